From an optimization exercise on the open Yosys and OpenROAD flow, aimed at small area; shortcuts taken in it are not production practice. The RTL was checked by simulation tests, not by an equivalence proof against the original design. Order is by start time. A run may have started before the one above it ended, and the first run may already hold edits. The series may have gaps, and a smaller design here may also do less where the tests do not look. Power figures rest on the tool's default switching activity, not on a simulated workload.

$ cat run.sh
#!/bin/bash
# synth_recipe.tcl (not shown) runs the flow's synth.tcl, then flattens the netlist and writes it again
# the make line also repeats each setting of config.mk as NAME=value (left out here)
make -C /OpenROAD-flow-scripts/flow DESIGN_CONFIG=/design/flow/config.mk WORK_HOME=/design/flow/orfs CLKGATE_MAP_FILE= SYNTH_SCRIPT=/design/flow/synth_recipe.tcl finish
$ cat constraint.sdc
create_clock -name core_clock -period 10.0 [get_ports {clk}]
set_input_delay 2.0000 -clock core_clock [delete_from_list [all_inputs] [get_ports {clk}]]
set_output_delay 2.0000 -clock core_clock [all_outputs]
set_load 0.01 [all_outputs]
$ cat config.mk
export PLATFORM = sky130hd
export DESIGN_NAME = simd_core
export DESIGN_NICKNAME = simd_core
export VERILOG_FILES = /design/flow/design.v
export SDC_FILE = /design/flow/constraint.sdc
export NUM_CORES = 4
export LEC_CHECK = 0
export CAP_MARGIN = 20
export CORE_MARGIN = 2
export CORE_UTILIZATION = 40
export SLEW_MARGIN = 20
$ cat design.v
module simd_alu #(
    parameter LANES = 4
)(
    input  wire               clk,
    input  wire               reset,
    input  wire [1:0]         op,      
    input  wire [32*LANES-1:0] a,
    input  wire [32*LANES-1:0] b,
    output reg  [32*LANES-1:0] result
);
integer i;
always @(posedge clk) begin
    if (reset) begin
        result <= {32*LANES{1'b0}};
    end else begin
        for (i = 0; i < LANES; i = i + 1) begin
            case (op)
                2'b00: result[i*32 +: 32] <= a[i*32 +: 32] + b[i*32 +: 32];
                2'b01: result[i*32 +: 32] <= a[i*32 +: 32] * b[i*32 +: 32];
                default: result[i*32 +: 32] <= 32'd0;
            endcase
        end
    end
end
endmodule
module simd_core (
    input  wire         clk,
    input  wire         reset,
    input  wire [1:0]   opcode,
    input  wire [127:0] src_a,
    input  wire [127:0] src_b,
    output wire [127:0] result
);
simd_alu #(
    .LANES(4)
) alu (
    .clk(clk),
    .reset(reset),
    .op(opcode),
    .a(src_a),
    .b(src_b),
    .result(result)
);
endmodule
==> results.toml, run 1 <==
[final_layout]
area.growth.synth_to_final_pct = 12.0
layoutNonFillerInstCount = 10797
fillerInstances = 17287
fin_nets = 10934
drive_gt1_share_pct = 4.55
multi_input_area_um2 = 62300
regMostFlops = "alu.result"
register_area_um2 = 2560
top_regs = "alu.result: 128 flops"
largest_reg_flops = 128
utilization_pct = 45.2

[global_route]
grt.overflow.total = 0
antenna_found_initial = 6
grt_start_max_net_pins = 71
grt_pass1_wl_um = 378000
grt_usage_pct = 27.0
grt_pass1_vias = 61782

[timing]
worst_slack_ns = 0.728
clock.fmax_ghz = 0.108
fin_crit_sh_pct = 92.7
drv_slew = 0
slew_headroom_pct = 26.8
final-hold-violation-count = 0
rsz0062_at_grt = "false"
finalSetupViolations = 0
period_needed_ns = 9.27
tns_ns = 0
tightest_slew_ns = 1.09

[logic_synthesis]
ys_seq_area_share_pct = 3.56
synth.distinct_cells = 87
ys_seq_elements = 128
synth_top_area_cell = "fa_1"
netlist_top_cells_count = "fa_1, inv_1, and2_1, nand2_1, ha_1"
syn_avg_cell_area_um2 = 8.94
synthesis.nets = 10572
syn_area_um2 = 72000
synth_edf_count = 0
async_reset_ff_share_pct = 0
synth_ff_type = "dfxtp_1"
yosys.area.top_type_share_pct = 45.5
synth.area.top_cells = "fa_1, ha_1, and2_1, inv_1, nand2_1"
synthMostInstantiatedCell = "fa_1"
synthesis.instances = 8060
ys_warn_count = 1

[critical_path]
crit_type = "in -> reg"
crit_fanout = 14
crit_path_start_kind = "input port"
end_kind = "flop"
arrival_ns = 9.63
required_ns = 10.36

[drt]
wirelength_um = 243000
drt-pass1-iter-count = 7
drtAntennaViolNets = 0
wl_per_cell_um = 22.5
num_vias = 56460
viasPerCell = 5.23
drc_errors = 0
drt_iter0_drc = 4007

[floorplan]
ios = 388
core_area_um2 = 179000
rows = 155
dieHeight_um = 428
start_util_pct = 40.3
die_w_um = 428
die-area_um2 = 184000

[cts]
clockBufferDepth = 2
numCtsBuffers = 17
cts.sinks = 128
clockRootBuffer = "clkbuf_16"
path_clk_slew_ns = 0.08
cts_setup_buffers = 0
cts_tree = "built"
htreeDepth = 4
post_cts_resized = 0
hold_buffers = 0

[placement]
gp_congestion = 0.958
portBuffers = 387
dp_hpwl_um = 204000
place_ws_ns = 0.232
place_inst = 10758

[min_path]
hold_path.class = "in -> reg"

[job]
maxCapViolations = 0

[status]
status = "complete, no violations"
-- per-layer routing --
layer	vias to the layer above	share of wire, %	track usage [%]
li1	24873	-	-
met1	29338	42	35.7
met4	0	5.0	12.0
met2	1884	48	45.1
met3	365	5.7	2.76
met5	-	0	0
-- kinds of logic after synthesis --
kind of cell | share of synthesized area, %
mux | 0.254
fa+ha+maj | 56.2
compound gates | 6.35
buf+inv | 10.0
xor+xnor | 5.30
flops | 3.56
simple gates | 18.4
-- stage by stage --
step                      area, um2  hold WS (ns)
after CTS                     80700          2.01
after floorplan               72000          2.25
after detailed placement      80100          2.56
final                         80700          2.04
after global routing          80700          2.05
after global placement        80100          2.54
-- worst max-delay path, stage by stage --
cell and delay (ns):
clkdlybuf4s50_1 0.77, and2_1 0.37, fa_1 0.50, inv_1 0.05
fa_1 0.35, inv_1 0.08, fa_1 0.42, inv_1 0.09
fa_1 0.42, inv_1 0.09, fa_1 0.47, fa_1 0.57
fa_1 0.43, fa_1 0.46, ha_1 0.32, a21oi_1 0.26
o2111ai_1 0.16, a221o_1 0.41, or3_1 0.35, o21ai_1 0.28
nor3_1 0.14, buf_4 0.16, nor3_1 0.20, xor2_1 0.17
o22ai_1 0.09
-- area by class of cell --
type / instances / area share, %
clock inverters: 15 / 0.181
clock buffers: 17 / 0.527
multi-input cells: 6023 / 77.2
repair buffers: 704 / 8.02
flip-flops and latches: 128 / 3.18
diodes: 7 / 0.0217
well taps: 2355 / 3.65
inverters: 1548 / 7.20
-- cell usage in the layout (no fill, tap or decap), types with 19 or more instances in the layout --
cell and n:
o21bai_1 20, nor3_1 33, o22ai_1 27, dfxtp_1 128, buf_4 300, nand2_1 990, xnor2_1 298, nand3_1 49
a211oi_1 49, o21ai_0 99, or3_1 19, a21oi_1 206, and2_1 1214, xor2_1 138, inv_1 1547, a31oi_1 33
fa_1 1636, o21ai_1 30, clkdlybuf4s50_1 386, o21a_1 37, nand2b_1 32, a21o_1 88, nor2_1 205, ha_1 616
-- worst paths after layout --
path | slack [ns] | depth (start not counted) | end | startpoint
setup / recovery | 0.73 | 25 | alu.result[29] | src_b[12]
hold / removal | 2.04 | 3 | alu.result[127] | opcode[0]
Power of run 1 is left out: the tool's default activity adds up to more than one toggle a clock period on the data nets, which glitch-free logic cannot reach.
==> run 2: changes to the inputs <==
==> design.v (replaced) <==
module simd_lane (
    input  wire        mul,
    input  wire        add,
    input  wire [31:0] a,
    input  wire [31:0] b,
    output wire [31:0] y
);
    wire [31:0] bm = b & {32{mul}};
    wire one0 = (bm[0] ^ 1'b0) | add;
    wire two0 = (bm[1] & ~bm[0] & ~1'b0) | (~bm[1] & bm[0] & 1'b0);
    wire neg0 = bm[1];
    wire pp0_0 = a[0] & one0;
    wire nc0 = neg0 & ~pp0_0;
    wire pp0_1 = ((a[1] & one0) | (a[0] & two0)) ^ neg0;
    wire pp0_2 = ((a[2] & one0) | (a[1] & two0)) ^ neg0;
    wire pp0_3 = ((a[3] & one0) | (a[2] & two0)) ^ neg0;
    wire pp0_4 = ((a[4] & one0) | (a[3] & two0)) ^ neg0;
    wire pp0_5 = ((a[5] & one0) | (a[4] & two0)) ^ neg0;
    wire pp0_6 = ((a[6] & one0) | (a[5] & two0)) ^ neg0;
    wire pp0_7 = ((a[7] & one0) | (a[6] & two0)) ^ neg0;
    wire pp0_8 = ((a[8] & one0) | (a[7] & two0)) ^ neg0;
    wire pp0_9 = ((a[9] & one0) | (a[8] & two0)) ^ neg0;
    wire pp0_10 = ((a[10] & one0) | (a[9] & two0)) ^ neg0;
    wire pp0_11 = ((a[11] & one0) | (a[10] & two0)) ^ neg0;
    wire pp0_12 = ((a[12] & one0) | (a[11] & two0)) ^ neg0;
    wire pp0_13 = ((a[13] & one0) | (a[12] & two0)) ^ neg0;
    wire pp0_14 = ((a[14] & one0) | (a[13] & two0)) ^ neg0;
    wire pp0_15 = ((a[15] & one0) | (a[14] & two0)) ^ neg0;
    wire pp0_16 = ((a[16] & one0) | (a[15] & two0)) ^ neg0;
    wire pp0_17 = ((a[17] & one0) | (a[16] & two0)) ^ neg0;
    wire pp0_18 = ((a[18] & one0) | (a[17] & two0)) ^ neg0;
    wire pp0_19 = ((a[19] & one0) | (a[18] & two0)) ^ neg0;
    wire pp0_20 = ((a[20] & one0) | (a[19] & two0)) ^ neg0;
    wire pp0_21 = ((a[21] & one0) | (a[20] & two0)) ^ neg0;
    wire pp0_22 = ((a[22] & one0) | (a[21] & two0)) ^ neg0;
    wire pp0_23 = ((a[23] & one0) | (a[22] & two0)) ^ neg0;
    wire pp0_24 = ((a[24] & one0) | (a[23] & two0)) ^ neg0;
    wire pp0_25 = ((a[25] & one0) | (a[24] & two0)) ^ neg0;
    wire pp0_26 = ((a[26] & one0) | (a[25] & two0)) ^ neg0;
    wire pp0_27 = ((a[27] & one0) | (a[26] & two0)) ^ neg0;
    wire pp0_28 = ((a[28] & one0) | (a[27] & two0)) ^ neg0;
    wire pp0_29 = ((a[29] & one0) | (a[28] & two0)) ^ neg0;
    wire pp0_30 = ((a[30] & one0) | (a[29] & two0)) ^ neg0;
    wire pp0_31 = ((a[31] & one0) | (a[30] & two0)) ^ neg0;
    wire one1 = (bm[2] ^ bm[1]);
    wire two1 = (bm[3] & ~bm[2] & ~bm[1]) | (~bm[3] & bm[2] & bm[1]);
    wire neg1 = bm[3];
    wire pp1_0 = a[0] & one1 | (b[2] & add);
    wire nc1 = neg1 & ~pp1_0;
    wire pp1_1 = ((a[1] & one1) | (a[0] & two1) | (b[3] & add)) ^ neg1;
    wire pp1_2 = ((a[2] & one1) | (a[1] & two1) | (b[4] & add)) ^ neg1;
    wire pp1_3 = ((a[3] & one1) | (a[2] & two1) | (b[5] & add)) ^ neg1;
    wire pp1_4 = ((a[4] & one1) | (a[3] & two1) | (b[6] & add)) ^ neg1;
    wire pp1_5 = ((a[5] & one1) | (a[4] & two1) | (b[7] & add)) ^ neg1;
    wire pp1_6 = ((a[6] & one1) | (a[5] & two1) | (b[8] & add)) ^ neg1;
    wire pp1_7 = ((a[7] & one1) | (a[6] & two1) | (b[9] & add)) ^ neg1;
    wire pp1_8 = ((a[8] & one1) | (a[7] & two1) | (b[10] & add)) ^ neg1;
    wire pp1_9 = ((a[9] & one1) | (a[8] & two1) | (b[11] & add)) ^ neg1;
    wire pp1_10 = ((a[10] & one1) | (a[9] & two1) | (b[12] & add)) ^ neg1;
    wire pp1_11 = ((a[11] & one1) | (a[10] & two1) | (b[13] & add)) ^ neg1;
    wire pp1_12 = ((a[12] & one1) | (a[11] & two1) | (b[14] & add)) ^ neg1;
    wire pp1_13 = ((a[13] & one1) | (a[12] & two1) | (b[15] & add)) ^ neg1;
    wire pp1_14 = ((a[14] & one1) | (a[13] & two1) | (b[16] & add)) ^ neg1;
    wire pp1_15 = ((a[15] & one1) | (a[14] & two1) | (b[17] & add)) ^ neg1;
    wire pp1_16 = ((a[16] & one1) | (a[15] & two1) | (b[18] & add)) ^ neg1;
    wire pp1_17 = ((a[17] & one1) | (a[16] & two1) | (b[19] & add)) ^ neg1;
    wire pp1_18 = ((a[18] & one1) | (a[17] & two1) | (b[20] & add)) ^ neg1;
    wire pp1_19 = ((a[19] & one1) | (a[18] & two1) | (b[21] & add)) ^ neg1;
    wire pp1_20 = ((a[20] & one1) | (a[19] & two1) | (b[22] & add)) ^ neg1;
    wire pp1_21 = ((a[21] & one1) | (a[20] & two1) | (b[23] & add)) ^ neg1;
    wire pp1_22 = ((a[22] & one1) | (a[21] & two1) | (b[24] & add)) ^ neg1;
    wire pp1_23 = ((a[23] & one1) | (a[22] & two1) | (b[25] & add)) ^ neg1;
    wire pp1_24 = ((a[24] & one1) | (a[23] & two1) | (b[26] & add)) ^ neg1;
    wire pp1_25 = ((a[25] & one1) | (a[24] & two1) | (b[27] & add)) ^ neg1;
    wire pp1_26 = ((a[26] & one1) | (a[25] & two1) | (b[28] & add)) ^ neg1;
    wire pp1_27 = ((a[27] & one1) | (a[26] & two1) | (b[29] & add)) ^ neg1;
    wire pp1_28 = ((a[28] & one1) | (a[27] & two1) | (b[30] & add)) ^ neg1;
    wire pp1_29 = ((a[29] & one1) | (a[28] & two1) | (b[31] & add)) ^ neg1;
    wire one2 = (bm[4] ^ bm[3]);
    wire two2 = (bm[5] & ~bm[4] & ~bm[3]) | (~bm[5] & bm[4] & bm[3]);
    wire neg2 = bm[5];
    wire pp2_0 = a[0] & one2;
    wire nc2 = neg2 & ~pp2_0;
    wire pp2_1 = ((a[1] & one2) | (a[0] & two2)) ^ neg2;
    wire pp2_2 = ((a[2] & one2) | (a[1] & two2)) ^ neg2;
    wire pp2_3 = ((a[3] & one2) | (a[2] & two2)) ^ neg2;
    wire pp2_4 = ((a[4] & one2) | (a[3] & two2)) ^ neg2;
    wire pp2_5 = ((a[5] & one2) | (a[4] & two2)) ^ neg2;
    wire pp2_6 = ((a[6] & one2) | (a[5] & two2)) ^ neg2;
    wire pp2_7 = ((a[7] & one2) | (a[6] & two2)) ^ neg2;
    wire pp2_8 = ((a[8] & one2) | (a[7] & two2)) ^ neg2;
    wire pp2_9 = ((a[9] & one2) | (a[8] & two2)) ^ neg2;
    wire pp2_10 = ((a[10] & one2) | (a[9] & two2)) ^ neg2;
    wire pp2_11 = ((a[11] & one2) | (a[10] & two2)) ^ neg2;
    wire pp2_12 = ((a[12] & one2) | (a[11] & two2)) ^ neg2;
    wire pp2_13 = ((a[13] & one2) | (a[12] & two2)) ^ neg2;
    wire pp2_14 = ((a[14] & one2) | (a[13] & two2)) ^ neg2;
    wire pp2_15 = ((a[15] & one2) | (a[14] & two2)) ^ neg2;
    wire pp2_16 = ((a[16] & one2) | (a[15] & two2)) ^ neg2;
    wire pp2_17 = ((a[17] & one2) | (a[16] & two2)) ^ neg2;
    wire pp2_18 = ((a[18] & one2) | (a[17] & two2)) ^ neg2;
    wire pp2_19 = ((a[19] & one2) | (a[18] & two2)) ^ neg2;
    wire pp2_20 = ((a[20] & one2) | (a[19] & two2)) ^ neg2;
    wire pp2_21 = ((a[21] & one2) | (a[20] & two2)) ^ neg2;
    wire pp2_22 = ((a[22] & one2) | (a[21] & two2)) ^ neg2;
    wire pp2_23 = ((a[23] & one2) | (a[22] & two2)) ^ neg2;
    wire pp2_24 = ((a[24] & one2) | (a[23] & two2)) ^ neg2;
    wire pp2_25 = ((a[25] & one2) | (a[24] & two2)) ^ neg2;
    wire pp2_26 = ((a[26] & one2) | (a[25] & two2)) ^ neg2;
    wire pp2_27 = ((a[27] & one2) | (a[26] & two2)) ^ neg2;
    wire one3 = (bm[6] ^ bm[5]);
    wire two3 = (bm[7] & ~bm[6] & ~bm[5]) | (~bm[7] & bm[6] & bm[5]);
    wire neg3 = bm[7];
    wire pp3_0 = a[0] & one3;
    wire nc3 = neg3 & ~pp3_0;
    wire pp3_1 = ((a[1] & one3) | (a[0] & two3)) ^ neg3;
    wire pp3_2 = ((a[2] & one3) | (a[1] & two3)) ^ neg3;
    wire pp3_3 = ((a[3] & one3) | (a[2] & two3)) ^ neg3;
    wire pp3_4 = ((a[4] & one3) | (a[3] & two3)) ^ neg3;
    wire pp3_5 = ((a[5] & one3) | (a[4] & two3)) ^ neg3;
    wire pp3_6 = ((a[6] & one3) | (a[5] & two3)) ^ neg3;
    wire pp3_7 = ((a[7] & one3) | (a[6] & two3)) ^ neg3;
    wire pp3_8 = ((a[8] & one3) | (a[7] & two3)) ^ neg3;
    wire pp3_9 = ((a[9] & one3) | (a[8] & two3)) ^ neg3;
    wire pp3_10 = ((a[10] & one3) | (a[9] & two3)) ^ neg3;
    wire pp3_11 = ((a[11] & one3) | (a[10] & two3)) ^ neg3;
    wire pp3_12 = ((a[12] & one3) | (a[11] & two3)) ^ neg3;
    wire pp3_13 = ((a[13] & one3) | (a[12] & two3)) ^ neg3;
    wire pp3_14 = ((a[14] & one3) | (a[13] & two3)) ^ neg3;
    wire pp3_15 = ((a[15] & one3) | (a[14] & two3)) ^ neg3;
    wire pp3_16 = ((a[16] & one3) | (a[15] & two3)) ^ neg3;
    wire pp3_17 = ((a[17] & one3) | (a[16] & two3)) ^ neg3;
    wire pp3_18 = ((a[18] & one3) | (a[17] & two3)) ^ neg3;
    wire pp3_19 = ((a[19] & one3) | (a[18] & two3)) ^ neg3;
    wire pp3_20 = ((a[20] & one3) | (a[19] & two3)) ^ neg3;
    wire pp3_21 = ((a[21] & one3) | (a[20] & two3)) ^ neg3;
    wire pp3_22 = ((a[22] & one3) | (a[21] & two3)) ^ neg3;
    wire pp3_23 = ((a[23] & one3) | (a[22] & two3)) ^ neg3;
    wire pp3_24 = ((a[24] & one3) | (a[23] & two3)) ^ neg3;
    wire pp3_25 = ((a[25] & one3) | (a[24] & two3)) ^ neg3;
    wire one4 = (bm[8] ^ bm[7]);
    wire two4 = (bm[9] & ~bm[8] & ~bm[7]) | (~bm[9] & bm[8] & bm[7]);
    wire neg4 = bm[9];
    wire pp4_0 = a[0] & one4;
    wire nc4 = neg4 & ~pp4_0;
    wire pp4_1 = ((a[1] & one4) | (a[0] & two4)) ^ neg4;
    wire pp4_2 = ((a[2] & one4) | (a[1] & two4)) ^ neg4;
    wire pp4_3 = ((a[3] & one4) | (a[2] & two4)) ^ neg4;
    wire pp4_4 = ((a[4] & one4) | (a[3] & two4)) ^ neg4;
    wire pp4_5 = ((a[5] & one4) | (a[4] & two4)) ^ neg4;
    wire pp4_6 = ((a[6] & one4) | (a[5] & two4)) ^ neg4;
    wire pp4_7 = ((a[7] & one4) | (a[6] & two4)) ^ neg4;
    wire pp4_8 = ((a[8] & one4) | (a[7] & two4)) ^ neg4;
    wire pp4_9 = ((a[9] & one4) | (a[8] & two4)) ^ neg4;
    wire pp4_10 = ((a[10] & one4) | (a[9] & two4)) ^ neg4;
    wire pp4_11 = ((a[11] & one4) | (a[10] & two4)) ^ neg4;
    wire pp4_12 = ((a[12] & one4) | (a[11] & two4)) ^ neg4;
    wire pp4_13 = ((a[13] & one4) | (a[12] & two4)) ^ neg4;
    wire pp4_14 = ((a[14] & one4) | (a[13] & two4)) ^ neg4;
    wire pp4_15 = ((a[15] & one4) | (a[14] & two4)) ^ neg4;
    wire pp4_16 = ((a[16] & one4) | (a[15] & two4)) ^ neg4;
    wire pp4_17 = ((a[17] & one4) | (a[16] & two4)) ^ neg4;
    wire pp4_18 = ((a[18] & one4) | (a[17] & two4)) ^ neg4;
    wire pp4_19 = ((a[19] & one4) | (a[18] & two4)) ^ neg4;
    wire pp4_20 = ((a[20] & one4) | (a[19] & two4)) ^ neg4;
    wire pp4_21 = ((a[21] & one4) | (a[20] & two4)) ^ neg4;
    wire pp4_22 = ((a[22] & one4) | (a[21] & two4)) ^ neg4;
    wire pp4_23 = ((a[23] & one4) | (a[22] & two4)) ^ neg4;
    wire one5 = (bm[10] ^ bm[9]);
    wire two5 = (bm[11] & ~bm[10] & ~bm[9]) | (~bm[11] & bm[10] & bm[9]);
    wire neg5 = bm[11];
    wire pp5_0 = a[0] & one5;
    wire nc5 = neg5 & ~pp5_0;
    wire pp5_1 = ((a[1] & one5) | (a[0] & two5)) ^ neg5;
    wire pp5_2 = ((a[2] & one5) | (a[1] & two5)) ^ neg5;
    wire pp5_3 = ((a[3] & one5) | (a[2] & two5)) ^ neg5;
    wire pp5_4 = ((a[4] & one5) | (a[3] & two5)) ^ neg5;
    wire pp5_5 = ((a[5] & one5) | (a[4] & two5)) ^ neg5;
    wire pp5_6 = ((a[6] & one5) | (a[5] & two5)) ^ neg5;
    wire pp5_7 = ((a[7] & one5) | (a[6] & two5)) ^ neg5;
    wire pp5_8 = ((a[8] & one5) | (a[7] & two5)) ^ neg5;
    wire pp5_9 = ((a[9] & one5) | (a[8] & two5)) ^ neg5;
    wire pp5_10 = ((a[10] & one5) | (a[9] & two5)) ^ neg5;
    wire pp5_11 = ((a[11] & one5) | (a[10] & two5)) ^ neg5;
    wire pp5_12 = ((a[12] & one5) | (a[11] & two5)) ^ neg5;
    wire pp5_13 = ((a[13] & one5) | (a[12] & two5)) ^ neg5;
    wire pp5_14 = ((a[14] & one5) | (a[13] & two5)) ^ neg5;
    wire pp5_15 = ((a[15] & one5) | (a[14] & two5)) ^ neg5;
    wire pp5_16 = ((a[16] & one5) | (a[15] & two5)) ^ neg5;
    wire pp5_17 = ((a[17] & one5) | (a[16] & two5)) ^ neg5;
    wire pp5_18 = ((a[18] & one5) | (a[17] & two5)) ^ neg5;
    wire pp5_19 = ((a[19] & one5) | (a[18] & two5)) ^ neg5;
    wire pp5_20 = ((a[20] & one5) | (a[19] & two5)) ^ neg5;
    wire pp5_21 = ((a[21] & one5) | (a[20] & two5)) ^ neg5;
    wire one6 = (bm[12] ^ bm[11]);
    wire two6 = (bm[13] & ~bm[12] & ~bm[11]) | (~bm[13] & bm[12] & bm[11]);
    wire neg6 = bm[13];
    wire pp6_0 = a[0] & one6;
    wire nc6 = neg6 & ~pp6_0;
    wire pp6_1 = ((a[1] & one6) | (a[0] & two6)) ^ neg6;
    wire pp6_2 = ((a[2] & one6) | (a[1] & two6)) ^ neg6;
    wire pp6_3 = ((a[3] & one6) | (a[2] & two6)) ^ neg6;
    wire pp6_4 = ((a[4] & one6) | (a[3] & two6)) ^ neg6;
    wire pp6_5 = ((a[5] & one6) | (a[4] & two6)) ^ neg6;
    wire pp6_6 = ((a[6] & one6) | (a[5] & two6)) ^ neg6;
    wire pp6_7 = ((a[7] & one6) | (a[6] & two6)) ^ neg6;
    wire pp6_8 = ((a[8] & one6) | (a[7] & two6)) ^ neg6;
    wire pp6_9 = ((a[9] & one6) | (a[8] & two6)) ^ neg6;
    wire pp6_10 = ((a[10] & one6) | (a[9] & two6)) ^ neg6;
    wire pp6_11 = ((a[11] & one6) | (a[10] & two6)) ^ neg6;
    wire pp6_12 = ((a[12] & one6) | (a[11] & two6)) ^ neg6;
    wire pp6_13 = ((a[13] & one6) | (a[12] & two6)) ^ neg6;
    wire pp6_14 = ((a[14] & one6) | (a[13] & two6)) ^ neg6;
    wire pp6_15 = ((a[15] & one6) | (a[14] & two6)) ^ neg6;
    wire pp6_16 = ((a[16] & one6) | (a[15] & two6)) ^ neg6;
    wire pp6_17 = ((a[17] & one6) | (a[16] & two6)) ^ neg6;
    wire pp6_18 = ((a[18] & one6) | (a[17] & two6)) ^ neg6;
    wire pp6_19 = ((a[19] & one6) | (a[18] & two6)) ^ neg6;
    wire one7 = (bm[14] ^ bm[13]);
    wire two7 = (bm[15] & ~bm[14] & ~bm[13]) | (~bm[15] & bm[14] & bm[13]);
    wire neg7 = bm[15];
    wire pp7_0 = a[0] & one7;
    wire nc7 = neg7 & ~pp7_0;
    wire pp7_1 = ((a[1] & one7) | (a[0] & two7)) ^ neg7;
    wire pp7_2 = ((a[2] & one7) | (a[1] & two7)) ^ neg7;
    wire pp7_3 = ((a[3] & one7) | (a[2] & two7)) ^ neg7;
    wire pp7_4 = ((a[4] & one7) | (a[3] & two7)) ^ neg7;
    wire pp7_5 = ((a[5] & one7) | (a[4] & two7)) ^ neg7;
    wire pp7_6 = ((a[6] & one7) | (a[5] & two7)) ^ neg7;
    wire pp7_7 = ((a[7] & one7) | (a[6] & two7)) ^ neg7;
    wire pp7_8 = ((a[8] & one7) | (a[7] & two7)) ^ neg7;
    wire pp7_9 = ((a[9] & one7) | (a[8] & two7)) ^ neg7;
    wire pp7_10 = ((a[10] & one7) | (a[9] & two7)) ^ neg7;
    wire pp7_11 = ((a[11] & one7) | (a[10] & two7)) ^ neg7;
    wire pp7_12 = ((a[12] & one7) | (a[11] & two7)) ^ neg7;
    wire pp7_13 = ((a[13] & one7) | (a[12] & two7)) ^ neg7;
    wire pp7_14 = ((a[14] & one7) | (a[13] & two7)) ^ neg7;
    wire pp7_15 = ((a[15] & one7) | (a[14] & two7)) ^ neg7;
    wire pp7_16 = ((a[16] & one7) | (a[15] & two7)) ^ neg7;
    wire pp7_17 = ((a[17] & one7) | (a[16] & two7)) ^ neg7;
    wire one8 = (bm[16] ^ bm[15]);
    wire two8 = (bm[17] & ~bm[16] & ~bm[15]) | (~bm[17] & bm[16] & bm[15]);
    wire neg8 = bm[17];
    wire pp8_0 = a[0] & one8;
    wire nc8 = neg8 & ~pp8_0;
    wire pp8_1 = ((a[1] & one8) | (a[0] & two8)) ^ neg8;
    wire pp8_2 = ((a[2] & one8) | (a[1] & two8)) ^ neg8;
    wire pp8_3 = ((a[3] & one8) | (a[2] & two8)) ^ neg8;
    wire pp8_4 = ((a[4] & one8) | (a[3] & two8)) ^ neg8;
    wire pp8_5 = ((a[5] & one8) | (a[4] & two8)) ^ neg8;
    wire pp8_6 = ((a[6] & one8) | (a[5] & two8)) ^ neg8;
    wire pp8_7 = ((a[7] & one8) | (a[6] & two8)) ^ neg8;
    wire pp8_8 = ((a[8] & one8) | (a[7] & two8)) ^ neg8;
    wire pp8_9 = ((a[9] & one8) | (a[8] & two8)) ^ neg8;
    wire pp8_10 = ((a[10] & one8) | (a[9] & two8)) ^ neg8;
    wire pp8_11 = ((a[11] & one8) | (a[10] & two8)) ^ neg8;
    wire pp8_12 = ((a[12] & one8) | (a[11] & two8)) ^ neg8;
    wire pp8_13 = ((a[13] & one8) | (a[12] & two8)) ^ neg8;
    wire pp8_14 = ((a[14] & one8) | (a[13] & two8)) ^ neg8;
    wire pp8_15 = ((a[15] & one8) | (a[14] & two8)) ^ neg8;
    wire one9 = (bm[18] ^ bm[17]);
    wire two9 = (bm[19] & ~bm[18] & ~bm[17]) | (~bm[19] & bm[18] & bm[17]);
    wire neg9 = bm[19];
    wire pp9_0 = a[0] & one9;
    wire nc9 = neg9 & ~pp9_0;
    wire pp9_1 = ((a[1] & one9) | (a[0] & two9)) ^ neg9;
    wire pp9_2 = ((a[2] & one9) | (a[1] & two9)) ^ neg9;
    wire pp9_3 = ((a[3] & one9) | (a[2] & two9)) ^ neg9;
    wire pp9_4 = ((a[4] & one9) | (a[3] & two9)) ^ neg9;
    wire pp9_5 = ((a[5] & one9) | (a[4] & two9)) ^ neg9;
    wire pp9_6 = ((a[6] & one9) | (a[5] & two9)) ^ neg9;
    wire pp9_7 = ((a[7] & one9) | (a[6] & two9)) ^ neg9;
    wire pp9_8 = ((a[8] & one9) | (a[7] & two9)) ^ neg9;
    wire pp9_9 = ((a[9] & one9) | (a[8] & two9)) ^ neg9;
    wire pp9_10 = ((a[10] & one9) | (a[9] & two9)) ^ neg9;
    wire pp9_11 = ((a[11] & one9) | (a[10] & two9)) ^ neg9;
    wire pp9_12 = ((a[12] & one9) | (a[11] & two9)) ^ neg9;
    wire pp9_13 = ((a[13] & one9) | (a[12] & two9)) ^ neg9;
    wire one10 = (bm[20] ^ bm[19]);
    wire two10 = (bm[21] & ~bm[20] & ~bm[19]) | (~bm[21] & bm[20] & bm[19]);
    wire neg10 = bm[21];
    wire pp10_0 = a[0] & one10;
    wire nc10 = neg10 & ~pp10_0;
    wire pp10_1 = ((a[1] & one10) | (a[0] & two10)) ^ neg10;
    wire pp10_2 = ((a[2] & one10) | (a[1] & two10)) ^ neg10;
    wire pp10_3 = ((a[3] & one10) | (a[2] & two10)) ^ neg10;
    wire pp10_4 = ((a[4] & one10) | (a[3] & two10)) ^ neg10;
    wire pp10_5 = ((a[5] & one10) | (a[4] & two10)) ^ neg10;
    wire pp10_6 = ((a[6] & one10) | (a[5] & two10)) ^ neg10;
    wire pp10_7 = ((a[7] & one10) | (a[6] & two10)) ^ neg10;
    wire pp10_8 = ((a[8] & one10) | (a[7] & two10)) ^ neg10;
    wire pp10_9 = ((a[9] & one10) | (a[8] & two10)) ^ neg10;
    wire pp10_10 = ((a[10] & one10) | (a[9] & two10)) ^ neg10;
    wire pp10_11 = ((a[11] & one10) | (a[10] & two10)) ^ neg10;
    wire one11 = (bm[22] ^ bm[21]);
    wire two11 = (bm[23] & ~bm[22] & ~bm[21]) | (~bm[23] & bm[22] & bm[21]);
    wire neg11 = bm[23];
    wire pp11_0 = a[0] & one11;
    wire nc11 = neg11 & ~pp11_0;
    wire pp11_1 = ((a[1] & one11) | (a[0] & two11)) ^ neg11;
    wire pp11_2 = ((a[2] & one11) | (a[1] & two11)) ^ neg11;
    wire pp11_3 = ((a[3] & one11) | (a[2] & two11)) ^ neg11;
    wire pp11_4 = ((a[4] & one11) | (a[3] & two11)) ^ neg11;
    wire pp11_5 = ((a[5] & one11) | (a[4] & two11)) ^ neg11;
    wire pp11_6 = ((a[6] & one11) | (a[5] & two11)) ^ neg11;
    wire pp11_7 = ((a[7] & one11) | (a[6] & two11)) ^ neg11;
    wire pp11_8 = ((a[8] & one11) | (a[7] & two11)) ^ neg11;
    wire pp11_9 = ((a[9] & one11) | (a[8] & two11)) ^ neg11;
    wire one12 = (bm[24] ^ bm[23]);
    wire two12 = (bm[25] & ~bm[24] & ~bm[23]) | (~bm[25] & bm[24] & bm[23]);
    wire neg12 = bm[25];
    wire pp12_0 = a[0] & one12;
    wire nc12 = neg12 & ~pp12_0;
    wire pp12_1 = ((a[1] & one12) | (a[0] & two12)) ^ neg12;
    wire pp12_2 = ((a[2] & one12) | (a[1] & two12)) ^ neg12;
    wire pp12_3 = ((a[3] & one12) | (a[2] & two12)) ^ neg12;
    wire pp12_4 = ((a[4] & one12) | (a[3] & two12)) ^ neg12;
    wire pp12_5 = ((a[5] & one12) | (a[4] & two12)) ^ neg12;
    wire pp12_6 = ((a[6] & one12) | (a[5] & two12)) ^ neg12;
    wire pp12_7 = ((a[7] & one12) | (a[6] & two12)) ^ neg12;
    wire one13 = (bm[26] ^ bm[25]);
    wire two13 = (bm[27] & ~bm[26] & ~bm[25]) | (~bm[27] & bm[26] & bm[25]);
    wire neg13 = bm[27];
    wire pp13_0 = a[0] & one13;
    wire nc13 = neg13 & ~pp13_0;
    wire pp13_1 = ((a[1] & one13) | (a[0] & two13)) ^ neg13;
    wire pp13_2 = ((a[2] & one13) | (a[1] & two13)) ^ neg13;
    wire pp13_3 = ((a[3] & one13) | (a[2] & two13)) ^ neg13;
    wire pp13_4 = ((a[4] & one13) | (a[3] & two13)) ^ neg13;
    wire pp13_5 = ((a[5] & one13) | (a[4] & two13)) ^ neg13;
    wire one14 = (bm[28] ^ bm[27]);
    wire two14 = (bm[29] & ~bm[28] & ~bm[27]) | (~bm[29] & bm[28] & bm[27]);
    wire neg14 = bm[29];
    wire pp14_0 = a[0] & one14;
    wire nc14 = neg14 & ~pp14_0;
    wire pp14_1 = ((a[1] & one14) | (a[0] & two14)) ^ neg14;
    wire pp14_2 = ((a[2] & one14) | (a[1] & two14)) ^ neg14;
    wire pp14_3 = ((a[3] & one14) | (a[2] & two14)) ^ neg14;
    wire one15 = (bm[30] ^ bm[29]);
    wire two15 = (bm[31] & ~bm[30] & ~bm[29]) | (~bm[31] & bm[30] & bm[29]);
    wire neg15 = bm[31];
    wire pp15_0 = a[0] & one15;
    wire nc15 = neg15 & ~pp15_0;
    wire pp15_1 = ((a[1] & one15) | (a[0] & two15)) ^ neg15;
    wire ab0 = b[0] & add;
    wire ab1 = b[1] & add;
    wire fs0, fc0;
    simd_fa u_fa0 (.a(ab1), .b(pp0_1), .c(nc0), .s(fs0), .co(fc0));
    wire fs1, fc1;
    simd_fa u_fa1 (.a(pp0_2), .b(pp1_0), .c(fc0), .s(fs1), .co(fc1));
    wire fs2, fc2;
    simd_fa u_fa2 (.a(pp0_3), .b(pp1_1), .c(nc1), .s(fs2), .co(fc2));
    wire fs3, fc3;
    simd_fa u_fa3 (.a(pp0_4), .b(pp1_2), .c(pp2_0), .s(fs3), .co(fc3));
    wire fs4, fc4;
    simd_fa u_fa4 (.a(pp0_5), .b(pp1_3), .c(pp2_1), .s(fs4), .co(fc4));
    wire fs5, fc5;
    simd_fa u_fa5 (.a(nc2), .b(fc3), .c(fs4), .s(fs5), .co(fc5));
    wire fs6, fc6;
    simd_fa u_fa6 (.a(pp0_6), .b(pp1_4), .c(pp2_2), .s(fs6), .co(fc6));
    wire fs7, fc7;
    simd_fa u_fa7 (.a(pp3_0), .b(fc4), .c(fs6), .s(fs7), .co(fc7));
    wire fs8, fc8;
    simd_fa u_fa8 (.a(pp0_7), .b(pp1_5), .c(pp2_3), .s(fs8), .co(fc8));
    wire fs9, fc9;
    simd_fa u_fa9 (.a(pp3_1), .b(nc3), .c(fc6), .s(fs9), .co(fc9));
    wire fs10, fc10;
    simd_fa u_fa10 (.a(fs8), .b(fs9), .c(fc7), .s(fs10), .co(fc10));
    wire fs11, fc11;
    simd_fa u_fa11 (.a(pp0_8), .b(pp1_6), .c(pp2_4), .s(fs11), .co(fc11));
    wire fs12, fc12;
    simd_fa u_fa12 (.a(pp3_2), .b(pp4_0), .c(fc8), .s(fs12), .co(fc12));
    wire fs13, fc13;
    simd_fa u_fa13 (.a(fs11), .b(fc9), .c(fs12), .s(fs13), .co(fc13));
    wire fs14, fc14;
    simd_fa u_fa14 (.a(pp0_9), .b(pp1_7), .c(pp2_5), .s(fs14), .co(fc14));
    wire fs15, fc15;
    simd_fa u_fa15 (.a(pp3_3), .b(pp4_1), .c(nc4), .s(fs15), .co(fc15));
    wire fs16, fc16;
    simd_fa u_fa16 (.a(fc11), .b(fs14), .c(fs15), .s(fs16), .co(fc16));
    wire fs17, fc17;
    simd_fa u_fa17 (.a(fc12), .b(fs16), .c(fc13), .s(fs17), .co(fc17));
    wire fs18, fc18;
    simd_fa u_fa18 (.a(pp0_10), .b(pp1_8), .c(pp2_6), .s(fs18), .co(fc18));
    wire fs19, fc19;
    simd_fa u_fa19 (.a(pp3_4), .b(pp4_2), .c(pp5_0), .s(fs19), .co(fc19));
    wire fs20, fc20;
    simd_fa u_fa20 (.a(fc14), .b(fs18), .c(fs19), .s(fs20), .co(fc20));
    wire fs21, fc21;
    simd_fa u_fa21 (.a(fc15), .b(fs20), .c(fc16), .s(fs21), .co(fc21));
    wire fs22, fc22;
    simd_fa u_fa22 (.a(pp0_11), .b(pp1_9), .c(pp2_7), .s(fs22), .co(fc22));
    wire fs23, fc23;
    simd_fa u_fa23 (.a(pp3_5), .b(pp4_3), .c(pp5_1), .s(fs23), .co(fc23));
    wire fs24, fc24;
    simd_fa u_fa24 (.a(nc5), .b(fc18), .c(fc19), .s(fs24), .co(fc24));
    wire fs25, fc25;
    simd_fa u_fa25 (.a(fs22), .b(fs23), .c(fs24), .s(fs25), .co(fc25));
    wire fs26, fc26;
    simd_fa u_fa26 (.a(fc20), .b(fs25), .c(fc21), .s(fs26), .co(fc26));
    wire fs27, fc27;
    simd_fa u_fa27 (.a(pp0_12), .b(pp1_10), .c(pp2_8), .s(fs27), .co(fc27));
    wire fs28, fc28;
    simd_fa u_fa28 (.a(pp3_6), .b(pp4_4), .c(pp5_2), .s(fs28), .co(fc28));
    wire fs29, fc29;
    simd_fa u_fa29 (.a(pp6_0), .b(fc22), .c(fc23), .s(fs29), .co(fc29));
    wire fs30, fc30;
    simd_fa u_fa30 (.a(fs27), .b(fs28), .c(fc24), .s(fs30), .co(fc30));
    wire fs31, fc31;
    simd_fa u_fa31 (.a(fs29), .b(fc25), .c(fs30), .s(fs31), .co(fc31));
    wire fs32, fc32;
    simd_fa u_fa32 (.a(pp0_13), .b(pp1_11), .c(pp2_9), .s(fs32), .co(fc32));
    wire fs33, fc33;
    simd_fa u_fa33 (.a(pp3_7), .b(pp4_5), .c(pp5_3), .s(fs33), .co(fc33));
    wire fs34, fc34;
    simd_fa u_fa34 (.a(pp6_1), .b(nc6), .c(fc27), .s(fs34), .co(fc34));
    wire fs35, fc35;
    simd_fa u_fa35 (.a(fc28), .b(fs32), .c(fs33), .s(fs35), .co(fc35));
    wire fs36, fc36;
    simd_fa u_fa36 (.a(fc29), .b(fs34), .c(fs35), .s(fs36), .co(fc36));
    wire fs37, fc37;
    simd_fa u_fa37 (.a(fc30), .b(fs36), .c(fc31), .s(fs37), .co(fc37));
    wire fs38, fc38;
    simd_fa u_fa38 (.a(pp0_14), .b(pp1_12), .c(pp2_10), .s(fs38), .co(fc38));
    wire fs39, fc39;
    simd_fa u_fa39 (.a(pp3_8), .b(pp4_6), .c(pp5_4), .s(fs39), .co(fc39));
    wire fs40, fc40;
    simd_fa u_fa40 (.a(pp6_2), .b(pp7_0), .c(fc32), .s(fs40), .co(fc40));
    wire fs41, fc41;
    simd_fa u_fa41 (.a(fc33), .b(fs38), .c(fs39), .s(fs41), .co(fc41));
    wire fs42, fc42;
    simd_fa u_fa42 (.a(fc34), .b(fs40), .c(fc35), .s(fs42), .co(fc42));
    wire fs43, fc43;
    simd_fa u_fa43 (.a(fs41), .b(fc36), .c(fs42), .s(fs43), .co(fc43));
    wire fs44, fc44;
    simd_fa u_fa44 (.a(pp0_15), .b(pp1_13), .c(pp2_11), .s(fs44), .co(fc44));
    wire fs45, fc45;
    simd_fa u_fa45 (.a(pp3_9), .b(pp4_7), .c(pp5_5), .s(fs45), .co(fc45));
    wire fs46, fc46;
    simd_fa u_fa46 (.a(pp6_3), .b(pp7_1), .c(nc7), .s(fs46), .co(fc46));
    wire fs47, fc47;
    simd_fa u_fa47 (.a(fc38), .b(fc39), .c(fs44), .s(fs47), .co(fc47));
    wire fs48, fc48;
    simd_fa u_fa48 (.a(fs45), .b(fs46), .c(fc40), .s(fs48), .co(fc48));
    wire fs49, fc49;
    simd_fa u_fa49 (.a(fc41), .b(fs47), .c(fc42), .s(fs49), .co(fc49));
    wire fs50, fc50;
    simd_fa u_fa50 (.a(fs48), .b(fc43), .c(fs49), .s(fs50), .co(fc50));
    wire fs51, fc51;
    simd_fa u_fa51 (.a(pp0_16), .b(pp1_14), .c(pp2_12), .s(fs51), .co(fc51));
    wire fs52, fc52;
    simd_fa u_fa52 (.a(pp3_10), .b(pp4_8), .c(pp5_6), .s(fs52), .co(fc52));
    wire fs53, fc53;
    simd_fa u_fa53 (.a(pp6_4), .b(pp7_2), .c(pp8_0), .s(fs53), .co(fc53));
    wire fs54, fc54;
    simd_fa u_fa54 (.a(fc44), .b(fc45), .c(fs51), .s(fs54), .co(fc54));
    wire fs55, fc55;
    simd_fa u_fa55 (.a(fs52), .b(fs53), .c(fc46), .s(fs55), .co(fc55));
    wire fs56, fc56;
    simd_fa u_fa56 (.a(fc47), .b(fs54), .c(fs55), .s(fs56), .co(fc56));
    wire fs57, fc57;
    simd_fa u_fa57 (.a(fc48), .b(fs56), .c(fc49), .s(fs57), .co(fc57));
    wire fs58, fc58;
    simd_fa u_fa58 (.a(pp0_17), .b(pp1_15), .c(pp2_13), .s(fs58), .co(fc58));
    wire fs59, fc59;
    simd_fa u_fa59 (.a(pp3_11), .b(pp4_9), .c(pp5_7), .s(fs59), .co(fc59));
    wire fs60, fc60;
    simd_fa u_fa60 (.a(pp6_5), .b(pp7_3), .c(pp8_1), .s(fs60), .co(fc60));
    wire fs61, fc61;
    simd_fa u_fa61 (.a(nc8), .b(fc51), .c(fc52), .s(fs61), .co(fc61));
    wire fs62, fc62;
    simd_fa u_fa62 (.a(fc53), .b(fs58), .c(fs59), .s(fs62), .co(fc62));
    wire fs63, fc63;
    simd_fa u_fa63 (.a(fs60), .b(fs61), .c(fc54), .s(fs63), .co(fc63));
    wire fs64, fc64;
    simd_fa u_fa64 (.a(fs62), .b(fc55), .c(fs63), .s(fs64), .co(fc64));
    wire fs65, fc65;
    simd_fa u_fa65 (.a(fc56), .b(fs64), .c(fc57), .s(fs65), .co(fc65));
    wire fs66, fc66;
    simd_fa u_fa66 (.a(pp0_18), .b(pp1_16), .c(pp2_14), .s(fs66), .co(fc66));
    wire fs67, fc67;
    simd_fa u_fa67 (.a(pp3_12), .b(pp4_10), .c(pp5_8), .s(fs67), .co(fc67));
    wire fs68, fc68;
    simd_fa u_fa68 (.a(pp6_6), .b(pp7_4), .c(pp8_2), .s(fs68), .co(fc68));
    wire fs69, fc69;
    simd_fa u_fa69 (.a(pp9_0), .b(fc58), .c(fc59), .s(fs69), .co(fc69));
    wire fs70, fc70;
    simd_fa u_fa70 (.a(fc60), .b(fs66), .c(fs67), .s(fs70), .co(fc70));
    wire fs71, fc71;
    simd_fa u_fa71 (.a(fs68), .b(fc61), .c(fs69), .s(fs71), .co(fc71));
    wire fs72, fc72;
    simd_fa u_fa72 (.a(fc62), .b(fs70), .c(fc63), .s(fs72), .co(fc72));
    wire fs73, fc73;
    simd_fa u_fa73 (.a(fs71), .b(fc64), .c(fs72), .s(fs73), .co(fc73));
    wire fs74, fc74;
    simd_fa u_fa74 (.a(pp0_19), .b(pp1_17), .c(pp2_15), .s(fs74), .co(fc74));
    wire fs75, fc75;
    simd_fa u_fa75 (.a(pp3_13), .b(pp4_11), .c(pp5_9), .s(fs75), .co(fc75));
    wire fs76, fc76;
    simd_fa u_fa76 (.a(pp6_7), .b(pp7_5), .c(pp8_3), .s(fs76), .co(fc76));
    wire fs77, fc77;
    simd_fa u_fa77 (.a(pp9_1), .b(nc9), .c(fc66), .s(fs77), .co(fc77));
    wire fs78, fc78;
    simd_fa u_fa78 (.a(fc67), .b(fc68), .c(fs74), .s(fs78), .co(fc78));
    wire fs79, fc79;
    simd_fa u_fa79 (.a(fs75), .b(fs76), .c(fc69), .s(fs79), .co(fc79));
    wire fs80, fc80;
    simd_fa u_fa80 (.a(fs77), .b(fc70), .c(fs78), .s(fs80), .co(fc80));
    wire fs81, fc81;
    simd_fa u_fa81 (.a(fc71), .b(fs79), .c(fs80), .s(fs81), .co(fc81));
    wire fs82, fc82;
    simd_fa u_fa82 (.a(fc72), .b(fs81), .c(fc73), .s(fs82), .co(fc82));
    wire fs83, fc83;
    simd_fa u_fa83 (.a(pp0_20), .b(pp1_18), .c(pp2_16), .s(fs83), .co(fc83));
    wire fs84, fc84;
    simd_fa u_fa84 (.a(pp3_14), .b(pp4_12), .c(pp5_10), .s(fs84), .co(fc84));
    wire fs85, fc85;
    simd_fa u_fa85 (.a(pp6_8), .b(pp7_6), .c(pp8_4), .s(fs85), .co(fc85));
    wire fs86, fc86;
    simd_fa u_fa86 (.a(pp9_2), .b(pp10_0), .c(fc74), .s(fs86), .co(fc86));
    wire fs87, fc87;
    simd_fa u_fa87 (.a(fc75), .b(fc76), .c(fs83), .s(fs87), .co(fc87));
    wire fs88, fc88;
    simd_fa u_fa88 (.a(fs84), .b(fs85), .c(fc77), .s(fs88), .co(fc88));
    wire fs89, fc89;
    simd_fa u_fa89 (.a(fs86), .b(fc78), .c(fs87), .s(fs89), .co(fc89));
    wire fs90, fc90;
    simd_fa u_fa90 (.a(fc79), .b(fs88), .c(fc80), .s(fs90), .co(fc90));
    wire fs91, fc91;
    simd_fa u_fa91 (.a(fs89), .b(fc81), .c(fs90), .s(fs91), .co(fc91));
    wire fs92, fc92;
    simd_fa u_fa92 (.a(pp0_21), .b(pp1_19), .c(pp2_17), .s(fs92), .co(fc92));
    wire fs93, fc93;
    simd_fa u_fa93 (.a(pp3_15), .b(pp4_13), .c(pp5_11), .s(fs93), .co(fc93));
    wire fs94, fc94;
    simd_fa u_fa94 (.a(pp6_9), .b(pp7_7), .c(pp8_5), .s(fs94), .co(fc94));
    wire fs95, fc95;
    simd_fa u_fa95 (.a(pp9_3), .b(pp10_1), .c(nc10), .s(fs95), .co(fc95));
    wire fs96, fc96;
    simd_fa u_fa96 (.a(fc83), .b(fc84), .c(fc85), .s(fs96), .co(fc96));
    wire fs97, fc97;
    simd_fa u_fa97 (.a(fs92), .b(fs93), .c(fs94), .s(fs97), .co(fc97));
    wire fs98, fc98;
    simd_fa u_fa98 (.a(fs95), .b(fc86), .c(fs96), .s(fs98), .co(fc98));
    wire fs99, fc99;
    simd_fa u_fa99 (.a(fc87), .b(fs97), .c(fc88), .s(fs99), .co(fc99));
    wire fs100, fc100;
    simd_fa u_fa100 (.a(fc89), .b(fs98), .c(fs99), .s(fs100), .co(fc100));
    wire fs101, fc101;
    simd_fa u_fa101 (.a(fc90), .b(fs100), .c(fc91), .s(fs101), .co(fc101));
    wire fs102, fc102;
    simd_fa u_fa102 (.a(pp0_22), .b(pp1_20), .c(pp2_18), .s(fs102), .co(fc102));
    wire fs103, fc103;
    simd_fa u_fa103 (.a(pp3_16), .b(pp4_14), .c(pp5_12), .s(fs103), .co(fc103));
    wire fs104, fc104;
    simd_fa u_fa104 (.a(pp6_10), .b(pp7_8), .c(pp8_6), .s(fs104), .co(fc104));
    wire fs105, fc105;
    simd_fa u_fa105 (.a(pp9_4), .b(pp10_2), .c(pp11_0), .s(fs105), .co(fc105));
    wire fs106, fc106;
    simd_fa u_fa106 (.a(fc92), .b(fc93), .c(fc94), .s(fs106), .co(fc106));
    wire fs107, fc107;
    simd_fa u_fa107 (.a(fs102), .b(fs103), .c(fs104), .s(fs107), .co(fc107));
    wire fs108, fc108;
    simd_fa u_fa108 (.a(fs105), .b(fc95), .c(fc96), .s(fs108), .co(fc108));
    wire fs109, fc109;
    simd_fa u_fa109 (.a(fs106), .b(fc97), .c(fs107), .s(fs109), .co(fc109));
    wire fs110, fc110;
    simd_fa u_fa110 (.a(fc98), .b(fs108), .c(fs109), .s(fs110), .co(fc110));
    wire fs111, fc111;
    simd_fa u_fa111 (.a(fc99), .b(fs110), .c(fc100), .s(fs111), .co(fc111));
    wire fs112, fc112;
    simd_fa u_fa112 (.a(pp0_23), .b(pp1_21), .c(pp2_19), .s(fs112), .co(fc112));
    wire fs113, fc113;
    simd_fa u_fa113 (.a(pp3_17), .b(pp4_15), .c(pp5_13), .s(fs113), .co(fc113));
    wire fs114, fc114;
    simd_fa u_fa114 (.a(pp6_11), .b(pp7_9), .c(pp8_7), .s(fs114), .co(fc114));
    wire fs115, fc115;
    simd_fa u_fa115 (.a(pp9_5), .b(pp10_3), .c(pp11_1), .s(fs115), .co(fc115));
    wire fs116, fc116;
    simd_fa u_fa116 (.a(nc11), .b(fc102), .c(fc103), .s(fs116), .co(fc116));
    wire fs117, fc117;
    simd_fa u_fa117 (.a(fc104), .b(fc105), .c(fs112), .s(fs117), .co(fc117));
    wire fs118, fc118;
    simd_fa u_fa118 (.a(fs113), .b(fs114), .c(fs115), .s(fs118), .co(fc118));
    wire fs119, fc119;
    simd_fa u_fa119 (.a(fc106), .b(fs116), .c(fc107), .s(fs119), .co(fc119));
    wire fs120, fc120;
    simd_fa u_fa120 (.a(fs117), .b(fs118), .c(fc108), .s(fs120), .co(fc120));
    wire fs121, fc121;
    simd_fa u_fa121 (.a(fc109), .b(fs119), .c(fs120), .s(fs121), .co(fc121));
    wire fs122, fc122;
    simd_fa u_fa122 (.a(fc110), .b(fs121), .c(fc111), .s(fs122), .co(fc122));
    wire fs123, fc123;
    simd_fa u_fa123 (.a(pp0_24), .b(pp1_22), .c(pp2_20), .s(fs123), .co(fc123));
    wire fs124, fc124;
    simd_fa u_fa124 (.a(pp3_18), .b(pp4_16), .c(pp5_14), .s(fs124), .co(fc124));
    wire fs125, fc125;
    simd_fa u_fa125 (.a(pp6_12), .b(pp7_10), .c(pp8_8), .s(fs125), .co(fc125));
    wire fs126, fc126;
    simd_fa u_fa126 (.a(pp9_6), .b(pp10_4), .c(pp11_2), .s(fs126), .co(fc126));
    wire fs127, fc127;
    simd_fa u_fa127 (.a(pp12_0), .b(fc112), .c(fc113), .s(fs127), .co(fc127));
    wire fs128, fc128;
    simd_fa u_fa128 (.a(fc114), .b(fc115), .c(fs123), .s(fs128), .co(fc128));
    wire fs129, fc129;
    simd_fa u_fa129 (.a(fs124), .b(fs125), .c(fs126), .s(fs129), .co(fc129));
    wire fs130, fc130;
    simd_fa u_fa130 (.a(fc116), .b(fs127), .c(fc117), .s(fs130), .co(fc130));
    wire fs131, fc131;
    simd_fa u_fa131 (.a(fc118), .b(fs128), .c(fs129), .s(fs131), .co(fc131));
    wire fs132, fc132;
    simd_fa u_fa132 (.a(fc119), .b(fs130), .c(fs131), .s(fs132), .co(fc132));
    wire fs133, fc133;
    simd_fa u_fa133 (.a(fc120), .b(fs132), .c(fc121), .s(fs133), .co(fc133));
    wire fs134, fc134;
    simd_fa u_fa134 (.a(pp0_25), .b(pp1_23), .c(pp2_21), .s(fs134), .co(fc134));
    wire fs135, fc135;
    simd_fa u_fa135 (.a(pp3_19), .b(pp4_17), .c(pp5_15), .s(fs135), .co(fc135));
    wire fs136, fc136;
    simd_fa u_fa136 (.a(pp6_13), .b(pp7_11), .c(pp8_9), .s(fs136), .co(fc136));
    wire fs137, fc137;
    simd_fa u_fa137 (.a(pp9_7), .b(pp10_5), .c(pp11_3), .s(fs137), .co(fc137));
    wire fs138, fc138;
    simd_fa u_fa138 (.a(pp12_1), .b(nc12), .c(fc123), .s(fs138), .co(fc138));
    wire fs139, fc139;
    simd_fa u_fa139 (.a(fc124), .b(fc125), .c(fc126), .s(fs139), .co(fc139));
    wire fs140, fc140;
    simd_fa u_fa140 (.a(fs134), .b(fs135), .c(fs136), .s(fs140), .co(fc140));
    wire fs141, fc141;
    simd_fa u_fa141 (.a(fs137), .b(fc127), .c(fs138), .s(fs141), .co(fc141));
    wire fs142, fc142;
    simd_fa u_fa142 (.a(fs139), .b(fc128), .c(fc129), .s(fs142), .co(fc142));
    wire fs143, fc143;
    simd_fa u_fa143 (.a(fs140), .b(fc130), .c(fc131), .s(fs143), .co(fc143));
    wire fs144, fc144;
    simd_fa u_fa144 (.a(fs141), .b(fs142), .c(fc132), .s(fs144), .co(fc144));
    wire fs145, fc145;
    simd_fa u_fa145 (.a(fs143), .b(fs144), .c(fc133), .s(fs145), .co(fc145));
    wire fs146, fc146;
    simd_fa u_fa146 (.a(pp0_26), .b(pp1_24), .c(pp2_22), .s(fs146), .co(fc146));
    wire fs147, fc147;
    simd_fa u_fa147 (.a(pp3_20), .b(pp4_18), .c(pp5_16), .s(fs147), .co(fc147));
    wire fs148, fc148;
    simd_fa u_fa148 (.a(pp6_14), .b(pp7_12), .c(pp8_10), .s(fs148), .co(fc148));
    wire fs149, fc149;
    simd_fa u_fa149 (.a(pp9_8), .b(pp10_6), .c(pp11_4), .s(fs149), .co(fc149));
    wire fs150, fc150;
    simd_fa u_fa150 (.a(pp12_2), .b(pp13_0), .c(fc134), .s(fs150), .co(fc150));
    wire fs151, fc151;
    simd_fa u_fa151 (.a(fc135), .b(fc136), .c(fc137), .s(fs151), .co(fc151));
    wire fs152, fc152;
    simd_fa u_fa152 (.a(fs146), .b(fs147), .c(fs148), .s(fs152), .co(fc152));
    wire fs153, fc153;
    simd_fa u_fa153 (.a(fs149), .b(fc138), .c(fc139), .s(fs153), .co(fc153));
    wire fs154, fc154;
    simd_fa u_fa154 (.a(fs150), .b(fs151), .c(fc140), .s(fs154), .co(fc154));
    wire fs155, fc155;
    simd_fa u_fa155 (.a(fs152), .b(fc141), .c(fc142), .s(fs155), .co(fc155));
    wire fs156, fc156;
    simd_fa u_fa156 (.a(fs153), .b(fs154), .c(fc143), .s(fs156), .co(fc156));
    wire fs157, fc157;
    simd_fa u_fa157 (.a(fs155), .b(fc144), .c(fs156), .s(fs157), .co(fc157));
    wire fs158, fc158;
    simd_fa u_fa158 (.a(pp0_27), .b(pp1_25), .c(pp2_23), .s(fs158), .co(fc158));
    wire fs159, fc159;
    simd_fa u_fa159 (.a(pp3_21), .b(pp4_19), .c(pp5_17), .s(fs159), .co(fc159));
    wire fs160, fc160;
    simd_fa u_fa160 (.a(pp6_15), .b(pp7_13), .c(pp8_11), .s(fs160), .co(fc160));
    wire fs161, fc161;
    simd_fa u_fa161 (.a(pp9_9), .b(pp10_7), .c(pp11_5), .s(fs161), .co(fc161));
    wire fs162, fc162;
    simd_fa u_fa162 (.a(pp12_3), .b(pp13_1), .c(nc13), .s(fs162), .co(fc162));
    wire fs163, fc163;
    simd_fa u_fa163 (.a(fc146), .b(fc147), .c(fc148), .s(fs163), .co(fc163));
    wire fs164, fc164;
    simd_fa u_fa164 (.a(fc149), .b(fs158), .c(fs159), .s(fs164), .co(fc164));
    wire fs165, fc165;
    simd_fa u_fa165 (.a(fs160), .b(fs161), .c(fs162), .s(fs165), .co(fc165));
    wire fs166, fc166;
    simd_fa u_fa166 (.a(fc150), .b(fc151), .c(fs163), .s(fs166), .co(fc166));
    wire fs167, fc167;
    simd_fa u_fa167 (.a(fc152), .b(fs164), .c(fs165), .s(fs167), .co(fc167));
    wire fs168, fc168;
    simd_fa u_fa168 (.a(fc153), .b(fc154), .c(fs166), .s(fs168), .co(fc168));
    wire fs169, fc169;
    simd_fa u_fa169 (.a(fs167), .b(fc155), .c(fs168), .s(fs169), .co(fc169));
    wire fs170, fc170;
    simd_fa u_fa170 (.a(fc156), .b(fs169), .c(fc157), .s(fs170), .co(fc170));
    wire fs171, fc171;
    simd_fa u_fa171 (.a(pp0_28), .b(pp1_26), .c(pp2_24), .s(fs171), .co(fc171));
    wire fs172, fc172;
    simd_fa u_fa172 (.a(pp3_22), .b(pp4_20), .c(pp5_18), .s(fs172), .co(fc172));
    wire fs173, fc173;
    simd_fa u_fa173 (.a(pp6_16), .b(pp7_14), .c(pp8_12), .s(fs173), .co(fc173));
    wire fs174, fc174;
    simd_fa u_fa174 (.a(pp9_10), .b(pp10_8), .c(pp11_6), .s(fs174), .co(fc174));
    wire fs175, fc175;
    simd_fa u_fa175 (.a(pp12_4), .b(pp13_2), .c(pp14_0), .s(fs175), .co(fc175));
    wire fs176, fc176;
    simd_fa u_fa176 (.a(fc158), .b(fc159), .c(fc160), .s(fs176), .co(fc176));
    wire fs177, fc177;
    simd_fa u_fa177 (.a(fc161), .b(fs171), .c(fs172), .s(fs177), .co(fc177));
    wire fs178, fc178;
    simd_fa u_fa178 (.a(fs173), .b(fs174), .c(fs175), .s(fs178), .co(fc178));
    wire fs179, fc179;
    simd_fa u_fa179 (.a(fc162), .b(fc163), .c(fs176), .s(fs179), .co(fc179));
    wire fs180, fc180;
    simd_fa u_fa180 (.a(fc164), .b(fs177), .c(fs178), .s(fs180), .co(fc180));
    wire fs181, fc181;
    simd_fa u_fa181 (.a(fc165), .b(fc166), .c(fs179), .s(fs181), .co(fc181));
    wire fs182, fc182;
    simd_fa u_fa182 (.a(fs180), .b(fc167), .c(fc168), .s(fs182), .co(fc182));
    wire fs183, fc183;
    simd_fa u_fa183 (.a(fs181), .b(fc169), .c(fs182), .s(fs183), .co(fc183));
    wire fs184, fc184;
    simd_fa u_fa184 (.a(pp0_29), .b(pp1_27), .c(pp2_25), .s(fs184), .co(fc184));
    wire fs185, fc185;
    simd_fa u_fa185 (.a(pp3_23), .b(pp4_21), .c(pp5_19), .s(fs185), .co(fc185));
    wire fs186, fc186;
    simd_fa u_fa186 (.a(pp6_17), .b(pp7_15), .c(pp8_13), .s(fs186), .co(fc186));
    wire fs187, fc187;
    simd_fa u_fa187 (.a(pp9_11), .b(pp10_9), .c(pp11_7), .s(fs187), .co(fc187));
    wire fs188, fc188;
    simd_fa u_fa188 (.a(pp12_5), .b(pp13_3), .c(pp14_1), .s(fs188), .co(fc188));
    wire fs189, fc189;
    simd_fa u_fa189 (.a(nc14), .b(fc171), .c(fc172), .s(fs189), .co(fc189));
    wire fs190, fc190;
    simd_fa u_fa190 (.a(fc173), .b(fc174), .c(fc175), .s(fs190), .co(fc190));
    wire fs191, fc191;
    simd_fa u_fa191 (.a(fs184), .b(fs185), .c(fs186), .s(fs191), .co(fc191));
    wire fs192, fc192;
    simd_fa u_fa192 (.a(fs187), .b(fs188), .c(fc176), .s(fs192), .co(fc192));
    wire fs193, fc193;
    simd_fa u_fa193 (.a(fs189), .b(fs190), .c(fc177), .s(fs193), .co(fc193));
    wire fs194, fc194;
    simd_fa u_fa194 (.a(fc178), .b(fs191), .c(fc179), .s(fs194), .co(fc194));
    wire fs195, fc195;
    simd_fa u_fa195 (.a(fs192), .b(fc180), .c(fs193), .s(fs195), .co(fc195));
    wire fs196, fc196;
    simd_fa u_fa196 (.a(fc181), .b(fs194), .c(fs195), .s(fs196), .co(fc196));
    wire fs197, fc197;
    simd_fa u_fa197 (.a(fc182), .b(fs196), .c(fc183), .s(fs197), .co(fc197));
    wire fs198, fc198;
    simd_fa u_fa198 (.a(pp0_30), .b(pp1_28), .c(pp2_26), .s(fs198), .co(fc198));
    wire fs199, fc199;
    simd_fa u_fa199 (.a(pp3_24), .b(pp4_22), .c(pp5_20), .s(fs199), .co(fc199));
    wire fs200, fc200;
    simd_fa u_fa200 (.a(pp6_18), .b(pp7_16), .c(pp8_14), .s(fs200), .co(fc200));
    wire fs201, fc201;
    simd_fa u_fa201 (.a(pp9_12), .b(pp10_10), .c(pp11_8), .s(fs201), .co(fc201));
    wire fs202, fc202;
    simd_fa u_fa202 (.a(pp12_6), .b(pp13_4), .c(pp14_2), .s(fs202), .co(fc202));
    wire fs203, fc203;
    simd_fa u_fa203 (.a(pp15_0), .b(fc184), .c(fc185), .s(fs203), .co(fc203));
    wire fs204, fc204;
    simd_fa u_fa204 (.a(fc186), .b(fc187), .c(fc188), .s(fs204), .co(fc204));
    wire fs205, fc205;
    simd_fa u_fa205 (.a(fs198), .b(fs199), .c(fs200), .s(fs205), .co(fc205));
    wire fs206, fc206;
    simd_fa u_fa206 (.a(fs201), .b(fs202), .c(fc189), .s(fs206), .co(fc206));
    wire fs207, fc207;
    simd_fa u_fa207 (.a(fc190), .b(fs203), .c(fs204), .s(fs207), .co(fc207));
    wire fs208, fc208;
    simd_fa u_fa208 (.a(fc191), .b(fs205), .c(fc192), .s(fs208), .co(fc208));
    wire fs209, fc209;
    simd_fa u_fa209 (.a(fc193), .b(fs206), .c(fs207), .s(fs209), .co(fc209));
    wire fs210, fc210;
    simd_fa u_fa210 (.a(fc194), .b(fs208), .c(fc195), .s(fs210), .co(fc210));
    wire fs211, fc211;
    simd_fa u_fa211 (.a(fs209), .b(fc196), .c(fs210), .s(fs211), .co(fc211));
    wire xs0 = pp0_31 ^ pp1_29;
    wire xs1 = pp2_27 ^ pp3_25;
    wire xs2 = pp4_23 ^ pp5_21;
    wire xs3 = pp6_19 ^ pp7_17;
    wire xs4 = pp8_15 ^ pp9_13;
    wire xs5 = pp10_11 ^ pp11_9;
    wire xs6 = pp12_7 ^ pp13_5;
    wire xs7 = pp14_3 ^ pp15_1;
    wire xs8 = nc15 ^ xs0;
    wire xs9 = xs1 ^ xs2;
    wire xs10 = xs3 ^ xs4;
    wire xs11 = xs5 ^ xs6;
    wire xs12 = xs7 ^ fc198;
    wire xs13 = fc199 ^ fc200;
    wire xs14 = fc201 ^ fc202;
    wire xs15 = xs8 ^ xs9;
    wire xs16 = xs10 ^ xs11;
    wire xs17 = xs12 ^ xs13;
    wire xs18 = xs14 ^ xs15;
    wire xs19 = xs16 ^ fc203;
    wire xs20 = fc204 ^ fc205;
    wire xs21 = xs17 ^ xs18;
    wire xs22 = xs19 ^ xs20;
    wire xs23 = fc206 ^ fc207;
    wire xs24 = xs21 ^ xs22;
    wire xs25 = xs23 ^ fc208;
    wire xs26 = xs24 ^ fc209;
    wire xs27 = xs25 ^ xs26;
    wire xs28 = fc210 ^ xs27;
    wire [31:0] r0 = {fc211, fc197, fs197, fc170, fs170, fc145, fs145, fc122, fs122, fc101, fs101, fc82, fs82, fc65, fs65, fc50, fs50, fc37, fs37, fc26, fs26, fc17, fs17, fc10, fs10, fc5, fs5, fc2, fc1, fs1, fs0, ab0};
    wire [31:0] r1 = {xs28, fs211, 1'b0, fs183, 1'b0, fs157, 1'b0, fs133, 1'b0, fs111, 1'b0, fs91, 1'b0, fs73, 1'b0, fs57, 1'b0, fs43, 1'b0, fs31, 1'b0, fs21, 1'b0, fs13, 1'b0, fs7, 1'b0, fs3, fs2, 1'b0, 1'b0, pp0_0};
    wire [32:0] cy;
    assign cy[0] = 1'b0;
    wire [31:0] p = r0 ^ r1;
    wire [31:0] g = r0 & r1;
    assign cy[1] = g[0] | (p[0] & cy[0]);
    assign cy[2] = g[1] | (p[1] & cy[1]);
    assign cy[3] = g[2] | (p[2] & cy[2]);
    assign cy[4] = g[3] | (p[3] & cy[3]);
    assign cy[5] = g[4] | (p[4] & cy[4]);
    assign cy[6] = g[5] | (p[5] & cy[5]);
    assign cy[7] = g[6] | (p[6] & cy[6]);
    assign cy[8] = g[7] | (p[7] & cy[7]);
    wire G0_0 = (g[8] | (p[8] & cy[8]));
    wire G0_1 = g[9];
    wire P0_1 = p[9];
    wire G0_2 = g[10];
    wire P0_2 = p[10];
    wire G0_3 = g[11];
    wire P0_3 = p[11];
    wire G0_4 = g[12];
    wire P0_4 = p[12];
    wire G0_5 = g[13];
    wire P0_5 = p[13];
    wire G0_6 = g[14];
    wire P0_6 = p[14];
    wire G0_7 = g[15];
    wire P0_7 = p[15];
    wire G0_8 = g[16];
    wire P0_8 = p[16];
    wire G0_9 = g[17];
    wire P0_9 = p[17];
    wire G0_10 = g[18];
    wire P0_10 = p[18];
    wire G0_11 = g[19];
    wire P0_11 = p[19];
    wire G0_12 = g[20];
    wire P0_12 = p[20];
    wire G0_13 = g[21];
    wire P0_13 = p[21];
    wire G0_14 = g[22];
    wire P0_14 = p[22];
    wire G0_15 = g[23];
    wire P0_15 = p[23];
    wire G0_16 = g[24];
    wire P0_16 = p[24];
    wire G0_17 = g[25];
    wire P0_17 = p[25];
    wire G0_18 = g[26];
    wire P0_18 = p[26];
    wire G0_19 = g[27];
    wire P0_19 = p[27];
    wire G0_20 = g[28];
    wire P0_20 = p[28];
    wire G0_21 = g[29];
    wire P0_21 = p[29];
    wire G0_22 = g[30];
    wire P0_22 = p[30];
    wire G0_23 = g[31];
    wire P0_23 = p[31];
    wire G1_1 = G0_1 | (P0_1 & G0_0);
    wire G1_3 = G0_3 | (P0_3 & G0_2);
    wire P1_3 = P0_3 & P0_2;
    wire G1_5 = G0_5 | (P0_5 & G0_4);
    wire P1_5 = P0_5 & P0_4;
    wire G1_7 = G0_7 | (P0_7 & G0_6);
    wire P1_7 = P0_7 & P0_6;
    wire G1_9 = G0_9 | (P0_9 & G0_8);
    wire P1_9 = P0_9 & P0_8;
    wire G1_11 = G0_11 | (P0_11 & G0_10);
    wire P1_11 = P0_11 & P0_10;
    wire G1_13 = G0_13 | (P0_13 & G0_12);
    wire P1_13 = P0_13 & P0_12;
    wire G1_15 = G0_15 | (P0_15 & G0_14);
    wire P1_15 = P0_15 & P0_14;
    wire G1_17 = G0_17 | (P0_17 & G0_16);
    wire P1_17 = P0_17 & P0_16;
    wire G1_19 = G0_19 | (P0_19 & G0_18);
    wire P1_19 = P0_19 & P0_18;
    wire G1_21 = G0_21 | (P0_21 & G0_20);
    wire P1_21 = P0_21 & P0_20;
    wire G1_23 = G0_23 | (P0_23 & G0_22);
    wire P1_23 = P0_23 & P0_22;
    wire G2_2 = G0_2 | (P0_2 & G1_1);
    wire G2_3 = G1_3 | (P1_3 & G1_1);
    wire G2_6 = G0_6 | (P0_6 & G1_5);
    wire P2_6 = P0_6 & P1_5;
    wire G2_7 = G1_7 | (P1_7 & G1_5);
    wire P2_7 = P1_7 & P1_5;
    wire G2_10 = G0_10 | (P0_10 & G1_9);
    wire P2_10 = P0_10 & P1_9;
    wire G2_11 = G1_11 | (P1_11 & G1_9);
    wire P2_11 = P1_11 & P1_9;
    wire G2_14 = G0_14 | (P0_14 & G1_13);
    wire P2_14 = P0_14 & P1_13;
    wire G2_15 = G1_15 | (P1_15 & G1_13);
    wire P2_15 = P1_15 & P1_13;
    wire G2_18 = G0_18 | (P0_18 & G1_17);
    wire P2_18 = P0_18 & P1_17;
    wire G2_19 = G1_19 | (P1_19 & G1_17);
    wire P2_19 = P1_19 & P1_17;
    wire G2_22 = G0_22 | (P0_22 & G1_21);
    wire P2_22 = P0_22 & P1_21;
    wire G2_23 = G1_23 | (P1_23 & G1_21);
    wire P2_23 = P1_23 & P1_21;
    wire G3_4 = G0_4 | (P0_4 & G2_3);
    wire G3_5 = G1_5 | (P1_5 & G2_3);
    wire G3_6 = G2_6 | (P2_6 & G2_3);
    wire G3_7 = G2_7 | (P2_7 & G2_3);
    wire G3_12 = G0_12 | (P0_12 & G2_11);
    wire P3_12 = P0_12 & P2_11;
    wire G3_13 = G1_13 | (P1_13 & G2_11);
    wire P3_13 = P1_13 & P2_11;
    wire G3_14 = G2_14 | (P2_14 & G2_11);
    wire P3_14 = P2_14 & P2_11;
    wire G3_15 = G2_15 | (P2_15 & G2_11);
    wire P3_15 = P2_15 & P2_11;
    wire G3_20 = G0_20 | (P0_20 & G2_19);
    wire P3_20 = P0_20 & P2_19;
    wire G3_21 = G1_21 | (P1_21 & G2_19);
    wire P3_21 = P1_21 & P2_19;
    wire G3_22 = G2_22 | (P2_22 & G2_19);
    wire P3_22 = P2_22 & P2_19;
    wire G3_23 = G2_23 | (P2_23 & G2_19);
    wire P3_23 = P2_23 & P2_19;
    wire G4_8 = G0_8 | (P0_8 & G3_7);
    wire G4_9 = G1_9 | (P1_9 & G3_7);
    wire G4_10 = G2_10 | (P2_10 & G3_7);
    wire G4_11 = G2_11 | (P2_11 & G3_7);
    wire G4_12 = G3_12 | (P3_12 & G3_7);
    wire G4_13 = G3_13 | (P3_13 & G3_7);
    wire G4_14 = G3_14 | (P3_14 & G3_7);
    wire G4_15 = G3_15 | (P3_15 & G3_7);
    wire G5_16 = G0_16 | (P0_16 & G4_15);
    wire G5_17 = G1_17 | (P1_17 & G4_15);
    wire G5_18 = G2_18 | (P2_18 & G4_15);
    wire G5_19 = G2_19 | (P2_19 & G4_15);
    wire G5_20 = G3_20 | (P3_20 & G4_15);
    wire G5_21 = G3_21 | (P3_21 & G4_15);
    wire G5_22 = G3_22 | (P3_22 & G4_15);
    wire G5_23 = G3_23 | (P3_23 & G4_15);
    assign cy[9] = G0_0;
    assign cy[10] = G1_1;
    assign cy[11] = G2_2;
    assign cy[12] = G2_3;
    assign cy[13] = G3_4;
    assign cy[14] = G3_5;
    assign cy[15] = G3_6;
    assign cy[16] = G3_7;
    assign cy[17] = G4_8;
    assign cy[18] = G4_9;
    assign cy[19] = G4_10;
    assign cy[20] = G4_11;
    assign cy[21] = G4_12;
    assign cy[22] = G4_13;
    assign cy[23] = G4_14;
    assign cy[24] = G4_15;
    assign cy[25] = G5_16;
    assign cy[26] = G5_17;
    assign cy[27] = G5_18;
    assign cy[28] = G5_19;
    assign cy[29] = G5_20;
    assign cy[30] = G5_21;
    assign cy[31] = G5_22;
    assign cy[32] = G5_23;
    assign y = p ^ cy[31:0];
endmodule
module simd_alu #(
    parameter LANES = 4
)(
    input  wire                clk,
    input  wire                reset,
    input  wire [1:0]          op,      
    input  wire [32*LANES-1:0] a,
    input  wire [32*LANES-1:0] b,
    output reg  [32*LANES-1:0] result
);
wire mul = ~reset & ~op[1] &  op[0];
wire add = ~reset & ~op[1] & ~op[0];
wire [32*LANES-1:0] y;
genvar i;
generate
    for (i = 0; i < LANES; i = i + 1) begin : lane
        simd_lane u (
            .mul(mul),
            .add(add),
            .a(a[i*32 +: 32]),
            .b(b[i*32 +: 32]),
            .y(y[i*32 +: 32])
        );
    end
endgenerate
always @(posedge clk)
    result <= y;
endmodule
module simd_fa (
    input  wire a,
    input  wire b,
    input  wire c,
    output wire s,
    output wire co
);
    assign s  = a ^ b ^ c;
    assign co = (a & b) | (a & c) | (b & c);
endmodule
module simd_core (
    input  wire         clk,
    input  wire         reset,
    input  wire [1:0]   opcode,
    input  wire [127:0] src_a,
    input  wire [127:0] src_b,
    output wire [127:0] result
);
simd_alu #(
    .LANES(4)
) alu (
    .clk(clk),
    .reset(reset),
    .op(opcode),
    .a(src_a),
    .b(src_b),
    .result(result)
);
endmodule
--- a/config.mk
+++ b/config.mk
@@ -5,7 +5,10 @@
 export SDC_FILE = /design/flow/constraint.sdc
 export NUM_CORES = 4
 export LEC_CHECK = 0
+export ABC_AREA = 1
 export CAP_MARGIN = 20
 export CORE_MARGIN = 2
-export CORE_UTILIZATION = 40
+export CORE_UTILIZATION = 60
 export SLEW_MARGIN = 20
+export SYNTH_HIERARCHICAL = 1
+export SYNTH_MINIMUM_KEEP_SIZE = 0
==> run 2 against run 1 <==
First-iteration DRC count up 36%. Area after synthesis is 34% lower. Global-route usage is 15 points higher. Die area decreased by 56%. Utilization is 21 points higher. Via count shrank 20%. Hold slack improved by 0.33 ns. Final area is 35% lower. Non-clock buffer count shrank 199. Fmax rose by 2.3%. Sequential share of layout area grew 1.7 points. Count of clock-buffer cells in the layout increased by 2. Critical endpoint is now alu.result[25]. Largest cell class unchanged.
==> results.toml, run 2 <==
[timing]
tightest_slew_ns = 1.14
drv_slew = 0
finalSetupViolations = 0
rsz0062_at_grt = "false"
period_needed_ns = 9.07
tns_ns = 0
final-hold-violation-count = 0
slew_headroom_pct = 23.7
clock.fmax_ghz = 0.110
fin_crit_sh_pct = 90.7
hold_slack_ns = 2.38

[floorplan]
dieHeight_um = 285
die-area_um2 = 81200
start_util_pct = 60.3
ios = 388
rows = 103
die_w_um = 285
core_area_um2 = 78600

[logic_synthesis]
ys_warn_count = 7
async_reset_ff_share_pct = 0
synthMostInstantiatedCell = "nand2_1"
synth.distinct_cells = 35
syn_avg_cell_area_um2 = 8.23
synth.area.top_cells = "fa_1, xor2_1, o22ai_1, nand2_1, dfxtp_1"
netlist_top_cells_count = "nand2_1, xor2_1, fa_1, o22ai_1, inv_1"
yosys.area.top_type_share_pct = 37.2
synthesis.nets = 6966
syn_area_um2 = 47400
synth_top_area_cell = "fa_1"
synth_edf_count = 0
ys_seq_area_share_pct = 5.41
synth_ff_type = "dfxtp_1"
synthesis.instances = 5758
ys_seq_elements = 128

[cts]
cts.sinks = 128
hold_buffers = 0
cts_setup_buffers = 0
clockRootBuffer = "clkbuf_16"
post_cts_resized = 0
numCtsBuffers = 17
clockBufferDepth = 2
cts_tree = "built"
htreeDepth = 4
path_clk_slew_ns = 0.08

[critical_path]
required_ns = 10.42
arrival_ns = 9.49
end_kind = "flop"
crit_path_start_kind = "input port"
crit_type = "in -> reg"
crit_fanout = 48

[min_path]
hold_path.class = "in -> reg"
min_path_cells = 4

[power_and_ir_drop]
pwr_density_cell_nw_per_um2 = 219
p_leak_nw = 28.3
p_total_w = 0.0115
vdd_drop_max_v = 0.000532

[final_layout]
layout_commonest_cell = "nand2_1"
fin_nets = 7078
final_area_um2 = 52300
multi_input_area_um2 = 41400
utilization_pct = 66.6
area.growth.synth_to_final_pct = 10.5
drive_gt1_share_pct = 4.40
mostFrequentLayoutCells = "nand2_1, xor2_1, fa_1"
top_regs = "alu.result: 128 flops"
register_area_um2 = 2560
fillerInstances = 6795
largest_reg_flops = 128
regMostFlops = "alu.result"

[drt]
drt-pass1-iter-count = 8
drc_errors = 0
num_vias = 44937
viasPerCell = 6.48
wl_per_cell_um = 24.4
drtAntennaViolNets = 0
wirelength_um = 170000
drt_iter0_drc = 5439

[global_route]
antenna_found_initial = 2
grt_start_max_net_pins = 68
grt_pass1_wl_um = 262000
grt_usage_pct = 42.0
grt.overflow.total = 0
grt_pass1_vias = 44611

[status]
status = "complete, no violations"

[placement]
gp_congestion = 1.00
portBuffers = 387
dp_hpwl_um = 130000
place_area_um2 = 51800

[job]
maxCapViolations = 0
run 2: where the power goes:
group | switching, W | total (W) | internal (W)
sequential | 0.0000833 | 0.000973 | 0.000890
combinational | 0.00572 | 0.00981 | 0.00409
clock | 0.000339 | 0.000691 | 0.000352
total | 0.00614 | 0.0115 | 0.00533
run 2: final cells by class:
type / count / area share [%]
clock inverter: 13 / 0.249
tap: 1050 / 2.51
clock buffer: 19 / 0.846
multi-input combinational: 4763 / 79.0
antenna: 2 / 0.00956
inverter: 455 / 3.30
sequential: 128 / 4.90
timing repair buffer: 505 / 9.17
run 2: per-stage QoR:
step	std cells	worst slack (ns)
global placement	6901	0.529
floorplan	5758	2.07
global route	6933	0.500
detailed placement	6901	0.415
CTS	6933	0.989
finish	6935	0.933
run 2: worst paths after layout:
| path | startpoint | end | slack (ns) |
|---|---|---|---|
| max | opcode[0] | alu.result[25] | 0.93 |
| min | src_a[0] | alu.result[0] | 2.38 |
run 2: logic make-up after synthesis:
logic type	Yosys count	synth area share, %
and+or+nand+nor	1667	14.7
DFF	128	5.41
AOI/OAI and AO/OA	1224	16.4
xor gates and xnor gates	924	17.1
adders and majority gates	948	39.0
buffers and inverters	867	7.33
run 2: worst max-delay path, cell delays in order:
cell and delay [ns]:
clkdlybuf4s50_1 0.55, inv_1 0.09, nor2_4 0.30, buf_12 0.28, nand2_2 0.14, nand2_1 0.12, nand2_1 0.08, nand2_1 0.56
buf_4 0.31, o22ai_1 0.08, a21oi_1 0.18, xor2_1 0.37, fa_1 0.51, fa_1 0.46, fa_1 0.53, fa_1 0.43
fa_1 0.49, ha_1 0.33, nand3_1 0.09, inv_1 0.05, a221oi_1 0.68, a21boi_2 0.22, fa_1 0.42, xor2_1 0.16
run 2: metal layers:
| layer | track usage (%) | part of all wire (%) |
|---|---|---|
| met1 | 54.9 | 37 |
| met2 | 64.8 | 45 |
| met3 | 11.4 | 12 |
| met4 | 20.7 | 5.7 |
| met5 | 0 | 0.016 |
run 2: per-module statistics from Yosys, one instance, submodules excluded, a selection:
module	area, um2	copies in the design	cells inside	flip-flops and latches
simd_lane	6950	4	1194	0
simd_fa	20.0	848	1	0
==> run 3: changes to the inputs <==
--- a/config.mk
+++ b/config.mk
@@ -8,7 +8,7 @@
 export ABC_AREA = 1
 export CAP_MARGIN = 20
 export CORE_MARGIN = 2
-export CORE_UTILIZATION = 60
+export CORE_UTILIZATION = 40
 export SLEW_MARGIN = 20
 export SYNTH_HIERARCHICAL = 1
 export SYNTH_MINIMUM_KEEP_SIZE = 0
==> run 3 against run 2 <==
Final cell count increased by 7.6%. Fmax increased by 1.6%. Power increased by 6.4%. Count of clock-buffer cells in the layout decreased by 1. Critical path depth decreased by 1. Flip-flop and latch count unchanged. Setup slack improved by 0.14 ns. First-iteration DRC count decreased by 9.1%. Die area increased by 49%. Utilization decreased by 21 points.
==> results.toml, run 3 <==
[cts]
post_cts_resized = 0
numCtsBuffers = 17
cts_tree = "built"
hold_buffers = 0
clockRootBuffer = "clkbuf_16"
cts.sinks = 128
path_clk_slew_ns = 0.07
cts_setup_buffers = 0
clockBufferDepth = 2
htreeDepth = 4

[drt]
wirelength_um = 182000
viasPerCell = 6.00
drt_iter0_drc = 4945
wl_per_cell_um = 24.4
drt-pass1-iter-count = 6
num_vias = 44723
drc_errors = 0
drtAntennaViolNets = 0

[final_layout]
multi_input_area_um2 = 41400
regMostFlops = "alu.result"
final_area_um2 = 53300
drive_gt1_share_pct = 5.00
largest_reg_flops = 128
layout_commonest_cell = "nand2_1"
layoutNonFillerInstCount = 7459
fillerInstances = 11460
fin_nets = 7114
area.growth.synth_to_final_pct = 12.5
mostFrequentLayoutCells = "nand2_1, xor2_1, fa_1"
top_regs = "alu.result: 128 flops"
register_area_um2 = 2560

[timing]
period_needed_ns = 8.93
rsz0062_at_grt = "false"
tns_ns = 0
fin_crit_sh_pct = 89.3
tightest_slew_ns = 1.11
drv_slew = 0
finalSetupViolations = 0
clock.fmax_ghz = 0.112
final-hold-violation-count = 0
hold_slack_ns = 2.40
slew_headroom_pct = 25.9

[power_and_ir_drop]
vdd_drop_max_v = 0.000336
combPwrFrac_pct = 86.2
seqPwrFrac_pct = 8.2
p_leak_nw = 28.5
p_sw_share_pct = 54.9
p_total_w = 0.0122
p_sw_w = 0.00670
pwr-share-clk_pct = 5.7
p_int_w = 0.00551
pwr_density_cell_nw_per_um2 = 229

[placement]
place_inst = 7422
gp_congestion = 0.980
portBuffers = 387
place_area_um2 = 52700
dp_hpwl_um = 140000

[global_route]
grt_usage_pct = 30.0
grt_pass1_wl_um = 277000
grt.overflow.total = 0
grt_start_max_net_pins = 63
grt_pass1_vias = 44492
antenna_found_initial = 5

[critical_path]
crit_path_start_kind = "input port"
crit_fanout = 52
arrival_ns = 9.35
end_kind = "flop"
crit_type = "in -> reg"
required_ns = 10.42

[job]
maxCapViolations = 0

[logic_synthesis]
ys_warn_count = 7
synthMostInstantiatedCell = "nand2_1"
synth_ff_type = "dfxtp_1"
syn_avg_cell_area_um2 = 8.23
synth.distinct_cells = 35
synth_edf_count = 0
netlist_top_cells_count = "nand2_1, xor2_1, fa_1, o22ai_1, inv_1"
synth.area.top_cells = "fa_1, xor2_1, o22ai_1, nand2_1, dfxtp_1"
yosys.area.top_type_share_pct = 37.2
synthesis.instances = 5758
ys_seq_elements = 128
async_reset_ff_share_pct = 0
ys_seq_area_share_pct = 5.41
synthesis.nets = 6966
synth_top_area_cell = "fa_1"
syn_area_um2 = 47400

[floorplan]
die_w_um = 348
dieHeight_um = 348
start_util_pct = 40.2
die-area_um2 = 121000
rows = 126
ios = 388
core_area_um2 = 118000

[status]
status = "complete, no violations"

[min_path]
hold_path.class = "in -> reg"
[run 3: cell count changes in the layout (fill, tap and decap cells not counted), sizes merged]
| cell | previous run | this run |
|---|---|---|
| clkbuf | 19 | 18 |
| clkinv | 44 | 46 |
| buf | 118 | 154 |
| clkinvlp | 3 | 4 |
| inv | 420 | 418 |
| diode | 2 | 4 |
[run 3: final cells by class]
| class | instances | area share (%) |
|---|---|---|
| timing repair buffer | 541 | 9.62 |
| sequential | 128 | 4.81 |
| tap | 1536 | 3.61 |
| multi-input combinational | 4763 | 77.6 |
| inverter | 455 | 3.24 |
| clock buffer | 18 | 0.824 |
| clock inverter | 14 | 0.251 |
| antenna | 4 | 0.0188 |
[run 3: routing by layer]
metal  GRT usage (%)  wire length, um  vias up
li1                -                -    19609
met1            40.9            75900    22076
met2            47.2            82800     2609
met3            6.05            17000      427
met4            10.9             6540        2
met5               0               13        -
[run 3: power groups by stage]
| stage | clock network (W) | registers (W) | logic, W |
|---|---|---|---|
| final | 0.000690 | 0.00100 | 0.0105 |
| after global routing | 0.000729 | 0.00102 | 0.0117 |
| after CTS | 0.000720 | 0.00101 | 0.0106 |
| after detailed placement | 0 | 0.00102 | 0.0105 |
| after global placement | 0 | 0.00102 | 0.0104 |
| after floorplan | 0 | 0.00109 | 0.00660 |
[run 3: cells by family (layout without fill, tap and decap cells)]
logic type,Yosys count,after routing,share of synthesized area [%]
buf+inv,867,1028,7.33
flops,128,128,5.41
simple gates,1667,1667,14.7
other cells,0,4,0
xor+xnor,924,924,17.1
fa+ha+maj,948,948,39.0
compound gates,1224,1224,16.4
[run 3: final timing paths]
path | start | endpoint | slack, ns | depth (start not counted)
worst max-delay path | opcode[0] | alu.result[88] | 1.07 | 23
worst min-delay path | src_a[96] | alu.result[96] | 2.40 | 4
[run 3: worst max-delay path: stages]
cell             delay (ns)
clkdlybuf4s50_1        0.54
inv_1                  0.09
nor2_4                 0.28
buf_12                 0.31
nand2_4                0.21
nand2_1                0.16
nand2_1                0.54
buf_4                  0.40
o22ai_1                0.18
xor2_1                 0.14
fa_1                   0.43
fa_1                   0.41
fa_1                   0.47
fa_1                   0.44
fa_1                   0.40
fa_1                   0.39
ha_1                   0.34
nand2_1                0.08
o22ai_1                0.35
a221oi_1               0.14
buf_4                  0.17
a21boi_2               0.30
fa_1                   0.49
[run 3: through the flow]
stage | worst slack, ns | util (%)
after detailed placement | 0.690 | 44.7
final | 1.07 | 45.2
after global routing | 0.798 | 45.2
after CTS | 1.28 | 45.2
after floorplan | 2.07 | -
after global placement | 0.766 | 44.7
[run 3: Yosys stat by module, one instance, submodules excluded, excerpt]
module	cell area (um2)	copies in the design
simd_fa	20.0	848
simd_lane	6950	4
==> run 4: changes to the inputs <==
==> flow/run.sh (new file) <==
#!/bin/bash
# The standard layout (standard.sh), with the ports buffered by the smallest buffer.
set -euo pipefail
export BUFFER_PORTS_ARGS="-buffer_cell sky130_fd_sc_hd__buf_1"
bash standard.sh > standard.log 2>&1
==> standard.sh (new file) <==
#!/bin/bash
# synth_recipe.tcl (not shown) runs the flow's synth.tcl, then flattens the netlist and writes it again
# the make line also repeats each setting of config.mk as NAME=value (left out here)
make -C /OpenROAD-flow-scripts/flow DESIGN_CONFIG=/design/flow/config.mk WORK_HOME=/design/flow/orfs CLKGATE_MAP_FILE= SYNTH_SCRIPT=/design/flow/synth_recipe.tcl "${@:-finish}"
removed: run.sh
==> run 4 against run 3 <==
Highest routed layer unchanged. Final cell count barely moved. Die area did not move. Sequential power barely moved. Flip-flop and latch count did not move. Largest cell class unchanged. Via count fell by 1.4%. Hold slack got worse by 0.33 ns. Power fell by 1.3%. Wire length fell by 3.3%. Sequential share of layout area rose by 0.23 points. Count of clock-buffer cells in the layout fell by 1.
==> results.toml, run 4 <==
[logic_synthesis]
syn_avg_cell_area_um2 = 8.23
synthesis.instances = 5758
synth.distinct_cells = 35
synth_edf_count = 0
ys_seq_area_share_pct = 5.41
synth_ff_type = "dfxtp_1"
ys_warn_count = 7
synth.area.top_cells = "fa_1, xor2_1, o22ai_1, nand2_1, dfxtp_1"
netlist_top_cells_count = "nand2_1, xor2_1, fa_1, o22ai_1, inv_1"
syn_area_um2 = 47400
synth_top_area_cell = "fa_1"
synthMostInstantiatedCell = "nand2_1"
ys_seq_elements = 128
yosys.area.top_type_share_pct = 37.2
async_reset_ff_share_pct = 0
synthesis.nets = 6966

[floorplan]
start_util_pct = 40.2
dieHeight_um = 348
ios = 388
die-area_um2 = 121000
core_area_um2 = 118000
rows = 126
die_w_um = 348

[placement]
place_inst = 7415
dp_hpwl_um = 138000
gp_congestion = 0.951
portBuffers = 387

[critical_path]
crit_path_start_kind = "input port"
crit_type = "in -> reg"
cp_slowest_cell = "fa_1"
required_ns = 10.43
endpoint = "alu.result[63]"
end_kind = "flop"
crit_buf_inv = 7
slowest_delay_ns = 0.54
crit_fanout = 26
arrival_ns = 8.94
crit_path_start = "opcode[0]"
cp_num_cells = 27
cp_top_family = "adder cells"

[cts]
hold_buffers = 0
htreeDepth = 4
numCtsBuffers = 17
cts.sinks = 128
clockBufferDepth = 2
path_clk_slew_ns = 0.06
clockRootBuffer = "clkbuf_16"
cts_tree = "built"
post_cts_resized = 0
cts_setup_buffers = 0

[global_route]
grt_pass1_vias = 43412
grt_usage_pct = 29.1
grt.overflow.total = 0
antenna_found_initial = 13
grt_start_max_net_pins = 94
grt_pass1_wl_um = 270000

[final_layout]
multi_input_area_um2 = 41400
layoutNonFillerInstCount = 7457
fillerInstances = 11864
area.growth.synth_to_final_pct = 7.22
register_area_um2 = 2560
layout_commonest_cell = "nand2_1"
fin_nets = 7106
top_regs = "alu.result: 128 flops"
largest_reg_flops = 128
regMostFlops = "alu.result"
mostFrequentLayoutCells = "nand2_1, xor2_1, fa_1"
drive_gt1_share_pct = 4.84

[drt]
drtAntennaViolNets = 0
drt-pass1-iter-count = 8
viasPerCell = 5.91
dr_wl_met2_um = 79700
wl_per_cell_um = 23.6
drt_iter0_drc = 4865
met3_length_um = 16900
wirelength_um = 176000
met1Wirelength_um = 73700
drc_errors = 0
top_layer_used = "met5"
num_vias = 44081

[timing]
tns_ns = 0
slew_headroom_pct = 25.2
period_needed_ns = 8.51
final-hold-violation-count = 0
clock.fmax_ghz = 0.117
tightest_slew_ns = 1.12
finalSetupViolations = 0
rsz0062_at_grt = "false"
drv_slew = 0
fin_crit_sh_pct = 85.1

[power_and_ir_drop]
p_leak_nw = 27.4
vdd_drop_max_v = 0.000409
pwr_density_cell_nw_per_um2 = 237

[job]
maxCapViolations = 0

[min_path]
min_path_cells = 5
hold_path.class = "in -> reg"

[status]
status = "complete, no violations"
[run 4: cell count changes in the layout (fill, tap and decap cells not counted)]
cell             change
buf_12               -2
buf_1              +387
diode_2              +8
bufinv_16            +2
buf_8                -1
inv_8                -1
clkinv_4             -1
clkinv_2             +1
clkbuf_8             -1
clkdlybuf4s50_1    -387
buf_4                -5
clkinvlp_4           -2
[run 4: modules after synthesis, one instance, submodules excluded, a selection]
| module | copies in the design | cell area [um2] | flops+latches | cells inside |
|---|---|---|---|---|
| simd_lane | 4 | 6950 | 0 | 1194 |
| simd_fa | 848 | 20.0 | 0 | 1 |
[run 4: cell type report]
cell class / instances / share of cell area [%]
multi-input cells: 4763 / 81.4
clock inverters: 13 / 0.323
well taps: 1536 / 3.78
inverters: 455 / 3.40
diodes: 12 / 0.0591
repair buffers: 533 / 5.14
clock buffers: 17 / 0.838
flip-flops and latches: 128 / 5.04
[run 4: logic make-up after synthesis]
kind of cell	count (synthesis)	synth area share, %
adder cells (fa/ha/maj)	948	39.0
buffers and inverters	867	7.33
AND/OR/NAND/NOR	1667	14.7
XOR/XNOR	924	17.1
AO/OA/AOI/OAI	1224	16.4
flip-flops	128	5.41
[run 4: worst min-delay path by stage]
stage               startpoint        endpoint  slack, ns
6_report             src_b[65]  alu.result[65]       2.07
5_1_grt               src_a[0]   alu.result[0]       2.06
4_1_cts              src_b[96]  alu.result[96]       2.03
3_5_place_dp   alu.result[104]     result[104]       2.38
3_3_place_gp    alu.result[42]      result[42]       2.39
2_1_floorplan    alu.result[0]       result[0]       2.30
[run 4: layer usage]
layer  GRT usage (%)  up-vias
met5               0        -
met4            9.66        8
met3            5.51      336
met2            45.4     2475
met1            40.5    21662
li1                -    19600
[run 4: through the flow]
step / utilization [%] / total power, W / worst slack [ns] / hold WS [ns] / area [um2]
detailed placement: 42.6 / 0.0114 / 1.06 / 2.38 / 50200
CTS: 43.1 / 0.0122 / 1.63 / 2.03 / 50800
global placement: 42.6 / 0.0113 / 1.10 / 2.39 / 50200
global route: 43.1 / 0.0134 / 1.19 / 2.06 / 50800
finish: 43.1 / 0.0121 / 1.49 / 2.07 / 50800
floorplan: - / 0.00769 / 2.07 / 2.30 / 47400
[run 4: where the power goes]
group / total [W] / switching (W) / internal [W]
combinational: 0.0103 / 0.00631 / 0.00401
clock: 0.000712 / 0.000324 / 0.000389
sequential: 0.00102 / 0.000130 / 0.000891
total: 0.0121 / 0.00677 / 0.00529
[run 4: tightest hold or removal path, cell delays in order]
cell and delay, ns:
buf_1 0.14, nand2_1 0.07, inv_1 0.07, fa_1 0.17
ha_1 0.13
--- run 5: outline of the changes from run 4 ---
design.v: 1024 -> 1835 lines; modules unchanged: 2
  simd_lane: edited, 967 -> 1683 lines, shown in part
  simd_alu: edited, 28 -> 29 lines
  simd_ha: new, 9 lines
  simd_pp: new, 11 lines
  simd_pp2: new, 9 lines
  simd_mux: new, 8 lines
  simd_xor: new, 7 lines
  simd_xnor: new, 7 lines
  simd_inv: new, 6 lines
  simd_nor2: new, 7 lines
  simd_nor2b: new, 7 lines
  simd_nand2: new, 7 lines
  simd_ao21i: new, 8 lines
  simd_oa21i: new, 8 lines
==> module simd_lane as of run 5, first 45 of 1683 lines <==
module simd_lane (
    input  wire        mul,
    input  wire        add,
    input  wire        opm,
    input  wire [31:0] a,
    input  wire [31:0] b,
    output wire [31:0] y
);
    wire [31:0] bm = b & {32{mul}};
    wire m0 = b[0] & ~opm;
    wire mux_0_y;
    simd_mux u_mux_0 (.a0(b[1]), .a1(a[0]), .s(opm), .y(mux_0_y));
    wire mux_1_y;
    simd_mux u_mux_1 (.a0(b[2]), .a1(a[1]), .s(opm), .y(mux_1_y));
    wire mux_2_y;
    simd_mux u_mux_2 (.a0(b[3]), .a1(a[2]), .s(opm), .y(mux_2_y));
    wire mux_3_y;
    simd_mux u_mux_3 (.a0(b[4]), .a1(a[3]), .s(opm), .y(mux_3_y));
    wire mux_4_y;
    simd_mux u_mux_4 (.a0(b[5]), .a1(a[4]), .s(opm), .y(mux_4_y));
    wire mux_5_y;
    simd_mux u_mux_5 (.a0(b[6]), .a1(a[5]), .s(opm), .y(mux_5_y));
    wire mux_6_y;
    simd_mux u_mux_6 (.a0(b[7]), .a1(a[6]), .s(opm), .y(mux_6_y));
    wire mux_7_y;
    simd_mux u_mux_7 (.a0(b[8]), .a1(a[7]), .s(opm), .y(mux_7_y));
    wire mux_8_y;
    simd_mux u_mux_8 (.a0(b[9]), .a1(a[8]), .s(opm), .y(mux_8_y));
    wire mux_9_y;
    simd_mux u_mux_9 (.a0(b[10]), .a1(a[9]), .s(opm), .y(mux_9_y));
    wire mux_10_y;
    simd_mux u_mux_10 (.a0(b[11]), .a1(a[10]), .s(opm), .y(mux_10_y));
    wire mux_11_y;
    simd_mux u_mux_11 (.a0(b[12]), .a1(a[11]), .s(opm), .y(mux_11_y));
    wire mux_12_y;
    simd_mux u_mux_12 (.a0(b[13]), .a1(a[12]), .s(opm), .y(mux_12_y));
    wire mux_13_y;
    simd_mux u_mux_13 (.a0(b[14]), .a1(a[13]), .s(opm), .y(mux_13_y));
    wire mux_14_y;
    simd_mux u_mux_14 (.a0(b[15]), .a1(a[14]), .s(opm), .y(mux_14_y));
    wire mux_15_y;
    simd_mux u_mux_15 (.a0(b[16]), .a1(a[15]), .s(opm), .y(mux_15_y));
    wire mux_16_y;
    simd_mux u_mux_16 (.a0(b[17]), .a1(a[16]), .s(opm), .y(mux_16_y));
    wire mux_17_y;
==> module simd_alu, changes in run 5 <==
@@ -17,6 +17,7 @@
         simd_lane u (
             .mul(mul),
             .add(add),
+            .opm(op[0]),
             .a(a[i*32 +: 32]),
             .b(b[i*32 +: 32]),
             .y(y[i*32 +: 32])
==> module simd_ha as of run 5 <==
module simd_ha (
    input  wire a,
    input  wire b,
    output wire s,
    output wire co
);
    assign s  = a ^ b;
    assign co = a & b;
endmodule
==> module simd_pp as of run 5 <==
module simd_pp (
    input  wire a1,
    input  wire s1,
    input  wire a2,
    input  wire s2,
    input  wire a3,
    input  wire s3,
    output wire y
);
    assign y = ~((a1 & s1) | (a2 & s2) | (a3 & s3));
endmodule
==> module simd_pp2 as of run 5 <==
module simd_pp2 (
    input  wire a1,
    input  wire s1,
    input  wire a2,
    input  wire s2,
    output wire y
);
    assign y = ~((a1 & s1) | (a2 & s2));
endmodule
==> module simd_mux as of run 5 <==
module simd_mux (
    input  wire a0,
    input  wire a1,
    input  wire s,
    output wire y
);
    assign y = s ? a1 : a0;
endmodule
==> module simd_xor as of run 5 <==
module simd_xor (
    input  wire a,
    input  wire b,
    output wire y
);
    assign y = a ^ b;
endmodule
==> module simd_xnor as of run 5 <==
module simd_xnor (
    input  wire a,
    input  wire b,
    output wire y
);
    assign y = ~(a ^ b);
endmodule
==> module simd_inv as of run 5 <==
module simd_inv (
    input  wire a,
    output wire y
);
    assign y = ~a;
endmodule
==> module simd_nor2 as of run 5 <==
module simd_nor2 (
    input  wire a,
    input  wire b,
    output wire y
);
    assign y = ~(a | b);
endmodule
==> module simd_nor2b as of run 5 <==
module simd_nor2b (
    input  wire a,
    input  wire bn,
    output wire y
);
    assign y = ~(a | ~bn);
endmodule
==> module simd_nand2 as of run 5 <==
module simd_nand2 (
    input  wire a,
    input  wire b,
    output wire y
);
    assign y = ~(a & b);
endmodule
==> module simd_ao21i as of run 5 <==
module simd_ao21i (
    input  wire a1,
    input  wire a2,
    input  wire b1,
    output wire y
);
    assign y = ~((a1 & a2) | b1);
endmodule
==> module simd_oa21i as of run 5 <==
module simd_oa21i (
    input  wire a1,
    input  wire a2,
    input  wire b1,
    output wire y
);
    assign y = ~((a1 | a2) & b1);
endmodule
==> flow/run.sh (replaced) <==
#!/bin/bash
set -euo pipefail
export SYNTH_CANONICALIZE_TCL=$PWD/flow/canon.tcl
export BUFFER_PORTS_ARGS="-buffer_cell sky130_fd_sc_hd__buf_1"
bash standard.sh > standard.log 2>&1
==> flow/canon.tcl (new file) <==
read_verilog -overwrite [file join [file dirname [info script]] cells.v]
hierarchy -check -top $::env(DESIGN_NAME)
==> flow/cells.v (new file) <==
// Library-cell bodies for the leaf modules of rtl/simd_alu.v,
// read by flow/canon.tcl in place of the behavioural ones.
module simd_fa (
    input  wire a,
    input  wire b,
    input  wire c,
    output wire s,
    output wire co
);
    sky130_fd_sc_hd__fa_1 u (.A(a), .B(b), .CIN(c), .SUM(s), .COUT(co));
endmodule

module simd_ha (
    input  wire a,
    input  wire b,
    output wire s,
    output wire co
);
    sky130_fd_sc_hd__ha_1 u (.A(a), .B(b), .SUM(s), .COUT(co));
endmodule

module simd_pp (
    input  wire a1,
    input  wire s1,
    input  wire a2,
    input  wire s2,
    input  wire a3,
    input  wire s3,
    output wire y
);
    sky130_fd_sc_hd__a222oi_1 u (.A1(a1), .A2(s1), .B1(a2), .B2(s2), .C1(a3), .C2(s3), .Y(y));
endmodule

module simd_pp2 (
    input  wire a1,
    input  wire s1,
    input  wire a2,
    input  wire s2,
    output wire y
);
    sky130_fd_sc_hd__a22oi_1 u (.A1(a1), .A2(s1), .B1(a2), .B2(s2), .Y(y));
endmodule

module simd_mux (
    input  wire a0,
    input  wire a1,
    input  wire s,
    output wire y
);
    sky130_fd_sc_hd__mux2_1 u (.A0(a0), .A1(a1), .S(s), .X(y));
endmodule

module simd_xor (
    input  wire a,
    input  wire b,
    output wire y
);
    sky130_fd_sc_hd__xor2_1 u (.A(a), .B(b), .X(y));
endmodule

module simd_xnor (
    input  wire a,
    input  wire b,
    output wire y
);
    sky130_fd_sc_hd__xnor2_1 u (.A(a), .B(b), .Y(y));
endmodule

module simd_inv (
    input  wire a,
    output wire y
);
    sky130_fd_sc_hd__inv_1 u (.A(a), .Y(y));
endmodule

module simd_nor2 (
    input  wire a,
    input  wire b,
    output wire y
);
    sky130_fd_sc_hd__nor2_1 u (.A(a), .B(b), .Y(y));
endmodule

module simd_nor2b (
    input  wire a,
    input  wire bn,
    output wire y
);
    sky130_fd_sc_hd__nor2b_1 u (.A(a), .B_N(bn), .Y(y));
endmodule

module simd_nand2 (
    input  wire a,
    input  wire b,
    output wire y
);
    sky130_fd_sc_hd__nand2_1 u (.A(a), .B(b), .Y(y));
endmodule

module simd_ao21i (
    input  wire a1,
    input  wire a2,
    input  wire b1,
    output wire y
);
    sky130_fd_sc_hd__a21oi_1 u (.A1(a1), .A2(a2), .B1(b1), .Y(y));
endmodule

module simd_oa21i (
    input  wire a1,
    input  wire a2,
    input  wire b1,
    output wire y
);
    sky130_fd_sc_hd__o21ai_1 u (.A1(a1), .A2(a2), .B1(b1), .Y(y));
endmodule
--- a/config.mk
+++ b/config.mk
@@ -7,8 +7,9 @@
 export LEC_CHECK = 0
 export ABC_AREA = 1
 export CAP_MARGIN = 20
+export CELL_PAD_IN_SITES_DETAIL_PLACEMENT = 1
+export CELL_PAD_IN_SITES_GLOBAL_PLACEMENT = 1
 export CORE_MARGIN = 2
 export CORE_UTILIZATION = 40
+export PLACE_DENSITY = 0.5
 export SLEW_MARGIN = 20
-export SYNTH_HIERARCHICAL = 1
-export SYNTH_MINIMUM_KEEP_SIZE = 0
==> run 5 against run 4 <==
Clock power rose by 1%. Critical path type unchanged. Die area fell by 15%. Synthesized cell count fell by 36%. Non-clock buffer count rose by 208. Utilization rose by 3.7 points. Largest cell class unchanged. Flip-flop and latch count did not move. Fmax fell by 10%. First-iteration DRC count rose by 150%. Wire length rose by 16%. Combinational power fell by 62%. Area after synthesis fell by 15%. Largest power group unchanged.
==> results.toml, run 5 <==
[global_route]
grt_usage_pct = 38.9
antenna_found_initial = 16
grt_pass1_wl_um = 301000
grt.overflow.total = 0
grt_pass1_vias = 44107
grt_start_max_net_pins = 70

[logic_synthesis]
syn_avg_cell_area_um2 = 10.9
syn_area_um2 = 40100
ys_seq_elements = 128
async_reset_ff_share_pct = 0
synth_edf_count = 0
synth_top_area_cell = "fa_1"
ys_warn_count = 1
yosys.area.top_type_share_pct = 39.1
synthesis.nets = 4837
synth_ff_type = "dfxtp_1"
ys_seq_area_share_pct = 6.39
synthesis.instances = 3665
synth.area.top_cells = "fa_1, a222oi_1, xor2_1, dfxtp_1, ha_1"
synthMostInstantiatedCell = "a222oi_1"
synth.distinct_cells = 22
netlist_top_cells_count = "a222oi_1, fa_1, xor2_1, nor2_1, a21oi_1"

[final_layout]
fillerInstances = 11127
fin_nets = 5576
regMostFlops = "alu.result"
area.growth.synth_to_final_pct = 16.4
final_area_um2 = 46700
drive_gt1_share_pct = 10.1
layout_commonest_cell = "a222oi_1"
top_regs = "alu.result: 128 flops"
mostFrequentLayoutCells = "a222oi_1, fa_1, buf_1"
largest_reg_flops = 128

[drt]
wl_per_cell_um = 35.5
wirelength_um = 203000
num_vias = 43520
viasPerCell = 7.60
drtAntennaViolNets = 0
drt-pass1-iter-count = 19
drt_iter0_drc = 11985
drc_errors = 0

[timing]
tightest_slew_ns = 1.16
clock.fmax_ghz = 0.106
slew_headroom_pct = 22.4
fin_crit_sh_pct = 94.6
tns_ns = 0
drv_slew = 0
hold_slack_ns = 2.27
finalSetupViolations = 0
final-hold-violation-count = 0
period_needed_ns = 9.46
rsz0062_at_grt = "false"

[critical_path]
required_ns = 10.43
timing.critical_path.mode_cell = "a21oi_1"
crit_type = "in -> reg"
crit_path_start_kind = "input port"
slowest_delay_ns = 0.84
end_kind = "flop"
cp_slowest_cell = "xor2_1"
crit_fanout = 51
arrival_ns = 9.89

[placement]
dp_hpwl_um = 150000
portBuffers = 387
place_area_um2 = 46100
gp_congestion = 0.938

[min_path]
hold_path.class = "in -> reg"

[power_and_ir_drop]
pwr_density_cell_nw_per_um2 = 116
combPwrFrac_pct = 72.3
p_sw_share_pct = 53.3
vdd_drop_max_v = 0.000125
p_leak_nw = 12.2
p_sw_w = 0.00289
p_int_w = 0.00254
pwr-share-clk_pct = 13.2
seqPwrFrac_pct = 14.5
p_total_w = 0.00543

[floorplan]
die_w_um = 321
start_util_pct = 40.2
ios = 388
core_area_um2 = 99700
die-area_um2 = 103000
dieHeight_um = 321
rows = 116

[cts]
clockRootBuffer = "clkbuf_16"
clockBufferDepth = 2
hold_buffers = 0
numCtsBuffers = 17
path_clk_slew_ns = 0.08
cts_setup_buffers = 0
htreeDepth = 4
cts_tree = "built"
post_cts_resized = 0
cts.sinks = 128

[status]
status = "complete, no violations"

[job]
maxCapViolations = 0
run 5: worst max-delay path, delay by kind of cell:
| family | cells | cell delay [ns] |
|---|---|---|
| AO/OA/AOI/OAI | 10 | 2.07 |
| buffers and inverters | 5 | 1.14 |
| adder cells (fa/ha/maj) | 6 | 2.81 |
| XOR/XNOR | 3 | 1.18 |
| multiplexers | 1 | 0.37 |
| AND/OR/NAND/NOR | 2 | 0.24 |
run 5: final cells by class:
class | instances | area, um2 | share of cell area, %
antenna | 11 | 27.5 | 0.0589
clock buffer | 17 | 425 | 0.911
clock inverter | 14 | 159 | 0.340
inverter | 125 | 469 | 1.00
multi-input combinational | 3391 | 37200 | 79.7
sequential | 128 | 2560 | 5.49
tap | 1298 | 1620 | 3.48
timing repair buffer | 741 | 4230 | 9.05
run 5: path summary, 6_finish.rpt:
path / endpoint / startpoint / depth (start not counted) / slack, ns
max: alu.result[29] / opcode[0] / 27 / 0.54
min: alu.result[96] / src_a[96] / 4 / 2.27
run 5: cell families (layout without fill, tap and decap cells):
group	Yosys count	in the layout	synth area share, %
buffers and inverters	146	897	1.43
other	0	11	0
xor gates and xnor gates	416	416	9.08
adders and majority gates	912	912	43.1
and+or+nand+nor	555	555	6.07
DFF	128	128	6.39
AOI/OAI and AO/OA	1384	1384	30.4
muxes	124	124	3.48
run 5: power by group through the flow:
stage | Clock (W) | Sequential [W] | Combinational (W)
finish | 0.000719 | 0.000788 | 0.00393
detailed placement | 0 | 0.000799 | 0.00386
CTS | 0.000741 | 0.000790 | 0.00389
global route | 0.000754 | 0.000803 | 0.00423
floorplan | 0 | 0.000888 | 0.00222
global placement | 0 | 0.000798 | 0.00383
run 5: per-layer routing:
| metal | share of wire (%) | global-route usage [%] | vias to the layer above | wire [um] |
|---|---|---|---|---|
| met5 | 0.037 | 0.284 | - | 76 |
| met4 | 4.4 | 14.6 | 10 | 9020 |
| met3 | 13 | 8.72 | 541 | 26100 |
| met2 | 45 | 60.5 | 3486 | 90700 |
| met1 | 38 | 52.8 | 22164 | 77500 |
| li1 | - | - | 17319 | - |
run 5: metrics by stage:
| step | setup slack [ns] | util [%] | std cells |
|---|---|---|---|
| after floorplan | 1.60 | - | 3665 |
| after global placement | 0.301 | 46.2 | 5683 |
| after detailed placement | 0.185 | 46.2 | 5683 |
| after CTS | 0.764 | 46.8 | 5714 |
| after global routing | 0.252 | 46.8 | 5722 |
| final | 0.539 | 46.8 | 5725 |
==> run 6: changes to the inputs <==
--- a/design.v
+++ b/design.v
@@ -1468,186 +1468,172 @@
     simd_xor u_xor_54 (.a(fa_168_co), .b(fa_181_s), .y(xor_54_y));
     wire ao21i_36_y;
     simd_ao21i u_ao21i_36 (.a1(xor_41_y), .a2(nor2_6_y), .b1(nor2_7_y), .y(ao21i_36_y));
+    wire nor2_21_y;
+    simd_nor2 u_nor2_21 (.a(fa_0_s), .b(ao21i_36_y), .y(nor2_21_y));
+    wire ao21i_37_y;
+    simd_ao21i u_ao21i_37 (.a1(xor_42_y), .a2(nor2_21_y), .b1(nor2_8_y), .y(ao21i_37_y));
+    wire nor2_22_y;
+    simd_nor2 u_nor2_22 (.a(fa_3_s), .b(ao21i_37_y), .y(nor2_22_y));
+    wire ao21i_38_y;
+    simd_ao21i u_ao21i_38 (.a1(xor_43_y), .a2(nor2_22_y), .b1(nor2_9_y), .y(ao21i_38_y));
+    wire nor2_23_y;
+    simd_nor2 u_nor2_23 (.a(fa_8_s), .b(ao21i_38_y), .y(nor2_23_y));
+    wire ao21i_39_y;
+    simd_ao21i u_ao21i_39 (.a1(xor_44_y), .a2(nor2_23_y), .b1(nor2_10_y), .y(ao21i_39_y));
+    wire nor2_24_y;
+    simd_nor2 u_nor2_24 (.a(fa_15_s), .b(ao21i_39_y), .y(nor2_24_y));
+    wire ao21i_40_y;
+    simd_ao21i u_ao21i_40 (.a1(xor_45_y), .a2(nor2_24_y), .b1(nor2_11_y), .y(ao21i_40_y));
+    wire nor2_25_y;
+    simd_nor2 u_nor2_25 (.a(fa_24_s), .b(ao21i_40_y), .y(nor2_25_y));
+    wire ao21i_41_y;
+    simd_ao21i u_ao21i_41 (.a1(xor_46_y), .a2(nor2_25_y), .b1(nor2_12_y), .y(ao21i_41_y));
+    wire nor2_26_y;
+    simd_nor2 u_nor2_26 (.a(fa_35_s), .b(ao21i_41_y), .y(nor2_26_y));
+    wire ao21i_42_y;
+    simd_ao21i u_ao21i_42 (.a1(xor_47_y), .a2(nor2_26_y), .b1(nor2_13_y), .y(ao21i_42_y));
+    wire nor2_27_y;
+    simd_nor2 u_nor2_27 (.a(fa_48_s), .b(ao21i_42_y), .y(nor2_27_y));
     wire nor2b_0_y;
-    simd_nor2b u_nor2b_0 (.a(fa_0_s), .bn(xor_42_y), .y(nor2b_0_y));
+    simd_nor2b u_nor2b_0 (.a(fa_63_s), .bn(nor2_14_y), .y(nor2b_0_y));
     wire nor2b_1_y;
-    simd_nor2b u_nor2b_1 (.a(fa_3_s), .bn(xor_43_y), .y(nor2b_1_y));
+    simd_nor2b u_nor2b_1 (.a(fa_63_s), .bn(xor_48_y), .y(nor2b_1_y));
     wire nor2b_2_y;
-    simd_nor2b u_nor2b_2 (.a(fa_8_s), .bn(xor_44_y), .y(nor2b_2_y));
+    simd_nor2b u_nor2b_2 (.a(fa_80_s), .bn(nor2_15_y), .y(nor2b_2_y));
     wire nor2b_3_y;
-    simd_nor2b u_nor2b_3 (.a(fa_15_s), .bn(xor_45_y), .y(nor2b_3_y));
+    simd_nor2b u_nor2b_3 (.a(fa_80_s), .bn(xor_49_y), .y(nor2b_3_y));
     wire nor2b_4_y;
-    simd_nor2b u_nor2b_4 (.a(fa_24_s), .bn(xor_46_y), .y(nor2b_4_y));
+    simd_nor2b u_nor2b_4 (.a(fa_99_s), .bn(nor2_16_y), .y(nor2b_4_y));
     wire nor2b_5_y;
-    simd_nor2b u_nor2b_5 (.a(fa_35_s), .bn(xor_47_y), .y(nor2b_5_y));
+    simd_nor2b u_nor2b_5 (.a(fa_99_s), .bn(xor_50_y), .y(nor2b_5_y));
     wire nor2b_6_y;
-    simd_nor2b u_nor2b_6 (.a(fa_48_s), .bn(xor_48_y), .y(nor2b_6_y));
+    simd_nor2b u_nor2b_6 (.a(fa_120_s), .bn(nor2_17_y), .y(nor2b_6_y));
     wire nor2b_7_y;
-    simd_nor2b u_nor2b_7 (.a(fa_63_s), .bn(xor_49_y), .y(nor2b_7_y));
+    simd_nor2b u_nor2b_7 (.a(fa_120_s), .bn(xor_51_y), .y(nor2b_7_y));
     wire nor2b_8_y;
-    simd_nor2b u_nor2b_8 (.a(fa_80_s), .bn(xor_50_y), .y(nor2b_8_y));
+    simd_nor2b u_nor2b_8 (.a(fa_143_s), .bn(nor2_18_y), .y(nor2b_8_y));
     wire nor2b_9_y;
-    simd_nor2b u_nor2b_9 (.a(fa_99_s), .bn(xor_51_y), .y(nor2b_9_y));
+    simd_nor2b u_nor2b_9 (.a(fa_143_s), .bn(xor_52_y), .y(nor2b_9_y));
     wire nor2b_10_y;
-    simd_nor2b u_nor2b_10 (.a(fa_120_s), .bn(xor_52_y), .y(nor2b_10_y));
+    simd_nor2b u_nor2b_10 (.a(fa_168_s), .bn(nor2_19_y), .y(nor2b_10_y));
     wire nor2b_11_y;
-    simd_nor2b u_nor2b_11 (.a(fa_143_s), .bn(xor_53_y), .y(nor2b_11_y));
+    simd_nor2b u_nor2b_11 (.a(fa_168_s), .bn(xor_53_y), .y(nor2b_11_y));
     wire nor2b_12_y;
-    simd_nor2b u_nor2b_12 (.a(fa_168_s), .bn(xor_54_y), .y(nor2b_12_y));
-    wire inv_10_y;
-    simd_inv u_inv_10 (.a(ao21i_36_y), .y(inv_10_y));
-    wire ao21i_37_y;
-    simd_ao21i u_ao21i_37 (.a1(nor2b_0_y), .a2(inv_10_y), .b1(nor2_8_y), .y(ao21i_37_y));
-    wire ao21i_38_y;
-    simd_ao21i u_ao21i_38 (.a1(nor2b_2_y), .a2(nor2_9_y), .b1(nor2_10_y), .y(ao21i_38_y));
+    simd_nor2b u_nor2b_12 (.a(fa_195_s), .bn(nor2_20_y), .y(nor2b_12_y));
+    wire nor2b_13_y;
+    simd_nor2b u_nor2b_13 (.a(fa_195_s), .bn(xor_54_y), .y(nor2b_13_y));
+    wire ao21i_43_y;
+    simd_ao21i u_ao21i_43 (.a1(nor2b_1_y), .a2(nor2_27_y), .b1(nor2b_0_y), .y(ao21i_43_y));
+    wire ao21i_44_y;
+    simd_ao21i u_ao21i_44 (.a1(nor2b_5_y), .a2(nor2b_2_y), .b1(nor2b_4_y), .y(ao21i_44_y));
     wire nand2_16_y;
-    simd_nand2 u_nand2_16 (.a(nor2b_2_y), .b(nor2b_1_y), .y(nand2_16_y));
-    wire ao21i_39_y;
-    simd_ao21i u_ao21i_39 (.a1(nor2b_4_y), .a2(nor2_11_y), .b1(nor2_12_y), .y(ao21i_39_y));
+    simd_nand2 u_nand2_16 (.a(nor2b_5_y), .b(nor2b_3_y), .y(nand2_16_y));
+    wire ao21i_45_y;
+    simd_ao21i u_ao21i_45 (.a1(nor2b_9_y), .a2(nor2b_6_y), .b1(nor2b_8_y), .y(ao21i_45_y));
     wire nand2_17_y;
-    simd_nand2 u_nand2_17 (.a(nor2b_4_y), .b(nor2b_3_y), .y(nand2_17_y));
-    wire ao21i_40_y;
-    simd_ao21i u_ao21i_40 (.a1(nor2b_6_y), .a2(nor2_13_y), .b1(nor2_14_y), .y(ao21i_40_y));
+    simd_nand2 u_nand2_17 (.a(nor2b_9_y), .b(nor2b_7_y), .y(nand2_17_y));
+    wire ao21i_46_y;
+    simd_ao21i u_ao21i_46 (.a1(nor2b_13_y), .a2(nor2b_10_y), .b1(nor2b_12_y), .y(ao21i_46_y));
     wire nand2_18_y;
-    simd_nand2 u_nand2_18 (.a(nor2b_6_y), .b(nor2b_5_y), .y(nand2_18_y));
-    wire ao21i_41_y;
-    simd_ao21i u_ao21i_41 (.a1(nor2b_8_y), .a2(nor2_15_y), .b1(nor2_16_y), .y(ao21i_41_y));
-    wire nand2_19_y;
-    simd_nand2 u_nand2_19 (.a(nor2b_8_y), .b(nor2b_7_y), .y(nand2_19_y));
-    wire ao21i_42_y;
-    simd_ao21i u_ao21i_42 (.a1(nor2b_10_y), .a2(nor2_17_y), .b1(nor2_18_y), .y(ao21i_42_y));
-    wire nand2_20_y;
-    simd_nand2 u_nand2_20 (.a(nor2b_10_y), .b(nor2b_9_y), .y(nand2_20_y));
-    wire ao21i_43_y;
-    simd_ao21i u_ao21i_43 (.a1(nor2b_12_y), .a2(nor2_19_y), .b1(nor2_20_y), .y(ao21i_43_y));
-    wire nand2_21_y;
-    simd_nand2 u_nand2_21 (.a(nor2b_12_y), .b(nor2b_11_y), .y(nand2_21_y));
+    simd_nand2 u_nand2_18 (.a(nor2b_13_y), .b(nor2b_11_y), .y(nand2_18_y));
     wire oa21i_16_y;
-    simd_oa21i u_oa21i_16 (.a1(nand2_16_y), .a2(ao21i_37_y), .b1(ao21i_38_y), .y(oa21i_16_y));
+    simd_oa21i u_oa21i_16 (.a1(nand2_16_y), .a2(ao21i_43_y), .b1(ao21i_44_y), .y(oa21i_16_y));
     wire oa21i_17_y;
-    simd_oa21i u_oa21i_17 (.a1(nand2_18_y), .a2(ao21i_39_y), .b1(ao21i_40_y), .y(oa21i_17_y));
-    wire nor2_21_y;
-    simd_nor2 u_nor2_21 (.a(nand2_18_y), .b(nand2_17_y), .y(nor2_21_y));
+    simd_oa21i u_oa21i_17 (.a1(nand2_18_y), .a2(ao21i_45_y), .b1(ao21i_46_y), .y(oa21i_17_y));
+    wire nor2_28_y;
+    simd_nor2 u_nor2_28 (.a(nand2_18_y), .b(nand2_17_y), .y(nor2_28_y));
+    wire ao21i_47_y;
+    simd_ao21i u_ao21i_47 (.a1(nor2_28_y), .a2(oa21i_16_y), .b1(oa21i_17_y), .y(ao21i_47_y));
+    wire inv_10_y;
+    simd_inv u_inv_10 (.a(oa21i_16_y), .y(inv_10_y));
     wire oa21i_18_y;
-    simd_oa21i u_oa21i_18 (.a1(nand2_20_y), .a2(ao21i_41_y), .b1(ao21i_42_y), .y(oa21i_18_y));
-    wire nor2_22_y;
-    simd_nor2 u_nor2_22 (.a(nand2_20_y), .b(nand2_19_y), .y(nor2_22_y));
-    wire ao21i_44_y;
-    simd_ao21i u_ao21i_44 (.a1(nor2_21_y), .a2(oa21i_16_y), .b1(oa21i_17_y), .y(ao21i_44_y));
+    simd_oa21i u_oa21i_18 (.a1(nand2_17_y), .a2(inv_10_y), .b1(ao21i_45_y), .y(oa21i_18_y));
     wire inv_11_y;
-    simd_inv u_inv_11 (.a(ao21i_44_y), .y(inv_11_y));
-    wire ao21i_45_y;
-    simd_ao21i u_ao21i_45 (.a1(nor2_22_y), .a2(inv_11_y), .b1(oa21i_18_y), .y(ao21i_45_y));
-    wire inv_12_y;
-    simd_inv u_inv_12 (.a(oa21i_16_y), .y(inv_12_y));
-    wire oa21i_19_y;
-    simd_oa21i u_oa21i_19 (.a1(nand2_17_y), .a2(inv_12_y), .b1(ao21i_39_y), .y(oa21i_19_y));
-    wire oa21i_20_y;
-    simd_oa21i u_oa21i_20 (.a1(nand2_19_y), .a2(ao21i_44_y), .b1(ao21i_41_y), .y(oa21i_20_y));
-    wire oa21i_21_y;
-    simd_oa21i u_oa21i_21 (.a1(nand2_21_y), .a2(ao21i_45_y), .b1(ao21i_43_y), .y(oa21i_21_y));
-    wire inv_13_y;
-    simd_inv u_inv_13 (.a(ao21i_37_y), .y(inv_13_y));
-    wire ao21i_46_y;
-    simd_ao21i u_ao21i_46 (.a1(nor2b_1_y), .a2(inv_13_y), .b1(nor2_9_y), .y(ao21i_46_y));
-    wire ao21i_47_y;
-    simd_ao21i u_ao21i_47 (.a1(nor2b_3_y), .a2(oa21i_16_y), .b1(nor2_11_y), .y(ao21i_47_y));
+    simd_inv u_inv_11 (.a(ao21i_43_y), .y(inv_11_y));
     wire ao21i_48_y;
-    simd_ao21i u_ao21i_48 (.a1(nor2b_5_y), .a2(oa21i_19_y), .b1(nor2_13_y), .y(ao21i_48_y));
+    simd_ao21i u_ao21i_48 (.a1(nor2b_3_y), .a2(inv_11_y), .b1(nor2b_2_y), .y(ao21i_48_y));
     wire ao21i_49_y;
-    simd_ao21i u_ao21i_49 (.a1(nor2b_7_y), .a2(inv_11_y), .b1(nor2_15_y), .y(ao21i_49_y));
+    simd_ao21i u_ao21i_49 (.a1(nor2b_7_y), .a2(oa21i_16_y), .b1(nor2b_6_y), .y(ao21i_49_y));
     wire ao21i_50_y;
-    simd_ao21i u_ao21i_50 (.a1(nor2b_9_y), .a2(oa21i_20_y), .b1(nor2_17_y), .y(ao21i_50_y));
-    wire inv_14_y;
-    simd_inv u_inv_14 (.a(ao21i_45_y), .y(inv_14_y));
+    simd_ao21i u_ao21i_50 (.a1(nor2b_11_y), .a2(oa21i_18_y), .b1(nor2b_10_y), .y(ao21i_50_y));
     wire ao21i_51_y;
-    simd_ao21i u_ao21i_51 (.a1(nor2b_11_y), .a2(inv_14_y), .b1(nor2_19_y), .y(ao21i_51_y));
-    wire nor2_23_y;
-    simd_nor2 u_nor2_23 (.a(fa_0_s), .b(ao21i_36_y), .y(nor2_23_y));
-    wire nor2_24_y;
-    simd_nor2 u_nor2_24 (.a(fa_3_s), .b(ao21i_37_y), .y(nor2_24_y));
-    wire nor2_25_y;
-    simd_nor2 u_nor2_25 (.a(fa_8_s), .b(ao21i_46_y), .y(nor2_25_y));
-    wire nor2b_13_y;
-    simd_nor2b u_nor2b_13 (.a(fa_15_s), .bn(oa21i_16_y), .y(nor2b_13_y));
-    wire nor2_26_y;
-    simd_nor2 u_nor2_26 (.a(fa_24_s), .b(ao21i_47_y), .y(nor2_26_y));
-    wire nor2b_14_y;
-    simd_nor2b u_nor2b_14 (.a(fa_35_s), .bn(oa21i_19_y), .y(nor2b_14_y));
-    wire nor2_27_y;
-    simd_nor2 u_nor2_27 (.a(fa_48_s), .b(ao21i_48_y), .y(nor2_27_y));
-    wire nor2_28_y;
-    simd_nor2 u_nor2_28 (.a(fa_63_s), .b(ao21i_44_y), .y(nor2_28_y));
-    wire nor2_29_y;
-    simd_nor2 u_nor2_29 (.a(fa_80_s), .b(ao21i_49_y), .y(nor2_29_y));
-    wire nor2b_15_y;
-    simd_nor2b u_nor2b_15 (.a(fa_99_s), .bn(oa21i_20_y), .y(nor2b_15_y));
-    wire nor2_30_y;
-    simd_nor2 u_nor2_30 (.a(fa_120_s), .b(ao21i_50_y), .y(nor2_30_y));
-    wire nor2_31_y;
-    simd_nor2 u_nor2_31 (.a(fa_143_s), .b(ao21i_45_y), .y(nor2_31_y));
-    wire nor2_32_y;
-    simd_nor2 u_nor2_32 (.a(fa_168_s), .b(ao21i_51_y), .y(nor2_32_y));
-    wire nor2b_16_y;
-    simd_nor2b u_nor2b_16 (.a(fa_195_s), .bn(oa21i_21_y), .y(nor2b_16_y));
+    simd_ao21i u_ao21i_51 (.a1(xor_48_y), .a2(nor2_27_y), .b1(nor2_14_y), .y(ao21i_51_y));
+    wire ao21i_52_y;
+    simd_ao21i u_ao21i_52 (.a1(xor_49_y), .a2(inv_11_y), .b1(nor2_15_y), .y(ao21i_52_y));
+    wire inv_12_y;
+    simd_inv u_inv_12 (.a(ao21i_48_y), .y(inv_12_y));
+    wire ao21i_53_y;
+    simd_ao21i u_ao21i_53 (.a1(xor_50_y), .a2(inv_12_y), .b1(nor2_16_y), .y(ao21i_53_y));
+    wire ao21i_54_y;
+    simd_ao21i u_ao21i_54 (.a1(xor_51_y), .a2(oa21i_16_y), .b1(nor2_17_y), .y(ao21i_54_y));
+    wire inv_13_y;
+    simd_inv u_inv_13 (.a(ao21i_49_y), .y(inv_13_y));
+    wire ao21i_55_y;
+    simd_ao21i u_ao21i_55 (.a1(xor_52_y), .a2(inv_13_y), .b1(nor2_18_y), .y(ao21i_55_y));
+    wire ao21i_56_y;
+    simd_ao21i u_ao21i_56 (.a1(xor_53_y), .a2(oa21i_18_y), .b1(nor2_19_y), .y(ao21i_56_y));
+    wire inv_14_y;
+    simd_inv u_inv_14 (.a(ao21i_50_y), .y(inv_14_y));
+    wire ao21i_57_y;
+    simd_ao21i u_ao21i_57 (.a1(xor_54_y), .a2(inv_14_y), .b1(nor2_20_y), .y(ao21i_57_y));
     wire xor_55_y;
     simd_xor u_xor_55 (.a(xor_41_y), .b(nor2_6_y), .y(xor_55_y));
     wire xor_56_y;
     simd_xor u_xor_56 (.a(fa_0_s), .b(ao21i_36_y), .y(xor_56_y));
     wire xor_57_y;
-    simd_xor u_xor_57 (.a(xor_42_y), .b(nor2_23_y), .y(xor_57_y));
+    simd_xor u_xor_57 (.a(xor_42_y), .b(nor2_21_y), .y(xor_57_y));
     wire xor_58_y;
     simd_xor u_xor_58 (.a(fa_3_s), .b(ao21i_37_y), .y(xor_58_y));
     wire xor_59_y;
-    simd_xor u_xor_59 (.a(xor_43_y), .b(nor2_24_y), .y(xor_59_y));
+    simd_xor u_xor_59 (.a(xor_43_y), .b(nor2_22_y), .y(xor_59_y));
     wire xor_60_y;
-    simd_xor u_xor_60 (.a(fa_8_s), .b(ao21i_46_y), .y(xor_60_y));
+    simd_xor u_xor_60 (.a(fa_8_s), .b(ao21i_38_y), .y(xor_60_y));
     wire xor_61_y;
-    simd_xor u_xor_61 (.a(xor_44_y), .b(nor2_25_y), .y(xor_61_y));
-    wire xnor_20_y;
-    simd_xnor u_xnor_20 (.a(fa_15_s), .b(oa21i_16_y), .y(xnor_20_y));
+    simd_xor u_xor_61 (.a(xor_44_y), .b(nor2_23_y), .y(xor_61_y));
     wire xor_62_y;
-    simd_xor u_xor_62 (.a(xor_45_y), .b(nor2b_13_y), .y(xor_62_y));
+    simd_xor u_xor_62 (.a(fa_15_s), .b(ao21i_39_y), .y(xor_62_y));
     wire xor_63_y;
-    simd_xor u_xor_63 (.a(fa_24_s), .b(ao21i_47_y), .y(xor_63_y));
+    simd_xor u_xor_63 (.a(xor_45_y), .b(nor2_24_y), .y(xor_63_y));
     wire xor_64_y;
-    simd_xor u_xor_64 (.a(xor_46_y), .b(nor2_26_y), .y(xor_64_y));
-    wire xnor_21_y;
-    simd_xnor u_xnor_21 (.a(fa_35_s), .b(oa21i_19_y), .y(xnor_21_y));
+    simd_xor u_xor_64 (.a(fa_24_s), .b(ao21i_40_y), .y(xor_64_y));
     wire xor_65_y;
-    simd_xor u_xor_65 (.a(xor_47_y), .b(nor2b_14_y), .y(xor_65_y));
+    simd_xor u_xor_65 (.a(xor_46_y), .b(nor2_25_y), .y(xor_65_y));
     wire xor_66_y;
-    simd_xor u_xor_66 (.a(fa_48_s), .b(ao21i_48_y), .y(xor_66_y));
+    simd_xor u_xor_66 (.a(fa_35_s), .b(ao21i_41_y), .y(xor_66_y));
     wire xor_67_y;
-    simd_xor u_xor_67 (.a(xor_48_y), .b(nor2_27_y), .y(xor_67_y));
+    simd_xor u_xor_67 (.a(xor_47_y), .b(nor2_26_y), .y(xor_67_y));
     wire xor_68_y;
-    simd_xor u_xor_68 (.a(fa_63_s), .b(ao21i_44_y), .y(xor_68_y));
+    simd_xor u_xor_68 (.a(fa_48_s), .b(ao21i_42_y), .y(xor_68_y));
     wire xor_69_y;
-    simd_xor u_xor_69 (.a(xor_49_y), .b(nor2_28_y), .y(xor_69_y));
+    simd_xor u_xor_69 (.a(xor_48_y), .b(nor2_27_y), .y(xor_69_y));
     wire xor_70_y;
-    simd_xor u_xor_70 (.a(fa_80_s), .b(ao21i_49_y), .y(xor_70_y));
+    simd_xor u_xor_70 (.a(fa_63_s), .b(ao21i_51_y), .y(xor_70_y));
+    wire xnor_20_y;
+    simd_xnor u_xnor_20 (.a(xor_49_y), .b(ao21i_43_y), .y(xnor_20_y));
     wire xor_71_y;
-    simd_xor u_xor_71 (.a(xor_50_y), .b(nor2_29_y), .y(xor_71_y));
-    wire xnor_22_y;
-    simd_xnor u_xnor_22 (.a(fa_99_s), .b(oa21i_20_y), .y(xnor_22_y));
+    simd_xor u_xor_71 (.a(fa_80_s), .b(ao21i_52_y), .y(xor_71_y));
+    wire xnor_21_y;
+    simd_xnor u_xnor_21 (.a(xor_50_y), .b(ao21i_48_y), .y(xnor_21_y));
     wire xor_72_y;
-    simd_xor u_xor_72 (.a(xor_51_y), .b(nor2b_15_y), .y(xor_72_y));
+    simd_xor u_xor_72 (.a(fa_99_s), .b(ao21i_53_y), .y(xor_72_y));
     wire xor_73_y;
-    simd_xor u_xor_73 (.a(fa_120_s), .b(ao21i_50_y), .y(xor_73_y));
+    simd_xor u_xor_73 (.a(xor_51_y), .b(oa21i_16_y), .y(xor_73_y));
     wire xor_74_y;
-    simd_xor u_xor_74 (.a(xor_52_y), .b(nor2_30_y), .y(xor_74_y));
+    simd_xor u_xor_74 (.a(fa_120_s), .b(ao21i_54_y), .y(xor_74_y));
+    wire xnor_22_y;
+    simd_xnor u_xnor_22 (.a(xor_52_y), .b(ao21i_49_y), .y(xnor_22_y));
     wire xor_75_y;
-    simd_xor u_xor_75 (.a(fa_143_s), .b(ao21i_45_y), .y(xor_75_y));
+    simd_xor u_xor_75 (.a(fa_143_s), .b(ao21i_55_y), .y(xor_75_y));
     wire xor_76_y;
-    simd_xor u_xor_76 (.a(xor_53_y), .b(nor2_31_y), .y(xor_76_y));
+    simd_xor u_xor_76 (.a(xor_53_y), .b(oa21i_18_y), .y(xor_76_y));
     wire xor_77_y;
-    simd_xor u_xor_77 (.a(fa_168_s), .b(ao21i_51_y), .y(xor_77_y));
-    wire xor_78_y;
-    simd_xor u_xor_78 (.a(xor_54_y), .b(nor2_32_y), .y(xor_78_y));
+    simd_xor u_xor_77 (.a(fa_168_s), .b(ao21i_56_y), .y(xor_77_y));
     wire xnor_23_y;
-    simd_xnor u_xnor_23 (.a(fa_195_s), .b(oa21i_21_y), .y(xnor_23_y));
-    wire xor_79_y;
-    simd_xor u_xor_79 (.a(xor_39_y), .b(nor2b_16_y), .y(xor_79_y));
+    simd_xnor u_xnor_23 (.a(xor_54_y), .b(ao21i_50_y), .y(xnor_23_y));
+    wire xor_78_y;
+    simd_xor u_xor_78 (.a(fa_195_s), .b(ao21i_57_y), .y(xor_78_y));
+    wire xnor_24_y;
+    simd_xnor u_xnor_24 (.a(xor_39_y), .b(ao21i_47_y), .y(xnor_24_y));
     assign y[0] = inv_8_y;
     assign y[1] = inv_9_y;
     assign y[2] = xor_40_y;
@@ -1658,28 +1644,28 @@
     assign y[7] = xor_59_y;
     assign y[8] = xor_60_y;
     assign y[9] = xor_61_y;
-    assign y[10] = xnor_20_y;
-    assign y[11] = xor_62_y;
-    assign y[12] = xor_63_y;
-    assign y[13] = xor_64_y;
-    assign y[14] = xnor_21_y;
-    assign y[15] = xor_65_y;
-    assign y[16] = xor_66_y;
-    assign y[17] = xor_67_y;
-    assign y[18] = xor_68_y;
-    assign y[19] = xor_69_y;
-    assign y[20] = xor_70_y;
-    assign y[21] = xor_71_y;
-    assign y[22] = xnor_22_y;
-    assign y[23] = xor_72_y;
-    assign y[24] = xor_73_y;
-    assign y[25] = xor_74_y;
+    assign y[10] = xor_62_y;
+    assign y[11] = xor_63_y;
+    assign y[12] = xor_64_y;
+    assign y[13] = xor_65_y;
+    assign y[14] = xor_66_y;
+    assign y[15] = xor_67_y;
+    assign y[16] = xor_68_y;
+    assign y[17] = xor_69_y;
+    assign y[18] = xor_70_y;
+    assign y[19] = xnor_20_y;
+    assign y[20] = xor_71_y;
+    assign y[21] = xnor_21_y;
+    assign y[22] = xor_72_y;
+    assign y[23] = xor_73_y;
+    assign y[24] = xor_74_y;
+    assign y[25] = xnor_22_y;
     assign y[26] = xor_75_y;
     assign y[27] = xor_76_y;
     assign y[28] = xor_77_y;
-    assign y[29] = xor_78_y;
-    assign y[30] = xnor_23_y;
-    assign y[31] = xor_79_y;
+    assign y[29] = xnor_23_y;
+    assign y[30] = xor_78_y;
+    assign y[31] = xnor_24_y;
 endmodule
 module simd_alu #(
     parameter LANES = 4
==> run 6 against run 5 <==
Non-clock buffer count rose by 37. Synthesized cell count fell by 0.76%. Die area fell by 0.30%. Critical path depth fell by 2. Hold slack got worse by 0.13 ns. First-iteration DRC count rose by 0.16%. Utilization rose by 0.61 points. Area after synthesis fell by 0.30%. Critical path type unchanged. Critical endpoint is now alu.result[63]. Largest cell class unchanged. Largest power group unchanged.
==> results.toml, run 6 <==
[status]
status = "complete, no violations"

[logic_synthesis]
synth_top_area_cell = "fa_1"
syn_avg_cell_area_um2 = 11.0
syn_area_um2 = 40000
ys_seq_area_share_pct = 6.41
async_reset_ff_share_pct = 0
ys_warn_count = 1
synthesis.instances = 3637
synth.distinct_cells = 22
synthMostInstantiatedCell = "a222oi_1"
yosys.area.top_type_share_pct = 39.2
ys_seq_elements = 128
synthesis.nets = 4809
synth_edf_count = 0
synth.area.top_cells = "fa_1, a222oi_1, xor2_1, dfxtp_1, ha_1"
synth_ff_type = "dfxtp_1"
netlist_top_cells_count = "a222oi_1, fa_1, xor2_1, nor2_1, a21oi_1"

[floorplan]
core_area_um2 = 98700
ios = 388
die-area_um2 = 103000
die_w_um = 320
start_util_pct = 40.5
rows = 115
dieHeight_um = 320

[min_path]
hold_path.class = "in -> reg"

[timing]
hold_slack_ns = 2.14
tns_ns = 0
rsz0062_at_grt = "false"
clock.fmax_ghz = 0.107
final-hold-violation-count = 0
drv_slew = 0
fin_crit_sh_pct = 93.4
tightest_slew_ns = 1.16
period_needed_ns = 9.34
slew_headroom_pct = 22.0
finalSetupViolations = 0

[cts]
clockRootBuffer = "clkbuf_16"
post_cts_resized = 0
cts_tree = "built"
htreeDepth = 4
numCtsBuffers = 17
cts_setup_buffers = 0
clockBufferDepth = 2
path_clk_slew_ns = 0.09
cts.sinks = 128
hold_buffers = 0

[final_layout]
fin_nets = 5585
top_regs = "alu.result: 128 flops"
layout_commonest_cell = "a222oi_1"
area.growth.synth_to_final_pct = 17.1
mostFrequentLayoutCells = "a222oi_1, fa_1, buf_1"
layoutNonFillerInstCount = 5722
regMostFlops = "alu.result"
drive_gt1_share_pct = 11.0
largest_reg_flops = 128
final_area_um2 = 46800

[global_route]
grt_usage_pct = 38.7
grt_start_max_net_pins = 36
grt_pass1_vias = 44229
antenna_found_initial = 13
grt_pass1_wl_um = 299000
grt.overflow.total = 0

[placement]
place_area_um2 = 46200
gp_congestion = 0.959
portBuffers = 387
dp_hpwl_um = 151000
place_inst = 5681

[drt]
viasPerCell = 7.60
wirelength_um = 201000
wl_per_cell_um = 35.1
num_vias = 43512
drt-pass1-iter-count = 20
drt_iter0_drc = 12004
drc_errors = 0
drtAntennaViolNets = 0

[critical_path]
end_kind = "flop"
crit_fanout = 31
arrival_ns = 9.81
required_ns = 10.47
crit_type = "in -> reg"
crit_path_start_kind = "input port"

[job]
maxCapViolations = 0

[power_and_ir_drop]
seqPwrFrac_pct = 14.4
p_sw_w = 0.00299
pwr_density_cell_nw_per_um2 = 118
p_sw_share_pct = 54.3
p_int_w = 0.00252
combPwrFrac_pct = 72.1
p_leak_nw = 12.3
vdd_drop_max_v = 0.000128
pwr-share-clk_pct = 13.5
==> run 6: cell families after synthesis <==
family / after synthesis / synth area share, %
mux: 124 / 3.49
xor+xnor: 416 / 9.11
compound gates: 1396 / 30.7
flops: 128 / 6.41
simple gates: 515 / 5.63
fa+ha+maj: 912 / 43.2
buf+inv: 146 / 1.43
==> run 6: path summary, 6_finish.rpt <==
kind                             end       from  depth (start not counted)  slack, ns
worst max-delay path  alu.result[63]  opcode[0]                         25       0.66
worst min-delay path  alu.result[96]  src_a[96]                          4       2.14
==> run 6: area by class of cell <==
class	count	area, um2
diodes	9	22.5
clock buffers	18	439
clock inverters	14	145
fillers	11055	51900
inverters	125	469
multi-input cells	3363	37100
flip-flops and latches	128	2560
well taps	1287	1610
repair buffers	778	4490
==> run 6: power by group through the flow <==
stage / clock network (W) / logic (W) / registers (W)
floorplan: 0 / 0.00223 / 0.000888
global placement: 0 / 0.00385 / 0.000808
detailed placement: 0 / 0.00390 / 0.000807
CTS: 0.000754 / 0.00393 / 0.000797
global route: 0.000763 / 0.00428 / 0.000809
finish: 0.000745 / 0.00398 / 0.000793
==> run 6: metrics by stage <==
stage / setup slack (ns) / utilization (%) / power [W]
after floorplan: 1.51 / - / 0.00312
after global placement: 0.338 / 46.8 / 0.00466
after global routing: 0.368 / 47.5 / 0.00585
after CTS: 0.889 / 47.4 / 0.00548
final: 0.658 / 47.5 / 0.00552
after detailed placement: 0.330 / 46.8 / 0.00471
==> run 6: critical path, cell delays in order <==
cell and delay [ns]:
clkbuf_4 0.34, buf_12 0.28, mux2_1 0.36, ha_1 0.32
a21oi_1 0.13, o21ai_1 0.14, a21oi_1 0.37, inv_1 0.11
a21oi_1 0.32, o21ai_1 0.15, a21oi_1 0.21, xnor2_1 0.27
buf_4 0.27, a222oi_1 0.45, fa_1 0.53, fa_1 0.40
fa_1 0.40, fa_1 0.51, fa_1 0.41, fa_1 0.61
nor2b_1 0.09, a21oi_1 0.33, o21ai_1 0.13, a21oi_1 0.46
xnor2_1 0.17
==> run 6: layer usage <==
layer	global-route usage [%]	part of all wire (%)
met2	60.6	45
met1	52.5	38
met3	8.49	13
met5	0	0.029
met4	14.4	4.5

## what the ideal ports hide
No port has a modelled driver above. Below, the same layouts with a new extraction and two added sets of constraints. Step 1, drivers: a clkbuf_16 drives clk and a buf_2 each remaining input, both assumed. Step 2 also shifts input and output timing later by t, the mid clock arrival at the registers, as if the neighbouring blocks saw the same clock. Slacks: ideal ports / drivers / drivers and shift; pairs: ideal ports / drivers.
| run | t (ns) | setup WS [ns] | pins driven straight from the clock port |
|---|---|---|---|
| run 1 | 0.566 | 0.728 / 0.772 / 0.206 | 1 |
| run 2 | 0.619 | 0.933 / 0.984 / 0.365 | 1 |
| run 3 | 0.625 | 1.072 / 1.121 / 0.497 | 1 |
| run 4 | 0.615 | 1.487 / 1.537 / 0.922 | 1 |
| run 5 | 0.605 | 0.539 / 0.589 / -0.016 | 1 |
| run 6 | 0.609 | 0.658 / 0.637 / 0.028 | 1 |
Met with ideal ports but missed after step 2: setup timing in run 5. The setup slack of run 6, which loses most, moves by -0.021 ns with the drivers and by -0.630 ns with both steps.
